Background: an optimization exercise with open tools, aiming at small area and a short achievable clock period. Do not read the settings as production practice.
At most, simulation tests tie the RTL to the original design; equivalence was not proved.
Order is by start time. A run may have started before the one above it ended, and the first run may already hold edits.
Some runs may be left out. An edit can pass the tests and still lose a function that they never use.
The RTL of runs 7 to 9 and 23 was laid out without a check of its function.
No activity file was given, so power comes from the tool's default toggle rates.

===== config.mk =====
export PLATFORM = sky130hd
export DESIGN_NAME = map_data_structure
export DESIGN_NICKNAME = map_data_structure
export VERILOG_FILES = /design/flow/design.v
export SDC_FILE = /design/flow/constraint.sdc
export NUM_CORES = 4
export LEC_CHECK = 0
export CAP_MARGIN = 20
export CORE_MARGIN = 2
export CORE_UTILIZATION = 45
export SLEW_MARGIN = 20

===== constraint.sdc =====
create_clock -name core_clock -period 10.0 [get_ports {clk}]
set_input_delay 2.0000 -clock core_clock [delete_from_list [all_inputs] [get_ports {clk}]]
set_output_delay 2.0000 -clock core_clock [all_outputs]
set_load 0.01 [all_outputs]

===== design.v =====
module map_data_structure_non_pipelined #(
    parameter KEY_WIDTH = 8,
    parameter VALUE_WIDTH = 16,
    parameter MAP_SIZE = 16,
    parameter MAP_INDEX_WIDTH = $clog2(MAP_SIZE)
)(
        input wire [KEY_WIDTH*MAP_SIZE-1:0] keys,
        input wire [VALUE_WIDTH*MAP_SIZE-1:0] values,
        input wire [MAP_SIZE-1:0] valid_vector,
        input wire [KEY_WIDTH-1:0] key_in,
        input wire [VALUE_WIDTH-1:0] value_in,
        output wire [MAP_INDEX_WIDTH-1:0] index_out,
        output wire [VALUE_WIDTH-1:0] value_out,
        output wire valid_out
);
    generate
        if(MAP_SIZE == 2) begin
                assign index_out = ((keys[KEY_WIDTH*2-1:KEY_WIDTH] == key_in) && valid_vector[1]) ? 1'b1 : 1'b0;
                assign valid_out = ((keys[KEY_WIDTH*2-1:KEY_WIDTH] == key_in) && valid_vector[1]) ? 1'b1 : 
                                        (((keys[KEY_WIDTH-1:0] == key_in) && valid_vector[0]) ? 1'b1 : 1'b0);
                assign value_out = ((keys[KEY_WIDTH*2-1:KEY_WIDTH] == key_in) && valid_vector[1]) ? values[VALUE_WIDTH*2-1:VALUE_WIDTH] : 
                                        (((keys[KEY_WIDTH-1:0] == key_in) && valid_vector[0]) ? values[VALUE_WIDTH-1:0] : 'd0);
        end
        else begin
            localparam HALF = MAP_SIZE / 2;
            wire [MAP_INDEX_WIDTH-2:0] low_index_out;
            wire [VALUE_WIDTH-1:0] low_value_out;
            wire low_valid_out;
            wire [MAP_INDEX_WIDTH-2:0] high_index_out;
            wire [VALUE_WIDTH-1:0] high_value_out;
            wire high_valid_out;
            map_data_structure_non_pipelined #(
                .KEY_WIDTH(KEY_WIDTH),
                .VALUE_WIDTH(VALUE_WIDTH),
                .MAP_SIZE(HALF),
                .MAP_INDEX_WIDTH(MAP_INDEX_WIDTH-1)
            ) upper_half (
                .keys(keys[KEY_WIDTH*MAP_SIZE-1:KEY_WIDTH*HALF]),
                .values(values[VALUE_WIDTH*MAP_SIZE-1:VALUE_WIDTH*HALF]),
                .valid_vector(valid_vector[MAP_SIZE-1:HALF]),
                .key_in(key_in),
                .value_in(value_in),
                .index_out(high_index_out),
                .value_out(high_value_out),
                .valid_out(high_valid_out)
            );
            map_data_structure_non_pipelined #(
                .KEY_WIDTH(KEY_WIDTH),
                .VALUE_WIDTH(VALUE_WIDTH),
                .MAP_SIZE(HALF),
                .MAP_INDEX_WIDTH(MAP_INDEX_WIDTH-1)
            ) lower_half (
                .keys(keys[KEY_WIDTH*HALF-1:0]),
                .values(values[VALUE_WIDTH*HALF-1:0]),
                .valid_vector(valid_vector[HALF-1:0]),
                .key_in(key_in),
                .value_in(value_in),
                .index_out(low_index_out),
                .value_out(low_value_out),
                .valid_out(low_valid_out)
            );
            assign index_out = (high_valid_out) ? {1'b1, high_index_out} : 
                                    ((low_valid_out) ? {1'b0, low_index_out} : 'd0);
            assign valid_out = high_valid_out | low_valid_out;
            assign value_out = high_valid_out ? high_value_out : 
                                    ((low_valid_out ? low_value_out : 'd0));
        end
    endgenerate
endmodule
module map_data_structure #(
    parameter KEY_WIDTH = 16,
    parameter VALUE_WIDTH = 16,
    parameter MAP_SIZE = 32
)(
    input wire clk,
    input wire reset,
    input wire [KEY_WIDTH-1:0] key_in,
    input wire [VALUE_WIDTH-1:0] value_in,
    input wire [1:0] op,  
    input wire valid_in,
    output wire ready_out,
    output wire [VALUE_WIDTH-1:0] value_out,
    output wire valid_out,
    input wire ready_in
);
    reg [KEY_WIDTH*MAP_SIZE-1:0] keys;
    reg [VALUE_WIDTH*MAP_SIZE-1:0] values;
    reg [MAP_SIZE-1:0] map_valid_vector;
    localparam FL_INDEX_WIDTH = $clog2(MAP_SIZE);
    reg [FL_INDEX_WIDTH-1:0] free_list [0:MAP_SIZE-1];
    reg [FL_INDEX_WIDTH-1:0] fl_rd_ptr, fl_wr_ptr;
    wire [FL_INDEX_WIDTH-1:0] map_key_index;
    wire valid_out_internal;
    localparam NOP = 2'b00,
               INSERT = 2'b01,
               DELETE = 2'b10,
               LOOKUP = 2'b11;
    always@(posedge clk) begin
        if(reset) begin  
            fl_rd_ptr <= 'd0;  
            fl_wr_ptr <= 'd0;  
            map_valid_vector <= 'd0;  
            for(integer i = 0; i < MAP_SIZE; i = i + 1) begin  
                free_list[i] <= i;
            end
            keys <= 'd0;  
            values <= 'd0;  
        end
        else begin  
            case(op)
                INSERT: begin  
                    if(valid_in && ready_out && ~valid_out_internal) begin  
                        keys[KEY_WIDTH*free_list[fl_rd_ptr] +: KEY_WIDTH] <= key_in;  
                        values[VALUE_WIDTH*free_list[fl_rd_ptr] +: VALUE_WIDTH] <= value_in;  
                        map_valid_vector[free_list[fl_rd_ptr]] <= 1'b1;  
                        fl_rd_ptr <= fl_rd_ptr + 1;  
                    end
                    else if(valid_in && ready_out && valid_out_internal) begin  
                        values[VALUE_WIDTH*map_key_index +: VALUE_WIDTH] <= value_in;  
                    end
                end
                DELETE: begin  
                    if(valid_in && valid_out_internal) begin  
                        map_valid_vector[map_key_index] <= 1'b0;  
                        free_list[fl_wr_ptr] <= map_key_index;  
                        fl_wr_ptr <= fl_wr_ptr + 1;  
                    end
                end
                default: begin  
                end
            endcase
        end
    end
    map_data_structure_non_pipelined #(
        .KEY_WIDTH(KEY_WIDTH),
        .VALUE_WIDTH(VALUE_WIDTH),
        .MAP_SIZE(MAP_SIZE)
    ) map_inst (
        .keys(keys),  
        .values(values),  
        .valid_vector(map_valid_vector),  
        .key_in(key_in),  
        .value_in(value_in),  
        .index_out(map_key_index),  
        .value_out(value_out),  
        .valid_out(valid_out_internal)  
    );
    assign valid_out = (op == LOOKUP) && valid_out_internal;
    assign ready_out = ~&map_valid_vector;
endmodule

===== run.sh =====
#!/bin/bash
# synth_recipe.tcl (not shown) runs the flow's synth.tcl, then flattens the netlist and writes it again
# the make line also repeats each setting of config.mk as NAME=value (left out here)
make -C /OpenROAD-flow-scripts/flow DESIGN_CONFIG=/design/flow/config.mk WORK_HOME=/design/flow/orfs CLKGATE_MAP_FILE= SYNTH_SCRIPT=/design/flow/synth_recipe.tcl finish

==> flow_metrics.env, run 1 <==
export IMPL_clk_pin_slew_ns=0.06
export IMPL_fin_worst_skew_ns=0.0392
export IMPL_grt_max_degree=152
export IMPL_fin_util=0.500
export IMPL_cts_made_buffers=141
export IMPL_layout_setup_ws_ns=1.14
export IMPL_drc=0
export IMPL_setup_viol=0
export IMPL_htree_levels=4
export IMPL_routedWlPerCell_um=24.2
export IMPL_core_area_um2=139000
export IMPL_area_growth_pct=10.5
export IMPL_cp_arrival_ns=6.86
export IMPL_hold_path_class="flop to flop"
export IMPL_drt_antenna_violating_nets=0
export IMPL_yosysTopAreaCell="dfxtp_1"
export IMPL_io_buffers=54
export IMPL_die_width_um=378
export IMPL_grt_usage=0.285
export IMPL_place_gp_congestion=0.985
export IMPL_synth_cell_types=115
export IMPL_dp_hpwl_um=142000
export IMPL_fin_nets=6704
export IMPL_rows=137
export IMPL_synthesis_area_per_instance_um2=9.21
export IMPL_crit_fanout=25
export IMPL_min_path_cells=2
export IMPL_ctsHoldBuffers=0
export IMPL_end_kind="output pin"
export IMPL_antenna_found_initial=3
export IMPL_yosys_warnings=1
export IMPL_io_pins=56
export IMPL_rsz0062_at_grt="false"
export IMPL_synthTopCellsByArea="dfxtp_1 (34%), mux2i_1 (14%), edfxtp_1 (7.6%)"
export IMPL_final_cell_mix="dfxtp_1 (1069), mux2i_1 (861), nand2_1 (816)"
export IMPL_cts_root_buffer="clkbuf_16"
export IMPL_cp_required_ns=8.00
export IMPL_ys_seq_area_frac=0.416
export IMPL_vias=52400
export IMPL_cts_resized_gates=0
export IMPL_synthArstFlopShare=0
export IMPL_insertion_delay_ns=0.81
export IMPL_power_mw=11.0
export IMPL_ys_seq_elements=1231
export IMPL_die_y_um=378
export IMPL_hold_viol=0
export IMPL_fin_crit_sh=0.886
export IMPL_numClockSinks=1231
export IMPL_drive_above_1_share=0.102
export IMPL_tns_ns=0
export IMPL_via_per_inst=6.06
export IMPL_grt_ovfl_total=0
export IMPL_synth_top_flop_cell="dfxtp_1"
export IMPL_worst_setup_path_type="input pin to output pin"
export IMPL_synth_edf_count=160
export IMPL_cts_tree="yes"
export IMPL_p_per_area_nw_per_um2=158
export IMPL_tightest_slew_ns=1.22
export IMPL_ir_worst_vdd_v=0.000139
export IMPL_drtIter0Drc=5536
export IMPL_grt_pass1_vias=48800
export IMPL_layout_commonest_cell="dfxtp_1"
export IMPL_grt_pass1_wl_um=311000
export IMPL_p_leak_nw=26.1
export IMPL_ff2ff_path_depth=13
export IMPL_netlist_area_um2=63100
export IMPL_slew_viol_final=0
export IMPL_netlist_instances=6848
export IMPL_status="finished clean"
export IMPL_post_cts_buffers=0
export IMPL_dieArea_um2=143000
export IMPL_initial_core_util=0.453
export IMPL_synth_top_cell_area_share=0.340
export IMPL_max_slew_margin=0.178
export IMPL_synth_net_count=6897
export IMPL_min_period_ns=8.86
export IMPL_cap_violations=0
export IMPL_start_kind="input pin"
export IMPL_finalWirelength_um=210000
export IMPL_dp_slack_ns=1.09
export IMPL_max_freq_ghz=0.113
export IMPL_clockBufferDepth=3
export IMPL_dr_pass1_iters=6
==> area by class of cell <==
type	instances	area, um2
Sequential cell	1231	26200
Antenna cell	1	2.50
Multi-Input combinational cell	4985	34100
Clock buffer	199	3970
Inverter	25	101
Timing Repair Buffer	271	2230
Fill cell	12900	69700
Clock inverter	58	703
Tap cell	1876	2350
==> worst max-delay path, cell delays in order <==
cell and delay, ns:
buf_4 0.33, buf_4 0.49, xnor2_1 0.22, nand3_1 0.15
or4_1 0.55, o22ai_1 0.57, or2_2 0.31, nand3_1 0.55
o221ai_1 0.43, a211o_1 0.16, a21o_1 0.18, o2bb2ai_1 0.26
clkdlybuf4s50_1 0.63
==> synth_stat cells, types with 20 or more instances <==
cell type	number
dfxtp_1	1071
mux2i_1	862
nand2_1	816
nor2_1	771
clkbuf_1	406
xnor2_1	372
a21oi_1	321
o21ai_0	203
nand4_1	168
nand3_1	161
edfxtp_1	160
xor2_1	154
nand4b_1	106
a32oi_1	93
nor3_1	79
or4_1	73
o311ai_0	65
buf_2	64
buf_4	58
o221ai_1	56
a31oi_1	51
buf_1	50
mux4_2	50
a211oi_1	45
nor4_1	38
or2_2	35
a21bo_2	32
o311ai_1	32
buf_6	28
o211ai_1	27
nor3b_1	25
o22ai_1	25
and3_1	22
inv_1	20
==> through the flow <==
stage                     cell area (um2)  hold WS [ns]  std cells
after floorplan                     63100         0.430       6848
after global placement              65000         0.440       8388
after detailed placement            65000         0.447       8388
after CTS                           69700         0.458       8645
after global routing                69700         0.472       8645
final                               69700         0.455       8646
==> metal layers <==
layer  routed length [um]  track usage  vias to the layer above
li1                     -            -                    24200
met1                89700        0.380                    25600
met2                96000        0.459                     2155
met3                16000       0.0522                      422
met4                 7790        0.108                        4
met5                   26            0                        -
==> registers in the layout, summed over array words and instances (netlist names), named ones only <==
| register | flops |
|---|---|
| keys | 512 |
| values | 512 |
| free_list | 160 |
| map_valid_vector | 32 |
| fl_rd_ptr | 5 |
| fl_wr_ptr | 5 |
==> kinds of logic after synthesis <==
group / synth area share
simple gates: 0.183
compound gates: 0.122
flops: 0.416
mux: 0.157
fa+ha+maj: 0.00218
xor+xnor: 0.0730
buf+inv: 0.0457
==> where the power goes <==
part | leakage, nW | total (mW) | internal (mW) | switching [mW]
logic | 13.6 | 0.688 | 0.200 | 0.488
registers | 10.2 | 5.08 | 5.06 | 0.0259
clock network | 2.29 | 5.27 | 3.04 | 2.24
==> final timing paths <==
path               start           end  slack [ns]
max           key_in[12]  value_out[9]        1.14
min          values[509]   values[509]        0.46
max reg2reg         flop      keys[83]        2.63
min reg2reg  values[509]   values[509]        0.46
==> run 2, diff against run 1 <==
==> design.v (replaced) <==
module map_data_structure #(
    parameter KEY_WIDTH = 16,
    parameter VALUE_WIDTH = 16,
    parameter MAP_SIZE = 32
)(
    input wire clk,
    input wire reset,
    input wire [KEY_WIDTH-1:0] key_in,
    input wire [VALUE_WIDTH-1:0] value_in,
    input wire [1:0] op,  
    input wire valid_in,
    output wire ready_out,
    output wire [VALUE_WIDTH-1:0] value_out,
    output wire valid_out,
    input wire ready_in
);
    localparam NOP = 2'b00,
               INSERT = 2'b01,
               DELETE = 2'b10,
               LOOKUP = 2'b11;
    reg [KEY_WIDTH-1:0] keys [0:MAP_SIZE-1];
    reg [VALUE_WIDTH-1:0] values [0:MAP_SIZE-1];
    reg [MAP_SIZE-1:0] valid;
    wire [MAP_SIZE-1:0] match;
    genvar g;
    generate
        for (g = 0; g < MAP_SIZE; g = g + 1) begin : m
            assign match[g] = valid[g] && (keys[g] == key_in);
        end
    endgenerate
    wire hit = |match;
    reg [VALUE_WIDTH-1:0] sel_value;
    integer i;
    always @(*) begin
        sel_value = {VALUE_WIDTH{1'b0}};
        for (i = 0; i < MAP_SIZE; i = i + 1)
            sel_value = sel_value | (values[i] & {VALUE_WIDTH{match[i]}});
    end
    wire [MAP_SIZE-1:0] first_free = ~valid & (valid + 1'b1);
    wire full = &valid;
    wire do_insert = (op == INSERT) && valid_in && !full;
    wire do_delete = (op == DELETE) && valid_in;
    always @(posedge clk) begin
        if (reset)
            valid <= {MAP_SIZE{1'b0}};
        else
            valid <= (valid & ~(match & {MAP_SIZE{do_insert | do_delete}}))
                   | (first_free & {MAP_SIZE{do_insert}});
    end
    always @(posedge clk) begin
        for (i = 0; i < MAP_SIZE; i = i + 1)
            if (!valid[i]) begin
                keys[i] <= key_in;
                values[i] <= value_in;
            end
    end
    assign value_out = sel_value;
    assign valid_out = (op == LOOKUP) && hit;
    assign ready_out = !full;
endmodule
==> run 2 against run 1 <==
  * Synthesized cell count down 61%
  * Core utilization grew 1.1 points
  * Via count is 55% lower
  * Setup slack improved by 0.75 ns
  * Critical endpoint is now valid_out
  * Largest power group is now sequential cells
  * Highest routed layer unchanged
==> flow_metrics.env, run 2 <==
export IMPL_status="finished clean"
export IMPL_io_buffers=54
export IMPL_layout_commonest_cell="edfxtp_1"
export IMPL_ys_seq_elements=1056
export IMPL_numClockSinks=1056
export IMPL_finalWirelength_um=103000
export IMPL_n_antenna_cell=0
export IMPL_synthArstFlopShare=0
export IMPL_cp_arrival_ns=6.11
export IMPL_crit_fanout=39
export IMPL_ff2ff_path_depth=8
export IMPL_grt_pass1_wl_um=153000
export IMPL_tightest_slew_ns=1.27
export IMPL_reg2reg_from="valid[30]"
export IMPL_clockBufferDepth=3
export IMPL_cap_violations=0
export IMPL_io_pins=56
export IMPL_fin_nets=2858
export IMPL_yosysTopAreaCell="edfxtp_1"
export IMPL_grt_pass1_vias=23700
export IMPL_via_per_inst=5.62
export IMPL_dieArea_um2=97500
export IMPL_synth_cell_types=53
export IMPL_clk_pin_slew_ns=0.06
export IMPL_critical_path_startpoint="key_in[1]"
export IMPL_drive_above_1_share=0.118
export IMPL_initial_core_util=0.452
export IMPL_reg2reg_slack_ns=7.39
export IMPL_drt_antenna_violating_nets=0
export IMPL_p_per_area_nw_per_um2=196
export IMPL_synth_top_cell_area_share=0.719
export IMPL_yosys_warnings=3
export IMPL_area_growth_pct=13.0
export IMPL_worstSetupEndpoint="valid_out"
export IMPL_synthesis_area_per_instance_um2=16.1
export IMPL_max_freq_ghz=0.123
export IMPL_start_kind="input pin"
export IMPL_netlist_instances=2653
export IMPL_ctsHoldBuffers=0
export IMPL_worst_setup_path_type="input pin to output pin"
export IMPL_setup_viol=0
export IMPL_yosys_top_cells_count="edfxtp_1 (1024), xnor2_1 (352), nand3_1 (263)"
export IMPL_hold_viol=0
export IMPL_grt_max_degree=45
export IMPL_crit_top_cell="buf_4"
export IMPL_synth_net_count=2691
export IMPL_cpPeakStageDelay_ns=0.82
export IMPL_place_gp_congestion=0.900
export IMPL_htree_levels=3
export IMPL_tns_ns=0
export IMPL_worstPathCellList="buf_4 -> buf_4 -> xnor2_1 -> nand4_1 -> nor4_1 -> nand3_1 -> or4bb_1 -> nor4bb_1 -> a41oi_1 -> clkdlybuf4s50_1"
export IMPL_drc=0
export IMPL_cts_tree="yes"
export IMPL_ys_seq_area_frac=0.734
export IMPL_ir_worst_vdd_v=0.000145
export IMPL_max_slew_margin=0.132
export IMPL_core_area_um2=94600
export IMPL_grt_ovfl_total=0
export IMPL_fin_worst_skew_ns=0.0291
export IMPL_end_kind="output pin"
export IMPL_dr_pass1_iters=5
export IMPL_die_y_um=312
export IMPL_drtIter0Drc=2329
export IMPL_die_width_um=312
export IMPL_synthMostInstantiatedCell="edfxtp_1"
export IMPL_cts_made_buffers=105
export IMPL_synth_edf_count=1024
export IMPL_hold_path_class="flop to flop"
export IMPL_dp_hpwl_um=59800
export IMPL_vias=23400
export IMPL_p_leak_nw=17.2
export IMPL_rr_endpoint="valid[6]"
export IMPL_synthTopCellsByArea="edfxtp_1 (72%), xnor2_1 (7.2%), xor2_1 (3.3%)"
export IMPL_insertion_delay_ns=0.67
export IMPL_cts_root_buffer="clkbuf_16"
export IMPL_layout_setup_ws_ns=1.89
export IMPL_grt_usage=0.209
export IMPL_reg_top3="keys: 512 flops, values: 512 flops, valid: 32 flops"
export IMPL_antenna_found_initial=2
export IMPL_synth_top_flop_cell="edfxtp_1"
export IMPL_fin_crit_sh=0.811
export IMPL_routedWlPerCell_um=24.6
export IMPL_final_cell_mix="edfxtp_1 (1024), xnor2_1 (352), nand3_1 (263)"
export IMPL_netlist_area_um2=42800
export IMPL_rows=113
export IMPL_dp_slack_ns=1.93
export IMPL_slew_viol_final=0
export IMPL_rsz0062_at_grt="false"
export IMPL_cp_required_ns=8.00
export IMPL_cts_resized_gates=0
export IMPL_critPathSlowestCell="nand3_1"
export IMPL_post_cts_buffers=0
export IMPL_min_period_ns=8.11
[run 2: area by class of cell]
type	count	area (um2)
inverter	150	563
clock buffer	139	2810
clock inverter	53	642
tap	1265	1580
sequential	1056	31400
timing repair buffer	175	1410
fill	7684	46300
multi-input combinational	1332	9940
[run 2: per-layer routing]
metal,part of all wire,track usage,vias up
met1,0.44,0.297,12000
met3,0.063,0.0299,154
li1,-,-,10400
met2,0.47,0.332,855
met5,0.00013,0,-
met4,0.029,0.0724,2
[run 2: cell families after synthesis]
kind of cell | count (synthesis) | share of synthesized area
flip-flops | 1056 | 0.734
XOR/XNOR | 512 | 0.105
AND/OR/NAND/NOR | 609 | 0.0841
AO/OA/AOI/OAI | 211 | 0.0414
buffers and inverters | 265 | 0.0353
[run 2: worst min-delay path by stage]
stage	start	cells after the start	endpoint
finish	valid[30]	2	valid[31]
global route	valid[30]	2	valid[31]
CTS	valid[30]	2	valid[31]
detailed placement	valid[30]	2	valid[31]
global placement	valid[30]	2	valid[31]
floorplan	valid[30]	2	valid[31]
[run 2: critical path, delay by kind of cell]
family          cells  cell delay (ns)
buf+inv             3             1.56
xor+xnor            1             0.13
compound gates      1             0.59
simple gates        5             1.76
[run 2: report_power, final]
group,switching (mW),internal [mW]
sequential,0.0765,5.07
combinational,0.241,0.157
clock,1.63,2.31
total,1.95,7.54
[run 2: stage by stage]
step / hold WS (ns) / std cells / power [mW] / area [um2] / utilization
floorplan: 0.448 / 2653 / 5.49 / 42800 / -
global placement: 0.486 / 3977 / 5.63 / 44900 / 0.475
detailed placement: 0.485 / 3977 / 5.65 / 44900 / 0.475
CTS: 0.493 / 4169 / 9.58 / 48300 / 0.511
global route: 0.521 / 4170 / 9.81 / 48300 / 0.511
finish: 0.499 / 4170 / 9.49 / 48300 / 0.511
==> run 3, diff against run 2 <==
--- a/config.mk
+++ b/config.mk
@@ -5,7 +5,10 @@
 export SDC_FILE = /design/flow/constraint.sdc
 export NUM_CORES = 4
 export LEC_CHECK = 0
+export ABC_CLOCK_PERIOD_IN_PS = 4000
 export CAP_MARGIN = 20
 export CORE_MARGIN = 2
-export CORE_UTILIZATION = 45
+export CORE_UTILIZATION = 60
+export CTS_BUF_LIST = sky130_fd_sc_hd__clkbuf_8
+export SETUP_SLACK_MARGIN = 4
 export SLEW_MARGIN = 20
==> run 3 against run 2 <==
  * Synthesized cell count unchanged
  * Critical path type unchanged
  * Setup slack gained 1.7 ns
  * Die area down 25%
  * Register-to-register slack lost 0.21 ns
  * Still clean on timing, DRC and antenna
  * Largest power group unchanged
  * Area after synthesis unchanged
  * Largest cell class unchanged
==> flow_metrics.env, run 3 <==
export IMPL_synth_cell_types=53
export IMPL_start_kind="input pin"
export IMPL_setup_viol=0
export IMPL_fin_worst_skew_ns=0.0382
export IMPL_synth_net_count=2691
export IMPL_grt_pass1_vias=25500
export IMPL_finalWirelength_um=121000
export IMPL_drt_antenna_violating_nets=0
export IMPL_area_growth_pct=23.7
export IMPL_clockBufferDepth=3
export IMPL_fin_crit_sh=0.642
export IMPL_ys_seq_elements=1056
export IMPL_ff2ff_path_depth=8
export IMPL_grt_usage=0.328
export IMPL_via_per_inst=6.15
export IMPL_dieArea_um2=73400
export IMPL_synth_top_flop_cell="edfxtp_1"
export IMPL_vias=25900
export IMPL_io_pins=56
export IMPL_cap_violations=0
export IMPL_cpPeakStageDelay_ns=0.47
export IMPL_ys_seq_area_frac=0.734
export IMPL_synthMostInstantiatedCell="edfxtp_1"
export IMPL_synthTopCellsByArea="edfxtp_1 (72%), xnor2_1 (7.2%), xor2_1 (3.3%)"
export IMPL_initial_core_util=0.608
export IMPL_grt_pass1_wl_um=172000
export IMPL_final_cell_mix="edfxtp_1 (1024), xnor2_1 (339), nand3_1 (261)"
export IMPL_p_leak_nw=20.0
export IMPL_yosys_warnings=3
export IMPL_critPathSlowestCell="nor4_4"
export IMPL_rsz0062_at_grt="true"
export IMPL_max_slew_margin=0.396
export IMPL_crit_fanout=8
export IMPL_p_per_area_nw_per_um2=170
export IMPL_fin_nets=3180
export IMPL_min_from="valid[30]"
export IMPL_status="finished clean"
export IMPL_synthesis_area_per_instance_um2=16.1
export IMPL_numClockSinks=1056
export IMPL_tightest_slew_ns=0.905
export IMPL_grt_ovfl_total=0
export IMPL_clk_pin_slew_ns=0.06
export IMPL_yosys_top_cells_count="edfxtp_1 (1024), xnor2_1 (352), nand3_1 (263)"
export IMPL_layout_setup_ws_ns=3.58
export IMPL_cts_root_buffer="clkbuf_8"
export IMPL_cp_required_ns=8.00
export IMPL_insertion_delay_ns=0.83
export IMPL_cp_arrival_ns=4.42
export IMPL_wl_met3_um=9330
export IMPL_max_freq_ghz=0.156
export IMPL_wl_met1_um=47300
export IMPL_worstPathCellList="buf_16 -> buf_16 -> buf_8 -> xnor2_2 -> nand4_1 -> nor4_4 -> nand3_4 -> buf_12 -> buf_8 -> o2111ai_4 -> a2111oi_4 -> nand4_1 -> buf_2"
export IMPL_die_y_um=271
export IMPL_worst_setup_path_type="input pin to output pin"
export IMPL_rows=97
export IMPL_io_buffers=54
export IMPL_dr_pass1_iters=5
export IMPL_dr_wl_met2_um=59200
export IMPL_min_period_ns=6.42
export IMPL_drtIter0Drc=2805
export IMPL_drive_above_1_share=0.247
export IMPL_synth_top_cell_area_share=0.719
export IMPL_core_area_um2=70300
export IMPL_critPathTopFamily="simple AND/OR/NAND/NOR gates"
export IMPL_end_kind="output pin"
export IMPL_place_gp_congestion=0.883
export IMPL_antenna_found_initial=3
export IMPL_htree_levels=4
export IMPL_hold_viol=0
export IMPL_cp_buffers_inverters=6
export IMPL_rr_endpoint="valid[0]"
export IMPL_fillers=4211
export IMPL_drc=0
export IMPL_reg2reg_from="valid[30]"
export IMPL_min_path_cells=2
export IMPL_grt_max_degree=36
export IMPL_yosysTopAreaCell="edfxtp_1"
export IMPL_layout_commonest_cell="edfxtp_1"
export IMPL_tns_ns=0
export IMPL_synth_edf_count=1024
export IMPL_holdPathEnd="valid[31]"
export IMPL_synthArstFlopShare=0
export IMPL_dp_hpwl_um=58200
export IMPL_cts_made_buffers=167
export IMPL_netlist_instances=2653
export IMPL_reg2reg_slack_ns=7.18
export IMPL_dp_slack_ns=2.07
export IMPL_ir_worst_vdd_v=0.000171
export IMPL_netlist_area_um2=42800
export IMPL_die_width_um=271
export IMPL_reg_top3="keys: 512 flops, values: 512 flops, valid: 32 flops"
export IMPL_slew_viol_final=0
export IMPL_hold_path_class="flop to flop"
export IMPL_routedWlPerCell_um=28.7
export IMPL_cts_tree="yes"
export IMPL_highest_layer="met4"
-- run 3: cell types whose count changed in the layout (fill, tap and decap cells not counted), sizes merged, moves of 18 or more --
cell           before  now
buf               143  387
inv               153  220
clkbuf            139  176
bufbuf              0   27
clkdlybuf4s50      32   12
clkinv             35   53
-- run 3: layout make-up --
type / instances / area, um2 / share of cell area
repair buffers: 433 / 5390 / 0.102
diodes: 3 / 7.51 / 0.000142
well taps: 940 / 1180 / 0.0222
repair inverters: 1 / 6.26 / 0.000118
inverters: 150 / 577 / 0.0109
flip-flops and latches: 1056 / 31400 / 0.594
clock inverters: 127 / 564 / 0.0107
clock buffers: 169 / 2330 / 0.0440
multi-input cells: 1333 / 11400 / 0.216
-- run 3: worst register-to-register path, delay by kind of cell (launching register included) --
kind                   cells  cell delay, ns
AOI/OAI and AO/OA          1            0.24
buffers and inverters      2            0.34
DFF                        1            0.32
and+or+nand+nor            5            1.86
-- run 3: how the worst max path moves through the flow --
| stage | start | to | slack, ns | depth (start not counted) |
|---|---|---|---|---|
| 2_1_floorplan | key_in[6] | valid_out | 4.16 | 11 |
| 5_1_grt | key_in[11] | value_out[5] | 3.56 | 11 |
| 6_report | key_in[2] | value_out[0] | 3.58 | 13 |
| 4_1_cts | key_in[6] | valid_out | 3.66 | 12 |
| 3_5_place_dp | key_in[11] | value_out[2] | 2.07 | 10 |
| 3_3_place_gp | key_in[1] | valid_out | 2.09 | 10 |
-- run 3: routing by layer --
metal | vias up | GRT usage
met5 | - | 0
met4 | 0 | 0.141
met3 | 228 | 0.0562
met2 | 1254 | 0.532
met1 | 13300 | 0.442
li1 | 11100 | -
-- run 3: through the flow --
step | util | power (mW) | cells | cell area (um2) | hold slack, ns
6_report | 0.752 | 8.99 | 4212 | 52900 | 0.479
2_1_floorplan | - | 5.49 | 2653 | 42800 | 0.448
4_1_cts | 0.737 | 8.99 | 4147 | 51800 | 0.482
5_1_grt | 0.752 | 9.27 | 4210 | 52900 | 0.521
3_3_place_gp | 0.635 | 5.63 | 3664 | 44600 | 0.471
3_5_place_dp | 0.635 | 5.65 | 3664 | 44600 | 0.474
-- run 3: where the power goes --
part	switching, mW	leakage [nW]	internal (mW)	total [mW]
Clock	1.65	1.71	1.57	3.23
Combinational	0.310	7.18	0.289	0.599
Sequential	0.0845	11.1	5.08	5.16
-- run 3: cells by family (layout without fill, tap and decap cells) --
kind of cell	Yosys count	count (layout)	share of synthesized area
xor gates and xnor gates	512	512	0.105
buffers and inverters	265	880	0.0353
and+or+nand+nor	609	610	0.0841
DFF	1056	1056	0.734
AOI/OAI and AO/OA	211	211	0.0414
other	0	3	0
-- run 3: what timing repair did --
item	CTS	global route
setup buffers	153	55
setup endpoints to repair	17	17
pin swaps	66	43
hold buffers	0	0
gates cloned	34	7
gates resized for setup	423	103
==> run 4, diff against run 3 <==
==> config.mk (replaced) <==
export PLATFORM = sky130hd
export DESIGN_NAME = map_data_structure
export DESIGN_NICKNAME = map_data_structure
export VERILOG_FILES = /design/flow/design.v
export SDC_FILE = /design/flow/constraint.sdc
export NUM_CORES = 4
export LEC_CHECK = 0
export CAP_MARGIN = 20
export CORE_MARGIN = 2
export CORE_UTILIZATION = 45
export CTS_BUF_LIST = sky130_fd_sc_hd__clkbuf_4 sky130_fd_sc_hd__clkbuf_8
export SETUP_SLACK_MARGIN = 4
export SLEW_MARGIN = 20
==> run 4 against run 3 <==
  * Sequential power about the same
  * Fmax is 1.3% lower
  * Critical endpoint is now valid_out
  * Non-clock buffer count is 4 higher
  * Sequential cell count is the same
  * Global-route usage fell by 7.3 points
  * First-iteration DRC count rose by 4.4%
  * Synthesized cell count unchanged
==> flow_metrics.env, run 4 <==
export IMPL_status="finished clean"
export IMPL_dp_hpwl_um=59800
export IMPL_reg_top3="keys: 512 flops, values: 512 flops, valid: 32 flops"
export IMPL_hold_path_class="flop to flop"
export IMPL_synthMostInstantiatedCell="edfxtp_1"
export IMPL_ir_worst_vdd_v=0.000146
export IMPL_grt_usage=0.255
export IMPL_ctsHoldBuffers=0
export IMPL_placed_area_um2=44900
export IMPL_vias=26200
export IMPL_max_freq_ghz=0.154
export IMPL_dieArea_um2=97500
export IMPL_hold_worst_slack_ns=0.480
export IMPL_netlist_area_um2=42800
export IMPL_end_kind="output pin"
export IMPL_insertion_delay_ns=0.86
export IMPL_layout_setup_ws_ns=3.50
export IMPL_io_buffers=54
export IMPL_clockBufferDepth=3
export IMPL_tightest_slew_ns=1.06
export IMPL_drive_above_1_share=0.273
export IMPL_cp_arrival_ns=4.50
export IMPL_synthesis_area_per_instance_um2=16.1
export IMPL_synth_edf_count=1024
export IMPL_routedWlPerCell_um=28.3
export IMPL_cts_root_buffer="clkbuf_8"
export IMPL_setup_viol=0
export IMPL_stdcell_area_um2=54200
export IMPL_drc=0
export IMPL_start_kind="input pin"
export IMPL_area_growth_pct=26.8
export IMPL_cp_required_ns=8.00
export IMPL_hold_viol=0
export IMPL_slew_viol_final=0
export IMPL_placed_cells=3977
export IMPL_synth_cell_types=53
export IMPL_die_width_um=312
export IMPL_cap_violations=0
export IMPL_worst_setup_path_type="input pin to output pin"
export IMPL_rows=113
export IMPL_dr_pass1_iters=6
export IMPL_netlist_instances=2653
export IMPL_finalWirelength_um=129000
export IMPL_synth_net_count=2691
export IMPL_cts_made_buffers=171
export IMPL_power_mw=9.38
export IMPL_yosysTopAreaCell="edfxtp_1"
export IMPL_dp_slack_ns=1.93
export IMPL_crit_fanout=6
export IMPL_grt_pass1_vias=25600
export IMPL_yosys_warnings=3
export IMPL_grt_max_degree=36
export IMPL_yosys_top_cells_count="edfxtp_1 (1024), xnor2_1 (352), nand3_1 (263)"
export IMPL_clk_pin_slew_ns=0.06
export IMPL_synth_top_cell_area_share=0.719
export IMPL_synthArstFlopShare=0
export IMPL_drtIter0Drc=2929
export IMPL_rsz0062_at_grt="true"
export IMPL_p_leak_nw=20.2
export IMPL_synthTopCellsByArea="edfxtp_1 (72%), xnor2_1 (7.2%), xor2_1 (3.3%)"
export IMPL_antenna_found_initial=3
export IMPL_final_cell_mix="edfxtp_1 (1024), xnor2_1 (343), nand3_1 (251)"
export IMPL_layout_commonest_cell="edfxtp_1"
export IMPL_io_pins=56
export IMPL_fin_worst_skew_ns=0.0472
export IMPL_tns_ns=0
export IMPL_grt_pass1_wl_um=179000
export IMPL_fin_util=0.573
export IMPL_fin_crit_sh=0.650
export IMPL_numClockSinks=1056
export IMPL_grt_ovfl_total=0
export IMPL_cts_tree="yes"
export IMPL_initial_core_util=0.452
export IMPL_ys_seq_elements=1056
export IMPL_p_per_area_nw_per_um2=173
export IMPL_via_per_inst=5.76
export IMPL_min_period_ns=6.50
export IMPL_max_slew_margin=0.293
export IMPL_finalNonFillerCells=4547
export IMPL_drt_antenna_violating_nets=0
export IMPL_core_area_um2=94600
export IMPL_htree_levels=4
export IMPL_synth_top_flop_cell="edfxtp_1"
export IMPL_die_y_um=312
export IMPL_ys_seq_area_frac=0.734
export IMPL_fin_nets=3187
export IMPL_place_gp_congestion=0.900
[run 4: power by group]
group	total [mW]	internal (mW)	switching [mW]
clock	3.60	1.88	1.71
sequential	5.16	5.08	0.0872
combinational	0.621	0.300	0.321
[run 4: what timing repair did]
action / CTS / global route
endpoints found under the setup margin: 17 / 17
cloned: 42 / 12
pin swaps: 65 / 79
buffers inserted: 140 / 69
gates resized for setup: 409 / 132
[run 4: worst max-delay path, stage by stage]
cell	delay (ns)
buf_16	0.12
buf_16	0.17
xor2_4	0.16
nor4_2	0.07
nand4_1	0.23
nor3_2	0.10
buf_6	0.15
or4bb_4	0.56
nor4bb_4	0.37
a41oi_2	0.30
buf_2	0.24
[run 4: layout make-up]
type                            instances  area (um2)
Fill cell                            7114       40400
Clock inverter                         68         398
Tap cell                             1265        1580
Inverter                              150         589
Timing Repair Buffer                  437        5720
Multi-Input combinational cell       1333       11700
Sequential cell                      1056       31400
Antenna cell                            3        7.51
Clock buffer                          235        2850
[run 4: worst paths after layout]
| check | end | from | slack (ns) | cells past startpoint |
|---|---|---|---|---|
| worst min register to register | valid[31] | valid[30] | 0.48 | 2 |
| worst max-delay path | valid_out | key_in[8] | 3.50 | 11 |
| worst min-delay path | valid[31] | valid[30] | 0.48 | 2 |
| worst max register to register | valid[24] | valid[30] | 7.38 | 8 |
[run 4: cell families after synthesis]
| group | synth area share |
|---|---|
| DFF | 0.734 |
| buffers and inverters | 0.0353 |
| xor gates and xnor gates | 0.105 |
| and+or+nand+nor | 0.0841 |
| AOI/OAI and AO/OA | 0.0414 |
[run 4: per-layer routing]
metal | GRT usage | part of all wire
met1 | 0.353 | 0.41
met2 | 0.412 | 0.48
met3 | 0.0403 | 0.077
met4 | 0.0880 | 0.030
met5 | 0 | 0
==> run 5, diff against run 4 <==
==> config.mk (replaced) <==
export PLATFORM = sky130hd
export DESIGN_NAME = map_data_structure
export DESIGN_NICKNAME = map_data_structure
export VERILOG_FILES = /design/flow/design.v
export SDC_FILE = /design/flow/constraint.sdc
export NUM_CORES = 4
export LEC_CHECK = 0
export ABC_AREA = 1
export CAP_MARGIN = 20
export CORE_MARGIN = 2
export CORE_UTILIZATION = 60
export CTS_BUF_LIST = sky130_fd_sc_hd__clkbuf_8
export CTS_CLUSTER_DIAMETER = 60
export CTS_CLUSTER_SIZE = 18
export SETUP_SLACK_MARGIN = 4.5
export SLEW_MARGIN = 20
==> run 5 against run 4 <==
  * Global-route usage grew 11 points
  * Clock skew shrank 0.026 ns
  * Largest cell class unchanged
  * Routed wire length grew 12%
  * Clock power shrank 38%
  * Core utilization grew 14 points
  * Clock-buffer cell count shrank 159
  * Area after synthesis grew 7.6%
  * Sequential cell count is the same
==> flow_metrics.env, run 5 <==
export IMPL_yosys_warnings=3
export IMPL_synthMostInstantiatedCell="edfxtp_1"
export IMPL_status="finished clean"
export IMPL_worstSetupEndpoint="value_out[0]"
export IMPL_p_leak_nw=22.0
export IMPL_ff2ff_path_depth=11
export IMPL_yosysTopAreaCell="edfxtp_1"
export IMPL_critical_path_startpoint="key_in[6]"
export IMPL_core_area_um2=75900
export IMPL_tns_ns=0
export IMPL_start_kind="input pin"
export IMPL_final_cell_mix="edfxtp_1 (1024), nand2_1 (854), inv_1 (449)"
export IMPL_die_width_um=281
export IMPL_cts_root_buffer="clkbuf_8"
export IMPL_slew_viol_final=0
export IMPL_cap_violations=0
export IMPL_drtIter0Drc=4364
export IMPL_dp_hpwl_um=75500
export IMPL_fin_worst_skew_ns=0.0214
export IMPL_clockBufferDepth=3
export IMPL_drive_above_1_share=0.168
export IMPL_drc=0
export IMPL_crit_fanout=16
export IMPL_finalWirelength_um=144000
export IMPL_grt_pass1_vias=31600
export IMPL_vias=33000
export IMPL_grt_pass1_wl_um=205000
export IMPL_via_per_inst=6.05
export IMPL_netlist_instances=4098
export IMPL_layout_commonest_cell="edfxtp_1"
export IMPL_ctsHoldBuffers=0
export IMPL_grt_max_degree=48
export IMPL_place_gp_congestion=0.913
export IMPL_reg2reg_from="valid[17]"
export IMPL_ys_seq_elements=1056
export IMPL_hold_viol=0
export IMPL_tightest_slew_ns=0.945
export IMPL_fin_nets=4433
export IMPL_worst_setup_path_type="input pin to output pin"
export IMPL_grt_usage=0.364
export IMPL_end_kind="output pin"
export IMPL_rr_endpoint="valid[24]"
export IMPL_synthesis_area_per_instance_um2=11.2
export IMPL_hold_path_class="flop to flop"
export IMPL_synth_top_flop_cell="edfxtp_1"
export IMPL_cts_tree="yes"
export IMPL_cts_made_buffers=74
export IMPL_reg_top3="keys: 512 flops, values: 512 flops, valid: 32 flops"
export IMPL_synth_edf_count=1024
export IMPL_ir_worst_vdd_v=0.000140
export IMPL_synthTopCellsByArea="edfxtp_1 (67%), nand2_1 (7.3%), o21ai_0 (3.9%)"
export IMPL_die_y_um=281
export IMPL_max_slew_margin=0.365
export IMPL_routedWlPerCell_um=26.4
export IMPL_reg2reg_slack_ns=6.71
export IMPL_dr_pass1_iters=8
export IMPL_antenna_found_initial=6
export IMPL_max_freq_ghz=0.162
export IMPL_hold_worst_slack_ns=0.513
export IMPL_rows=101
export IMPL_cp_arrival_ns=4.17
export IMPL_cp_required_ns=8.00
export IMPL_io_buffers=54
export IMPL_clk_pin_slew_ns=0.11
export IMPL_min_period_ns=6.17
export IMPL_ys_seq_area_frac=0.682
export IMPL_io_pins=56
export IMPL_p_per_area_nw_per_um2=150
export IMPL_fin_crit_sh=0.617
export IMPL_fin_util=0.711
export IMPL_initial_core_util=0.606
export IMPL_setup_viol=0
export IMPL_netlist_area_um2=46000
export IMPL_synth_cell_types=39
export IMPL_insertion_delay_ns=0.72
export IMPL_numClockSinks=1056
export IMPL_synthArstFlopShare=0
export IMPL_rsz0062_at_grt="true"
export IMPL_yosys_top_cells_count="edfxtp_1 (1024), nand2_1 (892), inv_1 (441)"
export IMPL_synth_net_count=4136
export IMPL_htree_levels=3
export IMPL_dieArea_um2=78900
export IMPL_drt_antenna_violating_nets=0
export IMPL_area_growth_pct=17.4
export IMPL_synth_top_cell_area_share=0.668
export IMPL_grt_ovfl_total=0
[run 5: repair_timing]
| item | 4_1_cts | 5_1_grt |
|---|---|---|
| pin swaps | 111 | 100 |
| cloned | 27 | 8 |
| buffers inserted | 184 | 22 |
| endpoints found under the setup margin | 17 | 17 |
| resized for setup | 483 | 164 |
[run 5: final cells by class]
type	instances	area (um2)
Clock inverter	39	342
Clock buffer	76	1050
Sequential cell	1056	31400
Antenna cell	2	5.00
Inverter	457	1920
Fill cell	5333	21900
Timing Repair Buffer	378	5260
Multi-Input combinational cell	2425	12700
Tap cell	1030	1290
Timing Repair inverter	3	30.0
[run 5: per-layer routing]
layer  vias up  track usage  wire [um]
met4         2        0.152       5880
met2      1935        0.563      66100
met3       348       0.0776      17100
met5         -            0          9
li1      14700            -          -
met1     16100        0.505      55200
[run 5: cell families (layout without fill, tap and decap cells)]
| kind of cell | count (synthesis) | after routing | synth area share |
|---|---|---|---|
| simple gates | 1769 | 1772 | 0.171 |
| compound gates | 530 | 530 | 0.0589 |
| buf+inv | 620 | 953 | 0.0640 |
| flops | 1056 | 1056 | 0.682 |
| xor+xnor | 123 | 123 | 0.0234 |
| other cells | 0 | 2 | 0 |
[run 5: report_power, final]
| group | total, mW | internal (mW) | switching [mW] |
|---|---|---|---|
| clock network | 2.25 | 0.832 | 1.41 |
| registers | 5.15 | 5.07 | 0.0815 |
| logic | 0.720 | 0.255 | 0.465 |
| total | 8.11 | 6.15 | 1.96 |
[run 5: how the worst min path moves through the flow]
stage | slack [ns] | cells after the start | end | from
3_3_place_gp | 0.49 | 2 | valid[31] | valid[31]
2_1_floorplan | 0.46 | 2 | valid[31] | valid[31]
6_report | 0.51 | 2 | valid[31] | valid[31]
5_1_grt | 0.54 | 2 | valid[31] | valid[31]
4_1_cts | 0.51 | 2 | valid[5] | valid[5]
3_5_place_dp | 0.49 | 2 | valid[5] | valid[5]
[run 5: critical path: stages]
cell,delay [ns]
buf_12,0.08
buf_12,0.13
inv_16,0.05
buf_16,0.14
buf_12,0.15
buf_12,0.13
o21ai_0,0.26
nor2_1,0.11
nand2_1,0.12
nor2_4,0.06
buf_12,0.15
nand4_1,0.07
o21ai_0,0.10
nor2_1,0.14
nand2_1,0.09
nor2_2,0.14
nand2_4,0.08
buf_6,0.13
[run 5: through the flow]
step | std cells | power (mW) | instance area, um2 | setup WS (ns)
after CTS | 5434 | 8.08 | 53200 | 3.79
after detailed placement | 5108 | 5.74 | 47300 | 2.07
after global routing | 5465 | 8.34 | 54000 | 3.74
after global placement | 5108 | 5.72 | 47300 | 2.14
after floorplan | 4098 | 5.53 | 46000 | 4.52
final | 5466 | 8.11 | 54000 | 3.83
==> run 6, diff against run 5 <==
--- a/config.mk
+++ b/config.mk
@@ -9,8 +9,8 @@
 export CAP_MARGIN = 20
 export CORE_MARGIN = 2
 export CORE_UTILIZATION = 60
-export CTS_BUF_LIST = sky130_fd_sc_hd__clkbuf_8
+export CTS_BUF_LIST = sky130_fd_sc_hd__clkbuf_16
 export CTS_CLUSTER_DIAMETER = 60
-export CTS_CLUSTER_SIZE = 18
-export SETUP_SLACK_MARGIN = 4.5
+export CTS_CLUSTER_SIZE = 30
+export SETUP_SLACK_MARGIN = 4
 export SLEW_MARGIN = 20
==> run 6 against run 5 <==
  * Total power is 13% higher
  * Design area is 1.3% higher
  * Clock skew is 0.017 ns higher
  * Die area stayed put
  * Worst hold slack better by 0.0058 ns
  * Critical path depth is 1 lower
  * Clock power is 47% higher
  * Sequential share of layout area is 0.77 points lower
  * Via count is 0.32% higher
  * Sequential power hardly changed
  * Sequential cell count stayed put
  * Critical path type unchanged
  * Largest cell class unchanged
==> flow_metrics.env, run 6 <==
export IMPL_antenna_found_initial=7
export IMPL_fin_crit_sh=0.607
export IMPL_cap_violations=0
export IMPL_dp_hpwl_um=75500
export IMPL_synth_cell_types=39
export IMPL_drive_above_1_share=0.171
export IMPL_routedWlPerCell_um=26.4
export IMPL_tightest_slew_ns=1.05
export IMPL_synth_edf_count=1024
export IMPL_die_width_um=281
export IMPL_cp_buffers_inverters=6
export IMPL_initial_core_util=0.606
export IMPL_vias=33200
export IMPL_fin_util=0.721
export IMPL_clk_pin_slew_ns=0.08
export IMPL_fillers=5220
export IMPL_grt_pass1_vias=31300
export IMPL_placed_area_um2=47300
export IMPL_power_switching_mw=2.21
export IMPL_fin_worst_skew_ns=0.0387
export IMPL_final_cell_mix="edfxtp_1 (1024), nand2_1 (859), inv_1 (442)"
export IMPL_finalWirelength_um=144000
export IMPL_p_comb_frac=0.077
export IMPL_cts_made_buffers=72
export IMPL_die_y_um=281
export IMPL_grt_usage=0.361
export IMPL_netlist_area_um2=46000
export IMPL_dieArea_um2=78900
export IMPL_start_kind="input pin"
export IMPL_grt_pass1_wl_um=204000
export IMPL_yosys_top_cells_count="edfxtp_1 (1024), nand2_1 (892), inv_1 (441)"
export IMPL_crit_fanout=13
export IMPL_layout_commonest_cell="edfxtp_1"
export IMPL_hold_path_class="flop to flop"
export IMPL_area_growth_pct=19.0
export IMPL_synthMostInstantiatedCell="edfxtp_1"
export IMPL_cpPeakStageDelay_ns=0.25
export IMPL_synthArstFlopShare=0
export IMPL_via_per_inst=6.08
export IMPL_insertion_delay_ns=0.66
export IMPL_seqPwrFrac=0.563
export IMPL_drc=0
export IMPL_grt_max_degree=48
export IMPL_cp_arrival_ns=4.07
export IMPL_intPower_mw=6.94
export IMPL_dr_pass1_iters=8
export IMPL_critPathSlowestCell="buf_6"
export IMPL_cts_root_buffer="clkbuf_16"
export IMPL_place_gp_congestion=0.913
export IMPL_worst_setup_path_type="input pin to output pin"
export IMPL_rows=101
export IMPL_hold_viol=0
export IMPL_critPathTopFamily="buffers and inverters"
export IMPL_fin_nets=4399
export IMPL_io_buffers=54
export IMPL_worstPathCellList="buf_12 -> buf_16 -> buf_6 -> nand2_1 -> o21ai_0 -> nor2_1 -> nand2_1 -> nor2_4 -> buf_12 -> buf_12 -> nand4_1 -> o21ai_0 -> nor2_1 -> nand2_1 -> nor2_4 -> nand2_1 -> buf_2"
export IMPL_p_clk_frac=0.360
export IMPL_status="finished clean"
export IMPL_ys_seq_elements=1056
export IMPL_yosys_warnings=3
export IMPL_synth_net_count=4136
export IMPL_synthTopCellsByArea="edfxtp_1 (67%), nand2_1 (7.3%), o21ai_0 (3.9%)"
export IMPL_htree_levels=3
export IMPL_netlist_instances=4098
export IMPL_ctsHoldBuffers=0
export IMPL_synthesis_area_per_instance_um2=11.2
export IMPL_crit_top_cell="nand2_1"
export IMPL_p_leak_nw=22.2
export IMPL_cts_tree="yes"
export IMPL_yosysTopAreaCell="edfxtp_1"
export IMPL_clockBufferDepth=3
export IMPL_numClockSinks=1056
export IMPL_drt_antenna_violating_nets=0
export IMPL_ys_seq_area_frac=0.682
export IMPL_hold_worst_slack_ns=0.519
export IMPL_cp_required_ns=8.00
export IMPL_synth_top_cell_area_share=0.668
export IMPL_p_per_area_nw_per_um2=167
export IMPL_synth_top_flop_cell="edfxtp_1"
export IMPL_rsz0062_at_grt="true"
export IMPL_min_period_ns=6.07
export IMPL_tns_ns=0
export IMPL_core_area_um2=75900
export IMPL_reg_top3="keys: 512 flops, values: 512 flops, valid: 32 flops"
export IMPL_drtIter0Drc=4485
export IMPL_setup_viol=0
export IMPL_max_freq_ghz=0.165
export IMPL_max_slew_margin=0.297
export IMPL_io_pins=56
export IMPL_switching_share=0.242
export IMPL_end_kind="output pin"
export IMPL_slew_viol_final=0
export IMPL_grt_ovfl_total=0
export IMPL_stdcell_area_um2=54700
export IMPL_ir_worst_vdd_v=0.000188
[run 6: cell counts after synthesis]
Identical to the previous run, type by type.
[run 6: stage by stage]
| step | total power, mW | worst slack, ns | cells |
|---|---|---|---|
| CTS | 9.11 | 3.99 | 5409 |
| global route | 9.38 | 3.86 | 5451 |
| finish | 9.15 | 3.93 | 5452 |
| floorplan | 5.53 | 4.52 | 4098 |
| detailed placement | 5.74 | 2.07 | 5108 |
| global placement | 5.72 | 2.14 | 5108 |
[run 6: kinds of logic (layout without fill, tap and decap cells)]
group                     Yosys count  after routing  synth area share
buffers and inverters             620            940            0.0640
other                               0              1                 0
AOI/OAI and AO/OA                 530            530            0.0589
DFF                              1056           1056             0.682
xor gates and xnor gates          123            123            0.0234
and+or+nand+nor                  1769           1772             0.171
[run 6: final cells by class]
type,instances,area (um2),share of cell area
diodes,1,2.50,0.0000457
clock buffers,77,1930,0.0352
clock inverters,57,654,0.0120
inverters,457,1940,0.0354
multi-input cells,2425,12800,0.234
flip-flops and latches,1056,31400,0.574
well taps,1030,1290,0.0235
repair buffers,342,4650,0.0849
repair inverters,7,60.1,0.00110
[run 6: metal layers]
layer	track usage	wire length, um	vias up
met5	0	9	-
met4	0.144	5570	2
met3	0.0692	16500	345
met2	0.561	66300	1963
met1	0.505	55700	16200
li1	-	-	14600
[run 6: path summary, 6_finish.rpt]
path / start / endpoint / slack (ns) / cells past startpoint
hold / removal: valid[5] / valid[5] / 0.52 / 2
setup reg to reg: valid[0] / valid[24] / 6.69 / 11
hold reg to reg: valid[5] / valid[5] / 0.52 / 2
setup / recovery: key_in[0] / value_out[6] / 3.93 / 17
[run 6: repair_timing]
action | CTS | global route
resized for setup | 497 | 169
gates cloned | 28 | 7
pin swaps | 97 | 79
hold endpoints to repair | 0 | 0
setup endpoints to repair | 17 | 17
buffers inserted | 139 | 35
[run 6: power by group through the flow]
stage	combinational, mW	sequential [mW]	clock (mW)
final	0.706	5.15	3.30
after global routing	0.745	5.17	3.47
after CTS	0.652	5.14	3.31
after detailed placement	0.497	5.25	0
after global placement	0.483	5.23	0
after floorplan	0.302	5.22	0
[run 6: worst register-to-register path: cells and delay by family (launching register included)]
kind,cells,cell delay [ns]
buffers and inverters,2,0.43
flip-flops,1,0.60
AO/OA/AOI/OAI,1,0.10
AND/OR/NAND/NOR,8,2.05
==> run 7, diff against run 6 <==
==> design.v (replaced) <==
module kv_slot_match (
    input wire [15:0] key_in,
    input wire [15:0] key,
    input wire free,
    output wire match
);
    assign match = !free && (key == key_in);
endmodule
module kv_sel_bit (
    input wire [31:0] match,
    input wire [31:0] bits,
    output wire out
);
    assign out = |(match & bits);
endmodule
module map_data_structure #(
    parameter KEY_WIDTH = 16,
    parameter VALUE_WIDTH = 16,
    parameter MAP_SIZE = 32
)(
    input wire clk,
    input wire reset,
    input wire [KEY_WIDTH-1:0] key_in,
    input wire [VALUE_WIDTH-1:0] value_in,
    input wire [1:0] op,  
    input wire valid_in,
    output wire ready_out,
    output wire [VALUE_WIDTH-1:0] value_out,
    output wire valid_out,
    input wire ready_in
);
    localparam NOP = 2'b00,
               INSERT = 2'b01,
               DELETE = 2'b10,
               LOOKUP = 2'b11;
    reg [KEY_WIDTH-1:0] keys [0:MAP_SIZE-1];
    reg [VALUE_WIDTH-1:0] values [0:MAP_SIZE-1];
    reg [MAP_SIZE-1:0] free;
    wire [MAP_SIZE-1:0] match;
    genvar g, b;
    generate
        for (g = 0; g < MAP_SIZE; g = g + 1) begin : m
            kv_slot_match u_match (
                .key_in(key_in), .key(keys[g]), .free(free[g]), .match(match[g])
            );
        end
        for (b = 0; b < VALUE_WIDTH; b = b + 1) begin : s
            wire [MAP_SIZE-1:0] column;
            for (g = 0; g < MAP_SIZE; g = g + 1) begin : c
                assign column[g] = values[g][b];
            end
            kv_sel_bit u_sel (.match(match), .bits(column), .out(value_out[b]));
        end
    endgenerate
    wire hit = |match;
    reg [MAP_SIZE-1:0] first_free;
    reg seen;
    integer i;
    always @(*) begin
        seen = 1'b0;
        for (i = 0; i < MAP_SIZE; i = i + 1) begin
            first_free[i] = free[i] && !seen;
            seen = seen | free[i];
        end
    end
    wire do_insert = (op == INSERT) && valid_in && ready_out;
    wire do_delete = (op == DELETE) && valid_in;
    always @(posedge clk) begin
        if (reset)
            free <= {MAP_SIZE{1'b1}};
        else
            free <= (free | (match & {MAP_SIZE{do_insert | do_delete}}))
                  & ~(first_free & {MAP_SIZE{do_insert}});
    end
    always @(posedge clk) begin
        for (i = 0; i < MAP_SIZE; i = i + 1)
            if (free[i]) begin
                keys[i] <= key_in;
                values[i] <= value_in;
            end
    end
    assign valid_out = (op == LOOKUP) && hit;
    assign ready_out = |free;
endmodule
--- a/config.mk
+++ b/config.mk
@@ -9,8 +9,10 @@
 export CAP_MARGIN = 20
 export CORE_MARGIN = 2
 export CORE_UTILIZATION = 60
-export CTS_BUF_LIST = sky130_fd_sc_hd__clkbuf_16
+export CTS_BUF_LIST = sky130_fd_sc_hd__clkbuf_8
 export CTS_CLUSTER_DIAMETER = 60
-export CTS_CLUSTER_SIZE = 30
+export CTS_CLUSTER_SIZE = 16
 export SETUP_SLACK_MARGIN = 4
 export SLEW_MARGIN = 20
+export SYNTH_HIERARCHICAL = 1
+export SYNTH_MINIMUM_KEEP_SIZE = 0
==> run 7 against run 6 <==
  * Clock skew up 0.0063 ns
  * Critical path type unchanged
  * Still clean on timing, DRC and antenna
  * Setup slack got worse by 0.063 ns
  * Critical endpoint is now valid_out
  * Die area is 0.38% lower
==> flow_metrics.env, run 7 <==
export IMPL_hold_worst_slack_ns=0.768
export IMPL_cts_made_buffers=81
export IMPL_synthArstFlopShare=0
export IMPL_max_slew_margin=0.288
export IMPL_grt_ovfl_total=0
export IMPL_ctsHoldBuffers=0
export IMPL_min_period_ns=6.14
export IMPL_grt_max_degree=38
export IMPL_fin_crit_sh=0.614
export IMPL_drtIter0Drc=4124
export IMPL_yosys_warnings=11
export IMPL_numClockSinks=1056
export IMPL_final_cell_mix="nand2_1 (1786), edfxtp_1 (1024), inv_1 (626)"
export IMPL_synth_cell_types=28
export IMPL_io_pins=56
export IMPL_via_per_inst=5.43
export IMPL_placed_cells=5638
export IMPL_io_buffers=54
export IMPL_cp_required_ns=8.00
export IMPL_finalWirelength_um=138000
export IMPL_hold_path_class="flop to flop"
export IMPL_dieArea_um2=78600
export IMPL_synth_edf_count=1024
export IMPL_synth_net_count=4541
export IMPL_grt_usage=0.338
export IMPL_ir_worst_vdd_v=0.000152
export IMPL_rsz0062_at_grt="true"
export IMPL_synth_compound_area_frac=0.00207
export IMPL_drc=0
export IMPL_yosys_area_share_simple=0.232
export IMPL_max_freq_ghz=0.163
export IMPL_grt_pass1_vias=29400
export IMPL_status="finished clean"
export IMPL_synthesis_area_per_instance_um2=10.2
export IMPL_p_leak_nw=25.4
export IMPL_hold_viol=0
export IMPL_drt_antenna_violating_nets=0
export IMPL_crit_fanout=7
export IMPL_clockBufferDepth=3
export IMPL_start_kind="input pin"
export IMPL_synth_top_flop_cell="edfxtp_1"
export IMPL_cts_tree="yes"
export IMPL_cpPeakStageDelay_ns=0.27
export IMPL_end_kind="output pin"
export IMPL_p_per_area_nw_per_um2=147
export IMPL_routedWlPerCell_um=23.0
export IMPL_fin_worst_skew_ns=0.0450
export IMPL_dp_slack_ns=2.24
export IMPL_layout_setup_ws_ns=3.86
export IMPL_rows=101
export IMPL_placed_area_um2=48400
export IMPL_die_width_um=280
export IMPL_yosys_top_cells_count="nand2_1 (1838), edfxtp_1 (1024), inv_1 (604)"
export IMPL_grt_pass1_wl_um=190000
export IMPL_antenna_found_initial=5
export IMPL_reg_top3="keys: 512 flops, values: 512 flops, free: 32 flops"
export IMPL_regArea_um2=31400
export IMPL_yosysTopAreaCell="edfxtp_1"
export IMPL_cp_arrival_ns=4.14
export IMPL_fillers=5357
export IMPL_synth_xor_area_frac=0.0306
export IMPL_min_path_cells=4
export IMPL_slew_viol_final=0
export IMPL_netlist_instances=4503
export IMPL_tightest_slew_ns=1.06
export IMPL_insertion_delay_ns=0.74
export IMPL_drive_above_1_share=0.161
export IMPL_stdcell_area_um2=54800
export IMPL_finalNonFillerCells=6010
export IMPL_core_area_um2=75800
export IMPL_ys_seq_area_frac=0.685
export IMPL_htree_levels=3
export IMPL_synthMostInstantiatedCell="nand2_1"
export IMPL_initial_core_util=0.604
export IMPL_cts_root_buffer="clkbuf_8"
export IMPL_yosys_area_share_adder=0
export IMPL_synth_top_cell_area_share=0.671
export IMPL_multi_input_area_um2=12700
export IMPL_synthMuxAreaShare=0
export IMPL_worstPathCellList="buf_16 -> buf_6 -> inv_1 -> or2_2 -> nand4_1 -> nor2_4 -> buf_6 -> buf_12 -> buf_4 -> nor4_4 -> nand4_1 -> nor2_4 -> nor3_2 -> buf_2"
export IMPL_worst_setup_path_type="input pin to output pin"
export IMPL_die_y_um=280
export IMPL_vias=32700
export IMPL_setup_viol=0
export IMPL_clk_pin_slew_ns=0.10
export IMPL_place_gp_congestion=0.797
export IMPL_critPathSlowestCell="or2_2"
export IMPL_synthTopCellsByArea="edfxtp_1 (67%), nand2_1 (15%), inv_1 (4.9%)"
export IMPL_layout_commonest_cell="nand2_1"
export IMPL_synth_top_family_by_area="simple AND/OR/NAND/NOR gates"
export IMPL_cap_violations=0
export IMPL_ff2ff_path_depth=9
export IMPL_tns_ns=0
export IMPL_dr_pass1_iters=6
export IMPL_dp_hpwl_um=64500
export IMPL_fin_nets=5021
export IMPL_ys_seq_elements=1056
export IMPL_netlist_area_um2=45800
export IMPL_area_growth_pct=19.5
run 7: cell types whose count changed after synthesis, moves of 116 or more:
cell / previous run / this run
nand4_1: 283 / 39
nor2_1: 414 / 542
o21ai_1: 118 / 2
nand2_1: 892 / 1838
o21ai_0: 362 / 10
inv_1: 441 / 604
run 7: path summary, 6_finish.rpt:
path,start,endpoint,slack [ns]
min,free[0],free[2],0.77
min reg2reg,free[0],free[2],0.77
max,key_in[9],valid_out,3.86
max reg2reg,free[5],free[13],7.23
run 7: through the flow:
stage	power, mW	util
2_1_floorplan	5.48	-
5_1_grt	8.31	0.723
4_1_cts	8.02	0.706
3_5_place_dp	5.70	0.639
6_report	8.07	0.723
3_3_place_gp	5.68	0.639
run 7: metal layers:
| layer | vias up | part of all wire | global-route usage |
|---|---|---|---|
| met5 | - | 0.000087 | 0 |
| met4 | 2 | 0.036 | 0.117 |
| met3 | 255 | 0.10 | 0.0535 |
| met2 | 1577 | 0.46 | 0.533 |
| met1 | 15600 | 0.40 | 0.483 |
| li1 | 15200 | - | - |
run 7: worst max-delay path, delay by kind of cell:
kind                   cells  cell delay, ns
buffers and inverters      7            0.93
and+or+nand+nor            7            1.19
run 7: kinds of logic (layout without fill, tap and decap cells):
| group | count (synthesis) | after routing |
|---|---|---|
| simple gates | 2655 | 2655 |
| other cells | 0 | 1 |
| buf+inv | 614 | 1142 |
| compound gates | 18 | 18 |
| xor+xnor | 160 | 160 |
| flops | 1056 | 1056 |
run 7: modules after synthesis, one instance, submodules excluded:
module,times used,cells inside
kv_sel_bit,16,63
kv_slot_match,32,69
map_data_structure,1,1287
run 7: what timing repair did:
action,in CTS,in global routing
gates cloned,36,17
setup buffers,139,48
resized for setup,346,140
setup endpoints to repair,17,17
pin swaps,49,107
hold endpoints to repair,0,0
run 7: power by group:
part	leakage (nW)	switching, mW	internal (mW)
Clock	0.820	1.45	0.827
Combinational	13.5	0.388	0.267
Sequential	11.1	0.0766	5.06
run 7: cell type report:
cell class	count	share of cell area
sequential	1056	0.574
multi-input combinational	2833	0.232
timing repair buffer	404	0.104
inverter	607	0.0417
tap	978	0.0223
clock buffer	84	0.0211
clock inverter	47	0.00534
antenna	1	0.0000457
==> run 8, diff against run 7 <==
--- a/config.mk
+++ b/config.mk
@@ -5,7 +5,6 @@
 export SDC_FILE = /design/flow/constraint.sdc
 export NUM_CORES = 4
 export LEC_CHECK = 0
-export ABC_AREA = 1
 export CAP_MARGIN = 20
 export CORE_MARGIN = 2
 export CORE_UTILIZATION = 60
==> run 8 against run 7 <==
  * Still clean on timing, DRC and antenna
  * Non-clock buffer count fell by 79
  * Global-route usage shrank 2.0 points
  * Sequential power grew 2%
  * Cell count down 41%
  * Largest power group unchanged
==> flow_metrics.env, run 8 <==
export IMPL_status="finished clean"
export IMPL_min_period_ns=6.49
export IMPL_yosys_area_share_adder=0
export IMPL_final_cell_mix="edfxtp_1 (1024), xor2_1 (486), a22oi_1 (194)"
export IMPL_worst_setup_path_type="input pin to output pin"
export IMPL_vias=22800
export IMPL_cp_buffers_inverters=5
export IMPL_grt_max_degree=40
export IMPL_reg_top3="keys: 512 flops, values: 512 flops, free: 32 flops"
export IMPL_yosys_warnings=11
export IMPL_drive_above_1_share=0.219
export IMPL_cp_required_ns=8.00
export IMPL_critPathSlowestCell="or4_4"
export IMPL_initial_core_util=0.605
export IMPL_rr_endpoint="free[26]"
export IMPL_io_buffers=54
export IMPL_ir_worst_vdd_v=0.000150
export IMPL_dp_hpwl_um=53500
export IMPL_fin_nets=2682
export IMPL_seqPwrFrac=0.664
export IMPL_worst_path_stages=12
export IMPL_synth_top_cell_area_share=0.758
export IMPL_synth_xor_area_frac=0.111
export IMPL_dieArea_um2=69700
export IMPL_cap_violations=0
export IMPL_io_pins=56
export IMPL_min_from="free[22]"
export IMPL_yosysTopAreaCell="edfxtp_1"
export IMPL_multi_input_area_um2=9840
export IMPL_die_width_um=264
export IMPL_netlist_instances=2249
export IMPL_start_kind="input pin"
export IMPL_numClockSinks=1056
export IMPL_p_clk_frac=0.265
export IMPL_drt_antenna_violating_nets=0
export IMPL_worstSetupEndpoint="value_out[9]"
export IMPL_grt_pass1_wl_um=157000
export IMPL_fin_crit_sh=0.649
export IMPL_finalWirelength_um=110000
export IMPL_synth_cell_types=34
export IMPL_end_kind="output pin"
export IMPL_drc=0
export IMPL_grt_usage=0.318
export IMPL_critical_path_startpoint="key_in[10]"
export IMPL_intPower_mw=6.12
export IMPL_layout_commonest_cell="edfxtp_1"
export IMPL_synth_edf_count=1024
export IMPL_place_gp_congestion=0.878
export IMPL_max_freq_ghz=0.154
export IMPL_fin_worst_skew_ns=0.0354
export IMPL_fin_util=0.719
export IMPL_tightest_slew_ns=1.11
export IMPL_antenna_found_initial=2
export IMPL_clockBufferDepth=3
export IMPL_reg2reg_from="free[15]"
export IMPL_synthMostInstantiatedCell="edfxtp_1"
export IMPL_max_slew_margin=0.255
export IMPL_grt_ovfl_total=0
export IMPL_yosys_top_cells_count="edfxtp_1 (1024), xor2_1 (512), a22oi_1 (240)"
export IMPL_regArea_um2=31400
export IMPL_cp_arrival_ns=4.49
export IMPL_setup_viol=0
export IMPL_rows=95
export IMPL_cts_tree="yes"
export IMPL_ys_seq_area_frac=0.774
export IMPL_switching_share=0.224
export IMPL_synthTopCellsByArea="edfxtp_1 (76%), xor2_1 (11%), a22oi_1 (4.4%)"
export IMPL_tns_ns=0
export IMPL_clk_pin_slew_ns=0.10
export IMPL_synth_net_count=2287
export IMPL_ff2ff_path_depth=7
export IMPL_drtIter0Drc=2605
export IMPL_hold_viol=0
export IMPL_hold_path_class="flop to flop"
export IMPL_area_growth_pct=18.9
export IMPL_routedWlPerCell_um=30.9
export IMPL_synthesis_area_per_instance_um2=18.0
export IMPL_htree_levels=3
export IMPL_slew_viol_final=0
export IMPL_die_y_um=264
export IMPL_fillers=4267
export IMPL_dr_pass1_iters=5
export IMPL_rsz0062_at_grt="true"
export IMPL_synthMuxAreaShare=0
export IMPL_ctsHoldBuffers=0
export IMPL_power_switching_mw=1.76
export IMPL_synth_compound_area_frac=0.0612
export IMPL_p_per_area_nw_per_um2=164
export IMPL_yosys_area_share_simple=0.0533
export IMPL_grt_pass1_vias=22400
export IMPL_via_per_inst=6.39
export IMPL_synth_top_flop_cell="edfxtp_1"
export IMPL_worstPathCellList="buf_16 -> buf_12 -> xor2_1 -> nor4_1 -> nand4_1 -> nor3_2 -> buf_6 -> buf_4 -> a22oi_2 -> nand4_1 -> or4_4 -> buf_6"
export IMPL_cts_made_buffers=76
export IMPL_insertion_delay_ns=0.70
export IMPL_ys_seq_elements=1056
export IMPL_synthArstFlopShare=0
export IMPL_netlist_area_um2=40600
export IMPL_reg2reg_slack_ns=6.59
export IMPL_core_area_um2=67000
export IMPL_cpPeakStageDelay_ns=0.64
export IMPL_critPathTopFamily="simple AND/OR/NAND/NOR gates"
export IMPL_p_leak_nw=17.5
export IMPL_cts_root_buffer="clkbuf_8"
export IMPL_p_comb_frac=0.071
export IMPL_crit_fanout=15
export IMPL_synth_top_family_by_area="XOR/XNOR gates"
==> run 8: cell count changes after synthesis, moves of 96 or more <==
cell	change
inv_1	-602
nand2_1	-1818
nor4_1	+101
nor2_1	-533
a22oi_1	+240
xnor2_1	-96
xor2_1	+448
==> run 8: Yosys stat by module, one instance, submodules excluded <==
module | area (um2) | flops+latches | times used
map_data_structure | 32300 | 1056 | 1
kv_slot_match | 180 | 0 | 32
kv_sel_bit | 158 | 0 | 16
==> run 8: per-stage QoR <==
stage / cells / power [mW] / hold WS, ns / setup WS (ns) / area (um2)
after detailed placement: 3258 / 5.73 / 0.655 / 2.23 / 42800
after floorplan: 2249 / 5.50 / 0.790 / 4.04 / 40600
after global routing: 3563 / 8.13 / 0.696 / 3.54 / 48200
after global placement: 3258 / 5.70 / 0.652 / 2.20 / 42900
after CTS: 3533 / 7.90 / 0.655 / 3.56 / 47600
final: 3564 / 7.88 / 0.668 / 3.51 / 48200
==> run 8: worst min-delay path by stage <==
stage | end | cells past startpoint | slack, ns
3_3_place_gp | keys[22][12] | 0 | 0.65
2_1_floorplan | free[22] | 4 | 0.79
6_report | keys[22][8] | 0 | 0.67
4_1_cts | keys[22][9] | 0 | 0.66
3_5_place_dp | keys[22][7] | 0 | 0.65
5_1_grt | keys[22][15] | 0 | 0.70
==> run 8: cells by family after synthesis <==
kind of cell | after synthesis
flip-flops | 1056
XOR/XNOR | 512
AND/OR/NAND/NOR | 341
AO/OA/AOI/OAI | 330
buffers and inverters | 10
==> run 8: routing by layer <==
| layer | share of wire | track usage | vias up |
|---|---|---|---|
| li1 | - | - | 9817 |
| met1 | 0.39 | 0.445 | 11700 |
| met2 | 0.49 | 0.522 | 1081 |
| met3 | 0.085 | 0.0444 | 159 |
| met4 | 0.034 | 0.104 | 0 |
| met5 | 0 | 0 | - |
==> run 8: power by group through the flow <==
stage	registers (mW)	logic, mW	clock network, mW
floorplan	5.32	0.171	0
global placement	5.31	0.384	0
detailed placement	5.33	0.400	0
CTS	5.23	0.544	2.12
global route	5.26	0.594	2.28
finish	5.23	0.561	2.09
==> run 8: worst register-to-register path: stages, from the launching register on <==
cell and delay [ns]:
dfxtp_1 0.58, buf_4 0.37, or4_1 0.66, or4_4 0.62, o41a_1 0.39, buf_4 0.26, a211oi_1 0.28, a31oi_1 0.09
==> run 8: repair_timing <==
| action | in CTS | in global routing |
|---|---|---|
| endpoints found under the setup margin | 17 | 17 |
| hold endpoints to repair | 0 | 0 |
| resized for setup | 355 | 56 |
| buffers inserted | 116 | 25 |
| gates cloned | 36 | 3 |
| pin swaps | 104 | 54 |
==> run 8: cell type report <==
class                           count  share of cell area
Clock buffer                       78              0.0223
Timing Repair Buffer              325              0.0942
Multi-Input combinational cell   1183               0.204
Sequential cell                  1056               0.652
Antenna cell                        2            0.000104
Tap cell                          873              0.0227
Inverter                            2            0.000156
Clock inverter                     45             0.00459
==> run 9, diff against run 8 <==
--- a/design.v
+++ b/design.v
@@ -1,17 +1,74 @@
+module kv_nor2 (input wire a, input wire b, output wire y);
+    assign y = !(a | b);
+endmodule
+module kv_nand2 (input wire a, input wire b, output wire y);
+    assign y = !(a & b);
+endmodule
+module kv_nor4 (input wire a, input wire b, input wire c, input wire d, output wire y);
+    assign y = !(a | b | c | d);
+endmodule
+module kv_nand4 (input wire a, input wire b, input wire c, input wire d, output wire y);
+    assign y = !(a & b & c & d);
+endmodule
+module kv_aoi22 (input wire a0, input wire a1, input wire b0, input wire b1, output wire y);
+    assign y = !((a0 & a1) | (b0 & b1));
+endmodule
 module kv_slot_match (
     input wire [15:0] key_in,
     input wire [15:0] key,
     input wire free,
     output wire match
 );
-    assign match = !free && (key == key_in);
+    wire [15:0] diff = key ^ key_in;
+    wire [3:0] same4;    
+    wire differs;        
+    genvar n;
+    generate
+        for (n = 0; n < 4; n = n + 1) begin : q
+            kv_nor4 u_nor (.a(diff[4*n]), .b(diff[4*n+1]), .c(diff[4*n+2]), .d(diff[4*n+3]), .y(same4[n]));
+        end
+    endgenerate
+    kv_nand4 u_all (.a(same4[0]), .b(same4[1]), .c(same4[2]), .d(same4[3]), .y(differs));
+    kv_nor2 u_match (.a(differs), .b(free), .y(match));
 endmodule
 module kv_sel_bit (
     input wire [31:0] match,
     input wire [31:0] bits,
     output wire out
 );
-    assign out = |(match & bits);
+    wire [15:0] pair_n;    
+    wire [3:0] oct;        
+    wire [1:0] half_n;     
+    genvar n;
+    generate
+        for (n = 0; n < 16; n = n + 1) begin : p
+            kv_aoi22 u_aoi (.a0(match[2*n]), .a1(bits[2*n]), .b0(match[2*n+1]), .b1(bits[2*n+1]), .y(pair_n[n]));
+        end
+        for (n = 0; n < 4; n = n + 1) begin : o
+            kv_nand4 u_nand (.a(pair_n[4*n]), .b(pair_n[4*n+1]), .c(pair_n[4*n+2]), .d(pair_n[4*n+3]), .y(oct[n]));
+        end
+        for (n = 0; n < 2; n = n + 1) begin : h
+            kv_nor2 u_nor (.a(oct[2*n]), .b(oct[2*n+1]), .y(half_n[n]));
+        end
+    endgenerate
+    kv_nand2 u_out (.a(half_n[0]), .b(half_n[1]), .y(out));
+endmodule
+module kv_miss (
+    input wire [31:0] match,
+    output wire miss
+);
+    wire [7:0] none4;
+    wire [1:0] any16;
+    genvar n;
+    generate
+        for (n = 0; n < 8; n = n + 1) begin : q
+            kv_nor4 u_nor (.a(match[4*n]), .b(match[4*n+1]), .c(match[4*n+2]), .d(match[4*n+3]), .y(none4[n]));
+        end
+        for (n = 0; n < 2; n = n + 1) begin : h
+            kv_nand4 u_nand (.a(none4[4*n]), .b(none4[4*n+1]), .c(none4[4*n+2]), .d(none4[4*n+3]), .y(any16[n]));
+        end
+    endgenerate
+    kv_nor2 u_out (.a(any16[0]), .b(any16[1]), .y(miss));
 endmodule
 module map_data_structure #(
     parameter KEY_WIDTH = 16,
@@ -52,7 +109,9 @@
             kv_sel_bit u_sel (.match(match), .bits(column), .out(value_out[b]));
         end
     endgenerate
-    wire hit = |match;
+    wire miss;
+    kv_miss u_miss (.match(match), .miss(miss));
+    wire hit = !miss;
     reg [MAP_SIZE-1:0] first_free;
     reg seen;
     integer i;
==> run 9 against run 8 <==
  * Global-route usage decreased by 0.31 points
  * Via count increased by 3.6%
  * Synthesized cell count increased by 2.1%
  * Sequential share of layout area decreased by 3.6 points
  * Critical endpoint is now value_out[10]
  * Still clean on timing, DRC and antenna
  * Die area increased by 5.2%
  * Design area increased by 5.9%
  * First-iteration DRC count decreased by 1.2%
  * Clock power about the same
  * Critical path type unchanged
  * Worst hold slack got worse by 0.0068 ns
  * Sequential power decreased by 1%
==> flow_metrics.env, run 9 <==
export IMPL_yosys_warnings=11
export IMPL_worst_setup_path_type="input pin to output pin"
export IMPL_worstPathCellList="buf_16 -> buf_12 -> xor2_2 -> nor4_4 -> nand4_1 -> nor2_4 -> buf_8 -> buf_6 -> a22oi_2 -> nand4_1 -> nor2_1 -> nand2_2 -> buf_6"
export IMPL_initial_core_util=0.608
export IMPL_io_buffers=54
export IMPL_fin_worst_skew_ns=0.0162
export IMPL_ys_seq_area_frac=0.735
export IMPL_min_period_ns=6.21
export IMPL_dr_pass1_iters=6
export IMPL_fillers=4269
export IMPL_p_per_area_nw_per_um2=154
export IMPL_tightest_slew_ns=1.16
export IMPL_setup_viol=0
export IMPL_final_cell_mix="edfxtp_1 (1024), xor2_1 (493), a22oi_2 (256)"
export IMPL_cts_root_buffer="clkbuf_8"
export IMPL_vias=23600
export IMPL_max_slew_margin=0.226
export IMPL_status="finished clean"
export IMPL_drtIter0Drc=2573
export IMPL_rsz0062_at_grt="true"
export IMPL_ys_seq_elements=1056
export IMPL_end_kind="output pin"
export IMPL_drive_above_1_share=0.349
export IMPL_htree_levels=3
export IMPL_clockBufferDepth=3
export IMPL_io_pins=56
export IMPL_reg_top3="keys: 512 flops, values: 512 flops, free: 32 flops"
export IMPL_min_path_cells=0
export IMPL_cp_required_ns=8.00
export IMPL_critPathTopFamily="simple AND/OR/NAND/NOR gates"
export IMPL_grt_use_met1=0.437
export IMPL_antenna_found_initial=2
export IMPL_grt_max_degree=41
export IMPL_cts_made_buffers=77
export IMPL_rows=97
export IMPL_place_gp_congestion=0.815
export IMPL_die_width_um=271
export IMPL_ir_worst_vdd_v=0.000136
export IMPL_hold_viol=0
export IMPL_crit_fanout=7
export IMPL_routedWlPerCell_um=31.3
export IMPL_cp_arrival_ns=4.21
export IMPL_placed_cells=3355
export IMPL_tns_ns=0
export IMPL_critPathSlowestCell="nor2_4"
export IMPL_netlist_area_um2=42700
export IMPL_p_leak_nw=18.1
export IMPL_synthArstFlopShare=0
export IMPL_ff2ff_path_depth=6
export IMPL_synthMostInstantiatedCell="edfxtp_1"
export IMPL_synthTopCellsByArea="edfxtp_1 (72%), xor2_1 (11%), a22oi_2 (7.5%)"
export IMPL_max_freq_ghz=0.161
export IMPL_yosysTopAreaCell="edfxtp_1"
export IMPL_synth_top_flop_cell="edfxtp_1"
export IMPL_slew_viol_final=0
export IMPL_insertion_delay_ns=0.70
export IMPL_hold_worst_slack_ns=0.662
export IMPL_dp_hpwl_um=53800
export IMPL_synth_net_count=2335
export IMPL_area_growth_pct=19.6
export IMPL_numClockSinks=1056
export IMPL_min_from="free[21]"
export IMPL_hold_path_class="flop to flop"
export IMPL_layout_commonest_cell="edfxtp_1"
export IMPL_via_per_inst=6.36
export IMPL_drt_antenna_violating_nets=0
export IMPL_drc=0
export IMPL_grt_usage=0.315
export IMPL_worst_path_stages=13
export IMPL_netlist_instances=2297
export IMPL_ctsHoldBuffers=0
export IMPL_fin_crit_sh=0.621
export IMPL_busiest_layer="met2"
export IMPL_synth_top_cell_area_share=0.720
export IMPL_grt_pass1_wl_um=164000
export IMPL_reg2reg_from="free[5]"
export IMPL_fin_nets=2776
export IMPL_start_kind="input pin"
export IMPL_synthesis_area_per_instance_um2=18.6
export IMPL_grt_pass1_vias=23400
export IMPL_cap_violations=0
export IMPL_fin_util=0.727
export IMPL_synth_cell_types=44
export IMPL_critical_path_startpoint="key_in[6]"
export IMPL_grt_ovfl_total=0
export IMPL_yosys_top_cells_count="edfxtp_1 (1024), xor2_1 (512), a22oi_2 (256)"
export IMPL_clk_pin_slew_ns=0.10
export IMPL_cts_tree="yes"
export IMPL_die_y_um=271
export IMPL_finalWirelength_um=116000
export IMPL_grt_use_met3=0.0407
export IMPL_synth_edf_count=1024
export IMPL_cp_buffers_inverters=5
export IMPL_dieArea_um2=73300
export IMPL_finalNonFillerCells=3714
export IMPL_cpPeakStageDelay_ns=0.35
export IMPL_core_area_um2=70300
export IMPL_grtUsageMet2=0.523
-- run 9: cell types whose count changed in the layout (fill, tap and decap cells not counted), moves of 20 or more --
cell | before | now
buf_4 | 129 | 159
a22oi_2 | 62 | 256
nor4_1 | 87 | 5
a22oi_1 | 194 | 0
nor3_1 | 38 | 5
nor4_2 | 23 | 133
buf_12 | 37 | 68
buf_6 | 69 | 28
nor3_2 | 22 | 0
nor2_2 | 0 | 39
nor2_1 | 9 | 29
-- run 9: area by class of cell --
| class | instances | area [um2] | area share |
|---|---|---|---|
| Multi-Input combinational cell | 1230 | 11700 | 0.229 |
| Antenna cell | 3 | 7.51 | 0.000147 |
| Timing Repair Buffer | 370 | 5450 | 0.107 |
| Tap cell | 940 | 1180 | 0.0230 |
| Sequential cell | 1056 | 31400 | 0.616 |
| Clock inverter | 30 | 146 | 0.00287 |
| Clock buffer | 82 | 1130 | 0.0221 |
| Inverter | 3 | 11.3 | 0.000221 |
-- run 9: path summary, 6_finish.rpt --
kind | slack, ns | end
worst max-delay path | 3.79 | value_out[10]
worst max register to register | 6.98 | free[16]
worst min register to register | 0.66 | keys[21][6]
worst min-delay path | 0.66 | keys[21][6]
-- run 9: cells by family after synthesis --
logic type / count (synthesis) / synth area share
flip-flops: 1056 / 0.735
buffers and inverters: 11 / 0.00144
AO/OA/AOI/OAI: 320 / 0.0858
AND/OR/NAND/NOR: 398 / 0.0725
XOR/XNOR: 512 / 0.105
-- run 9: per-stage QoR --
| step | setup slack (ns) | power, mW | cell area, um2 |
|---|---|---|---|
| floorplan | 4.00 | 5.46 | 42700 |
| global placement | 2.36 | 5.63 | 45000 |
| detailed placement | 2.33 | 5.66 | 45000 |
| CTS | 3.83 | 7.86 | 50300 |
| global route | 3.76 | 8.09 | 51100 |
| finish | 3.79 | 7.87 | 51100 |
-- run 9: where the power goes --
part | switching (mW) | internal, mW
clock network | 1.36 | 0.758
registers | 0.101 | 5.07
logic | 0.323 | 0.259
-- run 9: Yosys stat by module (local to each module, per instance), excerpt --
module	flops+latches	cell area, um2
kv_aoi22	0	12.5
kv_nand2	0	3.75
kv_nand4	0	6.26
kv_nor2	0	3.75
kv_nor4	0	12.5
kv_slot_match	0	140
map_data_structure	1056	32400
-- run 9: repair_timing --
action / in CTS / in global routing
gates cloned: 42 / 4
pin swaps: 99 / 48
setup endpoints to repair: 17 / 17
gates resized for setup: 348 / 40
buffers inserted: 147 / 50
-- run 9: worst reg2reg max path: stages (launching register included) --
cell and delay, ns:
dfxtp_2 1.12, nor2_1 0.25, and4_1 0.30, a31oi_2 0.58, buf_4 0.35, a211oi_1 0.11
a21oi_1 0.23
-- run 9: metal layers --
layer | wire [um] | vias up | part of all wire
met5 | 12 | - | 0.00010
met4 | 3940 | 2 | 0.034
met3 | 7840 | 177 | 0.067
met2 | 57500 | 899 | 0.49
met1 | 47000 | 12500 | 0.40
li1 | - | 10000 | -
==> run 10, diff against run 9 <==
--- a/design.v
+++ b/design.v
@@ -10,42 +10,32 @@
 module kv_nand4 (input wire a, input wire b, input wire c, input wire d, output wire y);
     assign y = !(a & b & c & d);
 endmodule
-module kv_aoi22 (input wire a0, input wire a1, input wire b0, input wire b1, output wire y);
-    assign y = !((a0 & a1) | (b0 & b1));
-endmodule
 module kv_slot_match (
     input wire [15:0] key_in,
     input wire [15:0] key,
     input wire free,
     output wire match
 );
-    wire [15:0] diff = key ^ key_in;
-    wire [3:0] same4;    
-    wire differs;        
-    genvar n;
-    generate
-        for (n = 0; n < 4; n = n + 1) begin : q
-            kv_nor4 u_nor (.a(diff[4*n]), .b(diff[4*n+1]), .c(diff[4*n+2]), .d(diff[4*n+3]), .y(same4[n]));
-        end
-    endgenerate
-    kv_nand4 u_all (.a(same4[0]), .b(same4[1]), .c(same4[2]), .d(same4[3]), .y(differs));
-    kv_nor2 u_match (.a(differs), .b(free), .y(match));
+    assign match = !free && (key == key_in);
+endmodule
+module kv_sel_oct (
+    input wire [7:0] match,
+    input wire [7:0] bits,
+    output wire out
+);
+    assign out = |(match & bits);
 endmodule
 module kv_sel_bit (
     input wire [31:0] match,
     input wire [31:0] bits,
     output wire out
 );
-    wire [15:0] pair_n;    
     wire [3:0] oct;        
     wire [1:0] half_n;     
     genvar n;
     generate
-        for (n = 0; n < 16; n = n + 1) begin : p
-            kv_aoi22 u_aoi (.a0(match[2*n]), .a1(bits[2*n]), .b0(match[2*n+1]), .b1(bits[2*n+1]), .y(pair_n[n]));
-        end
         for (n = 0; n < 4; n = n + 1) begin : o
-            kv_nand4 u_nand (.a(pair_n[4*n]), .b(pair_n[4*n+1]), .c(pair_n[4*n+2]), .d(pair_n[4*n+3]), .y(oct[n]));
+            kv_sel_oct u_oct (.match(match[8*n+7:8*n]), .bits(bits[8*n+7:8*n]), .out(oct[n]));
         end
         for (n = 0; n < 2; n = n + 1) begin : h
             kv_nor2 u_nor (.a(oct[2*n]), .b(oct[2*n+1]), .y(half_n[n]));
--- a/config.mk
+++ b/config.mk
@@ -11,7 +11,7 @@
 export CTS_BUF_LIST = sky130_fd_sc_hd__clkbuf_8
 export CTS_CLUSTER_DIAMETER = 60
 export CTS_CLUSTER_SIZE = 16
-export SETUP_SLACK_MARGIN = 4
+export SETUP_SLACK_MARGIN = 4.5
 export SLEW_MARGIN = 20
 export SYNTH_HIERARCHICAL = 1
 export SYNTH_MINIMUM_KEEP_SIZE = 0
==> run 10 against run 9 <==
  * Still clean on timing, DRC and antenna
  * Sequential power about the same
  * Fmax down 2.4%
  * Non-clock buffer count down 56
  * Global-route usage down 2.1 points
  * Register-to-register slack worse by 0.10 ns
  * Core utilization down 1.2 points
  * Area after synthesis down 4.5%
  * Sequential cell count unchanged
  * Largest cell class unchanged
==> flow_metrics.env, run 10 <==
export IMPL_status="finished clean"
export IMPL_crit_fanout=28
export IMPL_cp_buffers_inverters=4
export IMPL_rows=95
export IMPL_tns_ns=0
export IMPL_hold_path_class="flop to flop"
export IMPL_clockBufferDepth=3
export IMPL_worstPathCellList="buf_16 -> xor2_1 -> nor4_2 -> nand4_1 -> nor3_4 -> buf_6 -> buf_12 -> nor4_4 -> nand4_1 -> nor2_1 -> nor2_2 -> buf_2"
export IMPL_tightest_slew_ns=1.15
export IMPL_antenna_found_initial=4
export IMPL_synth_cell_types=45
export IMPL_critPathTopFamily="simple AND/OR/NAND/NOR gates"
export IMPL_ir_worst_vdd_v=0.000181
export IMPL_power_switching_mw=1.70
export IMPL_fillers=4284
export IMPL_die_width_um=265
export IMPL_rsz0062_at_grt="true"
export IMPL_grt_use_met1=0.410
export IMPL_power_mw=7.72
export IMPL_yosys_area_share_simple=0.0602
export IMPL_initial_core_util=0.606
export IMPL_grt_pass1_wl_um=149000
export IMPL_synth_top_family_by_area="XOR/XNOR gates"
export IMPL_reg2reg_from="free[22]"
export IMPL_layout_commonest_cell="edfxtp_1"
export IMPL_drc=0
export IMPL_numClockSinks=1056
export IMPL_drt_antenna_violating_nets=0
export IMPL_hold_viol=0
export IMPL_core_area_um2=67300
export IMPL_p_clk_frac=0.273
export IMPL_grt_usage=0.294
export IMPL_min_from="free[4]"
export IMPL_max_freq_ghz=0.157
export IMPL_synth_compound_area_frac=0.0584
export IMPL_dr_pass1_iters=7
export IMPL_synth_top_flop_cell="edfxtp_1"
export IMPL_synth_net_count=2335
export IMPL_via_per_inst=6.46
export IMPL_final_cell_mix="edfxtp_1 (1024), xor2_1 (508), a22oi_1 (243)"
export IMPL_reg_top3="keys: 512 flops, values: 512 flops, free: 32 flops"
export IMPL_p_comb_frac=0.060
export IMPL_cpPeakStageDelay_ns=0.37
export IMPL_fin_worst_skew_ns=0.0270
export IMPL_crit_top_cell="nand4_1"
export IMPL_max_slew_margin=0.231
export IMPL_routedWlPerCell_um=30.1
export IMPL_setup_viol=0
export IMPL_worst_setup_path_type="input pin to output pin"
export IMPL_grt_max_degree=51
export IMPL_grt_pass1_vias=22300
export IMPL_multi_input_area_um2=9970
export IMPL_io_pins=56
export IMPL_cap_violations=0
export IMPL_vias=23200
export IMPL_grt_use_met3=0.0351
export IMPL_area_growth_pct=17.9
export IMPL_yosysTopAreaCell="edfxtp_1"
export IMPL_drtIter0Drc=2584
export IMPL_synth_edf_count=1024
export IMPL_die_y_um=265
export IMPL_drive_above_1_share=0.206
export IMPL_dp_slack_ns=1.93
export IMPL_netlist_area_um2=40800
export IMPL_insertion_delay_ns=0.72
export IMPL_switching_share=0.220
export IMPL_grt_ovfl_total=0
export IMPL_dp_hpwl_um=51100
export IMPL_critPathSlowestCell="nand4_1"
export IMPL_io_buffers=54
export IMPL_fin_crit_sh=0.637
export IMPL_slew_viol_final=0
export IMPL_p_per_area_nw_per_um2=161
export IMPL_place_gp_congestion=0.805
export IMPL_fin_nets=2720
export IMPL_netlist_instances=2297
export IMPL_p_leak_nw=17.6
export IMPL_start_kind="input pin"
export IMPL_critical_path_startpoint="key_in[2]"
export IMPL_synthTopCellsByArea="edfxtp_1 (75%), xor2_1 (11%), a22oi_1 (4.7%)"
export IMPL_cts_root_buffer="clkbuf_8"
export IMPL_synthMuxAreaShare=0
export IMPL_synthMostInstantiatedCell="edfxtp_1"
export IMPL_clk_pin_slew_ns=0.11
export IMPL_ys_seq_area_frac=0.770
export IMPL_yosys_warnings=11
export IMPL_cts_made_buffers=77
export IMPL_ctsHoldBuffers=0
export IMPL_synth_top_cell_area_share=0.754
export IMPL_min_period_ns=6.37
export IMPL_grtUsageMet2=0.498
export IMPL_htree_levels=3
export IMPL_yosys_top_cells_count="edfxtp_1 (1024), xor2_1 (512), a22oi_1 (256)"
export IMPL_cp_arrival_ns=4.37
export IMPL_ys_seq_elements=1056
export IMPL_intPower_mw=6.02
export IMPL_dieArea_um2=70100
export IMPL_regArea_um2=31400
export IMPL_end_kind="output pin"
export IMPL_layout_setup_ws_ns=3.63
export IMPL_finalWirelength_um=108000
export IMPL_synthArstFlopShare=0
export IMPL_synth_xor_area_frac=0.110
export IMPL_cts_tree="yes"
export IMPL_synthesis_area_per_instance_um2=17.7
export IMPL_busiest_layer="met2"
export IMPL_cp_required_ns=8.00
export IMPL_seqPwrFrac=0.667
export IMPL_yosys_area_share_adder=0
-- run 10: changes by cell type in the layout (fill, tap and decap cells not counted), moves of 26 or more --
cell     change
a22oi_1    +243
nor4_2      -85
a22oi_2    -243
nor3_1      +31
nor3_4      +31
nor4_1      +57
nor2_2      -26
-- run 10: power by group through the flow --
| stage | clock network, mW | logic (mW) | registers [mW] |
|---|---|---|---|
| 2_1_floorplan | 0 | 0.163 | 5.23 |
| 3_3_place_gp | 0 | 0.322 | 5.24 |
| 3_5_place_dp | 0 | 0.336 | 5.25 |
| 4_1_cts | 2.14 | 0.416 | 5.15 |
| 5_1_grt | 2.29 | 0.491 | 5.17 |
| 6_report | 2.11 | 0.462 | 5.15 |
-- run 10: final timing paths --
check	cells after the start	slack, ns	endpoint
worst max-delay path	12	3.63	valid_out
worst min-delay path	2	0.50	free[4]
worst max register to register	6	6.88	free[28]
worst min register to register	2	0.50	free[4]
-- run 10: layer usage --
layer	wire, um	part of all wire
met5	7	0.000065
met4	3000	0.028
met3	7500	0.069
met2	54100	0.50
met1	43400	0.40
-- run 10: timing repair --
item                                    in CTS  in global routing
endpoints found under the setup margin      18                 18
pin swaps                                  129                 93
resized for setup                          265                 63
cloned                                      17                 15
endpoints found under the hold margin        0                  0
buffers inserted                           134                 48
-- run 10: metrics by stage --
stage	hold WS [ns]	instances	instance area, um2	utilization
2_1_floorplan	0.793	2297	41000	-
3_3_place_gp	0.474	3260	42900	0.637
6_report	0.504	3593	48100	0.714
4_1_cts	0.502	3526	47000	0.699
3_5_place_dp	0.478	3261	42900	0.637
5_1_grt	0.536	3591	48100	0.714
-- run 10: logic make-up after synthesis --
| logic type | after synthesis |
|---|---|
| and+or+nand+nor | 398 |
| DFF | 1056 |
| AOI/OAI and AO/OA | 320 |
| buffers and inverters | 11 |
| xor gates and xnor gates | 512 |
-- run 10: final cells by class --
class,count,share of cell area
clock inverters,35,0.00427
diodes,3,0.000156
multi-input cells,1230,0.207
well taps,873,0.0227
clock buffers,79,0.0226
inverters,3,0.000234
flip-flops and latches,1056,0.654
repair buffers,314,0.0883
-- run 10: worst register-to-register path, cell delays in order, from the launching register on --
cell and delay (ns):
dfxtp_2 0.65, or4_1 0.72, nor4_2 0.50, a31oi_2 0.43, buf_4 0.34, a211oi_1 0.26, a31oi_1 0.06
-- run 10: per-module statistics from Yosys, one instance, submodules excluded, a selection --
module | copies in the design | cells | area (um2) | flops+latches
kv_nor2 | 33 | 1 | 3.75 | 0
kv_nand2 | 16 | 1 | 3.75 | 0
map_data_structure | 1 | 1214 | 32400 | 1056
kv_nand4 | 2 | 1 | 6.26 | 0
kv_sel_oct | 64 | 5 | 36.3 | 0
kv_slot_match | 32 | 22 | 180 | 0
kv_nor4 | 8 | 1 | 12.5 | 0
==> run 11, diff against run 10 <==
--- a/design.v
+++ b/design.v
@@ -16,7 +16,25 @@
     input wire free,
     output wire match
 );
-    assign match = !free && (key == key_in);
+    wire [15:0] diff = key ^ key_in;
+    wire [7:0] same2;    
+    wire [3:0] diff4;    
+    wire [1:0] same8;    
+    wire differs;        
+    genvar n;
+    generate
+        for (n = 0; n < 8; n = n + 1) begin : l1
+            kv_nor2 u (.a(diff[2*n]), .b(diff[2*n+1]), .y(same2[n]));
+        end
+        for (n = 0; n < 4; n = n + 1) begin : l2
+            kv_nand2 u (.a(same2[2*n]), .b(same2[2*n+1]), .y(diff4[n]));
+        end
+        for (n = 0; n < 2; n = n + 1) begin : l3
+            kv_nor2 u (.a(diff4[2*n]), .b(diff4[2*n+1]), .y(same8[n]));
+        end
+    endgenerate
+    kv_nand2 u_l4 (.a(same8[0]), .b(same8[1]), .y(differs));
+    kv_nor2 u_l5 (.a(differs), .b(free), .y(match));
 endmodule
 module kv_sel_oct (
     input wire [7:0] match,
--- a/config.mk
+++ b/config.mk
@@ -11,7 +11,7 @@
 export CTS_BUF_LIST = sky130_fd_sc_hd__clkbuf_8
 export CTS_CLUSTER_DIAMETER = 60
 export CTS_CLUSTER_SIZE = 16
-export SETUP_SLACK_MARGIN = 4.5
+export SETUP_SLACK_MARGIN = 4
 export SLEW_MARGIN = 20
 export SYNTH_HIERARCHICAL = 1
 export SYNTH_MINIMUM_KEEP_SIZE = 0
==> run 11 against run 10 <==
  * Clock-buffer cell count stayed put
  * Critical path type unchanged
  * Setup slack better by 0.26 ns
  * First-iteration DRC count is 20% higher
  * Still clean
  * Clock power is 2% lower
  * Non-clock buffer count is 100 higher
==> flow_metrics.env, run 11 <==
export IMPL_ff2ff_path_depth=7
export IMPL_netlist_instances=2617
export IMPL_min_from="free[2]"
export IMPL_dr_pass1_iters=5
export IMPL_reg2reg_slack_ns=7.01
export IMPL_p_per_area_nw_per_um2=153
export IMPL_drc=0
export IMPL_synthMostInstantiatedCell="edfxtp_1"
export IMPL_setup_viol=0
export IMPL_grt_max_degree=40
export IMPL_dieArea_um2=71100
export IMPL_placed_area_um2=43600
export IMPL_fillers=4187
export IMPL_max_freq_ghz=0.164
export IMPL_min_path_cells=0
export IMPL_io_buffers=54
export IMPL_synthArstFlopShare=0
export IMPL_slew_viol_final=0
export IMPL_dp_hpwl_um=56300
export IMPL_p_leak_nw=18.8
export IMPL_cap_violations=0
export IMPL_drtIter0Drc=3106
export IMPL_yosys_top_cells_count="edfxtp_1 (1024), xor2_1 (512), nor2_1 (401)"
export IMPL_ys_seq_area_frac=0.758
export IMPL_ir_worst_vdd_v=0.000151
export IMPL_tns_ns=0
export IMPL_die_width_um=267
export IMPL_end_kind="output pin"
export IMPL_grt_pass1_vias=23800
export IMPL_switching_share=0.220
export IMPL_antenna_found_initial=5
export IMPL_status="finished clean"
export IMPL_min_period_ns=6.11
export IMPL_yosys_warnings=11
export IMPL_via_per_inst=6.28
export IMPL_area_growth_pct=22.5
export IMPL_stdcell_area_um2=50700
export IMPL_cp_arrival_ns=4.11
export IMPL_power_switching_mw=1.71
export IMPL_cp_required_ns=8.00
export IMPL_synthesis_area_per_instance_um2=15.8
export IMPL_synth_top_flop_cell="edfxtp_1"
export IMPL_place_gp_congestion=0.825
export IMPL_drive_above_1_share=0.225
export IMPL_ys_seq_elements=1056
export IMPL_finalWirelength_um=125000
export IMPL_clockBufferDepth=3
export IMPL_fin_crit_sh=0.611
export IMPL_intPower_mw=6.05
export IMPL_grt_usage=0.344
export IMPL_clk_pin_slew_ns=0.10
export IMPL_final_cell_mix="edfxtp_1 (1024), xor2_1 (491), nor2_1 (326)"
export IMPL_reg2reg_from="free[23]"
export IMPL_fin_worst_skew_ns=0.0389
export IMPL_holdPathEnd="keys[2][2]"
export IMPL_core_area_um2=68500
export IMPL_synth_top_cell_area_share=0.743
export IMPL_fin_nets=3139
export IMPL_layout_commonest_cell="edfxtp_1"
export IMPL_rr_endpoint="free[25]"
export IMPL_io_pins=56
export IMPL_die_y_um=267
export IMPL_reg_top3="keys: 512 flops, values: 512 flops, free: 32 flops"
export IMPL_synth_net_count=2655
export IMPL_cts_root_buffer="clkbuf_8"
export IMPL_netlist_area_um2=41400
export IMPL_hold_viol=0
export IMPL_p_comb_frac=0.069
export IMPL_vias=25300
export IMPL_seqPwrFrac=0.664
export IMPL_grt_ovfl_total=0
export IMPL_hold_path_class="flop to flop"
export IMPL_numClockSinks=1056
export IMPL_insertion_delay_ns=0.71
export IMPL_tightest_slew_ns=1.20
export IMPL_synth_cell_types=44
export IMPL_p_clk_frac=0.267
export IMPL_hold_worst_slack_ns=0.591
export IMPL_cts_tree="yes"
export IMPL_synthTopCellsByArea="edfxtp_1 (74%), xor2_1 (11%), a22oi_1 (4.6%)"
export IMPL_start_kind="input pin"
export IMPL_cts_made_buffers=76
export IMPL_worst_setup_path_type="input pin to output pin"
export IMPL_grt_pass1_wl_um=169000
export IMPL_rsz0062_at_grt="true"
export IMPL_crit_fanout=7
export IMPL_synth_edf_count=1024
export IMPL_initial_core_util=0.605
export IMPL_drt_antenna_violating_nets=0
export IMPL_routedWlPerCell_um=31.1
export IMPL_yosysTopAreaCell="edfxtp_1"
export IMPL_rows=96
export IMPL_htree_levels=3
export IMPL_max_slew_margin=0.203
run 11: cell types whose count changed after synthesis, sizes merged:
cell	delta
nor4	-96
nor2	+352
nand2	+160
nor3	-64
nand4	-32
run 11: metrics by stage:
stage | setup slack, ns | utilization | total power, mW | std cells
2_1_floorplan | 4.49 | - | 5.42 | 2617
3_3_place_gp | 2.57 | 0.637 | 5.58 | 3625
3_5_place_dp | 2.55 | 0.637 | 5.61 | 3625
4_1_cts | 3.97 | 0.723 | 7.75 | 3965
5_1_grt | 3.86 | 0.741 | 7.99 | 4026
6_report | 3.89 | 0.741 | 7.75 | 4026
run 11: per-layer routing:
metal | track usage | part of all wire
met5 | 0 | 0.00022
met4 | 0.191 | 0.057
met3 | 0.0554 | 0.091
met2 | 0.535 | 0.47
met1 | 0.470 | 0.39
run 11: what timing repair did:
item	in CTS	in global routing
setup endpoints to repair	17	17
setup buffers	166	46
hold buffers	0	0
gates cloned	56	11
endpoints found under the hold margin	0	0
pin swaps	90	136
resized for setup	409	129
run 11: worst max path at each step:
stage	startpoint	endpoint	slack, ns	cells past startpoint
2_1_floorplan	key_in[5]	valid_out	4.49	10
3_3_place_gp	key_in[6]	valid_out	2.57	14
5_1_grt	key_in[8]	valid_out	3.86	15
6_report	key_in[10]	value_out[11]	3.89	16
4_1_cts	key_in[10]	value_out[6]	3.97	15
3_5_place_dp	key_in[6]	valid_out	2.55	14
run 11: power groups by stage:
stage / Sequential [mW] / Combinational [mW] / Clock, mW
after global routing: 5.17 / 0.570 / 2.25
after detailed placement: 5.25 / 0.361 / 0
after global placement: 5.23 / 0.349 / 0
after CTS: 5.15 / 0.510 / 2.09
final: 5.15 / 0.532 / 2.07
after floorplan: 5.23 / 0.193 / 0
run 11: layout make-up:
type / instances / area [um2] / area share
Clock inverter: 39 / 168 / 0.00330
Antenna cell: 3 / 7.51 / 0.000148
Timing Repair Buffer: 414 / 6030 / 0.119
Tap cell: 882 / 1100 / 0.0218
Inverter: 3 / 11.3 / 0.000222
Clock buffer: 79 / 1090 / 0.0214
Sequential cell: 1056 / 31400 / 0.620
Multi-Input combinational cell: 1550 / 10900 / 0.215
run 11: cell families after synthesis:
logic type             after synthesis  synth area share
XOR/XNOR                           512             0.108
AND/OR/NAND/NOR                    718            0.0747
buffers and inverters               11           0.00148
flip-flops                        1056             0.758
AO/OA/AOI/OAI                      320            0.0575
run 11: Yosys stat by module (local to each module, per instance), a selection:
module / times used / flops+latches / area, um2 / cells
kv_nand4: 2 / 0 / 6.26 / 1
kv_nand2: 176 / 0 / 3.75 / 1
map_data_structure: 1 / 1056 / 32400 / 1214
kv_nor2: 385 / 0 / 3.75 / 1
kv_nor4: 8 / 0 / 12.5 / 1
kv_slot_match: 32 / 0 / 140 / 16
kv_sel_oct: 64 / 0 / 36.3 / 5
run 11: worst max-delay path, stage by stage:
cell and delay, ns:
buf_16 0.13, buf_16 0.15, buf_4 0.14, xor2_1 0.14, nor2_1 0.05, nand2_1 0.10, nor2_4 0.07, nand2_2 0.07
nor2_4 0.05, clkbuf_16 0.22, buf_12 0.15, a22oi_1 0.18, nand4_1 0.19, nor2_1 0.18, nand2_2 0.11, buf_6 0.14
==> run 12, diff against run 11 <==
--- a/design.v
+++ b/design.v
@@ -16,25 +16,7 @@
     input wire free,
     output wire match
 );
-    wire [15:0] diff = key ^ key_in;
-    wire [7:0] same2;    
-    wire [3:0] diff4;    
-    wire [1:0] same8;    
-    wire differs;        
-    genvar n;
-    generate
-        for (n = 0; n < 8; n = n + 1) begin : l1
-            kv_nor2 u (.a(diff[2*n]), .b(diff[2*n+1]), .y(same2[n]));
-        end
-        for (n = 0; n < 4; n = n + 1) begin : l2
-            kv_nand2 u (.a(same2[2*n]), .b(same2[2*n+1]), .y(diff4[n]));
-        end
-        for (n = 0; n < 2; n = n + 1) begin : l3
-            kv_nor2 u (.a(diff4[2*n]), .b(diff4[2*n+1]), .y(same8[n]));
-        end
-    endgenerate
-    kv_nand2 u_l4 (.a(same8[0]), .b(same8[1]), .y(differs));
-    kv_nor2 u_l5 (.a(differs), .b(free), .y(match));
+    assign match = !free && (key == key_in);
 endmodule
 module kv_sel_oct (
     input wire [7:0] match,
==> run 12 against run 11 <==
  * Via count shrank 8.9%
  * Core utilization is 3.2 points lower
  * Setup slack got worse by 0.30 ns
  * Routed wire length shrank 14%
  * Clock-buffer cell count down 2
  * Critical endpoint is now valid_out
  * Largest cell class unchanged
==> flow_metrics.env, run 12 <==
export IMPL_vias=23000
export IMPL_netlist_instances=2297
export IMPL_htree_levels=3
export IMPL_die_y_um=265
export IMPL_synth_cell_types=45
export IMPL_dr_pass1_iters=5
export IMPL_ys_seq_area_frac=0.770
export IMPL_io_buffers=54
export IMPL_synth_xor_area_frac=0.110
export IMPL_stdcell_area_um2=47700
export IMPL_critPathTopFamily="simple AND/OR/NAND/NOR gates"
export IMPL_grt_max_degree=55
export IMPL_ir_worst_vdd_v=0.000143
export IMPL_worst_setup_path_type="input pin to output pin"
export IMPL_place_gp_congestion=0.779
export IMPL_placed_cells=3308
export IMPL_drc=0
export IMPL_synthTopCellsByArea="edfxtp_1 (75%), xor2_1 (11%), a22oi_1 (4.7%)"
export IMPL_synthArstFlopShare=0
export IMPL_fin_worst_skew_ns=0.0245
export IMPL_synth_top_flop_cell="edfxtp_1"
export IMPL_critPathSlowestCell="nor4_2"
export IMPL_cts_root_buffer="clkbuf_8"
export IMPL_ys_seq_elements=1056
export IMPL_max_slew_margin=0.257
export IMPL_finalNonFillerCells=3616
export IMPL_routedWlPerCell_um=29.7
export IMPL_min_period_ns=6.41
export IMPL_hold_viol=0
export IMPL_rsz0062_at_grt="true"
export IMPL_clockBufferDepth=3
export IMPL_drtIter0Drc=2658
export IMPL_reg_top3="keys: 512 flops, values: 512 flops, free: 32 flops"
export IMPL_grt_usage=0.287
export IMPL_initial_core_util=0.606
export IMPL_dieArea_um2=70100
export IMPL_fillers=4337
export IMPL_power_mw=7.68
export IMPL_cts_tree="yes"
export IMPL_placed_area_um2=43100
export IMPL_cp_arrival_ns=4.41
export IMPL_multi_input_area_um2=9790
export IMPL_core_area_um2=67300
export IMPL_cp_required_ns=8.00
export IMPL_grt_ovfl_total=0
export IMPL_synthesis_area_per_instance_um2=17.7
export IMPL_setup_viol=0
export IMPL_cpPeakStageDelay_ns=0.35
export IMPL_yosysTopAreaCell="edfxtp_1"
export IMPL_io_pins=56
export IMPL_grt_pass1_vias=22100
export IMPL_yosys_area_share_adder=0
export IMPL_cap_violations=0
export IMPL_start_kind="input pin"
export IMPL_synthMuxAreaShare=0
export IMPL_fin_nets=2735
export IMPL_rows=95
export IMPL_regArea_um2=31400
export IMPL_die_width_um=265
export IMPL_tightest_slew_ns=1.11
export IMPL_cp_buffers_inverters=5
export IMPL_numClockSinks=1056
export IMPL_synth_compound_area_frac=0.0584
export IMPL_ctsHoldBuffers=0
export IMPL_yosys_warnings=11
export IMPL_p_per_area_nw_per_um2=161
export IMPL_antenna_found_initial=4
export IMPL_drt_antenna_violating_nets=0
export IMPL_cts_made_buffers=76
export IMPL_synthMostInstantiatedCell="edfxtp_1"
export IMPL_status="finished clean"
export IMPL_slew_viol_final=0
export IMPL_crit_fanout=17
export IMPL_insertion_delay_ns=0.69
export IMPL_tns_ns=0
export IMPL_synth_top_family_by_area="XOR/XNOR gates"
export IMPL_area_growth_pct=17.0
export IMPL_dp_hpwl_um=52300
export IMPL_fin_util=0.709
export IMPL_finalWirelength_um=108000
export IMPL_via_per_inst=6.37
export IMPL_grt_pass1_wl_um=146000
export IMPL_yosys_area_share_simple=0.0602
export IMPL_netlist_area_um2=40800
export IMPL_max_freq_ghz=0.156
export IMPL_synth_edf_count=1024
export IMPL_yosys_top_cells_count="edfxtp_1 (1024), xor2_1 (512), a22oi_1 (256)"
export IMPL_final_cell_mix="edfxtp_1 (1024), xor2_1 (506), a22oi_1 (246)"
export IMPL_worstPathCellList="buf_16 -> buf_8 -> buf_4 -> xor2_1 -> nor4_2 -> nand4_1 -> nor3_2 -> buf_6 -> nor4_2 -> nand4_1 -> nor2_2 -> nor2_4 -> buf_6"
export IMPL_p_leak_nw=17.4
export IMPL_fin_crit_sh=0.641
export IMPL_synth_top_cell_area_share=0.754
export IMPL_hold_path_class="flop to flop"
export IMPL_layout_commonest_cell="edfxtp_1"
export IMPL_clk_pin_slew_ns=0.10
export IMPL_synth_net_count=2335
export IMPL_end_kind="output pin"
export IMPL_drive_above_1_share=0.203
==> run 12: metal layers <==
layer	GRT usage	up-vias	routed length (um)
met3	0.0330	181	8920
met5	0	-	13
met1	0.418	11800	43500
met2	0.468	1052	52300
li1	-	9977	-
met4	0.0829	2	2850
==> run 12: final timing paths <==
check,startpoint,slack (ns),cells after the start,end
worst max register to register,free[9],7.01,7,free[8]
worst min register to register,free[13],0.72,4,free[13]
worst min-delay path,free[13],0.72,4,free[13]
worst max-delay path,key_in[15],3.59,13,valid_out
==> run 12: through the flow <==
stage / hold slack (ns) / worst slack [ns]
after floorplan: 0.793 / 4.41
after global placement: 0.622 / 2.17
after detailed placement: 0.625 / 2.16
after CTS: 0.710 / 3.58
after global routing: 0.732 / 3.54
final: 0.718 / 3.59
==> run 12: power by group <==
group | leakage (nW) | total (mW) | switching (mW) | internal (mW)
logic | 5.56 | 0.465 | 0.268 | 0.197
registers | 11.1 | 5.15 | 0.0826 | 5.07
clock network | 0.751 | 2.07 | 1.32 | 0.745
total | 17.4 | 7.68 | 1.68 | 6.01
==> run 12: Yosys stat by module (local to each module, per instance), a selection <==
module              flip-flops and latches  copies in the design
map_data_structure                    1056                     1
kv_nand2                                 0                    16
kv_sel_oct                               0                    64
kv_nor2                                  0                    33
kv_nor4                                  0                     8
kv_slot_match                            0                    32
kv_nand4                                 0                     2
==> run 12: logic make-up after synthesis <==
| family | Yosys count |
|---|---|
| AOI/OAI and AO/OA | 320 |
| xor gates and xnor gates | 512 |
| buffers and inverters | 11 |
| DFF | 1056 |
| and+or+nand+nor | 398 |
==> run 12: worst register-to-register path, stage by stage, from the launching register on <==
cell	delay (ns)
dfxtp_1	0.90
buf_4	0.46
nor4_2	0.13
nand4_2	0.27
nor3_1	0.08
buf_4	0.17
or4_1	0.50
a221o_1	0.36
==> run 12: timing repair <==
action                     CTS  global route
buffers inserted            80            73
pin swaps                   70            81
gates cloned                11            20
setup endpoints to repair   17            17
resized for setup          255           104
==> run 12: cell type report <==
type,count,share of cell area
multi-input cells,1230,0.205
repair buffers,330,0.0860
clock buffers,77,0.0222
flip-flops and latches,1056,0.659
clock inverters,43,0.00443
well taps,873,0.0229
diodes,4,0.000210
inverters,3,0.000236
==> run 13, diff against run 12 <==
--- a/config.mk
+++ b/config.mk
@@ -11,7 +11,7 @@
 export CTS_BUF_LIST = sky130_fd_sc_hd__clkbuf_8
 export CTS_CLUSTER_DIAMETER = 60
 export CTS_CLUSTER_SIZE = 16
-export SETUP_SLACK_MARGIN = 4
+export SETUP_SLACK_MARGIN = 3
 export SLEW_MARGIN = 20
 export SYNTH_HIERARCHICAL = 1
 export SYNTH_MINIMUM_KEEP_SIZE = 0
==> run 13 against run 12 <==
  * Cell count down 4.0%
  * First-iteration DRC count fell by 16%
  * Total power down 1.7%
  * Area after synthesis stayed put
  * Via count fell by 5.1%
  * Clock power is essentially flat
  * Core utilization shrank 3.6 points
  * Register-to-register slack improved by 0.02 ns
==> flow_metrics.env, run 13 <==
export IMPL_synth_top_flop_cell="edfxtp_1"
export IMPL_grt_ovfl_total=0
export IMPL_rsz0062_at_grt="true"
export IMPL_cap_violations=0
export IMPL_grt_usage=0.273
export IMPL_min_from="free[25]"
export IMPL_fin_nets=2590
export IMPL_grt_max_degree=55
export IMPL_layout_commonest_cell="edfxtp_1"
export IMPL_grt_pass1_wl_um=140000
export IMPL_synthTopCellsByArea="edfxtp_1 (75%), xor2_1 (11%), a22oi_1 (4.7%)"
export IMPL_via_per_inst=6.30
export IMPL_ys_seq_elements=1056
export IMPL_initial_core_util=0.606
export IMPL_place_gp_congestion=0.779
export IMPL_reg_top3="keys: 512 flops, values: 512 flops, free: 32 flops"
export IMPL_slew_viol_final=0
export IMPL_synthesis_area_per_instance_um2=17.7
export IMPL_status="finished clean"
export IMPL_clockBufferDepth=3
export IMPL_yosys_warnings=11
export IMPL_start_kind="input pin"
export IMPL_power_mw=7.56
export IMPL_die_width_um=265
export IMPL_worstPathCellList="buf_16 -> buf_6 -> xor2_1 -> nor4_2 -> nand4_1 -> nor3_2 -> buf_4 -> nor4_2 -> nand4_1 -> nor2_1 -> nor2_4 -> clkdlybuf4s50_1"
export IMPL_io_pins=56
export IMPL_hold_viol=0
export IMPL_switching_share=0.213
export IMPL_netlist_instances=2297
export IMPL_area_growth_pct=11.1
export IMPL_dieArea_um2=70100
export IMPL_drtIter0Drc=2235
export IMPL_ctsHoldBuffers=0
export IMPL_cts_tree="yes"
export IMPL_max_slew_margin=0.267
export IMPL_dp_hpwl_um=52300
export IMPL_min_path_cells=0
export IMPL_ir_worst_vdd_v=0.000143
export IMPL_min_period_ns=6.94
export IMPL_p_leak_nw=16.2
export IMPL_tns_ns=0
export IMPL_cts_root_buffer="clkbuf_8"
export IMPL_fin_worst_skew_ns=0.0261
export IMPL_dr_pass1_iters=5
export IMPL_p_clk_frac=0.271
export IMPL_synthArstFlopShare=0
export IMPL_htree_levels=3
export IMPL_crit_fanout=23
export IMPL_cp_required_ns=8.00
export IMPL_cp_buffers_inverters=4
export IMPL_ff2ff_path_depth=7
export IMPL_p_per_area_nw_per_um2=167
export IMPL_fin_util=0.673
export IMPL_core_area_um2=67300
export IMPL_power_switching_mw=1.61
export IMPL_synth_cell_types=45
export IMPL_vias=21900
export IMPL_numClockSinks=1056
export IMPL_yosysTopAreaCell="edfxtp_1"
export IMPL_p_comb_frac=0.048
export IMPL_cp_arrival_ns=4.94
export IMPL_synth_edf_count=1024
export IMPL_reg2reg_slack_ns=7.03
export IMPL_cts_made_buffers=76
export IMPL_drt_antenna_violating_nets=0
export IMPL_fin_crit_sh=0.694
export IMPL_end_kind="output pin"
export IMPL_critPathSlowestCell="clkdlybuf4s50_1"
export IMPL_routedWlPerCell_um=27.2
export IMPL_ys_seq_area_frac=0.770
export IMPL_die_y_um=265
export IMPL_grt_pass1_vias=21800
export IMPL_io_buffers=54
export IMPL_holdPathEnd="keys[25][14]"
export IMPL_synth_top_cell_area_share=0.754
export IMPL_cpPeakStageDelay_ns=0.57
export IMPL_worst_setup_path_type="input pin to output pin"
export IMPL_synthMostInstantiatedCell="edfxtp_1"
export IMPL_tightest_slew_ns=1.10
export IMPL_hold_path_class="flop to flop"
export IMPL_rr_endpoint="free[8]"
export IMPL_final_cell_mix="edfxtp_1 (1024), xor2_1 (512), a22oi_1 (256)"
export IMPL_drive_above_1_share=0.130
export IMPL_max_freq_ghz=0.144
export IMPL_setup_viol=0
export IMPL_finalWirelength_um=94400
export IMPL_rows=95
export IMPL_critPathTopFamily="simple AND/OR/NAND/NOR gates"
export IMPL_antenna_found_initial=4
export IMPL_insertion_delay_ns=0.69
export IMPL_drc=0
export IMPL_reg2reg_from="free[9]"
export IMPL_seqPwrFrac=0.681
export IMPL_netlist_area_um2=40800
export IMPL_yosys_top_cells_count="edfxtp_1 (1024), xor2_1 (512), a22oi_1 (256)"
export IMPL_clk_pin_slew_ns=0.10
export IMPL_synth_net_count=2335
export IMPL_intPower_mw=5.95
==> run 13: power by group through the flow <==
stage                     logic, mW  clock network (mW)  registers (mW)
final                         0.363                2.04            5.15
after global routing          0.398                2.26            5.17
after CTS                     0.367                2.11            5.15
after detailed placement      0.339                   0            5.25
after global placement        0.327                   0            5.24
after floorplan               0.158                   0            5.23
==> run 13: layer usage <==
layer	global-route usage	wire length (um)
met5	0	28
met4	0.0846	2320
met3	0.0347	5860
met2	0.438	45500
met1	0.397	40600
==> run 13: final cells by class <==
type                       instances  area (um2)
inverter                           3        11.3
antenna                            5        12.5
clock inverter                    43         211
timing repair buffer             185        2000
sequential                      1056       31400
multi-input combinational       1230        9460
fill                            4620       22000
tap                              873        1090
clock buffer                      77        1060
==> run 13: Yosys stat by module, one instance, submodules excluded, excerpt <==
module | cells inside | flip-flops and latches | times used | area [um2]
map_data_structure | 1214 | 1056 | 1 | 32400
kv_slot_match | 22 | 0 | 32 | 180
kv_sel_oct | 5 | 0 | 64 | 36.3
kv_nor4 | 1 | 0 | 8 | 12.5
kv_nand4 | 1 | 0 | 2 | 6.26
kv_nand2 | 1 | 0 | 16 | 3.75
kv_nor2 | 1 | 0 | 33 | 3.75
==> run 13: kinds of logic (layout without fill, tap and decap cells) <==
logic type | after synthesis | after routing | synth area share
buf+inv | 11 | 308 | 0.00150
compound gates | 320 | 320 | 0.0584
xor+xnor | 512 | 512 | 0.110
simple gates | 398 | 398 | 0.0602
other cells | 0 | 5 | 0
flops | 1056 | 1056 | 0.770
==> run 13: how the worst max path moves through the flow <==
stage | start | endpoint | slack, ns | cells after the start
after floorplan | key_in[14] | valid_out | 4.41 | 8
after global placement | key_in[15] | value_out[14] | 2.17 | 11
after detailed placement | key_in[3] | value_out[14] | 2.16 | 12
after CTS | key_in[8] | value_out[14] | 3.00 | 12
after global routing | key_in[8] | value_out[14] | 2.93 | 13
final | key_in[15] | valid_out | 3.06 | 12
==> run 13: stage by stage <==
step	setup WS [ns]	hold WS, ns	instance area [um2]	std cells
floorplan	4.41	0.793	40800	2297
global placement	2.17	0.622	43100	3308
detailed placement	2.16	0.625	43100	3308
CTS	3.00	0.713	45000	3453
global route	2.93	0.733	45300	3468
finish	3.06	0.715	45300	3472
==> run 13: worst reg2reg max path, cell delays in order, from the launching register on <==
cell and delay (ns):
dfxtp_1 0.89, buf_4 0.46, nor4_2 0.13, nand4_2 0.27, nor3_1 0.08, buf_4 0.17, or4_1 0.50, a221o_1 0.36
==> run 13: repair_timing <==
item                                    in CTS  in global routing
pin swaps                                   14                 13
resized for setup                           76                 23
endpoints found under the setup margin      17                 17
cloned                                       4                  0
endpoints found under the hold margin        0                  0
setup buffers                               21                 14
==> run 14, diff against run 13 <==
--- a/design.v
+++ b/design.v
@@ -16,7 +16,25 @@
     input wire free,
     output wire match
 );
-    assign match = !free && (key == key_in);
+    wire [15:0] diff = key ^ key_in;
+    wire [7:0] same2;    
+    wire [3:0] diff4;    
+    wire [1:0] same8;    
+    wire differs;        
+    genvar n;
+    generate
+        for (n = 0; n < 8; n = n + 1) begin : l1
+            kv_nor2 u (.a(diff[2*n]), .b(diff[2*n+1]), .y(same2[n]));
+        end
+        for (n = 0; n < 4; n = n + 1) begin : l2
+            kv_nand2 u (.a(same2[2*n]), .b(same2[2*n+1]), .y(diff4[n]));
+        end
+        for (n = 0; n < 2; n = n + 1) begin : l3
+            kv_nor2 u (.a(diff4[2*n]), .b(diff4[2*n+1]), .y(same8[n]));
+        end
+    endgenerate
+    kv_nand2 u_l4 (.a(same8[0]), .b(same8[1]), .y(differs));
+    kv_nor2 u_l5 (.a(differs), .b(free), .y(match));
 endmodule
 module kv_sel_oct (
     input wire [7:0] match,
--- a/config.mk
+++ b/config.mk
@@ -11,7 +11,7 @@
 export CTS_BUF_LIST = sky130_fd_sc_hd__clkbuf_8
 export CTS_CLUSTER_DIAMETER = 60
 export CTS_CLUSTER_SIZE = 16
-export SETUP_SLACK_MARGIN = 3
+export SETUP_SLACK_MARGIN = 3.5
 export SLEW_MARGIN = 20
 export SYNTH_HIERARCHICAL = 1
 export SYNTH_MINIMUM_KEEP_SIZE = 0
==> run 14 against run 13 <==
  * Largest power group unchanged
  * Cell count grew 10%
  * Global-route usage up 3.3 points
  * Core utilization increased by 1.3 points
  * Total power grew 0.95%
  * Sequential cell count unchanged
  * Worst hold slack lost 0.11 ns
  * Still clean on timing, DRC and antenna
  * Highest routed layer is now met4
  * Die area increased by 1.5%
  * Area after synthesis grew 1.6%
  * Critical endpoint unchanged
==> flow_metrics.env, run 14 <==
export IMPL_p_leak_nw=17.2
export IMPL_grt_pass1_wl_um=153000
export IMPL_power_switching_mw=1.65
export IMPL_switching_share=0.217
export IMPL_via_per_inst=6.20
export IMPL_p_per_area_nw_per_um2=162
export IMPL_netlist_instances=2617
export IMPL_synthMostInstantiatedCell="edfxtp_1"
export IMPL_max_freq_ghz=0.152
export IMPL_drive_above_1_share=0.126
export IMPL_clk_pin_slew_ns=0.10
export IMPL_status="finished clean"
export IMPL_area_growth_pct=13.5
export IMPL_synthesis_area_per_instance_um2=15.8
export IMPL_cp_arrival_ns=4.59
export IMPL_io_buffers=54
export IMPL_die_y_um=267
export IMPL_drt_antenna_violating_nets=0
export IMPL_reg2reg_from="free[23]"
export IMPL_grt_usage=0.306
export IMPL_power_mw=7.63
export IMPL_max_slew_margin=0.225
export IMPL_yosysTopAreaCell="edfxtp_1"
export IMPL_dr_pass1_iters=5
export IMPL_hold_worst_slack_ns=0.604
export IMPL_synthTopCellsByArea="edfxtp_1 (74%), xor2_1 (11%), a22oi_1 (4.6%)"
export IMPL_dp_hpwl_um=56300
export IMPL_worst_setup_path_type="input pin to output pin"
export IMPL_intPower_mw=5.97
export IMPL_setup_viol=0
export IMPL_cp_required_ns=8.00
export IMPL_fin_worst_skew_ns=0.0364
export IMPL_tns_ns=0
export IMPL_fin_crit_sh=0.659
export IMPL_cts_made_buffers=76
export IMPL_layout_commonest_cell="edfxtp_1"
export IMPL_routedWlPerCell_um=29.6
export IMPL_grt_max_degree=65
export IMPL_start_kind="input pin"
export IMPL_synth_top_cell_area_share=0.743
export IMPL_synth_net_count=2655
export IMPL_initial_core_util=0.605
export IMPL_cts_tree="yes"
export IMPL_core_area_um2=68500
export IMPL_reg_top3="keys: 512 flops, values: 512 flops, free: 32 flops"
export IMPL_rr_endpoint="free[18]"
export IMPL_netlist_area_um2=41400
export IMPL_seqPwrFrac=0.674
export IMPL_numClockSinks=1056
export IMPL_end_kind="output pin"
export IMPL_synth_edf_count=1024
export IMPL_cts_root_buffer="clkbuf_8"
export IMPL_rsz0062_at_grt="true"
export IMPL_drtIter0Drc=2762
export IMPL_reg2reg_slack_ns=7.05
export IMPL_cap_violations=0
export IMPL_synth_cell_types=44
export IMPL_finalWirelength_um=113000
export IMPL_placed_area_um2=43600
export IMPL_hold_path_class="flop to flop"
export IMPL_vias=23700
export IMPL_htree_levels=3
export IMPL_slew_viol_final=0
export IMPL_hold_viol=0
export IMPL_rows=96
export IMPL_dieArea_um2=71100
export IMPL_die_width_um=267
export IMPL_ff2ff_path_depth=7
export IMPL_place_gp_congestion=0.825
export IMPL_p_comb_frac=0.056
export IMPL_ctsHoldBuffers=0
export IMPL_stdcell_area_um2=47000
export IMPL_final_cell_mix="edfxtp_1 (1024), xor2_1 (512), nor2_1 (350)"
export IMPL_min_path_cells=0
export IMPL_holdPathEnd="keys[2][2]"
export IMPL_grt_ovfl_total=0
export IMPL_fin_util=0.686
export IMPL_crit_fanout=15
export IMPL_ir_worst_vdd_v=0.000150
export IMPL_antenna_found_initial=4
export IMPL_yosys_top_cells_count="edfxtp_1 (1024), xor2_1 (512), nor2_1 (401)"
export IMPL_fin_nets=2939
export IMPL_synthArstFlopShare=0
export IMPL_min_period_ns=6.59
export IMPL_yosys_warnings=11
export IMPL_ys_seq_area_frac=0.758
export IMPL_critical_path_startpoint="key_in[10]"
export IMPL_synth_top_flop_cell="edfxtp_1"
export IMPL_tightest_slew_ns=1.16
export IMPL_ys_seq_elements=1056
export IMPL_p_clk_frac=0.270
export IMPL_clockBufferDepth=3
export IMPL_io_pins=56
export IMPL_drc=0
export IMPL_min_from="free[2]"
export IMPL_insertion_delay_ns=0.71
export IMPL_grt_pass1_vias=22500
## run 14: cell types whose count changed after synthesis
| cell | delta |
|---|---|
| nand2_1 | +160 |
| nand4_1 | -32 |
| nor2_1 | +352 |
| nor3_1 | -32 |
| nor3_2 | -32 |
| nor4_1 | -96 |
## run 14: power groups by stage
stage / combinational [mW] / sequential (mW) / clock, mW
finish: 0.424 / 5.14 / 2.06
floorplan: 0.193 / 5.23 / 0
global placement: 0.349 / 5.23 / 0
CTS: 0.410 / 5.14 / 2.09
global route: 0.466 / 5.16 / 2.25
detailed placement: 0.361 / 5.25 / 0
## run 14: how the worst max path moves through the flow
stage | to | slack, ns
after detailed placement | valid_out | 2.55
after global routing | value_out[12] | 3.38
after CTS | value_out[11] | 3.45
after floorplan | valid_out | 4.49
final | valid_out | 3.41
after global placement | valid_out | 2.57
## run 14: logic make-up (layout without fill, tap and decap cells)
logic type	Yosys count	after routing	synth area share
other	0	3	0
DFF	1056	1056	0.758
AOI/OAI and AO/OA	320	320	0.0575
and+or+nand+nor	718	718	0.0747
buffers and inverters	11	335	0.00148
xor gates and xnor gates	512	512	0.108
## run 14: layout make-up
cell class	count	area (um2)
inverters	3	11.3
multi-input cells	1550	10200
flip-flops and latches	1056	31400
diodes	3	7.51
well taps	882	1100
repair buffers	214	2950
clock inverters	39	168
clock buffers	79	1090
fillers	4625	21500
## run 14: worst max-delay path, cell delays in order
cell             delay, ns
buf_8                 0.15
buf_16                0.18
xor2_1                0.18
nor2_1                0.17
nand2_1               0.15
nor2_4                0.22
nand2_1               0.13
nor2_4                0.19
buf_12                0.18
nor4_2                0.06
nand4_1               0.08
nor2_1                0.07
nor2_2                0.23
clkdlybuf4s50_1       0.59
## run 14: modules after synthesis, one instance, submodules excluded, excerpt
module	times used	cells inside	flops+latches
map_data_structure	1	1214	1056
kv_nor4	8	1	0
kv_slot_match	32	16	0
kv_nand2	176	1	0
kv_sel_oct	64	5	0
kv_nand4	2	1	0
kv_nor2	385	1	0
## run 14: routing by layer
metal	GRT usage	vias up	share of wire	routed length (um)
met5	0	-	0	0
met2	0.489	1187	0.47	53200
met1	0.416	11900	0.39	44400
met4	0.147	0	0.052	5860
met3	0.0470	251	0.087	9890
li1	-	10400	-	-
## run 14: stage by stage
| step | instances | setup WS [ns] |
|---|---|---|
| global route | 3825 | 3.38 |
| CTS | 3801 | 3.45 |
| detailed placement | 3625 | 2.55 |
| finish | 3826 | 3.41 |
| floorplan | 2617 | 4.49 |
| global placement | 3625 | 2.57 |
## run 14: repair_timing
| item | in CTS | in global routing |
|---|---|---|
| buffers inserted | 41 | 11 |
| gates cloned | 17 | 11 |
| resized for setup | 200 | 59 |
| endpoints found under the setup margin | 17 | 14 |
| pin swaps | 11 | 12 |
==> run 15, diff against run 14 <==
--- a/design.v
+++ b/design.v
@@ -16,25 +16,7 @@
     input wire free,
     output wire match
 );
-    wire [15:0] diff = key ^ key_in;
-    wire [7:0] same2;    
-    wire [3:0] diff4;    
-    wire [1:0] same8;    
-    wire differs;        
-    genvar n;
-    generate
-        for (n = 0; n < 8; n = n + 1) begin : l1
-            kv_nor2 u (.a(diff[2*n]), .b(diff[2*n+1]), .y(same2[n]));
-        end
-        for (n = 0; n < 4; n = n + 1) begin : l2
-            kv_nand2 u (.a(same2[2*n]), .b(same2[2*n+1]), .y(diff4[n]));
-        end
-        for (n = 0; n < 2; n = n + 1) begin : l3
-            kv_nor2 u (.a(diff4[2*n]), .b(diff4[2*n+1]), .y(same8[n]));
-        end
-    endgenerate
-    kv_nand2 u_l4 (.a(same8[0]), .b(same8[1]), .y(differs));
-    kv_nor2 u_l5 (.a(differs), .b(free), .y(match));
+    assign match = !free && (key == key_in);
 endmodule
 module kv_sel_oct (
     input wire [7:0] match,
--- a/config.mk
+++ b/config.mk
@@ -8,10 +8,10 @@
 export CAP_MARGIN = 20
 export CORE_MARGIN = 2
 export CORE_UTILIZATION = 60
-export CTS_BUF_LIST = sky130_fd_sc_hd__clkbuf_8
-export CTS_CLUSTER_DIAMETER = 60
-export CTS_CLUSTER_SIZE = 16
-export SETUP_SLACK_MARGIN = 3.5
+export CTS_BUF_LIST = sky130_fd_sc_hd__clkbuf_16
+export CTS_CLUSTER_DIAMETER = 100
+export CTS_CLUSTER_SIZE = 30
+export SETUP_SLACK_MARGIN = 4
 export SLEW_MARGIN = 20
 export SYNTH_HIERARCHICAL = 1
 export SYNTH_MINIMUM_KEEP_SIZE = 0
==> run 15 against run 14 <==
  * Worst hold slack better by 0.11 ns
  * Still clean on timing, DRC and antenna
  * Core utilization up 1.8 points
  * Area after synthesis decreased by 1.5%
  * Synthesized cell count fell by 12%
==> flow_metrics.env, run 15 <==
export IMPL_drtIter0Drc=2758
export IMPL_p_leak_nw=17.2
export IMPL_grt_ovfl_total=0
export IMPL_end_kind="output pin"
export IMPL_vias=22700
export IMPL_hold_worst_slack_ns=0.716
export IMPL_yosys_warnings=11
export IMPL_layout_setup_ws_ns=3.59
export IMPL_die_y_um=265
export IMPL_max_freq_ghz=0.156
export IMPL_synth_edf_count=1024
export IMPL_setup_viol=0
export IMPL_reg_top3="keys: 512 flops, values: 512 flops, free: 32 flops"
export IMPL_yosysTopAreaCell="edfxtp_1"
export IMPL_io_pins=56
export IMPL_worst_setup_path_type="input pin to output pin"
export IMPL_synthesis_area_per_instance_um2=17.7
export IMPL_cp_arrival_ns=4.41
export IMPL_min_path_cells=4
export IMPL_cts_root_buffer="clkbuf_16"
export IMPL_ir_worst_vdd_v=0.000170
export IMPL_final_cell_mix="edfxtp_1 (1024), xor2_1 (506), a22oi_1 (242)"
export IMPL_ys_seq_elements=1056
export IMPL_min_from="free[13]"
export IMPL_status="finished clean"
export IMPL_grt_usage=0.289
export IMPL_cts_made_buffers=41
export IMPL_layout_commonest_cell="edfxtp_1"
export IMPL_grt_pass1_wl_um=147000
export IMPL_synth_net_count=2335
export IMPL_slew_viol_final=0
export IMPL_drt_antenna_violating_nets=0
export IMPL_fin_crit_sh=0.641
export IMPL_holdPathEnd="free[13]"
export IMPL_wl_met3_um=7650
export IMPL_htree_levels=2
export IMPL_initial_core_util=0.606
export IMPL_hold_viol=0
export IMPL_reg2reg_from="free[9]"
export IMPL_clk_pin_slew_ns=0.11
export IMPL_rr_endpoint="free[8]"
export IMPL_yosys_top_cells_count="edfxtp_1 (1024), xor2_1 (512), a22oi_1 (256)"
export IMPL_ys_seq_area_frac=0.770
export IMPL_cp_required_ns=8.00
export IMPL_core_area_um2=67300
export IMPL_wl_met1_um=43300
export IMPL_insertion_delay_ns=0.63
export IMPL_rows=95
export IMPL_drive_above_1_share=0.190
export IMPL_io_buffers=54
export IMPL_synth_top_cell_area_share=0.754
export IMPL_dr_wl_met2_um=51700
export IMPL_dr_pass1_iters=5
export IMPL_grt_pass1_vias=21900
export IMPL_dp_hpwl_um=52300
export IMPL_tightest_slew_ns=1.11
export IMPL_max_slew_margin=0.258
export IMPL_min_period_ns=6.41
export IMPL_dp_slack_ns=2.16
export IMPL_grt_max_degree=54
export IMPL_antenna_found_initial=3
export IMPL_synthTopCellsByArea="edfxtp_1 (75%), xor2_1 (11%), a22oi_1 (4.7%)"
export IMPL_ff2ff_path_depth=7
export IMPL_hold_path_class="flop to flop"
export IMPL_reg2reg_slack_ns=7.03
export IMPL_numClockSinks=1056
export IMPL_finalNonFillerCells=3557
export IMPL_p_per_area_nw_per_um2=162
export IMPL_crit_fanout=12
export IMPL_placed_cells=3308
export IMPL_fin_nets=2686
export IMPL_via_per_inst=6.39
export IMPL_cap_violations=0
export IMPL_dieArea_um2=70100
export IMPL_start_kind="input pin"
export IMPL_place_gp_congestion=0.779
export IMPL_drc=0
export IMPL_synthMostInstantiatedCell="edfxtp_1"
export IMPL_highest_layer="met5"
export IMPL_netlist_area_um2=40800
export IMPL_routedWlPerCell_um=29.7
export IMPL_critical_path_startpoint="key_in[15]"
export IMPL_cts_tree="yes"
export IMPL_area_growth_pct=16.3
export IMPL_finalWirelength_um=106000
export IMPL_die_width_um=265
export IMPL_synthArstFlopShare=0
export IMPL_rsz0062_at_grt="true"
export IMPL_tns_ns=0
export IMPL_clockBufferDepth=3
export IMPL_netlist_instances=2297
export IMPL_fin_worst_skew_ns=0.0317
export IMPL_synth_top_flop_cell="edfxtp_1"
export IMPL_synth_cell_types=45
## run 15: worst max-delay path: stages
cell and delay (ns):
buf_16 0.14, buf_12 0.18, xor2_1 0.16, nor4_1 0.21, nand4_1 0.36, nor3_2 0.31
buf_4 0.16, buf_6 0.10, buf_6 0.10, nor4_2 0.04, nand4_1 0.16, nor2_2 0.07
nor2_4 0.21, buf_6 0.14
## run 15: logic make-up (layout without fill, tap and decap cells)
logic type             Yosys count  count (layout)  share of synthesized area
flip-flops                    1056            1056                      0.770
buffers and inverters           11             395                    0.00150
AND/OR/NAND/NOR                398             398                     0.0602
AO/OA/AOI/OAI                  320             320                     0.0584
other                            0               3                          0
XOR/XNOR                       512             512                      0.110
## run 15: Yosys stat by module (local to each module, per instance), excerpt
module | copies in the design | flip-flops and latches | cells | cell area, um2
kv_nand2 | 16 | 0 | 1 | 3.75
kv_nand4 | 2 | 0 | 1 | 6.26
kv_nor2 | 33 | 0 | 1 | 3.75
kv_nor4 | 8 | 0 | 1 | 12.5
kv_sel_oct | 64 | 0 | 5 | 36.3
kv_slot_match | 32 | 0 | 22 | 180
map_data_structure | 1 | 1056 | 1214 | 32400
## run 15: cell type report
cell class              count  area [um2]
multi-input cells        1230        9800
repair buffers            316        3830
clock buffers              43        1080
inverters                   3        11.3
clock inverters            33         156
flip-flops and latches   1056       31400
fillers                  4354       19900
diodes                      3        7.51
well taps                 873        1090
## run 15: repair_timing
| action | CTS | global route |
|---|---|---|
| endpoints found under the hold margin | 0 | 0 |
| pin swaps | 70 | 74 |
| gates cloned | 13 | 14 |
| setup endpoints to repair | 17 | 17 |
| buffers inserted | 94 | 49 |
| hold buffers | 0 | 0 |
| gates resized for setup | 258 | 101 |
## run 15: power breakdown
group	leakage, nW	total, mW	internal, mW	switching, mW
combinational	5.45	0.462	0.195	0.267
sequential	11.1	5.15	5.07	0.0827
clock	0.710	2.08	0.802	1.28
## run 15: routing by layer
metal / global-route usage / up-vias
li1: - / 9868
met1: 0.415 / 11800
met2: 0.478 / 930
met3: 0.0352 / 155
met4: 0.0759 / 2
met5: 0 / -
## run 15: how the worst max path moves through the flow
stage,cells past startpoint,endpoint
finish,14,valid_out
global route,14,value_out[5]
CTS,15,value_out[4]
detailed placement,12,value_out[14]
global placement,11,value_out[14]
floorplan,8,valid_out
## run 15: stage by stage
step / area [um2] / util / total power [mW]
floorplan: 40800 / - / 5.39
CTS: 46300 / 0.688 / 7.69
global placement: 43100 / 0.640 / 5.57
detailed placement: 43100 / 0.640 / 5.59
finish: 47400 / 0.705 / 7.69
global route: 47400 / 0.704 / 7.92
==> run 16, diff against run 15 <==
--- a/config.mk
+++ b/config.mk
@@ -7,10 +7,10 @@
 export LEC_CHECK = 0
 export CAP_MARGIN = 20
 export CORE_MARGIN = 2
-export CORE_UTILIZATION = 60
-export CTS_BUF_LIST = sky130_fd_sc_hd__clkbuf_16
-export CTS_CLUSTER_DIAMETER = 100
-export CTS_CLUSTER_SIZE = 30
+export CORE_UTILIZATION = 72
+export CTS_BUF_LIST = sky130_fd_sc_hd__clkbuf_8
+export CTS_CLUSTER_DIAMETER = 60
+export CTS_CLUSTER_SIZE = 16
 export SETUP_SLACK_MARGIN = 4
 export SLEW_MARGIN = 20
 export SYNTH_HIERARCHICAL = 1
==> run 16 against run 15 <==
  * Via count rose by 8.3%
  * Die area shrank 16%
  * Sequential share of layout area down 0.88 points
  * Clock skew is 0.023 ns higher
  * Non-clock buffer count is 23 higher
  * Clock-buffer cell count rose by 36
  * Routed wire length increased by 8.2%
  * First-iteration DRC count rose by 34%
  * Core utilization increased by 15 points
  * Area after synthesis did not move
  * Synthesized cell count is the same
  * Design area increased by 1.3%
  * Critical path type unchanged
  * Highest routed layer is now met4
==> flow_metrics.env, run 16 <==
export IMPL_ys_seq_elements=1056
export IMPL_area_growth_pct=17.8
export IMPL_rows=87
export IMPL_rsz0062_at_grt="true"
export IMPL_fin_crit_sh=0.630
export IMPL_synthMostInstantiatedCell="edfxtp_1"
export IMPL_tns_ns=0
export IMPL_grt_ovfl_total=0
export IMPL_io_pins=56
export IMPL_dp_slack_ns=2.20
export IMPL_fin_nets=2744
export IMPL_hold_viol=0
export IMPL_fillers=2462
export IMPL_fin_worst_skew_ns=0.0548
export IMPL_worst_setup_path_type="input pin to output pin"
export IMPL_status="finished clean"
export IMPL_numClockSinks=1056
export IMPL_drtIter0Drc=3690
export IMPL_dp_hpwl_um=50300
export IMPL_p_leak_nw=17.7
export IMPL_layout_commonest_cell="edfxtp_1"
export IMPL_synth_edf_count=1024
export IMPL_synthArstFlopShare=0
export IMPL_switching_share=0.224
export IMPL_p_clk_frac=0.269
export IMPL_clockBufferDepth=3
export IMPL_routedWlPerCell_um=32.6
export IMPL_die_width_um=242
export IMPL_place_gp_congestion=0.799
export IMPL_final_cell_mix="edfxtp_1 (1024), xor2_1 (508), a22oi_1 (242)"
export IMPL_antenna_found_initial=0
export IMPL_max_slew_margin=0.233
export IMPL_power_switching_mw=1.73
export IMPL_die_y_um=242
export IMPL_vias=24600
export IMPL_cap_violations=0
export IMPL_ys_seq_area_frac=0.770
export IMPL_yosys_top_cells_count="edfxtp_1 (1024), xor2_1 (512), a22oi_1 (256)"
export IMPL_htree_levels=3
export IMPL_seqPwrFrac=0.665
export IMPL_insertion_delay_ns=0.73
export IMPL_netlist_area_um2=40800
export IMPL_fin_util=0.855
export IMPL_cp_required_ns=8.00
export IMPL_ir_worst_vdd_v=0.000151
export IMPL_cp_arrival_ns=4.30
export IMPL_power_mw=7.75
export IMPL_start_kind="input pin"
export IMPL_finalNonFillerCells=3511
export IMPL_end_kind="output pin"
export IMPL_netlist_instances=2297
export IMPL_finalWirelength_um=114000
export IMPL_synthesis_area_per_instance_um2=17.7
export IMPL_grt_pass1_wl_um=161000
export IMPL_p_per_area_nw_per_um2=161
export IMPL_crit_fanout=10
export IMPL_core_area_um2=56200
export IMPL_cts_root_buffer="clkbuf_8"
export IMPL_drt_antenna_violating_nets=0
export IMPL_dieArea_um2=58500
export IMPL_reg_top3="keys: 512 flops, values: 512 flops, free: 32 flops"
export IMPL_synth_top_flop_cell="edfxtp_1"
export IMPL_clk_pin_slew_ns=0.12
export IMPL_setup_viol=0
export IMPL_grt_usage=0.385
export IMPL_cts_made_buffers=76
export IMPL_synth_net_count=2335
export IMPL_synth_top_cell_area_share=0.754
export IMPL_tightest_slew_ns=1.15
export IMPL_placed_cells=3170
export IMPL_yosys_warnings=11
export IMPL_ctsHoldBuffers=0
export IMPL_intPower_mw=6.02
export IMPL_p_comb_frac=0.065
export IMPL_min_period_ns=6.30
export IMPL_initial_core_util=0.726
export IMPL_via_per_inst=7.01
export IMPL_dr_pass1_iters=6
export IMPL_hold_path_class="flop to flop"
export IMPL_synth_cell_types=45
export IMPL_drive_above_1_share=0.210
export IMPL_synthTopCellsByArea="edfxtp_1 (75%), xor2_1 (11%), a22oi_1 (4.7%)"
export IMPL_slew_viol_final=0
export IMPL_cts_tree="yes"
export IMPL_grt_pass1_vias=23900
export IMPL_grt_max_degree=40
export IMPL_layout_setup_ws_ns=3.70
export IMPL_max_freq_ghz=0.159
export IMPL_yosysTopAreaCell="edfxtp_1"
export IMPL_drc=0
export IMPL_io_buffers=54
run 16: cell type report:
cell class              count  area, um2  share of cell area
diodes                      4       10.0            0.000208
clock buffers              79       1090              0.0226
clock inverters            44        196             0.00409
inverters                   3       11.3            0.000234
multi-input cells        1230       9880               0.206
flip-flops and latches   1056      31400               0.654
well taps                 756        946              0.0197
repair buffers            339       4480              0.0933
run 16: metrics by stage:
| stage | area [um2] | hold slack [ns] |
|---|---|---|
| global placement | 42800 | 0.591 |
| finish | 48000 | 0.660 |
| global route | 48000 | 0.675 |
| detailed placement | 42800 | 0.610 |
| CTS | 47200 | 0.638 |
| floorplan | 40800 | 0.793 |
run 16: worst paths after layout:
path	start	to	slack, ns	cells past startpoint
setup / recovery	key_in[8]	valid_out	3.70	15
hold / removal	free[20]	keys[20][6]	0.66	0
setup reg to reg	free[12]	free[8]	7.02	6
hold reg to reg	free[20]	keys[20][6]	0.66	0
run 16: per-module statistics from Yosys (local to each module, per instance), excerpt:
module | cells inside | flip-flops and latches | area (um2) | times used
kv_nor4 | 1 | 0 | 12.5 | 8
kv_sel_oct | 5 | 0 | 36.3 | 64
kv_nor2 | 1 | 0 | 3.75 | 33
kv_nand2 | 1 | 0 | 3.75 | 16
map_data_structure | 1214 | 1056 | 32400 | 1
kv_slot_match | 22 | 0 | 180 | 32
kv_nand4 | 1 | 0 | 6.26 | 2
run 16: power by group through the flow:
stage / sequential (mW) / clock, mW / combinational (mW)
floorplan: 5.23 / 0 / 0.158
CTS: 5.15 / 2.07 / 0.466
detailed placement: 5.25 / 0 / 0.343
global placement: 5.23 / 0 / 0.324
finish: 5.16 / 2.09 / 0.506
global route: 5.18 / 2.24 / 0.528
run 16: kinds of logic after synthesis:
family,Yosys count,share of synthesized area
compound gates,320,0.0584
xor+xnor,512,0.110
buf+inv,11,0.00150
flops,1056,0.770
simple gates,398,0.0602
run 16: worst max-delay path, cell delays in order:
cell and delay (ns):
buf_16 0.13, buf_12 0.15, buf_8 0.15, xor2_1 0.18, nor4_2 0.23, nand4_1 0.18
nor3_4 0.27, buf_6 0.16, buf_6 0.14, buf_6 0.10, nor4_2 0.03, nand4_1 0.13
nor2_2 0.09, nor2_4 0.20, buf_6 0.13
run 16: per-layer routing:
layer / vias up / routed length, um / GRT usage / share of wire
li1: 10000 / - / - / -
met1: 12500 / 40200 / 0.532 / 0.35
met2: 1827 / 54100 / 0.605 / 0.47
met3: 314 / 13800 / 0.0682 / 0.12
met4: 0 / 6280 / 0.191 / 0.055
met5: - / 0 / 0 / 0
run 16: what timing repair did:
action / CTS / global route
pin swaps: 83 / 76
cloned: 33 / 6
setup buffers: 142 / 33
setup endpoints to repair: 17 / 17
resized for setup: 283 / 98
==> run 17, diff against run 16 <==
==> config.mk (replaced) <==
export PLATFORM = sky130hd
export DESIGN_NAME = map_data_structure
export DESIGN_NICKNAME = map_data_structure
export VERILOG_FILES = /design/flow/design.v
export SDC_FILE = /design/flow/constraint.sdc
export NUM_CORES = 4
export LEC_CHECK = 0
export CAP_MARGIN = 20
export CORE_MARGIN = 2
export CORE_UTILIZATION = 68
export CTS_BUF_LIST = sky130_fd_sc_hd__clkbuf_16
export CTS_CLUSTER_DIAMETER = 100
export CTS_CLUSTER_SIZE = 30
export SETUP_SLACK_MARGIN = 4.25
export SLEW_MARGIN = 20
export SYNTH_HIERARCHICAL = 1
export SYNTH_MINIMUM_KEEP_SIZE = 0
==> run 17 against run 16 <==
  * Sequential power about the same
  * Clock skew decreased by 0.029 ns
  * Via count decreased by 2.3%
  * Sequential cell count unchanged
  * Worst hold slack got worse by 0.019 ns
  * Largest cell class unchanged
  * Critical path type unchanged
  * Sequential share of layout area decreased by 0.79 points
  * Die area increased by 5.8%
  * First-iteration DRC count decreased by 7.6%
  * Critical path depth decreased by 3
  * Highest routed layer is now met5
  * Design area increased by 1.2%
  * Clock-buffer cell count decreased by 36
  * Largest power group unchanged
  * Register-to-register slack got worse by 0.04 ns
==> flow_metrics.env, run 17 <==
export IMPL_insertion_delay_ns=0.64
export IMPL_synth_compound_area_frac=0.0584
export IMPL_tns_ns=0
export IMPL_synth_edf_count=1024
export IMPL_clk_pin_slew_ns=0.10
export IMPL_drive_above_1_share=0.213
export IMPL_yosys_top_cells_count="edfxtp_1 (1024), xor2_1 (512), a22oi_1 (256)"
export IMPL_area_growth_pct=19.3
export IMPL_min_period_ns=6.35
export IMPL_cp_required_ns=8.00
export IMPL_setup_viol=0
export IMPL_io_buffers=54
export IMPL_grt_max_degree=60
export IMPL_holdPathEnd="free[2]"
export IMPL_rr_endpoint="free[18]"
export IMPL_synth_top_flop_cell="edfxtp_1"
export IMPL_slew_viol_final=0
export IMPL_synthTopCellsByArea="edfxtp_1 (75%), xor2_1 (11%), a22oi_1 (4.7%)"
export IMPL_min_from="free[2]"
export IMPL_finalNonFillerCells=3511
export IMPL_fin_crit_sh=0.635
export IMPL_cap_violations=0
export IMPL_reg2reg_from="free[22]"
export IMPL_final_cell_mix="edfxtp_1 (1024), xor2_1 (497), a22oi_1 (245)"
export IMPL_clockBufferDepth=3
export IMPL_synth_top_cell_area_share=0.754
export IMPL_ir_worst_vdd_v=0.000231
export IMPL_placed_cells=3196
export IMPL_antenna_found_initial=5
export IMPL_fin_nets=2742
export IMPL_power_mw=7.74
export IMPL_die_width_um=249
export IMPL_dr_pass1_iters=6
export IMPL_synth_top_family_by_area="XOR/XNOR gates"
export IMPL_min_path_cells=1
export IMPL_cp_arrival_ns=4.35
export IMPL_yosys_area_share_adder=0
export IMPL_synthMuxAreaShare=0
export IMPL_crit_fanout=18
export IMPL_fin_worst_skew_ns=0.0257
export IMPL_reg2reg_slack_ns=6.98
export IMPL_synthMostInstantiatedCell="edfxtp_1"
export IMPL_critPathTopFamily="simple AND/OR/NAND/NOR gates"
export IMPL_reg_top3="keys: 512 flops, values: 512 flops, free: 32 flops"
export IMPL_grt_ovfl_total=0
export IMPL_drtIter0Drc=3410
export IMPL_hold_path_class="flop to flop"
export IMPL_critPathSlowestCell="nor4_1"
export IMPL_cts_made_buffers=41
export IMPL_yosysTopAreaCell="edfxtp_1"
export IMPL_grt_usage=0.361
export IMPL_hold_viol=0
export IMPL_p_comb_frac=0.067
export IMPL_core_area_um2=59100
export IMPL_seqPwrFrac=0.665
export IMPL_p_clk_frac=0.268
export IMPL_hold_worst_slack_ns=0.641
export IMPL_layout_commonest_cell="edfxtp_1"
export IMPL_dp_slack_ns=2.11
export IMPL_routedWlPerCell_um=32.1
export IMPL_cpPeakStageDelay_ns=0.38
export IMPL_dieArea_um2=61900
export IMPL_status="finished clean"
export IMPL_netlist_area_um2=40800
export IMPL_crit_top_cell="nand4_1"
export IMPL_max_slew_margin=0.232
export IMPL_worstPathCellList="bufbuf_16 -> buf_4 -> xor2_1 -> nor4_1 -> nand4_1 -> nor3_2 -> buf_6 -> nor4_2 -> nand4_1 -> nor2_1 -> nor2_2 -> buf_2"
export IMPL_switching_share=0.213
export IMPL_max_freq_ghz=0.158
export IMPL_yosys_warnings=11
export IMPL_p_leak_nw=17.9
export IMPL_start_kind="input pin"
export IMPL_io_pins=56
export IMPL_drt_antenna_violating_nets=0
export IMPL_grt_pass1_wl_um=159000
export IMPL_synth_cell_types=45
export IMPL_synth_net_count=2335
export IMPL_finalWirelength_um=113000
export IMPL_worst_setup_path_type="input pin to output pin"
export IMPL_synthesis_area_per_instance_um2=17.7
export IMPL_grt_pass1_vias=23100
export IMPL_place_gp_congestion=0.794
export IMPL_ys_seq_area_frac=0.770
export IMPL_netlist_instances=2297
export IMPL_cts_root_buffer="clkbuf_16"
export IMPL_synth_xor_area_frac=0.110
export IMPL_power_switching_mw=1.65
export IMPL_ys_seq_elements=1056
export IMPL_die_y_um=249
export IMPL_via_per_inst=6.85
export IMPL_yosys_area_share_simple=0.0602
export IMPL_cts_tree="yes"
export IMPL_rsz0062_at_grt="true"
export IMPL_cp_buffers_inverters=4
export IMPL_ff2ff_path_depth=6
export IMPL_p_per_area_nw_per_um2=159
export IMPL_synthArstFlopShare=0
export IMPL_rows=89
export IMPL_drc=0
export IMPL_initial_core_util=0.690
export IMPL_intPower_mw=6.09
export IMPL_htree_levels=2
export IMPL_layout_setup_ws_ns=3.65
export IMPL_vias=24100
export IMPL_tightest_slew_ns=1.15
export IMPL_end_kind="output pin"
export IMPL_numClockSinks=1056
export IMPL_dp_hpwl_um=50300
-- run 17: power groups by stage --
stage          combinational, mW  clock [mW]  sequential [mW]
5_1_grt                    0.541        2.22             5.17
3_3_place_gp               0.321           0             5.23
4_1_cts                    0.492        2.07             5.15
2_1_floorplan              0.158           0             5.23
6_report                   0.517        2.07             5.15
3_5_place_dp               0.338           0             5.25
-- run 17: stage by stage --
step                cell area [um2]  utilization
floorplan                     40800            -
global placement              42800        0.725
detailed placement            42900        0.725
CTS                           48200        0.814
global route                  48600        0.822
finish                        48600        0.822
-- run 17: routing by layer --
metal  track usage  part of all wire
met1         0.482              0.35
met2         0.581              0.48
met3        0.0685              0.11
met4         0.177             0.054
met5             0           0.00038
-- run 17: cell families (layout without fill, tap and decap cells) --
logic type	count (synthesis)	count (layout)
compound gates	320	320
xor+xnor	512	512
buf+inv	11	451
flops	1056	1056
other cells	0	1
simple gates	398	398
-- run 17: final cells by class --
type | count | area, um2
sequential | 1056 | 31400
fill | 2847 | 10500
multi-input combinational | 1230 | 9950
timing repair buffer | 372 | 5040
clock buffer | 43 | 1080
tap | 773 | 967
clock inverter | 33 | 156
inverter | 3 | 11.3
antenna | 1 | 2.50
-- run 17: worst max-delay path by stage --
stage	startpoint	end	slack (ns)	depth (start not counted)
after CTS	key_in[1]	valid_out	3.77	14
after detailed placement	key_in[8]	valid_out	2.11	12
after global placement	key_in[8]	valid_out	2.16	12
final	key_in[0]	valid_out	3.65	12
after floorplan	key_in[14]	valid_out	4.41	8
after global routing	key_in[1]	valid_out	3.62	14
-- run 17: repair_timing --
action	in CTS	in global routing
hold buffers	0	0
setup endpoints to repair	17	17
resized for setup	355	52
pin swaps	93	61
gates cloned	49	4
setup buffers	160	25
-- run 17: Yosys stat by module, one instance, submodules excluded, a selection --
module | cells | cell area (um2) | copies in the design
map_data_structure | 1214 | 32400 | 1
kv_slot_match | 22 | 180 | 32
kv_nand2 | 1 | 3.75 | 16
kv_nor2 | 1 | 3.75 | 33
kv_sel_oct | 5 | 36.3 | 64
kv_nand4 | 1 | 6.26 | 2
kv_nor4 | 1 | 12.5 | 8
==> run 18, diff against run 17 <==
--- a/design.v
+++ b/design.v
@@ -16,7 +16,25 @@
     input wire free,
     output wire match
 );
-    assign match = !free && (key == key_in);
+    wire [15:0] diff = key ^ key_in;
+    wire [7:0] same2;    
+    wire [3:0] diff4;    
+    wire [1:0] same8;    
+    wire differs;        
+    genvar n;
+    generate
+        for (n = 0; n < 8; n = n + 1) begin : l1
+            kv_nor2 u (.a(diff[2*n]), .b(diff[2*n+1]), .y(same2[n]));
+        end
+        for (n = 0; n < 4; n = n + 1) begin : l2
+            kv_nand2 u (.a(same2[2*n]), .b(same2[2*n+1]), .y(diff4[n]));
+        end
+        for (n = 0; n < 2; n = n + 1) begin : l3
+            kv_nor2 u (.a(diff4[2*n]), .b(diff4[2*n+1]), .y(same8[n]));
+        end
+    endgenerate
+    kv_nand2 u_l4 (.a(same8[0]), .b(same8[1]), .y(differs));
+    kv_nor2 u_l5 (.a(differs), .b(free), .y(match));
 endmodule
 module kv_sel_oct (
     input wire [7:0] match,
--- a/config.mk
+++ b/config.mk
@@ -7,11 +7,11 @@
 export LEC_CHECK = 0
 export CAP_MARGIN = 20
 export CORE_MARGIN = 2
-export CORE_UTILIZATION = 68
+export CORE_UTILIZATION = 60
 export CTS_BUF_LIST = sky130_fd_sc_hd__clkbuf_16
 export CTS_CLUSTER_DIAMETER = 100
 export CTS_CLUSTER_SIZE = 30
-export SETUP_SLACK_MARGIN = 4.25
+export SETUP_SLACK_MARGIN = 3.75
 export SLEW_MARGIN = 20
 export SYNTH_HIERARCHICAL = 1
 export SYNTH_MINIMUM_KEEP_SIZE = 0
==> run 18 against run 17 <==
  * Largest cell class unchanged
  * Sequential power is essentially flat
  * Register-to-register slack gained 0.03 ns
  * Design area shrank 0.39%
  * Worst hold slack lost 0.012 ns
  * Area after synthesis grew 1.6%
  * Setup slack gained 0.079 ns
  * Sequential cell count is the same
==> flow_metrics.env, run 18 <==
export IMPL_fin_crit_sh=0.627
export IMPL_synth_top_cell_area_share=0.743
export IMPL_grt_max_degree=53
export IMPL_final_cell_mix="edfxtp_1 (1024), xor2_1 (508), nor2_1 (339)"
export IMPL_core_area_um2=68500
export IMPL_end_kind="output pin"
export IMPL_cts_tree="yes"
export IMPL_synth_edf_count=1024
export IMPL_synthTopCellsByArea="edfxtp_1 (74%), xor2_1 (11%), a22oi_1 (4.6%)"
export IMPL_reg_top3="keys: 512 flops, values: 512 flops, free: 32 flops"
export IMPL_ir_worst_vdd_v=0.000180
export IMPL_dieArea_um2=71100
export IMPL_setup_viol=0
export IMPL_routedWlPerCell_um=30.4
export IMPL_die_width_um=267
export IMPL_max_slew_margin=0.230
export IMPL_worst_setup_path_type="input pin to output pin"
export IMPL_insertion_delay_ns=0.63
export IMPL_placed_area_um2=43600
export IMPL_synth_cell_types=44
export IMPL_yosys_warnings=11
export IMPL_synthesis_area_per_instance_um2=15.8
export IMPL_fin_util=0.708
export IMPL_netlist_instances=2617
export IMPL_layout_commonest_cell="edfxtp_1"
export IMPL_dp_hpwl_um=56300
export IMPL_hold_path_class="flop to flop"
export IMPL_drtIter0Drc=2862
export IMPL_ctsHoldBuffers=0
export IMPL_cap_violations=0
export IMPL_htree_levels=2
export IMPL_stdcell_area_um2=48400
export IMPL_fin_worst_skew_ns=0.0247
export IMPL_status="finished clean"
export IMPL_dr_pass1_iters=6
export IMPL_grt_ovfl_total=0
export IMPL_finalWirelength_um=118000
export IMPL_slew_viol_final=0
export IMPL_clockBufferDepth=3
export IMPL_tightest_slew_ns=1.16
export IMPL_tns_ns=0
export IMPL_drive_above_1_share=0.158
export IMPL_clk_pin_slew_ns=0.12
export IMPL_start_kind="input pin"
export IMPL_max_freq_ghz=0.160
export IMPL_numClockSinks=1056
export IMPL_initial_core_util=0.605
export IMPL_drt_antenna_violating_nets=0
export IMPL_hold_worst_slack_ns=0.629
export IMPL_rows=96
export IMPL_place_gp_congestion=0.825
export IMPL_synthArstFlopShare=0
export IMPL_rsz0062_at_grt="true"
export IMPL_cts_root_buffer="clkbuf_16"
export IMPL_via_per_inst=6.26
export IMPL_antenna_found_initial=4
export IMPL_p_leak_nw=17.8
export IMPL_io_pins=56
export IMPL_synth_top_flop_cell="edfxtp_1"
export IMPL_hold_viol=0
export IMPL_yosysTopAreaCell="edfxtp_1"
export IMPL_drc=0
export IMPL_netlist_area_um2=41400
export IMPL_ys_seq_area_frac=0.758
export IMPL_grt_usage=0.325
export IMPL_vias=24200
export IMPL_crit_fanout=13
export IMPL_grt_pass1_vias=22700
export IMPL_cts_made_buffers=41
export IMPL_finalNonFillerCells=3865
export IMPL_synth_net_count=2655
export IMPL_cp_arrival_ns=4.27
export IMPL_ys_seq_elements=1056
export IMPL_grt_pass1_wl_um=161000
export IMPL_area_growth_pct=17.0
export IMPL_yosys_top_cells_count="edfxtp_1 (1024), xor2_1 (512), nor2_1 (401)"
export IMPL_min_period_ns=6.27
export IMPL_die_y_um=267
export IMPL_synthMostInstantiatedCell="edfxtp_1"
export IMPL_cp_required_ns=8.00
export IMPL_io_buffers=54
export IMPL_p_per_area_nw_per_um2=159
export IMPL_placed_cells=3625
export IMPL_fin_nets=2995
[run 18: metrics by stage]
stage / power, mW / setup WS (ns)
floorplan: 5.42 / 4.49
global placement: 5.58 / 2.57
detailed placement: 5.61 / 2.55
CTS: 7.70 / 3.54
global route: 7.93 / 3.67
finish: 7.71 / 3.73
[run 18: critical path, cell delays in order]
cell	delay, ns
buf_16	0.15
buf_16	0.16
buf_4	0.13
xor2_1	0.17
nor2_1	0.09
nand2_1	0.11
nor2_4	0.07
nand2_2	0.08
nor2_4	0.05
buf_12	0.15
buf_8	0.15
buf_4	0.14
a22oi_1	0.16
nand4_1	0.14
nor2_2	0.21
nand2_2	0.11
buf_4	0.17
[run 18: cells by family (layout without fill, tap and decap cells)]
kind of cell    count (synthesis)  after routing  share of synthesized area
simple gates                  718            718                     0.0747
compound gates                320            320                     0.0575
other cells                     0              1                          0
flops                        1056           1056                      0.758
xor+xnor                      512            512                      0.108
buf+inv                        11            376                    0.00148
[run 18: repair_timing]
| action | CTS | global route |
|---|---|---|
| gates cloned | 41 | 5 |
| setup endpoints to repair | 17 | 17 |
| buffers inserted | 68 | 57 |
| gates resized for setup | 277 | 86 |
| pin swaps | 25 | 43 |
[run 18: worst paths after layout]
check,startpoint,to,slack (ns),cells after the start
hold / removal,free[1],keys[1][1],0.63,0
setup / recovery,key_in[8],value_out[13],3.73,17
setup reg to reg,free[23],free[16],7.01,7
hold reg to reg,free[1],keys[1][1],0.63,0
[run 18: per-layer routing]
metal | global-route usage | vias up | share of wire
met5 | 0 | - | 0.00015
met1 | 0.446 | 12200 | 0.39
met4 | 0.144 | 4 | 0.050
li1 | - | 10500 | -
met2 | 0.522 | 1225 | 0.47
met3 | 0.0509 | 250 | 0.087
[run 18: power breakdown]
part,switching (mW),internal [mW]
registers,0.0781,5.07
clock network,1.28,0.798
logic,0.272,0.216
total,1.63,6.08
[run 18: final cells by class]
type	count	area, um2
clock inverter	25	120
antenna	1	2.50
timing repair buffer	305	4260
multi-input combinational	1550	10400
tap	882	1100
fill	4426	20000
inverter	3	11.3
clock buffer	43	1080
sequential	1056	31400
[run 18: modules after synthesis (local to each module, per instance), a selection]
module	cell area (um2)	copies in the design
kv_nor4	12.5	8
kv_nor2	3.75	385
map_data_structure	32400	1
kv_sel_oct	36.3	64
kv_slot_match	140	32
kv_nand2	3.75	176
kv_nand4	6.26	2
==> run 19, diff against run 18 <==
--- a/config.mk
+++ b/config.mk
@@ -11,6 +11,7 @@
 export CTS_BUF_LIST = sky130_fd_sc_hd__clkbuf_16
 export CTS_CLUSTER_DIAMETER = 100
 export CTS_CLUSTER_SIZE = 30
+export PLACE_DENSITY = 0.85
 export SETUP_SLACK_MARGIN = 3.75
 export SLEW_MARGIN = 20
 export SYNTH_HIERARCHICAL = 1
==> run 19 against run 18 <==
  * Critical path depth down 4
  * Design area decreased by 0.37%
  * Setup slack lost 0.34 ns
  * First-iteration DRC count grew 39%
  * Fmax down 5.2%
  * Global-route usage shrank 3.9 points
  * Worst hold slack got worse by 0.030 ns
  * Sequential power barely moved
  * Critical path type unchanged
  * Critical endpoint is now value_out[10]
  * Largest power group unchanged
==> flow_metrics.env, run 19 <==
export IMPL_max_slew_margin=0.221
export IMPL_drtIter0Drc=3987
export IMPL_cts_made_buffers=41
export IMPL_grt_usage=0.286
export IMPL_status="finished clean"
export IMPL_critPathSlowestCell="clkdlybuf4s50_1"
export IMPL_numClockSinks=1056
export IMPL_cp_arrival_ns=4.61
export IMPL_antenna_found_initial=3
export IMPL_start_kind="input pin"
export IMPL_p_leak_nw=17.9
export IMPL_grt_max_degree=40
export IMPL_dr_pass1_iters=6
export IMPL_cpPeakStageDelay_ns=0.55
export IMPL_cts_tree="yes"
export IMPL_initial_core_util=0.605
export IMPL_end_kind="output pin"
export IMPL_placed_area_um2=43600
export IMPL_die_width_um=267
export IMPL_intPower_mw=6.05
export IMPL_placed_cells=3629
export IMPL_place_gp_congestion=0.804
export IMPL_tns_ns=0
export IMPL_reg_top3="keys: 512 flops, values: 512 flops, free: 32 flops"
export IMPL_layout_commonest_cell="edfxtp_1"
export IMPL_crit_fanout=24
export IMPL_switching_share=0.215
export IMPL_synthTopCellsByArea="edfxtp_1 (74%), xor2_1 (11%), a22oi_1 (4.6%)"
export IMPL_insertion_delay_ns=0.62
export IMPL_yosysTopAreaCell="edfxtp_1"
export IMPL_drive_above_1_share=0.159
export IMPL_ir_worst_vdd_v=0.000188
export IMPL_clk_pin_slew_ns=0.12
export IMPL_max_freq_ghz=0.151
export IMPL_fin_nets=3009
export IMPL_grtUsageMet2=0.476
export IMPL_synthesis_area_per_instance_um2=15.8
export IMPL_ff2ff_path_depth=6
export IMPL_p_per_area_nw_per_um2=160
export IMPL_p_clk_frac=0.262
export IMPL_stdcell_area_um2=48300
export IMPL_yosys_warnings=11
export IMPL_cts_root_buffer="clkbuf_16"
export IMPL_via_per_inst=6.61
export IMPL_dp_hpwl_um=53000
export IMPL_synth_top_cell_area_share=0.743
export IMPL_io_buffers=54
export IMPL_final_cell_mix="edfxtp_1 (1024), xor2_1 (506), nor2_1 (351)"
export IMPL_synthArstFlopShare=0
export IMPL_io_pins=56
export IMPL_synth_cell_types=44
export IMPL_netlist_instances=2617
export IMPL_vias=25700
export IMPL_rsz0062_at_grt="true"
export IMPL_cp_required_ns=8.00
export IMPL_hold_path_class="flop to flop"
export IMPL_htree_levels=2
export IMPL_area_growth_pct=16.5
export IMPL_min_path_cells=3
export IMPL_busiest_layer="met2"
export IMPL_min_period_ns=6.61
export IMPL_grt_use_met1=0.376
export IMPL_fin_util=0.705
export IMPL_synth_net_count=2655
export IMPL_finalWirelength_um=114000
export IMPL_synth_edf_count=1024
export IMPL_grt_use_met3=0.0494
export IMPL_drc=0
export IMPL_p_comb_frac=0.067
export IMPL_tightest_slew_ns=1.17
export IMPL_power_switching_mw=1.65
export IMPL_grt_pass1_wl_um=148000
export IMPL_fin_crit_sh=0.661
export IMPL_ys_seq_area_frac=0.758
export IMPL_slew_viol_final=0
export IMPL_yosys_top_cells_count="edfxtp_1 (1024), xor2_1 (512), nor2_1 (401)"
export IMPL_synth_top_flop_cell="edfxtp_1"
export IMPL_ys_seq_elements=1056
export IMPL_clockBufferDepth=3
export IMPL_power_mw=7.71
export IMPL_dp_slack_ns=2.44
export IMPL_dieArea_um2=71100
export IMPL_hold_viol=0
export IMPL_cap_violations=0
export IMPL_ctsHoldBuffers=0
export IMPL_fin_worst_skew_ns=0.0311
export IMPL_worstPathCellList="buf_12 -> xor2_1 -> nor2_1 -> nand2_1 -> nor2_2 -> nand2_1 -> nor2_4 -> buf_4 -> a22oi_1 -> nand4_1 -> nor2_1 -> nand2_1 -> clkdlybuf4s50_1"
export IMPL_core_area_um2=68500
export IMPL_seqPwrFrac=0.670
export IMPL_netlist_area_um2=41400
export IMPL_worst_setup_path_type="input pin to output pin"
export IMPL_drt_antenna_violating_nets=0
export IMPL_setup_viol=0
export IMPL_routedWlPerCell_um=29.5
export IMPL_hold_worst_slack_ns=0.599
export IMPL_rows=96
export IMPL_layout_setup_ws_ns=3.39
export IMPL_crit_top_cell="nand2_1"
export IMPL_synthMostInstantiatedCell="edfxtp_1"
export IMPL_grt_pass1_vias=23900
export IMPL_die_y_um=267
export IMPL_fillers=3857
export IMPL_grt_ovfl_total=0
export IMPL_finalNonFillerCells=3881
==> run 19: cell types whose count changed in the layout (fill, tap and decap cells not counted), sizes merged <==
cell / before / now
clkinv: 0 / 2
clkbuf: 61 / 68
inv: 28 / 27
buf: 239 / 259
bufbuf: 27 / 14
dlygate4sd2: 0 / 2
clkdlybuf4s50: 16 / 10
dlymetal6s2s: 1 / 7
clkdlybuf4s15: 4 / 0
diode: 1 / 4
==> run 19: modules after synthesis (local to each module, per instance), excerpt <==
module | area, um2 | times used | flip-flops and latches
map_data_structure | 32400 | 1 | 1056
kv_slot_match | 140 | 32 | 0
kv_sel_oct | 36.3 | 64 | 0
kv_nor4 | 12.5 | 8 | 0
kv_nand4 | 6.26 | 2 | 0
kv_nand2 | 3.75 | 176 | 0
kv_nor2 | 3.75 | 385 | 0
==> run 19: critical path: cells and delay by family <==
| kind | cells | cell delay (ns) |
|---|---|---|
| AOI/OAI and AO/OA | 1 | 0.11 |
| xor gates and xnor gates | 1 | 0.20 |
| buffers and inverters | 3 | 0.97 |
| and+or+nand+nor | 8 | 1.27 |
==> run 19: worst paths after layout <==
path / from / endpoint / slack (ns)
worst max-delay path: key_in[13] / value_out[10] / 3.39
worst min-delay path: free[24] / free[24] / 0.60
worst max register to register: free[23] / free[28] / 7.21
worst min register to register: free[24] / free[24] / 0.60
==> run 19: routing by layer <==
metal / part of all wire / routed length [um]
met5: 0.00019 / 22
met4: 0.054 / 6230
met3: 0.12 / 13900
met2: 0.49 / 56200
met1: 0.33 / 38100
==> run 19: logic make-up (layout without fill, tap and decap cells) <==
| kind of cell | Yosys count | after routing | share of synthesized area |
|---|---|---|---|
| other | 0 | 4 | 0 |
| flip-flops | 1056 | 1056 | 0.758 |
| AO/OA/AOI/OAI | 320 | 320 | 0.0575 |
| AND/OR/NAND/NOR | 718 | 718 | 0.0747 |
| buffers and inverters | 11 | 389 | 0.00148 |
| XOR/XNOR | 512 | 512 | 0.108 |
==> run 19: area by class of cell <==
type | instances | area, um2 | share of cell area
Sequential cell | 1056 | 31400 | 0.651
Multi-Input combinational cell | 1550 | 10400 | 0.215
Timing Repair Buffer | 319 | 4180 | 0.0865
Tap cell | 882 | 1100 | 0.0229
Clock buffer | 41 | 1030 | 0.0213
Clock inverter | 26 | 119 | 0.00246
Inverter | 3 | 11.3 | 0.000233
Antenna cell | 4 | 10.0 | 0.000207
==> run 19: power by group through the flow <==
| stage | sequential [mW] | combinational [mW] | clock [mW] |
|---|---|---|---|
| floorplan | 5.23 | 0.193 | 0 |
| global placement | 5.23 | 0.346 | 0 |
| detailed placement | 5.26 | 0.365 | 0 |
| CTS | 5.16 | 0.433 | 2.01 |
| global route | 5.18 | 0.546 | 2.16 |
| finish | 5.16 | 0.519 | 2.02 |
==> run 19: repair_timing <==
| action | 4_1_cts | 5_1_grt |
|---|---|---|
| buffers inserted | 39 | 95 |
| pin swaps | 18 | 46 |
| endpoints found under the hold margin | 0 | 0 |
| gates cloned | 21 | 25 |
| endpoints found under the setup margin | 17 | 17 |
| gates resized for setup | 245 | 118 |
==> run 20, diff against run 19 <==
--- a/design.v
+++ b/design.v
@@ -16,25 +16,7 @@
     input wire free,
     output wire match
 );
-    wire [15:0] diff = key ^ key_in;
-    wire [7:0] same2;    
-    wire [3:0] diff4;    
-    wire [1:0] same8;    
-    wire differs;        
-    genvar n;
-    generate
-        for (n = 0; n < 8; n = n + 1) begin : l1
-            kv_nor2 u (.a(diff[2*n]), .b(diff[2*n+1]), .y(same2[n]));
-        end
-        for (n = 0; n < 4; n = n + 1) begin : l2
-            kv_nand2 u (.a(same2[2*n]), .b(same2[2*n+1]), .y(diff4[n]));
-        end
-        for (n = 0; n < 2; n = n + 1) begin : l3
-            kv_nor2 u (.a(diff4[2*n]), .b(diff4[2*n+1]), .y(same8[n]));
-        end
-    endgenerate
-    kv_nand2 u_l4 (.a(same8[0]), .b(same8[1]), .y(differs));
-    kv_nor2 u_l5 (.a(differs), .b(free), .y(match));
+    assign match = !free && (key == key_in);
 endmodule
 module kv_sel_oct (
     input wire [7:0] match,
--- a/config.mk
+++ b/config.mk
@@ -11,8 +11,8 @@
 export CTS_BUF_LIST = sky130_fd_sc_hd__clkbuf_16
 export CTS_CLUSTER_DIAMETER = 100
 export CTS_CLUSTER_SIZE = 30
-export PLACE_DENSITY = 0.85
-export SETUP_SLACK_MARGIN = 3.75
+export PLACE_DENSITY = 0.72
+export SETUP_SLACK_MARGIN = 4
 export SLEW_MARGIN = 20
 export SYNTH_HIERARCHICAL = 1
 export SYNTH_MINIMUM_KEEP_SIZE = 0
==> run 20 against run 19 <==
  * Via count is 8.9% lower
  * Worst hold slack lost 0.017 ns
  * First-iteration DRC count decreased by 33%
  * Routed wire length shrank 6.0%
  * Global-route usage up 1.7 points
  * Clock-buffer cell count increased by 2
  * Synthesized cell count is 12% lower
  * Sequential cell count unchanged
  * Area after synthesis is 1.5% lower
  * Largest cell class unchanged
  * Still clean on timing, DRC and antenna
  * Total power down 0.12%
  * Register-to-register slack worse by 0.40 ns
  * Clock power up 2%
==> flow_metrics.env, run 20 <==
export IMPL_p_clk_frac=0.267
export IMPL_cts_root_buffer="clkbuf_16"
export IMPL_via_per_inst=6.57
export IMPL_start_kind="input pin"
export IMPL_multi_input_area_um2=9830
export IMPL_grt_max_degree=47
export IMPL_max_slew_margin=0.221
export IMPL_seqPwrFrac=0.669
export IMPL_ir_worst_vdd_v=0.000182
export IMPL_synthesis_area_per_instance_um2=17.7
export IMPL_slew_viol_final=0
export IMPL_hold_viol=0
export IMPL_synth_cell_types=45
export IMPL_initial_core_util=0.606
export IMPL_worstPathCellList="buf_16 -> buf_16 -> buf_6 -> xor2_1 -> nor4_1 -> nand4_1 -> nor3_4 -> buf_6 -> buf_6 -> nor4_4 -> nand4_1 -> nor2_2 -> nor2_4 -> buf_6"
export IMPL_ff2ff_path_depth=7
export IMPL_tns_ns=0
export IMPL_grt_pass1_wl_um=153000
export IMPL_status="finished clean"
export IMPL_critPathTopFamily="simple AND/OR/NAND/NOR gates"
export IMPL_synth_top_cell_area_share=0.754
export IMPL_insertion_delay_ns=0.62
export IMPL_cts_made_buffers=41
export IMPL_grt_ovfl_total=0
export IMPL_drive_above_1_share=0.191
export IMPL_fin_worst_skew_ns=0.0232
export IMPL_antenna_found_initial=3
export IMPL_die_width_um=265
export IMPL_htree_levels=2
export IMPL_fillers=4087
export IMPL_intPower_mw=6.08
export IMPL_ys_seq_elements=1056
export IMPL_layout_commonest_cell="edfxtp_1"
export IMPL_holdPathEnd="free[21]"
export IMPL_synthMostInstantiatedCell="edfxtp_1"
export IMPL_cp_arrival_ns=4.43
export IMPL_grt_pass1_vias=22900
export IMPL_netlist_area_um2=40800
export IMPL_grt_usage=0.303
export IMPL_reg_top3="keys: 512 flops, values: 512 flops, free: 32 flops"
export IMPL_cpPeakStageDelay_ns=0.32
export IMPL_rows=95
export IMPL_yosys_warnings=11
export IMPL_fin_nets=2689
export IMPL_ys_seq_area_frac=0.770
export IMPL_min_period_ns=6.43
export IMPL_regArea_um2=31400
export IMPL_synth_edf_count=1024
export IMPL_p_comb_frac=0.064
export IMPL_drtIter0Drc=2683
export IMPL_routedWlPerCell_um=30.2
export IMPL_reg2reg_slack_ns=6.81
export IMPL_vias=23400
export IMPL_place_gp_congestion=0.789
export IMPL_dr_pass1_iters=6
export IMPL_final_cell_mix="edfxtp_1 (1024), xor2_1 (508), a22oi_1 (243)"
export IMPL_max_freq_ghz=0.156
export IMPL_setup_viol=0
export IMPL_clk_pin_slew_ns=0.11
export IMPL_tightest_slew_ns=1.17
export IMPL_stdcell_area_um2=47700
export IMPL_fin_crit_sh=0.643
export IMPL_cp_buffers_inverters=6
export IMPL_min_from="free[21]"
export IMPL_numClockSinks=1056
export IMPL_synth_top_flop_cell="edfxtp_1"
export IMPL_yosysTopAreaCell="edfxtp_1"
export IMPL_cts_tree="yes"
export IMPL_synthArstFlopShare=0
export IMPL_clockBufferDepth=3
export IMPL_p_per_area_nw_per_um2=161
export IMPL_placed_area_um2=42900
export IMPL_cp_required_ns=8.00
export IMPL_dp_hpwl_um=50200
export IMPL_worst_setup_path_type="input pin to output pin"
export IMPL_cap_violations=0
export IMPL_synthTopCellsByArea="edfxtp_1 (75%), xor2_1 (11%), a22oi_1 (4.7%)"
export IMPL_yosys_top_cells_count="edfxtp_1 (1024), xor2_1 (512), a22oi_1 (256)"
export IMPL_crit_top_cell="buf_6"
export IMPL_netlist_instances=2297
export IMPL_reg2reg_from="free[12]"
export IMPL_core_area_um2=67300
export IMPL_io_buffers=54
export IMPL_power_mw=7.70
export IMPL_rsz0062_at_grt="true"
export IMPL_rr_endpoint="free[19]"
export IMPL_power_switching_mw=1.62
export IMPL_finalWirelength_um=108000
export IMPL_synth_net_count=2335
export IMPL_critPathSlowestCell="nor4_1"
export IMPL_p_leak_nw=17.4
export IMPL_io_pins=56
export IMPL_min_path_cells=2
export IMPL_switching_share=0.211
export IMPL_drt_antenna_violating_nets=0
export IMPL_drc=0
export IMPL_ctsHoldBuffers=0
export IMPL_area_growth_pct=16.9
export IMPL_dieArea_um2=70100
export IMPL_die_y_um=265
export IMPL_end_kind="output pin"
export IMPL_hold_path_class="flop to flop"
export IMPL_crit_fanout=8
-- run 20: cell count changes in the layout (fill, tap and decap cells not counted), moves of 17 or more --
cell and change:
nor3_2 +17, nand4_1 +32, nor2_1 -321, nand2_1 -158, nor3_1 +31, nor4_1 +65, nor4_2 +29, buf_6 +22
nor2_4 -24, clkbuf_16 -18
-- run 20: Yosys stat by module, one instance, submodules excluded, excerpt --
module	cells inside	times used	flops+latches	area, um2
kv_sel_oct	5	64	0	36.3
kv_nor4	1	8	0	12.5
kv_nand4	1	2	0	6.26
map_data_structure	1214	1	1056	32400
kv_nor2	1	33	0	3.75
kv_slot_match	22	32	0	180
kv_nand2	1	16	0	3.75
-- run 20: repair_timing --
| item | CTS | global route |
|---|---|---|
| setup endpoints to repair | 17 | 17 |
| cloned | 29 | 6 |
| pin swaps | 102 | 39 |
| setup buffers | 122 | 31 |
| gates resized for setup | 285 | 76 |
-- run 20: layer usage --
metal  GRT usage  routed length [um]  part of all wire  vias to the layer above
li1            -                   -                 -                     9877
met1       0.417               40800              0.38                    12000
met2       0.497               52700              0.49                     1300
met3      0.0505               10100             0.093                      185
met4       0.108                4050             0.038                        2
met5           0                  13           0.00012                        -
-- run 20: power by group through the flow --
stage / Clock (mW) / Combinational [mW] / Sequential, mW
2_1_floorplan: 0 / 0.158 / 5.23
3_3_place_gp: 0 / 0.321 / 5.23
3_5_place_dp: 0 / 0.338 / 5.25
4_1_cts: 2.07 / 0.465 / 5.15
5_1_grt: 2.23 / 0.518 / 5.17
6_report: 2.06 / 0.491 / 5.15
-- run 20: through the flow --
stage | setup WS [ns] | instances | hold WS [ns] | util
CTS | 3.63 | 3520 | 0.587 | 0.699
global route | 3.58 | 3557 | 0.618 | 0.709
finish | 3.57 | 3558 | 0.582 | 0.709
global placement | 2.38 | 3293 | 0.534 | 0.638
floorplan | 4.41 | 2297 | 0.793 | -
detailed placement | 2.34 | 3293 | 0.560 | 0.638
-- run 20: worst min-delay path: stages (launching register included) --
cell and delay (ns):
dfxtp_2 0.41, a21oi_1 0.08, o21ai_0 0.07
-- run 20: cell families (layout without fill, tap and decap cells) --
| kind of cell | count (synthesis) | count (layout) | share of synthesized area |
|---|---|---|---|
| AOI/OAI and AO/OA | 320 | 320 | 0.0584 |
| buffers and inverters | 11 | 398 | 0.00150 |
| xor gates and xnor gates | 512 | 512 | 0.110 |
| other | 0 | 1 | 0 |
| DFF | 1056 | 1056 | 0.770 |
| and+or+nand+nor | 398 | 398 | 0.0602 |
-- run 20: worst max path at each step --
stage | startpoint | end | slack [ns] | depth (start not counted)
after floorplan | key_in[14] | valid_out | 4.41 | 8
after global placement | key_in[14] | valid_out | 2.38 | 12
after detailed placement | key_in[14] | valid_out | 2.34 | 12
after CTS | key_in[12] | value_out[15] | 3.63 | 14
after global routing | key_in[15] | value_out[8] | 3.58 | 14
final | key_in[15] | valid_out | 3.57 | 14
-- run 20: cell type report --
type                       count  share of cell area
antenna                        1           0.0000525
clock buffer                  43              0.0226
clock inverter                33             0.00310
inverter                       3            0.000236
multi-input combinational   1230               0.206
sequential                  1056               0.659
tap                          873              0.0229
timing repair buffer         319              0.0858
==> run 21, diff against run 20 <==
--- a/design.v
+++ b/design.v
@@ -16,7 +16,25 @@
     input wire free,
     output wire match
 );
-    assign match = !free && (key == key_in);
+    wire [15:0] diff = key ^ key_in;
+    wire [7:0] same2;    
+    wire [3:0] diff4;    
+    wire [1:0] same8;    
+    wire differs;        
+    genvar n;
+    generate
+        for (n = 0; n < 8; n = n + 1) begin : l1
+            kv_nor2 u (.a(diff[2*n]), .b(diff[2*n+1]), .y(same2[n]));
+        end
+        for (n = 0; n < 4; n = n + 1) begin : l2
+            kv_nand2 u (.a(same2[2*n]), .b(same2[2*n+1]), .y(diff4[n]));
+        end
+        for (n = 0; n < 2; n = n + 1) begin : l3
+            kv_nor2 u (.a(diff4[2*n]), .b(diff4[2*n+1]), .y(same8[n]));
+        end
+    endgenerate
+    kv_nand2 u_l4 (.a(same8[0]), .b(same8[1]), .y(differs));
+    kv_nor2 u_l5 (.a(differs), .b(free), .y(match));
 endmodule
 module kv_sel_oct (
     input wire [7:0] match,
--- a/config.mk
+++ b/config.mk
@@ -11,7 +11,7 @@
 export CTS_BUF_LIST = sky130_fd_sc_hd__clkbuf_16
 export CTS_CLUSTER_DIAMETER = 100
 export CTS_CLUSTER_SIZE = 30
-export PLACE_DENSITY = 0.72
+export PLACE_DENSITY = 0.7
 export SETUP_SLACK_MARGIN = 4
 export SLEW_MARGIN = 20
 export SYNTH_HIERARCHICAL = 1
==> run 21 against run 20 <==
  * Area after synthesis grew 1.6%
  * Via count grew 7.2%
  * Critical endpoint is now value_out[4]
  * Total power grew 0.75%
  * Still clean on timing, DRC and antenna
==> flow_metrics.env, run 21 <==
export IMPL_netlist_area_um2=41400
export IMPL_cpPeakStageDelay_ns=0.25
export IMPL_fin_nets=3090
export IMPL_ys_seq_area_frac=0.758
export IMPL_yosys_area_share_simple=0.0747
export IMPL_synthMostInstantiatedCell="edfxtp_1"
export IMPL_intPower_mw=6.11
export IMPL_ir_worst_vdd_v=0.000173
export IMPL_final_cell_mix="edfxtp_1 (1024), xor2_1 (501), nor2_1 (312)"
export IMPL_synth_cell_types=44
export IMPL_clockBufferDepth=3
export IMPL_reg2reg_slack_ns=7.17
export IMPL_tightest_slew_ns=1.15
export IMPL_synthMuxAreaShare=0
export IMPL_synthesis_area_per_instance_um2=15.8
export IMPL_critPathSlowestCell="nand4_1"
export IMPL_cts_tree="yes"
export IMPL_cp_required_ns=8.00
export IMPL_netlist_instances=2617
export IMPL_drc=0
export IMPL_reg2reg_from="free[4]"
export IMPL_worst_setup_path_type="input pin to output pin"
export IMPL_dr_pass1_iters=6
export IMPL_end_kind="output pin"
export IMPL_grt_pass1_vias=23600
export IMPL_seqPwrFrac=0.665
export IMPL_fillers=4045
export IMPL_highest_layer="met5"
export IMPL_synth_compound_area_frac=0.0575
export IMPL_min_path_cells=0
export IMPL_p_comb_frac=0.070
export IMPL_synth_top_flop_cell="edfxtp_1"
export IMPL_synth_edf_count=1024
export IMPL_tns_ns=0
export IMPL_numClockSinks=1056
export IMPL_htree_levels=2
export IMPL_cp_buffers_inverters=6
export IMPL_start_kind="input pin"
export IMPL_fin_crit_sh=0.613
export IMPL_core_area_um2=68500
export IMPL_rr_endpoint="free[8]"
export IMPL_ys_seq_elements=1056
export IMPL_grt_ovfl_total=0
export IMPL_cap_violations=0
export IMPL_setup_viol=0
export IMPL_via_per_inst=6.32
export IMPL_initial_core_util=0.605
export IMPL_status="finished clean"
export IMPL_finalNonFillerCells=3962
export IMPL_drtIter0Drc=3196
export IMPL_placed_area_um2=43700
export IMPL_crit_fanout=9
export IMPL_p_clk_frac=0.265
export IMPL_p_leak_nw=18.7
export IMPL_grt_max_degree=40
export IMPL_die_y_um=267
export IMPL_max_slew_margin=0.233
export IMPL_yosys_area_share_adder=0
export IMPL_wl_met3_um=11400
export IMPL_switching_share=0.212
export IMPL_yosys_top_cells_count="edfxtp_1 (1024), xor2_1 (512), nor2_1 (401)"
export IMPL_min_period_ns=6.13
export IMPL_die_width_um=267
export IMPL_antenna_found_initial=1
export IMPL_grt_pass1_wl_um=164000
export IMPL_stdcell_area_um2=50500
export IMPL_synth_top_family_by_area="XOR/XNOR gates"
export IMPL_finalWirelength_um=119000
export IMPL_clk_pin_slew_ns=0.11
export IMPL_p_per_area_nw_per_um2=154
export IMPL_dr_wl_met2_um=56800
export IMPL_grt_usage=0.328
export IMPL_wl_met1_um=45100
export IMPL_routedWlPerCell_um=30.0
export IMPL_reg_top3="keys: 512 flops, values: 512 flops, free: 32 flops"
export IMPL_hold_viol=0
export IMPL_dp_hpwl_um=56200
export IMPL_power_switching_mw=1.65
export IMPL_hold_path_class="flop to flop"
export IMPL_critPathTopFamily="buffers and inverters"
export IMPL_synth_top_cell_area_share=0.743
export IMPL_fin_worst_skew_ns=0.0248
export IMPL_dieArea_um2=71100
export IMPL_multi_input_area_um2=10900
export IMPL_io_buffers=54
export IMPL_cts_made_buffers=41
export IMPL_placed_cells=3637
export IMPL_synthTopCellsByArea="edfxtp_1 (74%), xor2_1 (11%), a22oi_1 (4.6%)"
export IMPL_min_from="free[5]"
export IMPL_max_freq_ghz=0.163
export IMPL_slew_viol_final=0
export IMPL_io_pins=56
export IMPL_place_gp_congestion=0.818
export IMPL_synth_xor_area_frac=0.108
export IMPL_cp_arrival_ns=4.13
export IMPL_vias=25000
export IMPL_synth_net_count=2655
export IMPL_rsz0062_at_grt="true"
export IMPL_ff2ff_path_depth=6
export IMPL_rows=96
export IMPL_synthArstFlopShare=0
export IMPL_area_growth_pct=22.0
export IMPL_layout_commonest_cell="edfxtp_1"
export IMPL_insertion_delay_ns=0.63
export IMPL_yosys_warnings=11
export IMPL_worstPathCellList="buf_16 -> buf_12 -> buf_4 -> xor2_1 -> nor2_1 -> nand2_1 -> nor2_1 -> nand2_1 -> nor2_1 -> buf_6 -> buf_12 -> a22oi_1 -> nand4_1 -> nor2_2 -> nand2_1 -> buf_2"
export IMPL_drive_above_1_share=0.215
export IMPL_critical_path_startpoint="key_in[7]"
export IMPL_regArea_um2=31400
export IMPL_holdPathEnd="keys[5][8]"
export IMPL_yosysTopAreaCell="edfxtp_1"
export IMPL_drt_antenna_violating_nets=0
export IMPL_cts_root_buffer="clkbuf_16"
export IMPL_power_mw=7.75
## run 21: changes by cell type after synthesis
| cell | before | now |
|---|---|---|
| nand2_1 | 37 | 197 |
| nand4_1 | 101 | 69 |
| nor2_1 | 49 | 401 |
| nor3_1 | 37 | 5 |
| nor3_2 | 32 | 0 |
| nor4_1 | 101 | 5 |
## run 21: power by group through the flow
stage	registers [mW]	clock network (mW)	logic (mW)
floorplan	5.23	0	0.193
global placement	5.24	0	0.341
detailed placement	5.25	0	0.355
CTS	5.15	2.06	0.509
global route	5.18	2.20	0.578
finish	5.16	2.06	0.540
## run 21: how the worst max path moves through the flow
stage,endpoint,slack [ns],cells after the start
2_1_floorplan,valid_out,4.49,10
3_3_place_gp,value_out[10],1.92,14
3_5_place_dp,value_out[15],2.03,13
4_1_cts,valid_out,3.92,16
5_1_grt,value_out[15],3.84,18
6_report,value_out[4],3.87,16
## run 21: timing repair
action,in CTS,in global routing
resized for setup,472,128
pin swaps,111,121
buffers inserted,143,50
cloned,53,8
hold buffers,0,0
setup endpoints to repair,17,17
## run 21: logic make-up (layout without fill, tap and decap cells)
logic type / count (synthesis) / count (layout)
other: 0 / 2
buffers and inverters: 11 / 472
XOR/XNOR: 512 / 512
flip-flops: 1056 / 1056
AND/OR/NAND/NOR: 718 / 718
AO/OA/AOI/OAI: 320 / 320
## run 21: metal layers
metal,global-route usage,up-vias
li1,-,10700
met3,0.0508,286
met1,0.456,12600
met2,0.521,1469
met5,0,-
met4,0.143,2
## run 21: per-module statistics from Yosys (local to each module, per instance), a selection
module              flip-flops and latches  cells inside  area [um2]  times used
kv_nand2                                 0             1        3.75         176
kv_sel_oct                               0             5        36.3          64
kv_slot_match                            0            16         140          32
kv_nand4                                 0             1        6.26           2
kv_nor2                                  0             1        3.75         385
map_data_structure                    1056          1214       32400           1
kv_nor4                                  0             1        12.5           8
## run 21: per-stage QoR
step | setup slack, ns | util | hold slack [ns]
after floorplan | 4.49 | - | 0.939
after global placement | 1.92 | 0.638 | 0.550
after detailed placement | 2.03 | 0.638 | 0.558
after CTS | 3.92 | 0.720 | 0.585
after global routing | 3.84 | 0.738 | 0.602
final | 3.87 | 0.738 | 0.586
## run 21: final cells by class
type	instances	share of cell area
Inverter	3	0.000223
Tap cell	882	0.0219
Timing Repair Buffer	400	0.116
Multi-Input combinational cell	1550	0.216
Antenna cell	2	0.0000991
Clock inverter	27	0.00265
Sequential cell	1056	0.623
Clock buffer	42	0.0208
==> run 22, diff against run 21 <==
--- a/config.mk
+++ b/config.mk
@@ -11,8 +11,8 @@
 export CTS_BUF_LIST = sky130_fd_sc_hd__clkbuf_16
 export CTS_CLUSTER_DIAMETER = 100
 export CTS_CLUSTER_SIZE = 30
-export PLACE_DENSITY = 0.7
-export SETUP_SLACK_MARGIN = 4
+export PLACE_DENSITY = 0.72
+export SETUP_SLACK_MARGIN = 3.75
 export SLEW_MARGIN = 20
 export SYNTH_HIERARCHICAL = 1
 export SYNTH_MINIMUM_KEEP_SIZE = 0
==> run 22 against run 21 <==
  * Routed wire length is 5.3% lower
  * Combinational power fell by 1%
  * Area after synthesis is the same
  * Largest power group unchanged
  * Highest routed layer unchanged
==> flow_metrics.env, run 22 <==
export IMPL_insertion_delay_ns=0.63
export IMPL_finalNonFillerCells=3845
export IMPL_synth_edf_count=1024
export IMPL_antenna_found_initial=5
export IMPL_drtIter0Drc=3244
export IMPL_yosys_area_share_simple=0.0747
export IMPL_status="finished clean"
export IMPL_crit_fanout=24
export IMPL_cts_tree="yes"
export IMPL_io_buffers=54
export IMPL_synth_compound_area_frac=0.0575
export IMPL_hold_path_class="flop to flop"
export IMPL_ys_seq_area_frac=0.758
export IMPL_numClockSinks=1056
export IMPL_ys_seq_elements=1056
export IMPL_synth_cell_types=44
export IMPL_start_kind="input pin"
export IMPL_cap_violations=0
export IMPL_fin_nets=2971
export IMPL_hold_viol=0
export IMPL_cts_made_buffers=41
export IMPL_synth_top_flop_cell="edfxtp_1"
export IMPL_reg_top3="keys: 512 flops, values: 512 flops, free: 32 flops"
export IMPL_ctsHoldBuffers=0
export IMPL_grt_pass1_wl_um=156000
export IMPL_max_freq_ghz=0.161
export IMPL_netlist_instances=2617
export IMPL_grt_usage=0.312
export IMPL_power_mw=7.71
export IMPL_cp_required_ns=8.00
export IMPL_drc=0
export IMPL_min_from="free[21]"
export IMPL_reg2reg_from="free[15]"
export IMPL_rows=96
export IMPL_ff2ff_path_depth=6
export IMPL_drive_above_1_share=0.148
export IMPL_placed_cells=3611
export IMPL_cp_arrival_ns=4.21
export IMPL_htree_levels=2
export IMPL_synthMostInstantiatedCell="edfxtp_1"
export IMPL_critPathSlowestCell="clkdlybuf4s15_1"
export IMPL_yosys_warnings=11
export IMPL_fin_worst_skew_ns=0.0123
export IMPL_die_width_um=267
export IMPL_core_area_um2=68500
export IMPL_vias=24500
export IMPL_min_period_ns=6.21
export IMPL_area_growth_pct=16.0
export IMPL_cpPeakStageDelay_ns=0.25
export IMPL_end_kind="output pin"
export IMPL_tns_ns=0
export IMPL_dieArea_um2=71100
export IMPL_final_cell_mix="edfxtp_1 (1024), xor2_1 (510), nor2_1 (364)"
export IMPL_grt_max_degree=42
export IMPL_p_leak_nw=17.7
export IMPL_initial_core_util=0.605
export IMPL_grt_pass1_vias=23400
export IMPL_clockBufferDepth=3
export IMPL_synthMuxAreaShare=0
export IMPL_worstPathCellList="buf_12 -> buf_16 -> xor2_1 -> nor2_1 -> nand2_1 -> nor2_1 -> nand2_1 -> nor2_1 -> buf_6 -> a22oi_1 -> nand4_1 -> nor2_2 -> nand2_1 -> clkdlybuf4s15_1"
export IMPL_io_pins=56
export IMPL_min_path_cells=2
export IMPL_yosysTopAreaCell="edfxtp_1"
export IMPL_max_slew_margin=0.226
export IMPL_rr_endpoint="free[19]"
export IMPL_dr_pass1_iters=6
export IMPL_finalWirelength_um=113000
export IMPL_dp_hpwl_um=50000
export IMPL_via_per_inst=6.38
export IMPL_tightest_slew_ns=1.16
export IMPL_fillers=4311
export IMPL_clk_pin_slew_ns=0.11
export IMPL_layout_commonest_cell="edfxtp_1"
export IMPL_p_per_area_nw_per_um2=161
export IMPL_setup_viol=0
export IMPL_slew_viol_final=0
export IMPL_netlist_area_um2=41400
export IMPL_cts_root_buffer="clkbuf_16"
export IMPL_rsz0062_at_grt="true"
export IMPL_yosys_top_cells_count="edfxtp_1 (1024), xor2_1 (512), nor2_1 (401)"
export IMPL_routedWlPerCell_um=29.3
export IMPL_synth_top_cell_area_share=0.743
export IMPL_synthTopCellsByArea="edfxtp_1 (74%), xor2_1 (11%), a22oi_1 (4.6%)"
export IMPL_worst_setup_path_type="input pin to output pin"
export IMPL_drt_antenna_violating_nets=0
export IMPL_place_gp_congestion=0.798
export IMPL_fin_crit_sh=0.621
export IMPL_yosys_area_share_adder=0
export IMPL_synth_top_family_by_area="XOR/XNOR gates"
export IMPL_holdPathEnd="free[24]"
export IMPL_die_y_um=267
export IMPL_grt_ovfl_total=0
export IMPL_synth_xor_area_frac=0.108
export IMPL_reg2reg_slack_ns=7.10
export IMPL_synth_net_count=2655
export IMPL_synthesis_area_per_instance_um2=15.8
export IMPL_synthArstFlopShare=0
export IMPL_ir_worst_vdd_v=0.000180
-- run 22: cell types whose count changed in the layout (fill, tap and decap cells not counted), sizes merged --
| cell | delta |
|---|---|
| clkdlybuf4s50 | -12 |
| clkinv | -1 |
| buf | -102 |
| diode | +4 |
| clkbuf | +1 |
| clkdlybuf4s15 | +1 |
| bufbuf | -8 |
-- run 22: area by class of cell --
class	count	area (um2)	area share
diodes	6	15.0	0.000313
clock buffers	41	1030	0.0214
clock inverters	26	126	0.00263
inverters	3	11.3	0.000234
multi-input cells	1550	10300	0.214
flip-flops and latches	1056	31400	0.654
well taps	882	1100	0.0230
repair buffers	281	4020	0.0837
-- run 22: per-module statistics from Yosys, one instance, submodules excluded, excerpt --
module,flip-flops and latches,cells inside,cell area [um2]
kv_nor2,0,1,3.75
kv_nand2,0,1,3.75
kv_nor4,0,1,12.5
kv_nand4,0,1,6.26
kv_sel_oct,0,5,36.3
map_data_structure,1056,1214,32400
kv_slot_match,0,16,140
-- run 22: power breakdown --
group          internal (mW)  leakage (nW)  switching [mW]  total, mW
logic                  0.232          6.02           0.302      0.534
registers               5.07          11.1          0.0839       5.15
clock network          0.765         0.642            1.26       2.03
total                   6.06          17.7            1.65       7.71
-- run 22: kinds of logic (layout without fill, tap and decap cells) --
kind of cell    count (synthesis)  after routing
simple gates                  718            718
buf+inv                        11            351
other cells                     0              6
flops                        1056           1056
compound gates                320            320
xor+xnor                      512            512
-- run 22: worst max-delay path by stage --
stage                          start             to  depth (start not counted)  slack [ns]
final                     key_in[10]  value_out[12]                         14        3.79
after global routing       key_in[9]  value_out[12]                         14        3.71
after CTS                  key_in[0]  value_out[14]                         17        3.67
after detailed placement   key_in[0]  value_out[11]                         14        2.71
after global placement     key_in[4]      valid_out                         14        2.76
after floorplan            key_in[5]      valid_out                         10        4.49
-- run 22: worst max-delay path: cells and delay by family --
family          cells  cell delay (ns)
xor+xnor            1             0.20
compound gates      1             0.21
buf+inv             4             0.85
simple gates        8             0.89
-- run 22: metrics by stage --
step / utilization / worst slack [ns] / hold slack [ns] / cell area (um2)
after floorplan: - / 4.49 / 0.939 / 41400
after global placement: 0.635 / 2.76 / 0.528 / 43500
after detailed placement: 0.635 / 2.71 / 0.541 / 43500
after CTS: 0.692 / 3.67 / 0.565 / 47400
after global routing: 0.701 / 3.71 / 0.606 / 48000
final: 0.702 / 3.79 / 0.567 / 48000
-- run 22: layer usage --
layer  track usage  wire [um]
met5             0         51
met3        0.0616      11600
met1         0.424      43100
met2         0.501      53500
met4         0.128       4560
-- run 22: what timing repair did --
item                       CTS  global route
setup endpoints to repair   17            17
hold endpoints to repair     0             0
gates resized for setup    259            76
setup buffers               76            42
gates cloned                38             5
pin swaps                   37            49
==> run 23, diff against run 22 <==
--- a/design.v
+++ b/design.v
@@ -14,7 +14,8 @@
     input wire [15:0] key_in,
     input wire [15:0] key,
     input wire free,
-    output wire match
+    output wire match_a,
+    output wire match_b
 );
     wire [15:0] diff = key ^ key_in;
     wire [7:0] same2;    
@@ -33,8 +34,11 @@
             kv_nor2 u (.a(diff4[2*n]), .b(diff4[2*n+1]), .y(same8[n]));
         end
     endgenerate
+    wire differs_b;
     kv_nand2 u_l4 (.a(same8[0]), .b(same8[1]), .y(differs));
-    kv_nor2 u_l5 (.a(differs), .b(free), .y(match));
+    kv_nor2 u_l5 (.a(differs), .b(free), .y(match_a));
+    kv_nand2 u_l4b (.a(same8[0]), .b(same8[1]), .y(differs_b));
+    kv_nor2 u_l5b (.a(differs_b), .b(free), .y(match_b));
 endmodule
 module kv_sel_oct (
     input wire [7:0] match,
@@ -101,12 +105,12 @@
     reg [KEY_WIDTH-1:0] keys [0:MAP_SIZE-1];
     reg [VALUE_WIDTH-1:0] values [0:MAP_SIZE-1];
     reg [MAP_SIZE-1:0] free;
-    wire [MAP_SIZE-1:0] match;
+    wire [MAP_SIZE-1:0] match, match_b;
     genvar g, b;
     generate
         for (g = 0; g < MAP_SIZE; g = g + 1) begin : m
             kv_slot_match u_match (
-                .key_in(key_in), .key(keys[g]), .free(free[g]), .match(match[g])
+                .key_in(key_in), .key(keys[g]), .free(free[g]), .match_a(match[g]), .match_b(match_b[g])
             );
         end
         for (b = 0; b < VALUE_WIDTH; b = b + 1) begin : s
@@ -114,7 +118,7 @@
             for (g = 0; g < MAP_SIZE; g = g + 1) begin : c
                 assign column[g] = values[g][b];
             end
-            kv_sel_bit u_sel (.match(match), .bits(column), .out(value_out[b]));
+            kv_sel_bit u_sel (.match(b < VALUE_WIDTH/2 ? match : match_b), .bits(column), .out(value_out[b]));
         end
     endgenerate
     wire miss;
==> run 23 against run 22 <==
  * Sequential power about the same
  * Cell count rose by 3.4%
  * Design area rose by 2.3%
  * Critical path type unchanged
==> flow_metrics.env, run 23 <==
export IMPL_status="finished clean"
export IMPL_crit_fanout=22
export IMPL_power_switching_mw=1.69
export IMPL_tightest_slew_ns=1.10
export IMPL_vias=24800
export IMPL_cp_arrival_ns=4.23
export IMPL_cts_root_buffer="clkbuf_16"
export IMPL_ys_seq_elements=1056
export IMPL_grt_pass1_vias=23200
export IMPL_max_freq_ghz=0.160
export IMPL_crit_top_cell="nand2_1"
export IMPL_ys_seq_area_frac=0.754
export IMPL_cts_made_buffers=42
export IMPL_seqPwrFrac=0.660
export IMPL_placed_area_um2=43900
export IMPL_switching_share=0.216
export IMPL_finalNonFillerCells=3975
export IMPL_tns_ns=0
export IMPL_routedWlPerCell_um=28.4
export IMPL_fin_nets=3062
export IMPL_finalWirelength_um=113000
export IMPL_synthMostInstantiatedCell="edfxtp_1"
export IMPL_numClockSinks=1056
export IMPL_grt_usage=0.289
export IMPL_dr_pass1_iters=6
export IMPL_intPower_mw=6.12
export IMPL_synth_top_flop_cell="edfxtp_1"
export IMPL_rsz0062_at_grt="true"
export IMPL_cp_required_ns=8.00
export IMPL_cp_buffers_inverters=5
export IMPL_synthesis_area_per_instance_um2=15.5
export IMPL_max_slew_margin=0.265
export IMPL_final_cell_mix="edfxtp_1 (1024), xor2_1 (504), nor2_1 (313)"
export IMPL_htree_levels=2
export IMPL_cts_tree="yes"
export IMPL_clockBufferDepth=3
export IMPL_p_comb_frac=0.066
export IMPL_core_area_um2=68700
export IMPL_p_per_area_nw_per_um2=159
export IMPL_synth_edf_count=1024
export IMPL_power_mw=7.81
export IMPL_insertion_delay_ns=0.64
export IMPL_min_from="free[31]"
export IMPL_netlist_instances=2681
export IMPL_synth_cell_types=44
export IMPL_critPathSlowestCell="dlygate4sd2_1"
export IMPL_dieArea_um2=71500
export IMPL_worst_setup_path_type="input pin to output pin"
export IMPL_hold_path_class="flop to flop"
export IMPL_hold_viol=0
export IMPL_cap_violations=0
export IMPL_synthTopCellsByArea="edfxtp_1 (74%), xor2_1 (11%), a22oi_1 (4.6%)"
export IMPL_drc=0
export IMPL_placed_cells=3736
export IMPL_die_y_um=267
export IMPL_cpPeakStageDelay_ns=0.29
export IMPL_min_period_ns=6.23
export IMPL_grt_max_degree=41
export IMPL_reg2reg_from="free[16]"
export IMPL_drt_antenna_violating_nets=0
export IMPL_fin_worst_skew_ns=0.0234
export IMPL_synth_net_count=2719
export IMPL_setup_viol=0
export IMPL_critPathTopFamily="buffers and inverters"
export IMPL_initial_core_util=0.606
export IMPL_ir_worst_vdd_v=0.000142
export IMPL_antenna_found_initial=3
export IMPL_synth_top_cell_area_share=0.738
export IMPL_worstPathCellList="buf_16 -> buf_16 -> xor2_1 -> nor2_1 -> nand2_1 -> nor2_4 -> nand2_1 -> nor2_4 -> buf_12 -> buf_4 -> a22oi_1 -> nand4_1 -> nor2_2 -> nand2_1 -> dlygate4sd2_1"
export IMPL_via_per_inst=6.25
export IMPL_yosys_top_cells_count="edfxtp_1 (1024), xor2_1 (512), nor2_1 (433)"
export IMPL_yosysTopAreaCell="edfxtp_1"
export IMPL_fin_crit_sh=0.623
export IMPL_drive_above_1_share=0.180
export IMPL_fillers=4326
export IMPL_io_buffers=54
export IMPL_area_growth_pct=18.0
export IMPL_p_leak_nw=17.8
export IMPL_stdcell_area_um2=49100
export IMPL_layout_commonest_cell="edfxtp_1"
export IMPL_drtIter0Drc=3288
export IMPL_synthArstFlopShare=0
export IMPL_die_width_um=267
export IMPL_io_pins=56
export IMPL_end_kind="output pin"
export IMPL_clk_pin_slew_ns=0.11
export IMPL_grt_ovfl_total=0
export IMPL_reg_top3="keys: 512 flops, values: 512 flops, free: 32 flops"
export IMPL_netlist_area_um2=41700
export IMPL_rows=96
export IMPL_yosys_warnings=11
export IMPL_grt_pass1_wl_um=150000
export IMPL_dp_hpwl_um=58000
export IMPL_place_gp_congestion=0.831
export IMPL_p_clk_frac=0.274
export IMPL_critical_path_startpoint="key_in[6]"
export IMPL_start_kind="input pin"
export IMPL_slew_viol_final=0
[run 23: final cells by class]
class / instances / area [um2] / area share
clock buffers: 45 / 1130 / 0.0229
flip-flops and latches: 1056 / 31400 / 0.640
diodes: 1 / 2.50 / 0.0000509
clock inverters: 18 / 113 / 0.00229
inverters: 3 / 11.3 / 0.000229
well taps: 931 / 1160 / 0.0237
repair buffers: 306 / 4150 / 0.0844
multi-input cells: 1615 / 11100 / 0.227
[run 23: per-layer routing]
layer | part of all wire | global-route usage | vias up | wire [um]
met1 | 0.39 | 0.402 | 12500 | 43600
met3 | 0.10 | 0.0424 | 211 | 11700
met5 | 0.00024 | 0 | - | 27
met4 | 0.036 | 0.100 | 4 | 4090
met2 | 0.47 | 0.473 | 1425 | 53500
li1 | - | - | 10700 | -
[run 23: per-module statistics from Yosys, one instance, submodules excluded, a selection]
module / area [um2] / times used / cells / flip-flops and latches
kv_sel_oct: 36.3 / 64 / 5 / 0
kv_nand2: 3.75 / 208 / 1 / 0
kv_nor2: 3.75 / 417 / 1 / 0
map_data_structure: 32400 / 1 / 1214 / 1056
kv_slot_match: 140 / 32 / 16 / 0
kv_nand4: 6.26 / 2 / 1 / 0
kv_nor4: 12.5 / 8 / 1 / 0
[run 23: logic make-up (layout without fill, tap and decap cells)]
logic type,count (synthesis),after routing,synth area share
compound gates,320,320,0.0572
xor+xnor,512,512,0.108
buf+inv,11,372,0.00147
flops,1056,1056,0.754
other cells,0,1,0
simple gates,782,783,0.0801
[run 23: final timing paths]
kind                         to  slack [ns]  cells after the start
setup reg to reg        free[8]        7.15                      6
hold reg to reg     keys[31][9]        0.59                      0
setup / recovery  value_out[10]        3.77                     15
hold / removal      keys[31][9]        0.59                      0
[run 23: power groups by stage]
stage	registers, mW	clock network (mW)	logic, mW
floorplan	5.23	0	0.193
global placement	5.23	0	0.360
detailed placement	5.25	0	0.375
CTS	5.15	2.15	0.439
global route	5.17	2.28	0.557
finish	5.15	2.14	0.518
[run 23: timing repair]
item / CTS / global route
buffers inserted: 82 / 51
pin swaps: 63 / 35
gates resized for setup: 341 / 96
hold buffers: 0 / 0
cloned: 11 / 30
hold endpoints to repair: 0 / 0
endpoints found under the setup margin: 17 / 17
[run 23: through the flow]
stage                util  setup WS (ns)  hold slack (ns)
floorplan               -           4.71            0.902
global placement    0.639           2.00            0.560
detailed placement  0.639           1.97            0.569
CTS                 0.694           3.54            0.595
global route        0.715           3.69            0.603
finish              0.715           3.77            0.592
==> run 24, diff against run 23 <==
--- a/design.v
+++ b/design.v
@@ -14,8 +14,7 @@
     input wire [15:0] key_in,
     input wire [15:0] key,
     input wire free,
-    output wire match_a,
-    output wire match_b
+    output wire match
 );
     wire [15:0] diff = key ^ key_in;
     wire [7:0] same2;    
@@ -34,11 +33,8 @@
             kv_nor2 u (.a(diff4[2*n]), .b(diff4[2*n+1]), .y(same8[n]));
         end
     endgenerate
-    wire differs_b;
     kv_nand2 u_l4 (.a(same8[0]), .b(same8[1]), .y(differs));
-    kv_nor2 u_l5 (.a(differs), .b(free), .y(match_a));
-    kv_nand2 u_l4b (.a(same8[0]), .b(same8[1]), .y(differs_b));
-    kv_nor2 u_l5b (.a(differs_b), .b(free), .y(match_b));
+    kv_nor2 u_l5 (.a(differs), .b(free), .y(match));
 endmodule
 module kv_sel_oct (
     input wire [7:0] match,
@@ -105,12 +101,12 @@
     reg [KEY_WIDTH-1:0] keys [0:MAP_SIZE-1];
     reg [VALUE_WIDTH-1:0] values [0:MAP_SIZE-1];
     reg [MAP_SIZE-1:0] free;
-    wire [MAP_SIZE-1:0] match, match_b;
+    wire [MAP_SIZE-1:0] match;
     genvar g, b;
     generate
         for (g = 0; g < MAP_SIZE; g = g + 1) begin : m
             kv_slot_match u_match (
-                .key_in(key_in), .key(keys[g]), .free(free[g]), .match_a(match[g]), .match_b(match_b[g])
+                .key_in(key_in), .key(keys[g]), .free(free[g]), .match(match[g])
             );
         end
         for (b = 0; b < VALUE_WIDTH; b = b + 1) begin : s
@@ -118,7 +114,7 @@
             for (g = 0; g < MAP_SIZE; g = g + 1) begin : c
                 assign column[g] = values[g][b];
             end
-            kv_sel_bit u_sel (.match(b < VALUE_WIDTH/2 ? match : match_b), .bits(column), .out(value_out[b]));
+            kv_sel_bit u_sel (.match(match), .bits(column), .out(value_out[b]));
         end
     endgenerate
     wire miss;
--- a/config.mk
+++ b/config.mk
@@ -11,7 +11,7 @@
 export CTS_BUF_LIST = sky130_fd_sc_hd__clkbuf_16
 export CTS_CLUSTER_DIAMETER = 100
 export CTS_CLUSTER_SIZE = 30
-export PLACE_DENSITY = 0.72
+export PLACE_DENSITY = 0.65
 export SETUP_SLACK_MARGIN = 3.75
 export SLEW_MARGIN = 20
 export SYNTH_HIERARCHICAL = 1
==> run 24 against run 23 <==
  * Sequential cell count unchanged
  * Sequential power barely moved
  * Via count shrank 2.8%
  * Setup slack better by 0.0056 ns
  * Register-to-register slack worse by 0.21 ns
  * Worst hold slack got worse by 0.014 ns
  * Largest power group unchanged
  * Global-route usage up 2.7 points
==> flow_metrics.env, run 24 <==
export IMPL_cts_root_buffer="clkbuf_16"
export IMPL_core_area_um2=68500
export IMPL_min_from="free[31]"
export IMPL_fin_crit_sh=0.623
export IMPL_die_y_um=267
export IMPL_via_per_inst=6.26
export IMPL_slew_viol_final=0
export IMPL_synthMostInstantiatedCell="edfxtp_1"
export IMPL_tns_ns=0
export IMPL_layout_setup_ws_ns=3.77
export IMPL_dieArea_um2=71100
export IMPL_synthArstFlopShare=0
export IMPL_rsz0062_at_grt="true"
export IMPL_dp_slack_ns=2.61
export IMPL_synthTopCellsByArea="edfxtp_1 (74%), xor2_1 (11%), a22oi_1 (4.6%)"
export IMPL_synth_net_count=2655
export IMPL_clk_pin_slew_ns=0.12
export IMPL_netlist_instances=2617
export IMPL_ir_worst_vdd_v=0.000209
export IMPL_cap_violations=0
export IMPL_yosys_warnings=11
export IMPL_clockBufferDepth=3
export IMPL_place_gp_congestion=0.838
export IMPL_dp_hpwl_um=56600
export IMPL_hold_viol=0
export IMPL_grt_pass1_vias=23300
export IMPL_hold_worst_slack_ns=0.578
export IMPL_hold_path_class="flop to flop"
export IMPL_end_kind="output pin"
export IMPL_tightest_slew_ns=1.14
export IMPL_power_mw=7.67
export IMPL_placed_cells=3622
export IMPL_min_period_ns=6.23
export IMPL_status="finished clean"
export IMPL_cp_required_ns=8.00
export IMPL_cp_arrival_ns=4.23
export IMPL_synth_cell_types=44
export IMPL_synth_top_cell_area_share=0.743
export IMPL_io_buffers=54
export IMPL_vias=24200
export IMPL_p_leak_nw=17.7
export IMPL_drive_above_1_share=0.152
export IMPL_synth_top_flop_cell="edfxtp_1"
export IMPL_netlist_area_um2=41400
export IMPL_grt_max_degree=40
export IMPL_area_growth_pct=16.2
export IMPL_finalWirelength_um=116000
export IMPL_fin_util=0.703
export IMPL_die_width_um=267
export IMPL_max_slew_margin=0.241
export IMPL_drt_antenna_violating_nets=0
export IMPL_ys_seq_area_frac=0.758
export IMPL_cts_made_buffers=41
export IMPL_p_per_area_nw_per_um2=159
export IMPL_setup_viol=0
export IMPL_grt_pass1_wl_um=159000
export IMPL_drtIter0Drc=2936
export IMPL_critical_path_startpoint="key_in[11]"
export IMPL_final_cell_mix="edfxtp_1 (1024), xor2_1 (508), nor2_1 (338)"
export IMPL_yosys_top_cells_count="edfxtp_1 (1024), xor2_1 (512), nor2_1 (401)"
export IMPL_fillers=4509
export IMPL_synthesis_area_per_instance_um2=15.8
export IMPL_cts_tree="yes"
export IMPL_worst_setup_path_type="input pin to output pin"
export IMPL_reg2reg_from="free[22]"
export IMPL_max_freq_ghz=0.161
export IMPL_multi_input_area_um2=10300
export IMPL_finalNonFillerCells=3857
export IMPL_crit_fanout=14
export IMPL_grt_ovfl_total=0
export IMPL_fin_nets=2988
export IMPL_dr_pass1_iters=6
export IMPL_drc=0
export IMPL_initial_core_util=0.605
export IMPL_stdcell_area_um2=48100
export IMPL_reg_top3="keys: 512 flops, values: 512 flops, free: 32 flops"
export IMPL_synth_edf_count=1024
export IMPL_grt_usage=0.316
export IMPL_fin_worst_skew_ns=0.0319
export IMPL_numClockSinks=1056
export IMPL_antenna_found_initial=1
export IMPL_layout_commonest_cell="edfxtp_1"
export IMPL_routedWlPerCell_um=30.0
export IMPL_yosysTopAreaCell="edfxtp_1"
export IMPL_ys_seq_elements=1056
export IMPL_htree_levels=2
export IMPL_io_pins=56
export IMPL_rows=96
export IMPL_ctsHoldBuffers=0
export IMPL_insertion_delay_ns=0.63
export IMPL_start_kind="input pin"
export IMPL_placed_area_um2=43600
export IMPL_regArea_um2=31400
## run 24: metal layers
layer	vias to the layer above	wire (um)	global-route usage
met3	211	8580	0.0336
met1	12300	46300	0.434
met4	0	5240	0.130
met5	-	0	0
met2	1149	55600	0.523
li1	10500	-	-
## run 24: power breakdown
part / switching (mW) / internal, mW / leakage [nW] / total (mW)
Clock: 1.27 / 0.766 / 0.648 / 2.04
Sequential: 0.0801 / 5.07 / 11.1 / 5.15
Combinational: 0.270 / 0.212 / 5.94 / 0.482
## run 24: cells by family after synthesis
group / Yosys count / synth area share
DFF: 1056 / 0.758
xor gates and xnor gates: 512 / 0.108
buffers and inverters: 11 / 0.00148
AOI/OAI and AO/OA: 320 / 0.0575
and+or+nand+nor: 718 / 0.0747
## run 24: area by class of cell
cell class,instances,share of cell area
sequential,1056,0.653
multi-input combinational,1550,0.215
timing repair buffer,298,0.0849
tap,882,0.0229
clock buffer,41,0.0213
clock inverter,26,0.00278
inverter,3,0.000234
antenna,1,0.0000520
## run 24: worst paths after layout
path,endpoint,slack [ns],cells past startpoint
worst min-delay path,keys[31][1],0.58,0
worst max register to register,free[17],6.94,7
worst min register to register,keys[31][1],0.58,0
worst max-delay path,valid_out,3.77,16
## run 24: critical path: stages
cell and delay, ns:
buf_16 0.13, buf_12 0.15, buf_4 0.13, xor2_1 0.15
nor2_1 0.12, nand2_1 0.10, nor2_4 0.23, nand2_2 0.10
nor2_4 0.13, buf_12 0.14, clkbuf_16 0.18, nor4_2 0.05
nand4_1 0.11, nor2_1 0.07, nor2_2 0.23, buf_2 0.18
## run 24: Yosys stat by module, one instance, submodules excluded, a selection
module	times used	flops+latches	cell area [um2]
map_data_structure	1	1056	32400
kv_slot_match	32	0	140
kv_sel_oct	64	0	36.3
kv_nor4	8	0	12.5
kv_nand4	2	0	6.26
kv_nand2	176	0	3.75
kv_nor2	385	0	3.75
## run 24: what timing repair did
item | 4_1_cts | 5_1_grt
buffers inserted | 67 | 63
pin swaps | 19 | 39
resized for setup | 259 | 72
setup endpoints to repair | 17 | 17
endpoints found under the hold margin | 0 | 0
cloned | 23 | 14
==> run 25, diff against run 24 <==
--- a/config.mk
+++ b/config.mk
@@ -7,11 +7,11 @@
 export LEC_CHECK = 0
 export CAP_MARGIN = 20
 export CORE_MARGIN = 2
-export CORE_UTILIZATION = 60
+export CORE_UTILIZATION = 55
 export CTS_BUF_LIST = sky130_fd_sc_hd__clkbuf_16
 export CTS_CLUSTER_DIAMETER = 100
 export CTS_CLUSTER_SIZE = 30
-export PLACE_DENSITY = 0.65
+export PLACE_DENSITY = 0.72
 export SETUP_SLACK_MARGIN = 3.75
 export SLEW_MARGIN = 20
 export SYNTH_HIERARCHICAL = 1
==> run 25 against run 24 <==
  * Still clean on timing, DRC and antenna
  * Fmax decreased by 2.0%
  * Sequential power about the same
  * Design area increased by 1.5%
  * Cell count grew 3.7%
  * Sequential cell count stayed put
  * Synthesized cell count stayed put
  * Worst hold slack better by 0.069 ns
  * Setup slack worse by 0.12 ns
  * Register-to-register slack improved by 0.08 ns
  * Critical path depth grew 1
  * First-iteration DRC count is 1.4% higher
  * Sequential share of layout area is 1.0 points lower
==> flow_metrics.env, run 25 <==
export IMPL_status="finished clean"
export IMPL_routedWlPerCell_um=28.5
export IMPL_fin_worst_skew_ns=0.0228
export IMPL_die_width_um=278
export IMPL_dieArea_um2=77500
export IMPL_core_area_um2=74400
export IMPL_busiest_layer="met2"
export IMPL_numClockSinks=1056
export IMPL_grt_usage=0.287
export IMPL_regArea_um2=31400
export IMPL_slew_viol_final=0
export IMPL_p_leak_nw=18.3
export IMPL_drtIter0Drc=2976
export IMPL_clockBufferDepth=3
export IMPL_cp_required_ns=8.00
export IMPL_reg_top3="keys: 512 flops, values: 512 flops, free: 32 flops"
export IMPL_crit_fanout=9
export IMPL_synth_cell_types=44
export IMPL_synthArstFlopShare=0
export IMPL_layout_commonest_cell="edfxtp_1"
export IMPL_hold_path_class="flop to flop"
export IMPL_grt_max_degree=41
export IMPL_initial_core_util=0.556
export IMPL_dr_pass1_iters=5
export IMPL_fin_crit_sh=0.635
export IMPL_final_cell_mix="edfxtp_1 (1024), xor2_1 (502), nor2_1 (364)"
export IMPL_netlist_area_um2=41400
export IMPL_synth_top_cell_area_share=0.743
export IMPL_grtUsageMet2=0.480
export IMPL_p_per_area_nw_per_um2=159
export IMPL_worst_setup_path_type="input pin to output pin"
export IMPL_die_y_um=278
export IMPL_netlist_instances=2617
export IMPL_antenna_found_initial=5
export IMPL_synth_edf_count=1024
export IMPL_insertion_delay_ns=0.63
export IMPL_hold_viol=0
export IMPL_synthesis_area_per_instance_um2=15.8
export IMPL_power_mw=7.77
export IMPL_fillers=4839
export IMPL_cap_violations=0
export IMPL_max_slew_margin=0.227
export IMPL_synth_top_flop_cell="edfxtp_1"
export IMPL_yosysTopAreaCell="edfxtp_1"
export IMPL_ir_worst_vdd_v=0.000223
export IMPL_grt_pass1_wl_um=159000
export IMPL_cts_made_buffers=41
export IMPL_yosys_top_cells_count="edfxtp_1 (1024), xor2_1 (512), nor2_1 (401)"
export IMPL_synthTopCellsByArea="edfxtp_1 (74%), xor2_1 (11%), a22oi_1 (4.6%)"
export IMPL_ys_seq_area_frac=0.758
export IMPL_min_path_cells=4
export IMPL_drt_antenna_violating_nets=0
export IMPL_ff2ff_path_depth=6
export IMPL_tightest_slew_ns=1.16
export IMPL_cts_root_buffer="clkbuf_16"
export IMPL_rows=100
export IMPL_multi_input_area_um2=10300
export IMPL_rsz0062_at_grt="true"
export IMPL_placed_cells=3704
export IMPL_grt_pass1_vias=23300
export IMPL_drc=0
export IMPL_io_buffers=54
export IMPL_yosys_warnings=11
export IMPL_finalWirelength_um=114000
export IMPL_ys_seq_elements=1056
export IMPL_setup_viol=0
export IMPL_clk_pin_slew_ns=0.12
export IMPL_synthMostInstantiatedCell="edfxtp_1"
export IMPL_vias=24700
export IMPL_grt_use_met1=0.383
export IMPL_grt_ovfl_total=0
export IMPL_max_freq_ghz=0.157
export IMPL_start_kind="input pin"
export IMPL_fin_nets=3041
export IMPL_placed_area_um2=43700
export IMPL_area_growth_pct=18.0
export IMPL_via_per_inst=6.19
export IMPL_stdcell_area_um2=48900
export IMPL_dp_hpwl_um=49300
export IMPL_drive_above_1_share=0.167
export IMPL_finalNonFillerCells=4001
export IMPL_cp_arrival_ns=4.35
export IMPL_synth_net_count=2655
export IMPL_grt_use_met3=0.0506
export IMPL_htree_levels=2
export IMPL_end_kind="output pin"
export IMPL_min_period_ns=6.35
export IMPL_cts_tree="yes"
export IMPL_io_pins=56
export IMPL_tns_ns=0
export IMPL_place_gp_congestion=0.782
[run 25: cell counts after synthesis]
No cell type changed its count.
[run 25: worst max-delay path, stage by stage]
cell           delay, ns
buf_16              0.12
buf_16              0.14
buf_12              0.15
xor2_2              0.17
nor2_1              0.09
nand2_1             0.07
nor2_1              0.04
nand2_1             0.11
nor2_4              0.06
buf_6               0.19
buf_4               0.14
buf_4               0.15
a22oi_1             0.22
nand4_1             0.16
nor2_1              0.12
nand2_1             0.10
dlygate4sd2_1       0.30
[run 25: power breakdown]
| part | total [mW] | switching (mW) | internal (mW) |
|---|---|---|---|
| clock | 2.07 | 1.27 | 0.798 |
| sequential | 5.15 | 0.0849 | 5.07 |
| combinational | 0.544 | 0.302 | 0.242 |
[run 25: final timing paths]
path / start / endpoint / slack, ns
worst min-delay path: free[18] / free[20] / 0.65
worst max-delay path: key_in[6] / value_out[7] / 3.65
worst max register to register: free[16] / free[3] / 7.02
worst min register to register: free[18] / free[20] / 0.65
[run 25: layout make-up]
class / count / area share
clock inverters: 25 / 0.00246
clock buffers: 43 / 0.0220
flip-flops and latches: 1056 / 0.643
repair buffers: 351 / 0.0960
well taps: 969 / 0.0248
multi-input cells: 1550 / 0.211
inverters: 3 / 0.000230
diodes: 4 / 0.000205
[run 25: timing repair]
item | 4_1_cts | 5_1_grt
cloned | 46 | 5
endpoints found under the setup margin | 17 | 17
setup buffers | 108 | 66
resized for setup | 247 | 83
hold buffers | 0 | 0
pin swaps | 38 | 55
[run 25: logic make-up after synthesis]
family / after synthesis / share of synthesized area
buffers and inverters: 11 / 0.00148
DFF: 1056 / 0.758
xor gates and xnor gates: 512 / 0.108
AOI/OAI and AO/OA: 320 / 0.0575
and+or+nand+nor: 718 / 0.0747
[run 25: Yosys stat by module (local to each module, per instance), a selection]
| module | cells | times used | flip-flops and latches |
|---|---|---|---|
| kv_nand4 | 1 | 2 | 0 |
| kv_nor4 | 1 | 8 | 0 |
| kv_sel_oct | 5 | 64 | 0 |
| kv_nand2 | 1 | 176 | 0 |
| kv_slot_match | 16 | 32 | 0 |
| kv_nor2 | 1 | 385 | 0 |
| map_data_structure | 1214 | 1 | 1056 |
[run 25: per-stage QoR]
stage | setup slack, ns | util | hold WS [ns]
after floorplan | 4.49 | - | 0.939
after global placement | 2.59 | 0.586 | 0.617
after detailed placement | 2.53 | 0.586 | 0.625
after CTS | 3.63 | 0.646 | 0.651
after global routing | 3.57 | 0.656 | 0.684
final | 3.65 | 0.657 | 0.647
[run 25: per-layer routing]
| layer | wire length [um] | share of wire | up-vias |
|---|---|---|---|
| li1 | - | - | 10600 |
| met3 | 12300 | 0.11 | 231 |
| met2 | 56100 | 0.49 | 1521 |
| met5 | 27 | 0.00024 | - |
| met4 | 4250 | 0.037 | 4 |
| met1 | 41500 | 0.36 | 12400 |

-- static timing again, ports no longer ideal --
In the flow no input, the clock included, has a driving cell. The finished layouts below were timed again as built, in two steps. Step 1 sets driving cells, clkbuf_16 on the clock port and buf_2 on the other inputs (assumed; they add their load-dependent delay and slew). Step 2 times the ports against the registers' clock, not the clock port: input delays grow and output delays shrink by t, the midpoint of the rising clock arrivals with the driver on. Slacks: ideal / step 1 / step 2; pairs: ideal / step 1.
| run | shift t [ns] | slack for setup (ns) | worst setup path at the end | worst register clock-pin slew, ns | cell pins on the clock port's net |
|---|---|---|---|---|---|
| run 1 | 0.871 | 1.136 / 1.113 / 0.878 | input to register | 0.06 / 0.06 | 1 |
| run 2 | 0.722 | 1.889 / 1.852 / 1.852 | input to output | 0.07 / 0.07 | 1 |
| run 3 | 0.875 | 3.585 / 3.326 / 3.326 | input to output | 0.07 / 0.07 | 1 |
| run 4 | 0.889 | 3.503 / 3.243 / 3.243 | input to output | 0.07 / 0.07 | 1 |
| run 5 | 0.778 | 3.833 / 3.756 / 3.756 | input to output | 0.12 / 0.12 | 1 |
| run 6 | 0.714 | 3.927 / 3.866 / 3.866 | input to output | 0.10 / 0.10 | 1 |
| run 7 | 0.786 | 3.864 / 3.580 / 3.580 | input to output | 0.11 / 0.11 | 1 |
| run 8 | 0.742 | 3.507 / 3.234 / 3.234 | input to output | 0.11 / 0.11 | 1 |
| run 9 | 0.760 | 3.785 / 3.571 / 3.571 | input to output | 0.11 / 0.11 | 1 |
| run 10 | 0.774 | 3.633 / 3.426 / 3.426 | input to output | 0.11 / 0.11 | 1 |
| run 11 | 0.760 | 3.892 / 3.693 / 3.693 | input to output | 0.11 / 0.11 | 1 |
| run 12 | 0.746 | 3.590 / 3.387 / 3.387 | input to output | 0.11 / 0.11 | 1 |
| run 13 | 0.744 | 3.061 / 2.856 / 2.856 | input to output | 0.11 / 0.11 | 1 |
| run 14 | 0.751 | 3.413 / 3.183 / 3.183 | input to output | 0.11 / 0.11 | 1 |
| run 15 | 0.674 | 3.593 / 3.406 / 3.406 | input to output | 0.12 / 0.12 | 1 |
| run 16 | 0.763 | 3.696 / 3.507 / 3.507 | input to output | 0.12 / 0.12 | 1 |
| run 17 | 0.682 | 3.654 / 3.515 / 3.515 | input to output | 0.12 / 0.12 | 1 |
| run 18 | 0.692 | 3.733 / 3.578 / 3.578 | input to output | 0.12 / 0.12 | 1 |
| run 19 | 0.676 | 3.391 / 3.274 / 3.274 | input to output | 0.12 / 0.12 | 1 |
| run 20 | 0.674 | 3.575 / 3.402 / 3.402 | input to output | 0.12 / 0.12 | 1 |
| run 21 | 0.676 | 3.872 / 3.714 / 3.714 | input to output | 0.12 / 0.12 | 1 |
| run 22 | 0.688 | 3.793 / 3.553 / 3.553 | input to output | 0.12 / 0.12 | 1 |
| run 23 | 0.683 | 3.768 / 3.527 / 3.527 | input to output | 0.12 / 0.12 | 1 |
| run 24 | 0.680 | 3.774 / 3.598 / 3.598 | input to output | 0.12 / 0.12 | 1 |
| run 25 | 0.679 | 3.649 / 3.454 / 3.454 | input to output | 0.12 / 0.12 | 1 |
After both steps every run listed still meets setup and hold. The setup slack of run 7, which loses most, moves by -0.284 ns with the drivers and by -0.284 ns with both steps.
